This is an optimization exercise on Yosys and OpenROAD, whose aim is a short achievable clock period and few clock cycles, not a production implementation.
Only simulation tests tie the RTL to the original design; equivalence was not proved.
Order is by start time. A run may have started before the one above it ended, and the first run may already hold edits.
Some runs may be left out. An edit can pass the tests and still lose a function that they never use.
Power and IR drop assume default switching activity.

[design/flow/design.v]
module fsm_b1 (
	input 	logic clk,
	input	logic rst,
	input 	logic req_1,
	output 	logic req_2,
	output 	logic ack_1,
	input  	logic ack_2,
	output 	logic req_int_a,
	output 	logic req_int_b,
	input  	logic ack_int_a,
	input  	logic ack_int_b,
	output  logic req_init,
	input   logic ack_init,
	output 	logic init_br,
	output	logic eoc,
	input   logic eol_a,
	input	logic eol_b
); 
	typedef enum {Wait, Req_Init, Init, Init_Br, Calc, Fill_First, Wait_Fill_First, Wait_Calc, Wait_Ack_Fill, Req_Fill, Wait_Ack, Stage_Two, End} fsm_t;
	fsm_t state, next_state;
	logic next_ack_1, stage_2, next_stage_2;
	always_ff @ ( posedge clk )
		begin
			if (rst == 1'b0)
				begin
					ack_1   <= 1'b0;
					stage_2 <= 1'b0;
					state   <= Wait;
				end
			else
				begin
					stage_2 <= next_stage_2;
					ack_1   <= next_ack_1;
					state   <= next_state;
				end
		end
	always_comb 
		begin
			init_br    	= 1'b0;
			req_int_a  	= 1'b0;
			req_int_b  	= 1'b0;
			req_2      	= 1'b0;		
			req_init   	= 1'b0;
			eoc 		= 1'b0;
			next_ack_1 	 = ack_1;
			next_stage_2 = stage_2;
			next_state 	 = state;
			case (state)
				Wait: begin
					next_ack_1 = 1'b0;
					next_stage_2    = 1'b0;
					if( req_1 == 1'b0 ) begin
							next_state = Req_Init;
					end
				end
				Req_Init : begin
					req_init   = 1'b1;
					next_ack_1 = 1'b1;
					next_state = Init;
				end
				Init :
					if ( ack_init == 1'b0 ) begin
						next_state = Init_Br;
					end
				Init_Br : begin
					init_br    = 1'b1;
					next_state = Calc;
				end
				Calc:
					if ( ack_int_a == 1'b0 && ack_int_b == 1'b0 ) begin
						next_state = Fill_First;
					end
				Fill_First : begin
					req_2 = 1'b1;
					next_state = Wait_Fill_First;
				end
				Wait_Fill_First : begin
					if ( ack_2 == 1'b0 ) begin
						next_state = Wait_Calc;
					end
				end
				Wait_Calc: begin
					req_int_a = 1'b1;
					req_int_b = 1'b1; 
					next_state = Wait_Ack_Fill;
				end
				Wait_Ack_Fill : begin
					if ( ack_int_a == 1'b0 && ack_int_b == 1'b0 )begin
							next_state = Req_Fill;
					end
				end
				Req_Fill: begin
					req_2 = 1'b1;
					next_state = Wait_Ack;
				end
				Wait_Ack: begin
					req_2 = 1'b0;
					if ( eoc == 1'b1 ) begin
						next_state = Wait;
					end
					else if ( ( stage_2 == 1'b1 && (eol_a == 1'b1 || eol_b == 1'b1 ) ) && ack_int_a == 1'b0 && ack_int_b == 1'b0 && ack_2 == 1'b0 )begin
						next_state = End;					
					end
					else if ( ( eol_a == 1'b1 && eol_b == 1'b1 ) && ack_int_a == 1'b0 && ack_int_b == 1'b0 && ack_2 == 1'b0 ) begin
						next_state = End;
					end
					else if ( ( eol_a == 1'b1 || eol_b == 1'b1 ) && ack_int_a == 1'b0 && ack_int_b == 1'b0 && ack_2 == 1'b0 ) begin
						next_state = Stage_Two;
					end
					else begin
						if ( ack_2 == 1'b0 ) begin
							next_state = Wait_Calc;
						end
					end
				end
				Stage_Two : begin
					next_stage_2 = 1'b1;
					next_state   = Req_Init;				
				end
				End : begin
					eoc = 1'b1;
					next_state = Wait;
				end
				default : begin
					req_init   	= 1'b0;
					next_ack_1 	= 1'b0;
					req_int_a  	= 1'b0;
					req_int_b  	= 1'b0;
					init_br    	= 1'b0;
					req_2      	= 1'b0;
					next_state 	= Wait;
				end
				endcase
		end
endmodule 
module initiator (
	input 	logic clk,
	input	logic rst,
	input 	logic req_init,
	output 	logic ack_init,
	input	logic eoc,
	input   logic [23:0] point_a,
    input   logic [23:0] point_b,
    input   logic [23:0] point_c,
    input   logic [23:0] point_out_a,
    input   logic [23:0] point_out_b,
    output  logic [23:0] point_max,
    output  logic [23:0] point_1,
    output  logic [23:0] point_2
); 
	typedef enum {Wait, Init_Max, Calc_Max, Req_Init_Br_Max, Wait_Eol, Init_Min, Calc_Min, Req_Init_Br_Min, End} fsm_t;
	fsm_t state, next_state;
    logic [23:0] a, b, c, next_point_max, next_point_1, next_point_2;
    logic [23:0] next_a, next_b, next_c;
    always_ff @ ( posedge clk )
		begin
			if ( rst == 1'b0 )
				begin
					a         <= 0;
					b	      <= 0;
					c	      <= 0;
					point_max <= 0;
					point_1   <= 0;
					point_2   <= 0;
					state     <= Wait;
				end
			else
				begin
                    a         <= next_a;
                    b         <= next_b;
                    c         <= next_c;
                    point_max <= next_point_max;
                    point_1   <= next_point_1;
                    point_2   <= next_point_2;
					state     <= next_state;
				end
		end
    always_comb begin
            ack_init       = 1'b0;
            next_a         = a;
            next_b         = b;
            next_c         = c;
            next_point_max = point_max;
            next_point_1   = point_1;
            next_point_2   = point_2;
            next_state     = state;
            case (state)
                Wait: begin
                    if ( req_init == 1'b1 ) begin
                            next_state = Init_Max; 
                    end
                end
                Init_Max : begin
                	ack_init = 1'b1;
                	next_state    = Calc_Max;
                end
                Calc_Max: begin
                		ack_init = 1'b1;
                		if ( point_a[15:8] == point_b[15:8] && point_a[15:8] < point_c[15:8] ) begin
                			    next_point_max = point_c;
                                next_point_1   = point_b;
                                next_point_2   = point_a;
                                next_a = point_c;
                                next_b = point_a;
                                next_c = point_c;
                				next_state = Req_Init_Br_Max;
                		end
                		else if ( point_c[15:8] == point_b[15:8] && point_c[15:8] < point_a[15:8] ) begin
                			    next_point_max = point_a;
                                next_point_1   = point_b;
                                next_point_2   = point_c;
                                next_a = point_a;
                                next_b = point_b;
                                next_c = point_c;
                				next_state = Req_Init_Br_Max;
                		end
                		else if ( point_a[15:8] == point_c[15:8] && point_a[15:8] < point_b[15:8] ) begin
                			    next_point_max = point_b;
                                next_point_1   = point_c;
                                next_point_2   = point_a;
                                next_a = point_b;
                                next_b = point_a;
                                next_c = point_c;
                				next_state = Req_Init_Br_Max;
                		end
                        else if ( point_a[15:8] <= point_b[15:8] && point_a[15:8] <= point_c[15:8] ) begin
                                next_point_max = point_a;
                                next_point_1   = point_b;
                                next_point_2   = point_c;
                                next_a = point_a;
                                next_b = point_b;
                                next_c = point_c;
                				next_state = Req_Init_Br_Max;
                            end
                        else if ( point_b[15:8] <= point_a[15:8] && point_b[15:8] <= point_c[15:8] ) begin
                                next_point_max = point_b;
                                next_point_1   = point_a;
                                next_point_2   = point_c;
                                next_a = point_b;
                                next_b = point_a;
                                next_c = point_c;
                				next_state = Req_Init_Br_Max;
                        end
                        else if ( point_c[15:8] <= point_a[15:8] && point_c[15:8] <= point_b[15:8] ) begin
                                next_point_max = point_c;
                                next_point_1   = point_a;
                                next_point_2   = point_b;
                                next_a = point_c;
                                next_b = point_a;
                                next_c = point_b;
                				next_state = Req_Init_Br_Max;
                        end
                        else
                            begin
                                next_state = End;
                            end
                end
                Req_Init_Br_Max: begin
                	ack_init    = 1'b1;
                	next_state  = Wait_Eol;
                end
                Wait_Eol: begin
                    if ( req_init == 1'b1 ) begin
                    	next_state = Init_Min;
                    end
                    else if ( eoc ) begin
                    	next_state = End;
                    end
                end
                Init_Min : begin
                    ack_init      = 1'b1;
                	next_state    = Calc_Min;
                end
                Calc_Min: begin
                	ack_init   = 1'b1;
                	next_state = Req_Init_Br_Min;
                	if ( point_out_b == b ) begin
                		next_point_max = c;
                		next_point_1   = b;
                		next_point_2   = point_out_a;
                	end
                	else if ( point_out_b == c ) begin
                		next_point_max = b;
                		next_point_1   = c;
                		next_point_2   = point_out_a;
                	end
                	else if ( point_out_a == b ) begin
                		next_point_max = c;
                		next_point_1   = b;
                		next_point_2   = point_out_b;
                	end
                	else if ( point_out_a == c ) begin
                		next_point_max = b;
                		next_point_1   = c;
                		next_point_2   = point_out_b;
                	end
                end
                Req_Init_Br_Min : begin
                	ack_init    = 1'b1;
                	next_state  = End;
                end
                End: begin
                	next_state     = Wait;
                end
            default : begin
            	ack_init   = 1'b0;
            	next_state      = Wait;
            end 
            endcase
        end
endmodule
module brensenham_line (
	input logic clk,  
	input logic rst,
	input  logic req,
	output logic ack,
	input  logic init,
	input  logic eoc,
	output logic eol,
	input  logic [23:0] point_a,   
	input  logic [23:0] point_b,   
	output logic [23:0] point_out  
);
	logic [7:0] dx, next_dx;
	logic [7:0] dy, next_dy;
	logic [7:0] dz, next_dz;
	logic [7:0] x1, next_x1;
	logic [7:0] y1, next_y1, i_y1;
	logic [7:0] z1, next_z1, i_z1;
	logic [7:0] y_old, next_y_old;
	logic [7:0] xs, next_xs;
	logic [7:0] ys, next_ys;
	logic [7:0] zs, next_zs;
	logic [23:0] p_o, next_p_o;
	logic [8:0] p1, next_p1, i_p1;
	logic [8:0] p2, next_p2, i_p2;
	typedef enum {Wait,Init,Axis,Calc_x,Calc_y,Calc_z, Wait_x,Wait_y,Wait_z, Inter_x, Inter_z, End} fsm_t;  
	fsm_t state,next_state;
  always_ff @( posedge clk ) begin 
	if( rst == 1'b0 ) begin
		state <= Wait;
		p1    <= 0;
		p2    <= 0;
		x1    <= 0;
		y1    <= 0;
		z1    <= 0;
		p_o   <= 0;
		y_old <= 0;
		dx <= next_dx;
	    dy <= next_dy;
		dz <= next_dz;
	end
	else begin
			p1 <= next_p1;
			p2 <= next_p2;
			x1 <= next_x1;
			y1 <= next_y1;
			z1 <= next_z1;
			xs <= next_xs;
			ys <= next_ys;
			zs <= next_zs;
			dx <= next_dx;
			dy <= next_dy;
			dz <= next_dz;
			p_o 	<= next_p_o;
			state   <= next_state;
			y_old   <= next_y_old;
	end
  end
  always_comb begin
		next_p1 = p1;
		next_p2 = p2;
		next_x1 = x1;
		next_y1 = y1;
		next_z1 = z1;
		next_dx = dx;
		next_dy = dy;
		next_dz = dz;
		next_xs = xs;
		next_ys = ys;
		next_zs = zs;
		next_y_old = y_old;
		next_p_o = p_o;
		next_state = state;
		i_y1 = y_old;
		ack = 1'b0;
		eol = 1'b0;
		point_out = p_o;
		i_p1=0;
		i_p2=0;
		i_z1=0;
	  case (state)
	  	Wait : begin
			next_p1 = 0;
			next_p2 = 0;
			next_x1 = 0;
			next_y1 = 0;
			next_z1 = 0;
			next_y_old = 0;
			  if( init == 1'b1 ) begin
				  next_state = Init;
			  end
		end 
		Init : begin
			ack  = 1'b1	;
			next_dx = (point_a[23:16]<point_b[23:16])? (point_b[23:16]-point_a[23:16])     : (point_a[23:16]-point_b[23:16]);
			next_dy = (point_a[15:8]<point_b[15:8])?   (point_b[15:8]-point_a[15:8])       : (point_a[15:8]-point_b[15:8]);
			next_dz = (point_a[7:0]<point_b[7:0])?     (point_b[7:0]-point_a[7:0])         : (point_a[7:0]-point_b[7:0]);
			next_xs = (point_a[23:16]<point_b[23:16])? 1 : -1;
			next_ys = (point_a[15:8] <point_b[15:8])?  1 : -1;
			next_zs = (point_a[7:0]  <point_b[7:0])?   1 : -1;
			next_x1 = point_a[23:16];
			next_y1 = point_a[15:8];
			next_z1 = point_a[7:0];
			next_y_old = point_a[15:8];
			next_state = Axis;
			end
		Axis : begin
			ack  = 1'b1;
			if( dx >= dy && dx >= dz) begin 
				next_p1 = 2*dy - dx;
				next_p2 = 2*dz - dx;
				next_state = Wait_x;
			end
			else if (dy >= dx && dy >=dz ) begin 
				next_p1 = 2*dx - dy;
				next_p2 = 2*dz - dy;
				next_state = Wait_y;
			end
			else begin
				next_p1 = 2*dy - dz;
				next_p2 = 2*dx - dz;
				next_state = Wait_z;
			end
		end 
		Calc_x : begin 
			ack = 1'b1;
			next_x1 = x1 + xs;
			if(p1[8] == 1'b0) begin
				next_y1 = y1 + ys;
				i_y1 = y1 + ys;
				i_p1 = - 2 * dx;
			end
			else begin
				i_p1 = 0;
				end
			if(p2[8] == 1'b0) begin
				next_z1 = z1 + zs;
				i_p2 = - 2 * dx;
			end
			else begin
				i_p2 = 0;
				end
			next_p1 = p1 + i_p1 + 2 * dy;
			next_p2 = p2 + i_p2 + 2 * dz;
			if (y_old == i_y1 &&  i_y1 != point_b[15:8] ) begin
				next_state = Calc_x;
				next_y_old = y_old;
			end
			else begin
				next_y_old = i_y1;
				next_state = Inter_x;
			end 
		end 
		Calc_y : begin
			ack = 1'b1;
			next_y1 = y1 + ys;
			if(p1[8] == 1'b0) begin
				next_x1 = x1 + xs;
				i_p1 = - 2 * dy;
			end
			else begin
				i_p1 = 0;
			end
			if(p2[8] == 1'b0) begin
				next_z1 = z1 + zs;
				i_p2 = - 2 * dy;
			end 
			else begin
				i_p2 = 0;
			end
			next_p1 = p1 + i_p1 + 2 * dx;
			next_p2 = p2 + i_p2 + 2 * dz;
			next_y_old = y_old + ys;
			next_state = Wait_y;
		end
		Calc_z : begin 
			ack = 1'b1;
			next_z1 = z1 + zs;
			i_z1 = z1 + zs;
			if(p1[8] == 1'b0) begin
				next_y1 = y1 + ys;
				i_y1 = y1 + ys;
				i_p1 = - 2 * dz;
			end 
			else begin
				i_p1 = 0;
			end 
			if(p2[8] == 1'b0) begin
				next_x1 = x1 + xs;
				i_p2 = - 2 * dz;
			end 
			else begin
				i_p2 = 0;
			end
			next_p1 = p1 + i_p1 + 2 * dy;
			next_p2 = p2 + i_p2 + 2 * dx;
			if (y_old == i_y1 && i_y1 != point_b[15:8] && i_z1 != point_b[7:0]) begin
				next_state = Calc_z;
				next_y_old = y_old;
			end
			else begin
				next_state = Inter_z;
			end 
		end
		Wait_x : begin
			next_p_o[23:16]  = x1;
			next_p_o[15:8]   = y1;
			next_p_o[7:0]    = z1;
			point_out[23:16] = x1;
			point_out[15:8]  = y1;
			point_out[7:0]   = z1;
			if( req ==1'b1 && x1 != point_b[23:16] ) begin
				next_state = Calc_x;
			end
			else if (  x1 == point_b[23:16] && y1 == point_b[15:8] && z1 == point_b[7:0]) begin
				next_state = End;
			end
			else if( init == 1'b1) begin
			next_state = Init;
			end
		end
		Wait_y : begin 
			next_p_o[23:16]  = x1;
			next_p_o[15:8]   = y1;
			next_p_o[7:0]    = z1;
			point_out[23:16] = x1;
			point_out[15:8]  = y1;
			point_out[7:0]   = z1;
			if( req ==1'b1 && y1 != point_b[15:8]  ) begin
				next_state = Calc_y;
			end
			else if ( x1 == point_b[23:16] && y1 == point_b[15:8] && z1 == point_b[7:0]) begin
				next_state = End;
			end
			else if( init == 1'b1) begin
			next_state = Init;
			end
		end
		Wait_z : begin 
			next_p_o[23:16]  = x1;
			next_p_o[15:8]   = y1;
			next_p_o[7:0]    = z1;
			point_out[23:16] = x1;
			point_out[15:8]  = y1;
			point_out[7:0]   = z1;
			if( req == 1'b1 && z1 != point_b[7:0]) begin
				next_state = Calc_z;
			end
			else if ( x1 == point_b[23:16] && y1 == point_b[15:8] && z1 == point_b[7:0]) begin
				next_state = End;
			end
			else if( init == 1'b1) begin
			next_state = Init;
			end
		end
		Inter_x : begin
			ack = 1'b1;
			if ( ( x1 != point_b[23:16] || z1 != point_b[7:0] ) && y1 == point_b[15:8] ) begin
				next_state = Calc_x;
			end
			else begin
				next_state = Wait_x;
			end			
		end
		Inter_z : begin
			ack = 1'b1;
			if ( ( x1 != point_b[23:16] || z1 != point_b[7:0] ) && y1 == point_b[15:8] ) begin
				next_state = Calc_z;
			end
			else begin
				next_state = Wait_z;
			end	
		end
		End : begin
		eol = 1'b1;
		if(init == 1'b1) begin
			next_state = Init;
			end 
		else if( eoc == 1'b1 ) begin
			next_state = Wait;
		end 
		end 
	  default : begin
	  		next_p1 = p1;
		next_p2 = p2;
		next_x1 = x1;
		next_y1 = y1;
		next_z1 = z1;
		next_dx = dx;
		next_dy = dy;
		next_dz = dz;
		next_xs = xs;
		next_ys = ys;
		next_zs = zs;
		next_p_o = p_o;
		next_state = state;
		ack = 1'b0;
		point_out = p_o;
	  end
	  endcase
	end
endmodule 
module b1( 
    input  logic clk,
    input  logic rst,
    input  logic req_1,
    output logic ack_1,
    output logic req_2,
    input  logic ack_2,
    input  logic [23:0] point_a,
    input  logic [23:0] point_b,
    input  logic [23:0] point_c,
    output logic [23:0] point_out_a,
    output logic [23:0] point_out_b
);
logic req_int_a, req_int_b, ack_int_a, ack_int_b;
logic req_init, eoc, eol_a, eol_b, ack_init, init_br;
logic [23:0] point_max, point_1, point_2;
fsm_b1 u_fsm_b1(
	.clk 		  ( clk ),
	.rst 		  ( rst ),
	.req_1 		  ( req_1 ),
	.req_2 		  ( req_2 ),
	.ack_1 		  ( ack_1 ),
	.ack_2 	      ( ack_2 ),
	.req_int_a    ( req_int_a ),
	.req_int_b    ( req_int_b ),
	.ack_int_a    ( ack_int_a ),
	.ack_int_b 	  ( ack_int_b ),
	.req_init     ( req_init ),
	.ack_init     ( ack_init ),
    .init_br      ( init_br ),
    .eoc          ( eoc ),
    .eol_a		  ( eol_a ),
    .eol_b        ( eol_b )
);
initiator u_initiator (
	.clk 		 ( clk ),
	.rst 		 ( rst ),
	.req_init    ( req_init ),
	.ack_init 	 ( ack_init ),
	.eoc         ( eoc ),
	.point_a 	 ( point_a ),
    .point_b 	 ( point_b ),
    .point_c     ( point_c ),
    .point_out_a ( point_out_a ),
    .point_out_b ( point_out_b ),
    .point_max   ( point_max ),
    .point_1     ( point_1 ),
    .point_2	 ( point_2 )
);
brensenham_line u_bresenham_line_a (
	.clk       ( clk ),  
	.rst       ( rst ),
	.req 	   ( req_int_a ),
	.ack 	   ( ack_int_a ),
	.init 	   ( init_br ),
	.eol       ( eol_a ),
	.eoc 	   ( eoc ),
	.point_a   ( point_max ),   
	.point_b   ( point_1 ),   
	.point_out ( point_out_a )  
);
brensenham_line u_bresenham_line_b (
	.clk       ( clk ),  
	.rst       ( rst ),
	.req 	   ( req_int_b ),
	.ack 	   ( ack_int_b ),
	.init 	   ( init_br ),
	.eol       ( eol_b   ),
	.eoc       ( eoc ),
	.point_a   ( point_max ),   
	.point_b   ( point_2 ),   
	.point_out ( point_out_b )  
);
endmodule 
module b2_with_z (
    input  logic clk, 
    input  logic rst,
    input  logic req_2,
    output logic ack_2, 
    input  logic [23:0] point_out_a,  
    input  logic [23:0] point_out_b, 
    input  logic [23:0] rgb,
    output logic [7:0]  rdata,
    output logic [7:0]  gdata,
    output logic [7:0]  bdata,
    output logic [15:0] waddr,
    output logic [15:0] raddr,
    output logic we,
    output logic [7:0] zdata_out,
    output logic wez,
    input  logic [7:0] zdata_in
); 
    typedef enum {Wait, Initiate_b,Axis_b, Calc_x_b,X_axis, Z_axis, Calc_z_b, Wait_x_b, Wait_z_b, Calc_Addr,Wait_Addr, Wait_To_Write, Write_RGB, End} fsm_t;
    fsm_t state, next_state;
    reg [15:0] next_waddr, next_raddr;
    reg [7:0]  next_rdata, next_gdata, next_bdata, next_zdata;
	logic [7:0] dx, next_dx;
	logic [7:0] dz, next_dz;
	logic [7:0] x1, next_x1;
	logic [7:0] z1, next_z1;
	logic [7:0] xs, next_xs;
	logic [7:0] zs, next_zs;
	logic [8:0] p2, next_p2, i_p2;
    logic axis, next_axis;
    always_ff @(posedge clk) begin
        if ( rst == 1'b0 ) begin
            state       <= Wait;
            waddr       <= 0;
            rdata       <= 0;
            gdata       <= 0;
            bdata       <= 0;
            dx          <= 0;
            dz          <= 0;
            x1          <= 0;
            z1          <= 0;
            xs          <= 0;
            zs          <= 0;
            p2          <= 0;
            axis        <= 0;
            zdata_out   <= 0;
            raddr		<= 0;
        end
        else begin
        	raddr       <= next_raddr;
            rdata       <= next_rdata;
            gdata       <= next_gdata;
            bdata       <= next_bdata;
            zdata_out   <= next_zdata;
            waddr       <= next_waddr;
            state       <= next_state;
            dx          <= next_dx;
            dz          <= next_dz;
            x1          <= next_x1;
            z1          <= next_z1;
            xs          <= next_xs;
            zs          <= next_zs;
            p2          <= next_p2;
            axis        <= next_axis;
        end
    end
    always_comb begin
    	next_state   = state;	
    	next_rdata   = rdata;
    	next_gdata   = gdata;
    	next_bdata   = bdata;
        next_zdata   = zdata_out ;
        next_dx      = dx;
        next_dz      = dz;
        next_x1      = x1;
        next_z1      = z1;
        next_xs      = xs;
        next_zs      = zs;
        next_p2      = p2;
        next_axis    = axis;
		ack_2        = 1'b0;
    	we 		     = 1'b0;
        wez 		 = 1'b0;
		i_p2 		 = 1'b0;
		next_waddr[15:8]   = point_out_b[15:8];
       	next_waddr[7:0]    = x1;
        next_raddr[15:8]   = point_out_b[15:8];
        next_raddr[7:0]    = x1;
        case (state)
            Wait:
                if ( req_2 == 1'b1 ) begin
                    next_state = Initiate_b;
                end
            Initiate_b: begin
                ack_2      = 1'b1; 
				next_state = Calc_Addr;
                next_dx = (point_out_a[23:16]<point_out_b[23:16])? (point_out_b[23:16]-point_out_a[23:16])     : (point_out_a[23:16]-point_out_b[23:16]);
                next_dz = (point_out_a[7:0]<point_out_b[7:0])?     (point_out_b[7:0]-point_out_a[7:0])         : (point_out_a[7:0]-point_out_b[7:0]);
                next_xs = (point_out_a[23:16]<point_out_b[23:16])? 1 : -1;
                next_zs = (point_out_a[7:0]  <point_out_b[7:0])?   1 : -1;
                next_x1 = point_out_a[23:16];
                next_z1 = point_out_a[7:0];
                next_state = Axis_b;
            end
            Axis_b : begin
                ack_2 = 1'b1;
                if( dx >= dz) begin 
				    next_p2    = 2*dz - dx;
				    next_state = X_axis;
			    end
                else begin
                    next_p2    = 2*dx - dz;
                    next_state = Z_axis;
                end
            end
            X_axis : begin
            	ack_2     = 1'b1;
            	next_axis  = 1'b1;
            	next_state = Calc_Addr;
            end 
            Z_axis : begin
            	ack_2     = 1'b1;
            	next_axis  = 1'b0;
            	next_state = Calc_Addr;
            end 
            Calc_x_b : begin
                ack_2     = 1'b1;
                next_axis = 1'b1; 
                next_x1   = x1 + xs;
			    if(p2[8] == 1'b0) begin
			    	next_z1 = z1 + zs;
			    	i_p2    = 2 * dx;
			    end
			    else begin
				    i_p2 = 0;
			    end
                next_p2    = p2 - i_p2 + 2 * dz;
                next_state = Calc_Addr;
            end
            Calc_z_b : begin
                ack_2     = 1'b1;
                next_axis = 1'b0;
                next_z1   = z1 + zs;
			    if(p2[8] == 1'b0) begin
				    next_x1 = x1 + xs;
				    i_p2    = 2 * dz;
			    end 
			    else begin
				    i_p2 = 0;
			    end
			    next_p2    = p2 - i_p2 + 2 * dx;
                next_state = Calc_Addr;
            end
            Calc_Addr: begin
                ack_2              = 1'b1;	
                next_zdata = z1;
                next_state         = Wait_Addr;
            end
            Wait_Addr : begin
            	ack_2              = 1'b1;
            	next_state = Wait_To_Write;
            end
            Wait_To_Write: begin
                ack_2      = 1'b1;
                next_rdata = ( rgb[23:16] < z1 ) ? 0 : rgb[23:16] - z1;
                next_gdata = ( rgb[15:8] < z1 ) ? 0 : rgb[15:8] - z1;
                next_bdata = ( rgb[7:0] < z1 ) ? 0 : rgb[7:0] - z1;
                if( zdata_in < z1 && zdata_in != 0 )begin
                    if(x1 == point_out_b[23:16] && z1 == point_out_b[7:0]) begin
                        next_state   = End;
                    end  
                    else if(axis == 1'b1) begin
                        next_state   = Calc_x_b;
                    end
                    else begin
                        next_state   = Calc_z_b;
                    end
                end
                else begin
                	next_state = Write_RGB;
                end
            end
            Write_RGB : begin
                ack_2        = 1'b1;
                we           = 1'b1;
                wez          = 1'b1;
                if(x1 == point_out_b[23:16] && z1 == point_out_b[7:0]) begin
                    next_state   = End;
                end  
                else if(axis == 1'b1) begin
                    next_state   = Calc_x_b;
                end
                else begin
                    next_state   = Calc_z_b;
                end
            end
            End: begin
               ack_2      = 1'b1;
               next_state = Wait; 
            end
            default: begin
            	we		   = 1'b0;
                ack_2      = 1'b0;
            	next_state = Wait;
            	end 
        endcase        
    end
endmodule 
module zbuf_raster (
    input  logic        clk,
    input  logic        rst,
    input  logic        req_1,
    output logic        ack_1,
    input  logic [23:0] point_a,
    input  logic [23:0] point_b,
    input  logic [23:0] point_c,
    input  logic [23:0] rgb,
    output logic        we,
    output logic [15:0] waddr,
    output logic [7:0]  rdata,
    output logic [7:0]  gdata,
    output logic [7:0]  bdata,
    output logic [7:0]  zdata_out,
    output logic [15:0] raddr,
    input  logic [7:0]  zdata_in
);
logic [23:0] point_out_a, point_out_b;
logic req_2, ack_2, wez;
b1 u_b1(
    .clk         ( clk ),
    .rst         ( rst ),
    .req_1       ( req_1 ),
    .ack_1       ( ack_1 ),
    .req_2       ( req_2 ),
    .ack_2       ( ack_2 ),
    .point_a     ( point_a ),
    .point_b     ( point_b ),
    .point_c     ( point_c ),
    .point_out_a ( point_out_a ),
    .point_out_b ( point_out_b )
);
b2_with_z u_b2_with_z (
    .clk         ( clk ),
    .rst         ( rst ),
    .req_2       ( req_2 ),
    .ack_2       ( ack_2 ),
    .point_out_a ( point_out_a ),
    .point_out_b ( point_out_b ),
    .rgb         ( rgb ),
    .rdata       ( rdata ),
    .gdata       ( gdata ),
    .bdata       ( bdata ),
    .waddr       ( waddr ),
    .zdata_in    ( zdata_in ),
    .zdata_out   ( zdata_out ),
    .wez         ( wez ),
    .raddr       ( raddr ),
    .we          ( we )
);
endmodule
[design/flow/config.mk]
export PLATFORM = sky130hd
export DESIGN_NAME = zbuf_raster
export DESIGN_NICKNAME = zbuf_raster
export VERILOG_FILES = /design/flow/design.v
export SDC_FILE = /design/flow/constraint.sdc
export NUM_CORES = 4
export LEC_CHECK = 0
export CAP_MARGIN = 20
export CORE_MARGIN = 2
export CORE_UTILIZATION = 40
export SLEW_MARGIN = 20
[design/flow/constraint.sdc]
create_clock -name core_clock -period 6.0 [get_ports {clk}]
set_input_delay 1.2000 -clock core_clock [delete_from_list [all_inputs] [get_ports {clk}]]
set_output_delay 1.2000 -clock core_clock [all_outputs]
set_load 0.01 [all_outputs]
[design/flow/run.sh]
#!/bin/bash
# synth_recipe.tcl (not shown) runs the flow's synth.tcl, then flattens the netlist and writes it again
# the make line also repeats each setting of config.mk as NAME=value (left out here)
make -C /OpenROAD-flow-scripts/flow DESIGN_CONFIG=/design/flow/config.mk WORK_HOME=/design/flow/orfs CLKGATE_MAP_FILE= SYNTH_SCRIPT=/design/flow/synth_recipe.tcl finish
==> flow_summary_export.csv, run 1 <==
group,metric,value,unit
final_layout,drive_gt1_share,6.27,%
die,die_area,133000,µm²
final_layout,fillers,12900,
final_layout,synthToLayoutAreaGrowth,12.3,%
timing,max_slew_margin,26.4,%
die,ioPinCount,173,
route,drt-met1-wl,87800,µm
global_routing,grt_overflow,0,
die,coreArea,129000,µm²
die,fp.dieW,365,µm
synthesis,syn_area,52200,µm²
job,maxCapViolations,0,
cts,h-tree-depth,3,
cts,clk_pin_slew,0.06,ns
power,p_per_area,610,nW/µm²
synthesis,yosysWarningCount,4,
route,via_per_inst,5.92,
critical_path,crit_required,6.52,ns
cts,cts_made_buffers,67,
critical_path,worstSetupPathType,"register to register",
cts,cts_resized,0,
final_layout,final_core_util,45.2,%
power,vdd_drop_max,0.659,mV
synthesis,ys_seq_elements,508,
critical_path,critical_path_arrival,6.01,ns
critical_path,critPathMaxStageDelay,0.62,ns
synthesis,synth_area_per_cell,8.18,µm²
synthesis,ys_seq_area_share,20.5,%
final_layout,fin_nets,7328,
worst_hold_path,min_path_cells,1,
cts,cts_hold_buf,0,
synthesis,synth_edf_count,54,
global_routing,grt_pass1_wl,302000,µm
placed_design,port_buffers,172,
timing,fmax,182,MHz
timing,report.final.slew_viol_count,0,
cts,postCtsSetupBuffers,0,
worst_hold_path,holdPathEnd,"u_b1.u_bresenham_line_a.state[28]",
die,die_h,365,µm
critical_path,crit_top_cell,"fa_1",
global_routing,grt_pass1_vias,47000,
route,drc,0,
cts,cts_tree,"done",
timing,period_needed,5.49,ns
timing,setup_violations,0,
global_routing,antenna_found_initial,5,
synthesis,yosysUniqueCellTypes,91,
critical_path,cp_max_fo,8,
critical_path,cp_slowest_cell,"edfxtp_1",
placed_design,place_congestion,1.02,
timing,hold_viol_final,0,
timing,rsz0062_at_grt,"no",
critical_path,cp-end-kind,"register",
global_routing,grt_max_degree,87,
die,initial_core_util,40.3,%
placed_design,place_hpwl,156000,µm
global_routing,track_usage,29.7,%
power,p_total,35.7,mW
die,rows,132,
critical_path,worstReg2RegStart,"u_b1.u_bresenham_line_a.dx[3]",
synthesis,post_synth_inst_count,6375,
worst_hold_path,min_path_type,"register to register",
timing,fin_setup_tns,0,ns
route,wl_met2,87800,µm
route,routed.top_layer,"met5",
power,p_leak,25.3,nW
final_layout,final_area,58600,µm²
route,num_vias,48800,
timing,worstMarginPinSlew,1.10,ns
synthesis,synthArstFlopShare,0,%
critical_path,path_cells,"fa_1 > fa_1 > inv_1 > fa_1 > inv_1 > fa_1 > ha_1 > xor2_1 > nor2_1 > fa_1 > ha_1 > a21oi_1 > xnor2_1 > o22ai_1 > nor3_1 > nor2_1 > nor3_1 > a21oi_1",
worst_hold_path,hp-start,"u_b1.u_bresenham_line_a.state[28]",
cts,cts.sinks,508,
route,drtIter0Drc,5032,
critical_path,regToRegSetupSlack,0.51,ns
critical_path,r2r_end,"u_b1.u_bresenham_line_a.p1[8]",
cts,clockBufferDepth,3,
route,wl_met3,15400,µm
synthesis,synth_flop_cell,"dfxtp_1",
route,antenna_violating_nets_post_route,0,
outcome,status,"finished clean",
cts,cts_root_buf,"clkbuf_16",
critical_path,critPathLaunchType,"register",
cts,clkLatencyLatePin,0.68,ns
timing,min_period_over_period,91.4,%
route,drt-pass1-iter-count,6,
critical_path,reg2reg_depth,18,
route,route.detailed.wl_per_inst,24.4,µm
timing,clock_skew,0.0366,ns
route,wl,201000,µm
placed_design,placed_area,56200,µm²
stage by stage:
step | worst slack, ns | hold slack (ns) | cells
after detailed placement | 0.528 | 0.444 | 8125
after global placement | 0.621 | 0.442 | 8124
after CTS | 0.511 | 0.462 | 8245
after floorplan | 1.05 | 0.430 | 6402
after global routing | 0.231 | 0.468 | 8246
final | 0.515 | 0.457 | 8248
worst max path at each step:
stage	endpoint	depth (start not counted)	startpoint	slack [ns]
6_report	u_b1.u_bresenham_line_a.p1[8]	18	u_b1.u_bresenham_line_a.dx[3]	0.51
2_1_floorplan	u_b1.u_bresenham_line_a.p1[8]	18	u_b1.u_bresenham_line_a.dx[2]	1.05
3_3_place_gp	u_b1.u_bresenham_line_a.p1[8]	18	u_b1.u_bresenham_line_a.dx[3]	0.62
3_5_place_dp	u_b1.u_bresenham_line_a.p1[8]	18	u_b1.u_bresenham_line_a.dx[3]	0.53
4_1_cts	u_b1.u_bresenham_line_a.p1[8]	18	u_b1.u_bresenham_line_a.dx[3]	0.51
5_1_grt	u_b1.u_bresenham_line_a.p1[8]	18	u_b1.u_bresenham_line_a.dx[3]	0.23
flip-flops by register name (all words and copies together) (netlist names), 24 cells and up:
name	cells
u_b1.u_bresenham_line_a.state	32
u_b1.u_bresenham_line_b.state	32
u_b1.u_fsm_b1.state	32
u_b1.u_bresenham_line_a.p_o	24
u_b1.u_bresenham_line_b.p_o	24
u_b1.u_initiator.b	24
u_b1.u_initiator.c	24
u_b1.u_initiator.point_1	24
u_b1.u_initiator.point_2	24
u_b1.u_initiator.point_max	24
metal layers:
layer / global-route usage (%) / up-vias
li1: - / 22800
met1: 40.2 / 23500
met2: 46.0 / 2080
met3: 4.86 / 434
met4: 13.5 / 2
met5: 0 / -
Yosys cell counts (all sizes together), types with 25 or more instances:
| cell type | instances | area, µm² |
|---|---|---|
| o31ai | 48 | 360 |
| a32o | 28 | 280 |
| a221o | 28 | 280 |
| nor2b | 111 | 694 |
| o21ai | 309 | 1550 |
| a311oi | 44 | 385 |
| o21a | 39 | 293 |
| edfxtp | 54 | 1620 |
| mux2i | 131 | 1330 |
| fa | 209 | 4180 |
| nand3 | 119 | 608 |
| a22oi | 98 | 736 |
| xnor2 | 312 | 2730 |
| a22o | 49 | 429 |
| o22ai | 73 | 457 |
| inv | 582 | 2180 |
| nor2 | 519 | 1950 |
| and2 | 95 | 594 |
| o2111ai | 25 | 219 |
| a221oi | 38 | 333 |
| a31oi | 68 | 425 |
| o21bai | 66 | 495 |
| a21boi | 42 | 315 |
| dfxtp | 454 | 9090 |
| nor3 | 71 | 360 |
| a211oi | 55 | 413 |
| ha | 559 | 6990 |
| a21o | 152 | 1140 |
| nand4 | 47 | 294 |
| o211ai | 102 | 766 |
| clkbuf | 299 | 1120 |
| nand2 | 416 | 1560 |
| nor4 | 64 | 407 |
| mux2 | 30 | 338 |
| a21oi | 401 | 2010 |
| buf | 82 | 500 |
| nand2b | 70 | 438 |
| o221a | 29 | 327 |
| xor2 | 210 | 1840 |
report_power, final:
group          total (mW)  internal [mW]  leakage [nW]  switching, mW
sequential           4.65           3.80          4.17          0.843
clock                4.39           2.58          1.16           1.81
combinational        26.7           11.6          20.0           15.1
total                35.7           18.0          25.3           17.7
kinds of logic after synthesis:
logic type | after synthesis | synth area share, %
and+or+nand+nor | 1611 | 14.7
DFF | 508 | 20.5
other | 1 | 0.00719
muxes | 161 | 3.19
AOI/OAI and AO/OA | 1837 | 24.0
buffers and inverters | 964 | 7.31
xor gates and xnor gates | 524 | 8.85
adders and majority gates | 769 | 21.5
critical path: cells and delay by family (launching register included):
kind	cells	cell delay (ns)
XOR/XNOR	2	0.44
buffers and inverters	2	0.15
adder cells (fa/ha/maj)	7	3.17
AO/OA/AOI/OAI	3	0.39
flip-flops	1	0.62
AND/OR/NAND/NOR	4	0.58
cell usage in the layout, fill, tap and decap left out, drive strengths merged, types with 119 or more instances in the layout:
cell           instances
ha                   559
a21o                 152
inv                  586
nand2                416
nor2                 519
fa                   209
buf                  191
xor2                 210
mux2i                131
o21ai                309
nand3                119
a21oi                401
xnor2                312
clkdlybuf4s50        171
dfxtp                454
final cells by class:
cell class	instances	area, µm²	share of cell area (%)
antenna	2	5.00	0.00854
multi-input combinational	4930	37900	64.7
clock buffer	88	1920	3.27
tap	1742	2180	3.72
inverter	583	2200	3.75
timing repair buffer	363	3270	5.58
sequential	508	10700	18.3
clock inverter	32	429	0.733
Testbench counts, summed over its fixed seeds: cycles 719,944.
==> run 2, diff against run 1 <==
==> design/flow/design.v (replaced) <==
module fsm_b1 (
    input  logic clk,
    input  logic rst,
    input  logic req_1,
    output logic busy_next,        
    input  logic emit_ok,
    output logic emit,
    output logic init_br,
    output logic go,
    output logic stage2,
    output logic load,             
    input  logic busy_a,
    input  logic busy_b,
    input  logic eol_a,
    input  logic eol_b
);
    typedef enum logic [2:0] {Wait, Setup, Init, Axis, First, Row, Min} fsm_t;
    fsm_t state, next_state;
    logic next_stage2;
    always_ff @(posedge clk) begin
        if (rst == 1'b0) begin
            state  <= Wait;
            stage2 <= 1'b0;
        end else begin
            state  <= next_state;
            stage2 <= next_stage2;
        end
    end
    always_comb begin
        next_state  = state;
        next_stage2 = stage2;
        emit    = 1'b0;
        init_br = 1'b0;
        go      = 1'b0;
        load    = 1'b0;
        case (state)
            Wait: begin
                next_stage2 = 1'b0;
                if (req_1 == 1'b0) next_state = Setup;
            end
            Setup: begin
                load = 1'b1;
                next_state = Init;
            end
            Init: begin
                init_br = 1'b1;
                next_state = Axis;
            end
            Axis: next_state = First;
            First:
                if (emit_ok) begin
                    emit = 1'b1;
                    go   = 1'b1;
                    next_state = Row;
                end
            Row:
                if (!busy_a && !busy_b && emit_ok) begin
                    emit = 1'b1;
                    if ((stage2 && (eol_a || eol_b)) || (eol_a && eol_b)) begin
                        next_state = Wait;
                    end else if (eol_a || eol_b) begin
                        next_stage2 = 1'b1;
                        next_state = Min;
                    end else begin
                        go = 1'b1;
                    end
                end
            Min: begin
                load = 1'b1;
                next_state = Init;
            end
            default: next_state = Wait;
        endcase
        busy_next = (next_state != Wait);
    end
endmodule
module initiator (
    input  logic        stage2,       
    input  logic [23:0] point_a,
    input  logic [23:0] point_b,
    input  logic [23:0] point_c,
    input  logic [23:0] point_out_a,
    input  logic [23:0] point_out_b,
    input  logic [23:0] b,            
    input  logic [23:0] c,
    input  logic [23:0] point_max,    
    input  logic [23:0] point_1,
    input  logic [23:0] point_2,
    output logic [23:0] next_point_max,
    output logic [23:0] next_point_1,
    output logic [23:0] next_point_2,
    output logic [23:0] next_b,
    output logic [23:0] next_c
);
    logic [7:0] ya, yb, yc;
    assign ya = point_a[15:8];
    assign yb = point_b[15:8];
    assign yc = point_c[15:8];
    always_comb begin
        next_point_max = point_max;
        next_point_1   = point_1;
        next_point_2   = point_2;
        next_b         = b;
        next_c         = c;
        if (!stage2) begin
            if (ya == yb && ya < yc) begin
                next_point_max = point_c; next_point_1 = point_b; next_point_2 = point_a;
                next_b = point_a; next_c = point_c;
            end else if (yc == yb && yc < ya) begin
                next_point_max = point_a; next_point_1 = point_b; next_point_2 = point_c;
                next_b = point_b; next_c = point_c;
            end else if (ya == yc && ya < yb) begin
                next_point_max = point_b; next_point_1 = point_c; next_point_2 = point_a;
                next_b = point_a; next_c = point_c;
            end else if (ya <= yb && ya <= yc) begin
                next_point_max = point_a; next_point_1 = point_b; next_point_2 = point_c;
                next_b = point_b; next_c = point_c;
            end else if (yb <= ya && yb <= yc) begin
                next_point_max = point_b; next_point_1 = point_a; next_point_2 = point_c;
                next_b = point_a; next_c = point_c;
            end else begin
                next_point_max = point_c; next_point_1 = point_a; next_point_2 = point_b;
                next_b = point_a; next_c = point_b;
            end
        end else begin
            if (point_out_b == b) begin
                next_point_max = c; next_point_1 = b; next_point_2 = point_out_a;
            end else if (point_out_b == c) begin
                next_point_max = b; next_point_1 = c; next_point_2 = point_out_a;
            end else if (point_out_a == b) begin
                next_point_max = c; next_point_1 = b; next_point_2 = point_out_b;
            end else if (point_out_a == c) begin
                next_point_max = b; next_point_1 = c; next_point_2 = point_out_b;
            end
        end
    end
endmodule
module brensenham_line (
    input  logic clk,
    input  logic rst,
    input  logic init,
    input  logic go,
    output logic busy,
    output logic at_b,
    input  logic [23:0] point_a,    
    input  logic [23:0] point_b,    
    output logic [23:0] point_out
);
    localparam logic [1:0] MX = 2'd0, MY = 2'd1, MZ = 2'd2;
    logic [7:0] x, y, z;
    logic [7:0] xb, yb, zb;
    logic [7:0] dx, dy, dz;
    logic       xs, ys, zs;           
    logic       setup;                
    logic [1:0] mode;
    logic [8:0] p1, p2;
    logic [8:0] ia1, ib1, ia2, ib2;       
    logic [7:0] xb_m, yb_m, zb_m;     
    logic [7:0] yo_m;                 
    logic       yo_ne_yb;             
    assign point_out = {x, y, z};
    assign at_b = (x == xb) && (y == yb) && (z == zb);
    function [7:0] stp;
        input [7:0] v;
        input       s;
        stp = s ? v + 8'd1 : v - 8'd1;
    endfunction
    logic [7:0] nx, ny, nz;
    logic [8:0] np1, np2;
    logic       cont;                 
    logic       guard;                
    always_comb begin
        nx = x; ny = y; nz = z;
        np1 = p1 + (p1[8] ? ib1 : ia1);
        np2 = p2 + (p2[8] ? ib2 : ia2);
        cont = 1'b0;
        guard = 1'b0;
        case (mode)
            MX: begin
                nx = stp(x, xs);
                if (!p1[8]) ny = stp(y, ys);
                if (!p2[8]) nz = stp(z, zs);
                guard = (x != xb);
                cont = (p1[8] && (y != yb))
                    || (((x != xb_m) || (p2[8] ? (z != zb) : (z != zb_m)))
                        && (p1[8] ? (y == yb) : (y == yb_m)));
            end
            MY: begin
                ny = stp(y, ys);
                if (!p1[8]) nx = stp(x, xs);
                if (!p2[8]) nz = stp(z, zs);
                guard = (y != yb);
                cont = 1'b0;
            end
            default: begin
                nz = stp(z, zs);
                if (!p1[8]) ny = stp(y, ys);
                if (!p2[8]) nx = stp(x, xs);
                guard = (z != zb);
                cont = ((p1[8] ? yo_ne_yb : ((y == yo_m) && (y != yb_m))) && (z != zb_m))
                    || (((p2[8] ? (x != xb) : (x != xb_m)) || (z != zb_m))
                        && (p1[8] ? (y == yb) : (y == yb_m)));
            end
        endcase
    end
    logic step;
    assign step = busy || (go && guard);
    always_ff @(posedge clk) begin
        if (rst == 1'b0) begin
            busy  <= 1'b0;
            setup <= 1'b0;
        end else begin
            setup <= init;
            if (init) begin
                busy <= 1'b0;
                x  <= point_a[23:16];
                y  <= point_a[15:8];
                z  <= point_a[7:0];
                xb <= point_b[23:16];
                yb <= point_b[15:8];
                zb <= point_b[7:0];
                xs <= point_a[23:16] < point_b[23:16];
                ys <= point_a[15:8]  < point_b[15:8];
                zs <= point_a[7:0]   < point_b[7:0];
                dx <= (point_a[23:16] < point_b[23:16]) ? point_b[23:16] - point_a[23:16] : point_a[23:16] - point_b[23:16];
                dy <= (point_a[15:8]  < point_b[15:8])  ? point_b[15:8]  - point_a[15:8]  : point_a[15:8]  - point_b[15:8];
                dz <= (point_a[7:0]   < point_b[7:0])   ? point_b[7:0]   - point_a[7:0]   : point_a[7:0]   - point_b[7:0];
            end else if (setup) begin
                xb_m     <= stp(xb, !xs);
                yb_m     <= stp(yb, !ys);
                zb_m     <= stp(zb, !zs);
                yo_m     <= stp(y, !ys);
                yo_ne_yb <= (y != yb);
                if (dx >= dy && dx >= dz) begin
                    mode <= MX;
                    p1 <= 9'(2*dy - dx);
                    p2 <= 9'(2*dz - dx);
                    ia1 <= 9'(2*dy - 2*dx);
                    ib1 <= 9'(2*dy);
                    ia2 <= 9'(2*dz - 2*dx);
                    ib2 <= 9'(2*dz);
                end else if (dy >= dx && dy >= dz) begin
                    mode <= MY;
                    p1 <= 9'(2*dx - dy);
                    p2 <= 9'(2*dz - dy);
                    ia1 <= 9'(2*dx - 2*dy);
                    ib1 <= 9'(2*dx);
                    ia2 <= 9'(2*dz - 2*dy);
                    ib2 <= 9'(2*dz);
                end else begin
                    mode <= MZ;
                    p1 <= 9'(2*dy - dz);
                    p2 <= 9'(2*dx - dz);
                    ia1 <= 9'(2*dy - 2*dz);
                    ib1 <= 9'(2*dy);
                    ia2 <= 9'(2*dx - 2*dz);
                    ib2 <= 9'(2*dx);
                end
            end else if (step) begin
                x  <= nx;
                y  <= ny;
                z  <= nz;
                p1 <= np1;
                p2 <= np2;
                busy <= cont;
            end
        end
    end
endmodule
module b1 (
    input  logic clk,
    input  logic rst,
    input  logic req_1,
    output logic busy_next,
    input  logic emit_ok,
    output logic emit,
    input  logic [23:0] point_a,
    input  logic [23:0] point_b,
    input  logic [23:0] point_c,
    output logic [23:0] point_out_a,
    output logic [23:0] point_out_b
);
    logic init_br, go, stage2, load;
    logic busy_a, busy_b, eol_a, eol_b;
    logic [23:0] point_max, point_1, point_2, reg_b, reg_c;
    logic [23:0] n_max, n_1, n_2, n_b, n_c;
    fsm_b1 u_fsm_b1 (
        .clk       ( clk ),
        .rst       ( rst ),
        .req_1     ( req_1 ),
        .busy_next ( busy_next ),
        .emit_ok   ( emit_ok ),
        .emit      ( emit ),
        .init_br   ( init_br ),
        .go        ( go ),
        .stage2    ( stage2 ),
        .load      ( load ),
        .busy_a    ( busy_a ),
        .busy_b    ( busy_b ),
        .eol_a     ( eol_a ),
        .eol_b     ( eol_b )
    );
    initiator u_initiator (
        .stage2         ( stage2 ),
        .point_a        ( point_a ),
        .point_b        ( point_b ),
        .point_c        ( point_c ),
        .point_out_a    ( point_out_a ),
        .point_out_b    ( point_out_b ),
        .b              ( reg_b ),
        .c              ( reg_c ),
        .point_max      ( point_max ),
        .point_1        ( point_1 ),
        .point_2        ( point_2 ),
        .next_point_max ( n_max ),
        .next_point_1   ( n_1 ),
        .next_point_2   ( n_2 ),
        .next_b         ( n_b ),
        .next_c         ( n_c )
    );
    always_ff @(posedge clk) begin
        if (load) begin
            point_max <= n_max;
            point_1   <= n_1;
            point_2   <= n_2;
            reg_b     <= n_b;
            reg_c     <= n_c;
        end
    end
    brensenham_line u_bresenham_line_a (
        .clk       ( clk ),
        .rst       ( rst ),
        .init      ( init_br ),
        .go        ( go ),
        .busy      ( busy_a ),
        .at_b      ( eol_a ),
        .point_a   ( point_max ),
        .point_b   ( point_1 ),
        .point_out ( point_out_a )
    );
    brensenham_line u_bresenham_line_b (
        .clk       ( clk ),
        .rst       ( rst ),
        .init      ( init_br ),
        .go        ( go ),
        .busy      ( busy_b ),
        .at_b      ( eol_b ),
        .point_a   ( point_max ),
        .point_b   ( point_2 ),
        .point_out ( point_out_b )
    );
endmodule
module b2_with_z #(
    parameter int K = 4
) (
    input  logic clk,
    input  logic rst,
    input  logic emit,          
    output logic emit_ok,       
    output logic pending,       
    input  logic [23:0] point_out_a,
    input  logic [23:0] point_out_b,
    input  logic [23:0] rgb,
    output logic [7:0]  rdata,
    output logic [7:0]  gdata,
    output logic [7:0]  bdata,
    output logic [15:0] waddr,
    output logic [15:0] raddr,
    output logic we,
    output logic [7:0] zdata_out,
    input  logic [7:0] zdata_in
);
    localparam int DEPTH = 8;
    localparam int W = 8*5 + 3 + 9*2 + 9*K + 9*K + 8*K + 8*K;
    logic       c_v;
    logic [7:0] c_xa, c_za, c_xb, c_zb, c_y, c_dx, c_dz;
    logic       c_xs, c_zs;    
    logic [7:0] i_xa, i_za, i_y, i_xb, i_zb;
    logic       i_xs, i_zs, i_axis;
    logic [8:0] i_p2, i_inca;
    logic [9*K-1:0] i_m;
    logic [9*K-1:0] i_n;
    logic [8*K-1:0] i_ze;
    logic [8*K-1:0] i_zz;
    logic [W-1:0] q_in;
    logic [W-1:0] q [DEPTH];
    logic [2:0] q_rd, q_wr;
    logic [3:0] q_cnt, q_cnt_next;
    logic [W-1:0] qh;
    logic       s_v;
    logic [7:0] s_x, s_z, s_y, s_xb, s_zb;
    logic       s_xs, s_zs, s_axis;
    logic [8:0] s_p2, s_inca;
    logic [9*K-1:0] s_m;
    logic [9*K-1:0] s_n;
    logic [8*K-1:0] s_ze;
    logic [8*K-1:0] s_zz;
    logic [7:0] h_xa, h_za, h_y, h_xb, h_zb;
    logic       h_xs, h_zs, h_axis;
    logic [8:0] h_p2, h_inca;
    logic [9*K-1:0] h_m;
    logic [9*K-1:0] h_n;
    logic [8*K-1:0] h_ze;
    logic [8*K-1:0] h_zz;
    logic        v1;
    logic [15:0] a1;
    logic [7:0]  z1;
    logic        we3;
    logic [15:0] a3;
    logic [7:0]  z3;
    logic s_last, pop, push;
    always_comb begin
        i_xa = c_xa; i_za = c_za; i_y = c_y; i_xb = c_xb; i_zb = c_zb;
        i_xs = c_xs; i_zs = c_zs;
        i_axis = (c_dx >= c_dz);
        if (i_axis) begin
            i_p2   = 9'(2*c_dz - c_dx);
            i_inca = 9'(2*c_dz - 2*c_dx);
            for (int j = 0; j < K; j++) begin
                i_m[9*(j) +: 9] = 9'((j+1)*2*c_dz);
                i_n[9*(j) +: 9] = 9'((j+1)*2*c_dz - 2*c_dx);
            end
        end else begin
            i_p2   = 9'(2*c_dx - c_dz);
            i_inca = 9'(2*c_dx - 2*c_dz);
            for (int j = 0; j < K; j++) begin
                i_m[9*(j) +: 9] = 9'((j+1)*2*c_dx);
                i_n[9*(j) +: 9] = 9'((j+1)*2*c_dx - 2*c_dz);
            end
        end
        for (int j = 0; j < K; j++) begin
            i_ze[8*(j) +: 8] = c_zs ? 8'(c_zb - j) : 8'(c_zb + j);
            i_zz[8*(j) +: 8] = c_zs ? 8'(0 - j)    : 8'(j);
        end
        q_in = '0;
        q_in[39:0] = {i_xa, i_za, i_y, i_xb, i_zb};
        q_in[42:40] = {i_xs, i_zs, i_axis};
        q_in[60:43] = {i_p2, i_inca};
        for (int j = 0; j < K; j++) begin
            q_in[61 + 9*j +: 9]         = i_m[9*(j) +: 9];
            q_in[61 + 9*K + 9*j +: 9]   = i_n[9*(j) +: 9];
            q_in[61 + 18*K + 8*j +: 8]  = i_ze[8*(j) +: 8];
            q_in[61 + 26*K + 8*j +: 8]  = i_zz[8*(j) +: 8];
        end
    end
    assign qh = q[q_rd];
    always_comb begin
        {h_xa, h_za, h_y, h_xb, h_zb} = qh[39:0];
        {h_xs, h_zs, h_axis} = qh[42:40];
        {h_p2, h_inca} = qh[60:43];
        for (int j = 0; j < K; j++) begin
            h_m[9*(j) +: 9]  = qh[61 + 9*j +: 9];
            h_n[9*(j) +: 9]  = qh[61 + 9*K + 9*j +: 9];
            h_ze[8*(j) +: 8] = qh[61 + 18*K + 8*j +: 8];
            h_zz[8*(j) +: 8] = qh[61 + 26*K + 8*j +: 8];
        end
    end
    logic [8:0] pj [K+1];
    logic [8:0] pn [K];
    logic [7:0] zj [K+1];
    logic       inc [K];      
    logic       endj [K];     
    logic [7:0] g_zmin;
    logic [7:0] nx_x, nx_z;
    logic [8:0] nx_p;
    always_comb begin
        pj[0] = s_p2;
        zj[0] = s_z;
        for (int j = 1; j <= K; j++) begin
            pj[j] = s_p2 + s_m[9*(j-1) +: 9];
            zj[j] = s_zs ? 8'(s_z + j) : 8'(s_z - j);
        end
        for (int j = 0; j < K; j++) begin
            pn[j] = s_p2 + s_n[9*(j) +: 9];
            endj[j] = (s_x == s_xb) && (s_z == s_ze[8*(j) +: 8]);
        end
        inc[0] = 1'b1;
        for (int j = 1; j < K; j++)
            inc[j] = inc[j-1] && !s_axis && pj[j-1][8] && !endj[j-1]
                     && (s_z != s_zz[8*(j) +: 8]) && (s_z != 8'd0);
        s_last = 1'b0;
        g_zmin = s_z;
        nx_x = s_x; nx_z = s_z; nx_p = s_p2;
        for (int j = 0; j < K; j++) begin
            if (inc[j] && (j == K-1 || !inc[j+1])) begin
                s_last = endj[j];
                g_zmin = s_zs ? s_z : zj[j];
                nx_z = zj[j+1];
                if (s_axis) begin
                    nx_x = s_xs ? s_x + 8'd1 : s_x - 8'd1;
                    nx_p = pj[j][8] ? pj[1] : pn[0];
                    nx_z = pj[j][8] ? s_z : zj[1];
                end else begin
                    nx_x = pj[j][8] ? s_x : (s_xs ? s_x + 8'd1 : s_x - 8'd1);
                    nx_p = pj[j][8] ? pj[j+1] : pn[j];
                end
            end
        end
    end
    assign push   = c_v;
    assign pop    = (q_cnt != 0) && (!s_v || s_last);
    assign emit_ok = ({1'b0, q_cnt} + c_v) <= DEPTH-1;
    logic [7:0] zd;
    logic       wr1;
    always_comb begin
        if (we && waddr == a1)      zd = zdata_out;
        else if (we3 && a3 == a1)   zd = z3;
        else                        zd = zdata_in;
        wr1 = v1 && ((zd == 8'd0) || !(zd < z1));
    end
    logic s_v_next;
    assign s_v_next = pop || (s_v && !s_last);
    assign q_cnt_next = q_cnt + (push ? 4'd1 : 4'd0) - (pop ? 4'd1 : 4'd0);
    assign pending = emit || c_v || (q_cnt_next != 0) || s_v_next || s_v || v1;
    always_ff @(posedge clk) begin
        if (rst == 1'b0) begin
            c_v   <= 1'b0;
            q_rd  <= 0;
            q_wr  <= 0;
            q_cnt <= 0;
            s_v   <= 1'b0;
            v1    <= 1'b0;
            we    <= 1'b0;
            we3   <= 1'b0;
        end else begin
            c_v  <= emit;
            c_xa <= point_out_a[23:16];
            c_za <= point_out_a[7:0];
            c_xb <= point_out_b[23:16];
            c_y  <= point_out_b[15:8];
            c_zb <= point_out_b[7:0];
            c_xs <= point_out_a[23:16] < point_out_b[23:16];
            c_zs <= point_out_a[7:0]   < point_out_b[7:0];
            c_dx <= (point_out_a[23:16] < point_out_b[23:16]) ? point_out_b[23:16] - point_out_a[23:16]
                                                              : point_out_a[23:16] - point_out_b[23:16];
            c_dz <= (point_out_a[7:0] < point_out_b[7:0]) ? point_out_b[7:0] - point_out_a[7:0]
                                                          : point_out_a[7:0] - point_out_b[7:0];
            if (push) begin
                q[q_wr] <= q_in;
                q_wr    <= q_wr + 1'b1;
            end
            if (pop) q_rd <= q_rd + 1'b1;
            q_cnt <= q_cnt_next;
            s_v <= s_v_next;
            if (pop) begin
                s_x <= h_xa; s_z <= h_za; s_y <= h_y; s_xb <= h_xb; s_zb <= h_zb;
                s_xs <= h_xs; s_zs <= h_zs; s_axis <= h_axis;
                s_p2 <= h_p2; s_inca <= h_inca;
                s_m <= h_m; s_n <= h_n; s_ze <= h_ze; s_zz <= h_zz;
            end else if (s_v) begin
                s_x  <= nx_x;
                s_z  <= nx_z;
                s_p2 <= nx_p;
            end
            v1 <= s_v;
            a1 <= {s_y, s_x};
            z1 <= g_zmin;
            we        <= wr1;
            waddr     <= a1;
            zdata_out <= z1;
            rdata     <= (rgb[23:16] < z1) ? 8'd0 : rgb[23:16] - z1;
            gdata     <= (rgb[15:8]  < z1) ? 8'd0 : rgb[15:8]  - z1;
            bdata     <= (rgb[7:0]   < z1) ? 8'd0 : rgb[7:0]   - z1;
            we3 <= we;
            a3  <= waddr;
            z3  <= zdata_out;
        end
    end
    assign raddr = {s_y, s_x};
endmodule
module zbuf_raster (
    input  logic        clk,
    input  logic        rst,
    input  logic        req_1,
    output logic        ack_1,
    input  logic [23:0] point_a,
    input  logic [23:0] point_b,
    input  logic [23:0] point_c,
    input  logic [23:0] rgb,
    output logic        we,
    output logic [15:0] waddr,
    output logic [7:0]  rdata,
    output logic [7:0]  gdata,
    output logic [7:0]  bdata,
    output logic [7:0]  zdata_out,
    output logic [15:0] raddr,
    input  logic [7:0]  zdata_in
);
logic [23:0] point_out_a, point_out_b;
logic emit, emit_ok, b1_busy, fill_pending;
b1 u_b1(
    .clk         ( clk ),
    .rst         ( rst ),
    .req_1       ( req_1 ),
    .busy_next   ( b1_busy ),
    .emit_ok     ( emit_ok ),
    .emit        ( emit ),
    .point_a     ( point_a ),
    .point_b     ( point_b ),
    .point_c     ( point_c ),
    .point_out_a ( point_out_a ),
    .point_out_b ( point_out_b )
);
b2_with_z u_b2_with_z (
    .clk         ( clk ),
    .rst         ( rst ),
    .emit        ( emit ),
    .emit_ok     ( emit_ok ),
    .pending     ( fill_pending ),
    .point_out_a ( point_out_a ),
    .point_out_b ( point_out_b ),
    .rgb         ( rgb ),
    .rdata       ( rdata ),
    .gdata       ( gdata ),
    .bdata       ( bdata ),
    .waddr       ( waddr ),
    .zdata_in    ( zdata_in ),
    .zdata_out   ( zdata_out ),
    .raddr       ( raddr ),
    .we          ( we )
);
always_ff @(posedge clk) begin
    if (rst == 1'b0) ack_1 <= 1'b0;
    else             ack_1 <= b1_busy | fill_pending;
end
endmodule
==> run 2 against run 1 <==
Net effect:
- clock power is 150% higher
- via count is 19% higher
- setup slack improved by 0.30 ns
- die area increased by 73%
- utilization is 0.094 points higher
- wire length rose by 28%
- final area grew 74%
- synthesized cell count rose by 9.4%
- sequential power rose to 3.3 times the previous value
- power rose by 10%
- sequential cell count up 1123
==> flow_summary_export.csv, run 2 <==
group,metric,value,unit
synthesis,yosysUniqueCellTypes,88,
global_routing,antenna_found_initial,3,
die,ioPinCount,173,
placed_design,placed_cells,9946,
placed_design,port_buffers,172,
synthesis,synth_top_area_share,53.2,%
critical_path,endpoint,"ack_1",
route,drt-pass1-iter-count,6,
synthesis,synth_edf_count,1605,
route,num_vias,58200,
critical_path,path_depth,20,
timing,report.final.slew_viol_count,0,
job,maxCapViolations,0,
die,coreArea,225000,µm²
final_layout,instances_no_fill,10300,
critical_path,cp_max_fo,12,
critical_path,cp-end-kind,"register",
power,vdd_drop_max,0.322,mV
cts,cts.sinks,1631,
final_layout,drive_gt1_share,11.8,%
outcome,status,"finished clean",
die,die_area,230000,µm²
final_layout,seqCellArea,48700,µm²
cts,clk_pin_slew,0.06,ns
die,fp.dieW,480,µm
final_layout,synthToLayoutAreaGrowth,12.6,%
critical_path,cp_slowest_cell,"ha_1",
synthesis,synth_common_cells,"edfxtp_1 (1,605), ha_1 (584), inv_1 (469)",
critical_path,critPathLaunchType,"register",
global_routing,grt_pass1_wl,382000,µm
synthesis,ys_seq_elements,1631,
cts,cts_resized,0,
final_layout,largest_register,"u_b2_with_z.q",
cts,cts_hold_buf,0,
cts,clkLatencyLatePin,0.84,ns
synthesis,synth_area_per_cell,13.0,µm²
placed_design,place_congestion,0.970,
worst_hold_path,min_path_type,"register to register",
synthesis,post_synth_inst_count,6976,
global_routing,grt_max_degree,135,
timing,worstMarginPinSlew,1.08,ns
synthesis,syn_area,90600,µm²
critical_path,worstReg2RegStart,"u_b2_with_z.s_zz[30]",
final_layout,fin_nets,7907,
critical_path,reg2reg_depth,20,
synthesis,yosysMostFrequentCell,"edfxtp_1",
final_layout,multi_input_area,39100,µm²
cts,cts_tree,"done",
synthesis,ys_seq_area_share,53.7,%
timing,max_slew_margin,27.3,%
global_routing,grt_pass1_vias,58500,
cts,cts_root_buf,"clkbuf_16",
critical_path,crit_start,"u_b2_with_z.s_zz[30]",
critical_path,cp_top_family,"compound AO/OA/AOI/OAI gates",
timing,period_needed,5.18,ns
critical_path,crit_required,6.72,ns
cts,cts_made_buffers,177,
cts,h-tree-depth,4,
final_layout,final_cell_mix,"edfxtp_1 (1,605), ha_1 (584), inv_1 (469)",
die,die_h,480,µm
final_layout,largest_reg_flops,896,
route,wl,257000,µm
critical_path,critPathMaxStageDelay,0.48,ns
route,drtIter0Drc,5604,
critical_path,path_buf_inv,5,
die,rows,174,
route,route.detailed.wl_per_inst,25.0,µm
power,p_per_area,387,nW/µm²
synthesis,synth_flop_cell,"edfxtp_1",
route,antenna_violating_nets_post_route,0,
final_layout,fillers,20100,
route,drc,0,
critical_path,r2r_end,"ack_1",
critical_path,worstSetupPathType,"register to register",
power,p_total,39.5,mW
synthesis,yosysWarningCount,11,
timing,hold_viol_final,0,
critical_path,path_cells,"buf_4 > inv_1 > ha_1 > and4_1 > nand3_1 > o31ai_1 > nor3_4 > a211oi_1 > o32a_1 > o21ai_4 > inv_2 > ha_1 > inv_1 > ha_1 > inv_1 > fa_1 > xnor2_1 > a2111oi_0 > nand4_1 > a21o_1",
synthesis,yosys-top-cells-area,"edfxtp_1 (53%), ha_1 (8.1%), mux4_2 (5.7%), xnor2_1 (4.0%), xor2_1 (2.5%)",
timing,fin_setup_tns,0,ns
critical_path,regToRegSetupSlack,0.82,ns
timing,fmax,193,MHz
final_layout,largestRegisters,"u_b2_with_z.q: 896 flops, u_b2_with_z.s_n: 30 flops, u_b2_with_z.s_ze: 30 flops",
cts,postCtsSetupBuffers,0,
synthesis,yosys.area.top_type,"edfxtp_1",
critical_path,critical_path_arrival,5.91,ns
placed_design,place_hpwl,181000,µm
final_layout,final_common_cell,"edfxtp_1",
synthesis,synthArstFlopShare,0,%
die,initial_core_util,40.3,%
global_routing,grt_overflow,0,
route,via_per_inst,5.67,
timing,min_period_over_period,86.4,%
cts,clockBufferDepth,3,
timing,setup_violations,0,
timing,clock_skew,0.0411,ns
timing,rsz0062_at_grt,"no",
power,p_leak,36.7,nW
global_routing,track_usage,22.0,%
-- run 2: cell types whose count changed in the layout (fill, tap and decap cells not counted), moves of 101 or more --
cell / change
edfxtp_1: +1551
dfxtp_1: -432
nor2_1: -288
mux4_2: +228
mux2_2: +152
o21ai_0: +146
fa_1: -127
clkbuf_16: +111
inv_1: -111
xnor2_1: +101
-- run 2: where the power goes --
| part | leakage (nW) | total (mW) | switching, mW | internal, mW |
|---|---|---|---|---|
| clock network | 2.80 | 10.9 | 4.72 | 6.19 |
| registers | 14.9 | 15.3 | 1.03 | 14.3 |
| logic | 19.0 | 13.2 | 7.72 | 5.53 |
-- run 2: worst min-delay path by stage --
stage                                 startpoint                  endpoint  slack (ns)  cells after the start
floorplan           u_b1.u_bresenham_line_b.y[7]        u_b2_with_z.c_y[7]        0.42                      0
global placement              u_b2_with_z.s_y[7]        u_b2_with_z.a1[15]        0.43                      0
CTS                           u_b2_with_z.s_y[1]         u_b2_with_z.a1[9]        0.45                      0
detailed placement            u_b2_with_z.s_y[1]         u_b2_with_z.a1[9]        0.44                      0
global route                   u_b2_with_z.z1[2]  u_b2_with_z.zdata_out[2]        0.47                      0
finish                        u_b2_with_z.s_y[1]         u_b2_with_z.a1[9]        0.45                      0
-- run 2: area by class of cell --
class | instances | share of cell area [%]
Inverter | 477 | 1.75
Tap cell | 2992 | 3.67
Clock inverter | 105 | 1.16
Sequential cell | 1631 | 47.7
Antenna cell | 2 | 0.00490
Multi-Input combinational cell | 4559 | 38.3
Clock buffer | 218 | 4.53
Timing Repair Buffer | 288 | 2.81
-- run 2: cell families after synthesis --
group                      share of synthesized area, %
DFF                                                53.7
AOI/OAI and AO/OA                                  11.4
adders and majority gates                          9.87
and+or+nand+nor                                    5.54
buffers and inverters                              3.36
muxes                                              9.61
xor gates and xnor gates                           6.53
-- run 2: stage by stage --
| stage | utilization (%) | setup slack, ns | cell area, µm² | hold WS [ns] |
|---|---|---|---|---|
| 2_1_floorplan | - | -0.798 | 90700 | 0.421 |
| 3_3_place_gp | 42.7 | 0.796 | 96200 | 0.435 |
| 3_5_place_dp | 42.7 | 0.880 | 96200 | 0.439 |
| 4_1_cts | 45.3 | 0.834 | 102000 | 0.455 |
| 5_1_grt | 45.3 | 0.424 | 102000 | 0.465 |
| 6_report | 45.3 | 0.817 | 102000 | 0.452 |
-- run 2: layer usage --
metal / vias up / share of wire, % / global-route usage, %
met5: - / 0 / 0
met4: 0 / 3.6 / 7.88
met3: 436 / 6.2 / 3.26
met2: 2106 / 46 / 35.6
met1: 29100 / 44 / 30.2
li1: 26500 / - / -
-- run 2: worst reg2reg max path: cells and delay by family (launching register included) --
family,cells,cell delay (ns)
fa+ha+maj,4,1.31
compound gates,6,1.69
simple gates,4,0.70
xor+xnor,1,0.15
flops,1,0.37
buf+inv,5,0.89
Testbench counts for the RTL of run 2, summed over its fixed seeds: cycles 118,787.
==> run 3, diff against run 2 <==
--- a/design/flow/design.v
+++ b/design/flow/design.v
@@ -372,151 +372,166 @@
 );
     localparam int DEPTH = 8;
-    localparam int W = 8*5 + 3 + 9*2 + 9*K + 9*K + 8*K + 8*K;
+    localparam int NM = 2*K;        
+    localparam int W = 52 + K + 18*NM + 16*K;
     logic       c_v;
     logic [7:0] c_xa, c_za, c_xb, c_zb, c_y, c_dx, c_dz;
     logic       c_xs, c_zs;    
-    logic [7:0] i_xa, i_za, i_y, i_xb, i_zb;
-    logic       i_xs, i_zs, i_axis;
-    logic [8:0] i_p2, i_inca;
-    logic [9*K-1:0] i_m;
-    logic [9*K-1:0] i_n;
-    logic [8*K-1:0] i_ze;
-    logic [8*K-1:0] i_zz;
-    logic [W-1:0] q_in;
+    logic       d_v;
+    logic [7:0] d_xa, d_za, d_xb, d_zb, d_y;
+    logic       d_xs, d_zs, d_axis;
+    logic [8:0] d_p0, d_inca, d_incb;
+    logic       e_v;
+    logic [7:0] e_xa, e_za, e_xb, e_zb, e_y;
+    logic       e_xs, e_zs, e_axis;
+    logic [8:0] e_p0, e_inca;
+    logic [9*NM-1:0] e_m;
+    logic [W-1:0] f_q;
+    logic       f_v;
     logic [W-1:0] q [DEPTH];
     logic [2:0] q_rd, q_wr;
-    logic [3:0] q_cnt, q_cnt_next;
+    logic [3:0] q_cnt;
+    logic [3:0] occ;              
     logic [W-1:0] qh;
     logic       s_v;
-    logic [7:0] s_x, s_z, s_y, s_xb, s_zb;
+    logic [7:0] s_x, s_z, s_y, s_xb;
     logic       s_xs, s_zs, s_axis;
-    logic [8:0] s_p2, s_inca;
-    logic [9*K-1:0] s_m;
-    logic [9*K-1:0] s_n;
-    logic [8*K-1:0] s_ze;
-    logic [8*K-1:0] s_zz;
-    logic [7:0] h_xa, h_za, h_y, h_xb, h_zb;
-    logic       h_xs, h_zs, h_axis;
-    logic [8:0] h_p2, h_inca;
-    logic [9*K-1:0] h_m;
-    logic [9*K-1:0] h_n;
-    logic [8*K-1:0] h_ze;
-    logic [8*K-1:0] h_zz;
+    logic [8:0] s_p;              
+    logic [K-1:0] s_s;            
+    logic [9*NM-1:0] s_m, s_mn;   
+    logic [8*K-1:0] s_ze, s_zz;
     logic        v1;
     logic [15:0] a1;
     logic [7:0]  z1;
+    logic        f2, f3;          
     logic        we3;
     logic [15:0] a3;
     logic [7:0]  z3;
-    logic s_last, pop, push;
-    always_comb begin
-        i_xa = c_xa; i_za = c_za; i_y = c_y; i_xb = c_xb; i_zb = c_zb;
-        i_xs = c_xs; i_zs = c_zs;
-        i_axis = (c_dx >= c_dz);
-        if (i_axis) begin
-            i_p2   = 9'(2*c_dz - c_dx);
-            i_inca = 9'(2*c_dz - 2*c_dx);
-            for (int j = 0; j < K; j++) begin
-                i_m[9*(j) +: 9] = 9'((j+1)*2*c_dz);
-                i_n[9*(j) +: 9] = 9'((j+1)*2*c_dz - 2*c_dx);
-            end
+    logic pop;
+    always_ff @(posedge clk) begin
+        if (rst == 1'b0) begin
+            c_v <= 1'b0; d_v <= 1'b0; e_v <= 1'b0; f_v <= 1'b0;
         end else begin
-            i_p2   = 9'(2*c_dx - c_dz);
-            i_inca = 9'(2*c_dx - 2*c_dz);
-            for (int j = 0; j < K; j++) begin
-                i_m[9*(j) +: 9] = 9'((j+1)*2*c_dx);
-                i_n[9*(j) +: 9] = 9'((j+1)*2*c_dx - 2*c_dz);
-            end
+            c_v <= emit; d_v <= c_v; e_v <= d_v; f_v <= e_v;
         end
-        for (int j = 0; j < K; j++) begin
-            i_ze[8*(j) +: 8] = c_zs ? 8'(c_zb - j) : 8'(c_zb + j);
-            i_zz[8*(j) +: 8] = c_zs ? 8'(0 - j)    : 8'(j);
+        c_xa <= point_out_a[23:16];
+        c_za <= point_out_a[7:0];
+        c_xb <= point_out_b[23:16];
+        c_y  <= point_out_b[15:8];
+        c_zb <= point_out_b[7:0];
+        c_xs <= point_out_a[23:16] < point_out_b[23:16];
+        c_zs <= point_out_a[7:0]   < point_out_b[7:0];
+        c_dx <= (point_out_a[23:16] < point_out_b[23:16]) ? point_out_b[23:16] - point_out_a[23:16]
+                                                          : point_out_a[23:16] - point_out_b[23:16];
+        c_dz <= (point_out_a[7:0] < point_out_b[7:0]) ? point_out_b[7:0] - point_out_a[7:0]
+                                                      : point_out_a[7:0] - point_out_b[7:0];
+        d_xa <= c_xa; d_za <= c_za; d_xb <= c_xb; d_zb <= c_zb; d_y <= c_y;
+        d_xs <= c_xs; d_zs <= c_zs;
+        d_axis <= (c_dx >= c_dz);
+        if (c_dx >= c_dz) begin
+            d_p0   <= 9'(2*c_dz - c_dx);
+            d_inca <= 9'(2*c_dz - 2*c_dx);
+            d_incb <= 9'(2*c_dz);
+        end else begin
+            d_p0   <= 9'(2*c_dx - c_dz);
+            d_inca <= 9'(2*c_dx - 2*c_dz);
+            d_incb <= 9'(2*c_dx);
         end
-        q_in = '0;
-        q_in[39:0] = {i_xa, i_za, i_y, i_xb, i_zb};
-        q_in[42:40] = {i_xs, i_zs, i_axis};
-        q_in[60:43] = {i_p2, i_inca};
+        e_xa <= d_xa; e_za <= d_za; e_xb <= d_xb; e_zb <= d_zb; e_y <= d_y;
+        e_xs <= d_xs; e_zs <= d_zs; e_axis <= d_axis;
+        e_p0 <= d_p0; e_inca <= d_inca;
+        for (int j = 0; j < NM; j++) e_m[9*j +: 9] <= 9'(j * d_incb);
+        f_q <= f_next;
+    end
+    logic [W-1:0] f_next;
+    always_comb begin
+        f_next = '0;
+        f_next[39:0]  = {e_xa, e_za, e_y, e_xb, e_zb};
+        f_next[42:40] = {e_xs, e_zs, e_axis};
+        f_next[51:43] = e_p0;
         for (int j = 0; j < K; j++) begin
-            q_in[61 + 9*j +: 9]         = i_m[9*(j) +: 9];
-            q_in[61 + 9*K + 9*j +: 9]   = i_n[9*(j) +: 9];
-            q_in[61 + 18*K + 8*j +: 8]  = i_ze[8*(j) +: 8];
-            q_in[61 + 26*K + 8*j +: 8]  = i_zz[8*(j) +: 8];
+            f_next[52 + j] = e_sp[j][8];
+            f_next[52 + K + 8*j +: 8]       = e_zs ? 8'(e_zb - j) : 8'(e_zb + j);
+            f_next[52 + K + 8*K + 8*j +: 8] = e_zs ? 8'(0 - j) : 8'(j);
+        end
+        for (int j = 0; j < NM; j++) begin
+            f_next[52 + 17*K + 9*j +: 9]      = e_m[9*j +: 9];
+            f_next[52 + 17*K + 9*NM + 9*j +: 9] = 9'(e_m[9*j +: 9] + e_inca);
         end
     end
+    logic [8:0] e_sp [K];
+    always_comb
+        for (int j = 0; j < K; j++) e_sp[j] = 9'(e_p0 + e_m[9*j +: 9]);
     assign qh = q[q_rd];
+    assign emit_ok = (occ <= DEPTH - 1);
+    logic [8*K-1:0] h_ze, h_zz;
+    logic [9*NM-1:0] h_m, h_mn;
     always_comb begin
-        {h_xa, h_za, h_y, h_xb, h_zb} = qh[39:0];
-        {h_xs, h_zs, h_axis} = qh[42:40];
-        {h_p2, h_inca} = qh[60:43];
-        for (int j = 0; j < K; j++) begin
-            h_m[9*(j) +: 9]  = qh[61 + 9*j +: 9];
-            h_n[9*(j) +: 9]  = qh[61 + 9*K + 9*j +: 9];
-            h_ze[8*(j) +: 8] = qh[61 + 18*K + 8*j +: 8];
-            h_zz[8*(j) +: 8] = qh[61 + 26*K + 8*j +: 8];
-        end
+        h_ze = qh[52 + K +: 8*K];
+        h_zz = qh[52 + 9*K +: 8*K];
+        h_m  = qh[52 + 17*K +: 9*NM];
+        h_mn = qh[52 + 17*K + 9*NM +: 9*NM];
     end
-    logic [8:0] pj [K+1];
-    logic [8:0] pn [K];
-    logic [7:0] zj [K+1];
-    logic       inc [K];      
+    logic [8:0] am [NM];      
+    logic [8:0] an [NM];      
+    logic [7:0] zj [K+1];     
     logic       endj [K];     
-    logic [7:0] g_zmin;
-    logic [7:0] nx_x, nx_z;
+    logic       inc [K+1];    
+    logic       sel [K];      
+    logic       s_last;
+    logic [7:0] g_zmin, nx_x, nx_z;
     logic [8:0] nx_p;
+    logic [K-1:0] nx_s;
     always_comb begin
-        pj[0] = s_p2;
-        zj[0] = s_z;
-        for (int j = 1; j <= K; j++) begin
-            pj[j] = s_p2 + s_m[9*(j-1) +: 9];
-            zj[j] = s_zs ? 8'(s_z + j) : 8'(s_z - j);
-        end
-        for (int j = 0; j < K; j++) begin
-            pn[j] = s_p2 + s_n[9*(j) +: 9];
-            endj[j] = (s_x == s_xb) && (s_z == s_ze[8*(j) +: 8]);
+        for (int j = 0; j < NM; j++) begin
+            am[j] = s_p + s_m[9*j +: 9];
+            an[j] = s_p + s_mn[9*j +: 9];
         end
+        zj[0] = s_z;
+        for (int j = 1; j <= K; j++) zj[j] = s_zs ? 8'(s_z + j) : 8'(s_z - j);
+        for (int j = 0; j < K; j++) endj[j] = (s_x == s_xb) && (s_z == s_ze[8*j +: 8]);
         inc[0] = 1'b1;
         for (int j = 1; j < K; j++)
-            inc[j] = inc[j-1] && !s_axis && pj[j-1][8] && !endj[j-1]
-                     && (s_z != s_zz[8*(j) +: 8]) && (s_z != 8'd0);
+            inc[j] = inc[j-1] && !s_axis && s_s[j-1] && !endj[j-1]
+                     && (s_z != s_zz[8*j +: 8]) && (s_z != 8'd0);
+        inc[K] = 1'b0;
+        for (int j = 0; j < K; j++) sel[j] = inc[j] && !inc[j+1];
         s_last = 1'b0;
         g_zmin = s_z;
-        nx_x = s_x; nx_z = s_z; nx_p = s_p2;
+        nx_x = s_x; nx_z = s_z; nx_p = s_p; nx_s = s_s;
         for (int j = 0; j < K; j++) begin
-            if (inc[j] && (j == K-1 || !inc[j+1])) begin
+            if (sel[j]) begin
                 s_last = endj[j];
                 g_zmin = s_zs ? s_z : zj[j];
-                nx_z = zj[j+1];
-                if (s_axis) begin
-                    nx_x = s_xs ? s_x + 8'd1 : s_x - 8'd1;
-                    nx_p = pj[j][8] ? pj[1] : pn[0];
-                    nx_z = pj[j][8] ? s_z : zj[1];
+                if (s_s[j]) begin
+                    nx_p = am[j+1];
+                    for (int i = 0; i < K; i++) nx_s[i] = am[j+1+i][8];
+                    nx_x = s_axis ? (s_xs ? s_x + 8'd1 : s_x - 8'd1) : s_x;
+                    nx_z = s_axis ? s_z : zj[j+1];
                 end else begin
-                    nx_x = pj[j][8] ? s_x : (s_xs ? s_x + 8'd1 : s_x - 8'd1);
-                    nx_p = pj[j][8] ? pj[j+1] : pn[j];
+                    nx_p = an[j];
+                    for (int i = 0; i < K; i++) nx_s[i] = an[j+i][8];
+                    nx_x = s_xs ? s_x + 8'd1 : s_x - 8'd1;
+                    nx_z = zj[j+1];
                 end
             end
         end
     end
-    assign push   = c_v;
-    assign pop    = (q_cnt != 0) && (!s_v || s_last);
-    assign emit_ok = ({1'b0, q_cnt} + c_v) <= DEPTH-1;
-    logic [7:0] zd;
-    logic       wr1;
+    assign pop = (q_cnt != 0) && (!s_v || s_last);
+    logic wr1, t_in, t2, t3;
     always_comb begin
-        if (we && waddr == a1)      zd = zdata_out;
-        else if (we3 && a3 == a1)   zd = z3;
-        else                        zd = zdata_in;
-        wr1 = v1 && ((zd == 8'd0) || !(zd < z1));
-    end
-    logic s_v_next;
-    assign s_v_next = pop || (s_v && !s_last);
-    assign q_cnt_next = q_cnt + (push ? 4'd1 : 4'd0) - (pop ? 4'd1 : 4'd0);
-    assign pending = emit || c_v || (q_cnt_next != 0) || s_v_next || s_v || v1;
+        t_in = (zdata_in == 8'd0) || !(zdata_in < z1);
+        t2   = (zdata_out == 8'd0) || !(zdata_out < z1);
+        t3   = (z3 == 8'd0) || !(z3 < z1);
+        if (f2 && we)        wr1 = v1 && t2;
+        else if (f3 && we3)  wr1 = v1 && t3;
+        else                 wr1 = v1 && t_in;
+    end
+    assign pending = emit || (occ != 0) || s_v || v1;
     always_ff @(posedge clk) begin
         if (rst == 1'b0) begin
-            c_v   <= 1'b0;
             q_rd  <= 0;
             q_wr  <= 0;
             q_cnt <= 0;
+            occ   <= 0;
             s_v   <= 1'b0;
             v1    <= 1'b0;
@@ -524,46 +539,42 @@
             we3   <= 1'b0;
         end else begin
-            c_v  <= emit;
-            c_xa <= point_out_a[23:16];
-            c_za <= point_out_a[7:0];
-            c_xb <= point_out_b[23:16];
-            c_y  <= point_out_b[15:8];
-            c_zb <= point_out_b[7:0];
-            c_xs <= point_out_a[23:16] < point_out_b[23:16];
-            c_zs <= point_out_a[7:0]   < point_out_b[7:0];
-            c_dx <= (point_out_a[23:16] < point_out_b[23:16]) ? point_out_b[23:16] - point_out_a[23:16]
-                                                              : point_out_a[23:16] - point_out_b[23:16];
-            c_dz <= (point_out_a[7:0] < point_out_b[7:0]) ? point_out_b[7:0] - point_out_a[7:0]
-                                                          : point_out_a[7:0] - point_out_b[7:0];
-            if (push) begin
-                q[q_wr] <= q_in;
+            if (f_v) begin
+                q[q_wr] <= f_q;
                 q_wr    <= q_wr + 1'b1;
             end
             if (pop) q_rd <= q_rd + 1'b1;
-            q_cnt <= q_cnt_next;
-            s_v <= s_v_next;
-            if (pop) begin
-                s_x <= h_xa; s_z <= h_za; s_y <= h_y; s_xb <= h_xb; s_zb <= h_zb;
-                s_xs <= h_xs; s_zs <= h_zs; s_axis <= h_axis;
-                s_p2 <= h_p2; s_inca <= h_inca;
-                s_m <= h_m; s_n <= h_n; s_ze <= h_ze; s_zz <= h_zz;
-            end else if (s_v) begin
-                s_x  <= nx_x;
-                s_z  <= nx_z;
-                s_p2 <= nx_p;
-            end
-            v1 <= s_v;
-            a1 <= {s_y, s_x};
-            z1 <= g_zmin;
-            we        <= wr1;
-            waddr     <= a1;
-            zdata_out <= z1;
-            rdata     <= (rgb[23:16] < z1) ? 8'd0 : rgb[23:16] - z1;
-            gdata     <= (rgb[15:8]  < z1) ? 8'd0 : rgb[15:8]  - z1;
-            bdata     <= (rgb[7:0]   < z1) ? 8'd0 : rgb[7:0]   - z1;
-            we3 <= we;
-            a3  <= waddr;
-            z3  <= zdata_out;
+            q_cnt <= q_cnt + (f_v ? 4'd1 : 4'd0) - (pop ? 4'd1 : 4'd0);
+            occ   <= occ + (emit ? 4'd1 : 4'd0) - (pop ? 4'd1 : 4'd0);
+            s_v   <= pop || (s_v && !s_last);
+            v1    <= s_v;
+            we    <= wr1;
+            we3   <= we;
+        end
+        if (pop) begin
+            {s_x, s_z, s_y, s_xb} <= qh[39:8];
+            {s_xs, s_zs, s_axis}  <= qh[42:40];
+            s_p  <= qh[51:43];
+            s_s  <= qh[52 +: K];
+            s_ze <= h_ze;
+            s_zz <= h_zz;
+            s_m  <= h_m;
+            s_mn <= h_mn;
+        end else begin
+            s_x <= nx_x;
+            s_z <= nx_z;
+            s_p <= nx_p;
+            s_s <= nx_s;
         end
+        a1 <= {s_y, s_x};
+        z1 <= g_zmin;
+        f2 <= (a1 == {s_y, s_x});
+        f3 <= (waddr == {s_y, s_x});
+        waddr     <= a1;
+        zdata_out <= z1;
+        rdata     <= (rgb[23:16] < z1) ? 8'd0 : rgb[23:16] - z1;
+        gdata     <= (rgb[15:8]  < z1) ? 8'd0 : rgb[15:8]  - z1;
+        bdata     <= (rgb[7:0]   < z1) ? 8'd0 : rgb[7:0]   - z1;
+        a3  <= waddr;
+        z3  <= zdata_out;
     end
     assign raddr = {s_y, s_x};
@@ -589,4 +600,11 @@
 logic [23:0] point_out_a, point_out_b;
 logic emit, emit_ok, b1_busy, fill_pending;
+logic [23:0] pa_r, pb_r, pc_r, rgb_r;
+always_ff @(posedge clk) begin
+    pa_r  <= point_a;
+    pb_r  <= point_b;
+    pc_r  <= point_c;
+    rgb_r <= rgb;
+end
 b1 u_b1(
     .clk         ( clk ),
@@ -596,7 +614,7 @@
     .emit_ok     ( emit_ok ),
     .emit        ( emit ),
-    .point_a     ( point_a ),
-    .point_b     ( point_b ),
-    .point_c     ( point_c ),
+    .point_a     ( pa_r ),
+    .point_b     ( pb_r ),
+    .point_c     ( pc_r ),
     .point_out_a ( point_out_a ),
     .point_out_b ( point_out_b )
@@ -610,5 +628,5 @@
     .point_out_a ( point_out_a ),
     .point_out_b ( point_out_b ),
-    .rgb         ( rgb ),
+    .rgb         ( rgb_r ),
     .rdata       ( rdata ),
     .gdata       ( gdata ),
--- a/design/flow/config.mk
+++ b/design/flow/config.mk
@@ -6,6 +6,9 @@
 export NUM_CORES = 4
 export LEC_CHECK = 0
+export ABC_CLOCK_PERIOD_IN_PS = 2500
 export CAP_MARGIN = 20
 export CORE_MARGIN = 2
 export CORE_UTILIZATION = 40
+export SETUP_SLACK_MARGIN = 3.0
 export SLEW_MARGIN = 20
+export TNS_END_PERCENT = 100
==> run 3 against run 2 <==
Net effect:
- global-route usage increased by 0.79 points
- synthesized cell count rose by 17%
- power rose by 57%
- clock skew up 0.050 ns
- clock-buffer cell count rose by 118
- clock power increased by 42%
- combinational power is 78% higher
- final area is 36% higher
- sequential cell count increased by 747
- sequential share of layout area fell by 0.36 points
- wire length increased by 32%
- first-iteration DRC count increased by 13%
- critical endpoint is now u_b2_with_z.occ[2]
==> flow_summary_export.csv, run 3 <==
group,metric,value,unit
synthesis,post_synth_inst_count,8179,
cts,h-tree-depth,4,
final_layout,drive_gt1_share,26.2,%
route,drtIter0Drc,6328,
synthesis,synth-simple-area-share,5.26,%
timing,max_slew_margin,41.0,%
route,num_vias,72400,
cts,cts_tree,"done",
job,maxCapViolations,0,
synthesis,ys_seq_area_share,58.3,%
die,coreArea,280000,µm²
timing,setup_slack,2.60,ns
timing,setup_violations,0,
die,die_h,534,µm
final_layout,synthToLayoutAreaGrowth,23.3,%
synthesis,yosysWarningCount,13,
timing,worstMarginPinSlew,0.883,ns
timing,min_period_over_period,56.7,%
global_routing,track_usage,22.8,%
timing,clock_skew,0.0907,ns
global_routing,antenna_found_initial,18,
timing,report.final.slew_viol_count,0,
die,fp.dieW,534,µm
cts,clk_pin_slew,0.07,ns
worst_hold_path,min_path_cells,0,
synthesis,ys_seq_elements,2378,
synthesis,synth_mux_area_share,9.73,%
die,rows,194,
placed_design,place_ws,1.28,ns
cts,clkLatencyLatePin,0.90,ns
route,wl,339000,µm
critical_path,cp-end-kind,"register",
placed_design,place_hpwl,219000,µm
synthesis,synthAdderAreaFrac,9.02,%
final_layout,largestRegisters,"u_b2_with_z.q: 1216 flops, u_b2_with_z.f_q: 152 flops, u_b2_with_z.s_mn: 48 flops",
route,drt-pass1-iter-count,6,
power,combPwrFrac,37.9,%
critical_path,cp_slowest_cell,"a311o_2",
synthesis,yosysUniqueCellTypes,102,
die,initial_core_util,40.3,%
synthesis,yosysMostFrequentCell,"edfxtp_1",
timing,period_needed,3.40,ns
power,seqPwrFrac,37.2,%
power,intPower,40.7,mW
timing,hold_viol_final,0,
global_routing,grt_max_degree,101,
critical_path,cp_max_fo,6,
critical_path,reg2reg_depth,17,
power,p_per_area,448,nW/µm²
critical_path,critPathMaxStageDelay,0.43,ns
final_layout,final_cell_mix,"edfxtp_1 (1,804), ha_1 (610), dfxtp_1 (541)",
cts,cts_hold_buf,0,
synthesis,yosys.area.top_type,"edfxtp_1",
die,die_area,286000,µm²
power,switchingPower,21.5,mW
power,vdd_drop_max,0.367,mV
timing,rsz0062_at_grt,"yes",
synthesis,synth-compound-area-share,9.24,%
cts,clockBufferDepth,4,
timing,fmax,294,MHz
timing,holdWs,0.263,ns
critical_path,worstSetupPathType,"register to register",
synthesis,synthArstFlopShare,0,%
critical_path,critical_path_arrival,4.20,ns
critical_path,path_depth,17,
synthesis,synthXorXnorAreaFrac,5.63,%
placed_design,port_buffers,172,
route,drc,0,
cts,cts_root_buf,"clkbuf_16",
power,p_leak,51.4,nW
synthesis,synth_top_family_by_area,"multiplexers",
synthesis,synth_common_cells,"edfxtp_1 (1,804), ha_1 (663), dfxtp_1 (574)",
critical_path,path_cells,"clkinvlp_4 > buf_8 > buf_6 > ha_4 > nand2_4 > nor3_4 > a311o_2 > a211oi_4 > a21oi_4 > buf_12 > nor2_8 > xor2_2 > ha_2 > inv_2 > fa_2 > xnor2_1 > and2_1",
synthesis,synth_edf_count,1804,
final_layout,final_common_cell,"edfxtp_1",
timing,fin_setup_tns,0,ns
power,p_clk_share,24.9,%
route,via_per_inst,5.55,
route,route.detailed.wl_per_inst,26.0,µm
global_routing,grt_pass1_vias,71900,
synthesis,yosys-top-cells-area,"edfxtp_1 (48%), dfxtp_1 (10%), ha_1 (7.4%), mux4_2 (6.1%), xnor2_1 (3.4%)",
synthesis,synth_area_per_cell,13.8,µm²
final_layout,fin_nets,9955,
critical_path,path_buf_inv,5,
synthesis,synth_top_area_share,48.1,%
worst_hold_path,min_path_type,"register to register",
final_layout,largest_register,"u_b2_with_z.q",
final_layout,largest_reg_flops,1216,
outcome,status,"finished clean",
synthesis,synth_flop_cell,"edfxtp_1",
power,p_sw_share,34.6,%
global_routing,grt_pass1_wl,484000,µm
die,ioPinCount,173,
placed_design,place_congestion,0.936,
critical_path,crit_required,6.80,ns
final_layout,fillers,23600,
cts,cts.sinks,2378,
critical_path,critPathLaunchType,"register",
synthesis,syn_area,113000,µm²
cts,cts_made_buffers,248,
global_routing,grt_overflow,0,
critical_path,cp_top_family,"compound AO/OA/AOI/OAI gates",
route,antenna_violating_nets_post_route,0,
run 3: area by class of cell:
| cell class | instances | area, µm² | share of cell area [%] |
|---|---|---|---|
| flip-flops and latches | 2378 | 65700 | 47.4 |
| inverters | 447 | 1760 | 1.27 |
| clock buffers | 336 | 7120 | 5.13 |
| clock inverters | 125 | 1160 | 0.834 |
| well taps | 3724 | 4660 | 3.36 |
| repair inverters | 10 | 80.1 | 0.0577 |
| diodes | 6 | 15.0 | 0.0108 |
| multi-input cells | 5041 | 48000 | 34.6 |
| repair buffers | 966 | 10200 | 7.35 |
run 3: path summary, 6_finish.rpt:
check,from,to,slack (ns)
setup / recovery,u_b2_with_z.s_zz[30],u_b2_with_z.occ[2],2.60
hold / removal,u_b2_with_z.d_xb[2],u_b2_with_z.e_xb[2],0.26
setup reg to reg,u_b2_with_z.s_zz[30],u_b2_with_z.occ[2],2.60
hold reg to reg,u_b2_with_z.d_xb[2],u_b2_with_z.e_xb[2],0.26
run 3: power by group through the flow:
stage	sequential [mW]	clock, mW	combinational [mW]
3_3_place_gp	23.8	0	18.0
4_1_cts	23.1	15.8	21.8
3_5_place_dp	23.9	0	18.2
2_1_floorplan	22.4	0	12.8
5_1_grt	23.3	16.4	25.2
6_report	23.1	15.5	23.5
run 3: stage by stage:
step                instance area [µm²]  std cells  power [mW]  util [%]
global route                     139000      13000        64.9      49.6
detailed placement               119000      11900        42.1      42.6
floorplan                        113000       8195        35.3         -
global placement                 119000      11900        41.8      42.6
finish                           139000      13000        62.2      49.6
CTS                              135000      12800        60.7      48.2
run 3: routing by layer:
| layer | vias to the layer above | GRT usage, % | part of all wire, % | routed length, µm |
|---|---|---|---|---|
| met5 | - | 0 | 0 | 0 |
| met4 | 0 | 10.5 | 5.5 | 18700 |
| met3 | 712 | 3.11 | 6.2 | 20900 |
| met2 | 2744 | 37.4 | 47 | 160000 |
| met1 | 36600 | 30.1 | 41 | 140000 |
| li1 | 32400 | - | - | - |
run 3: logic make-up after synthesis:
group | Yosys count
buf+inv | 784
mux | 688
fa+ha+maj | 756
flops | 2378
simple gates | 1231
xor+xnor | 721
compound gates | 1620
other cells | 1
run 3: worst register-to-register path, stage by stage, from the launching register on:
cell and delay, ns:
edfxtp_1 0.42, clkinvlp_4 0.13, buf_8 0.15, buf_6 0.12
ha_4 0.22, nand2_4 0.08, nor3_4 0.05, a311o_2 0.43
a211oi_4 0.29, a21oi_4 0.13, buf_12 0.16, nor2_8 0.11
xor2_2 0.15, ha_2 0.22, inv_2 0.05, fa_2 0.33
xnor2_1 0.13, and2_1 0.15
run 3: timing repair:
action,CTS,global route
cloned,47,22
resized for setup,754,514
endpoints found under the setup margin,844,558
pin swaps,189,217
buffers inserted,423,178
Testbench counts for the RTL of run 3, summed over its fixed seeds: cycles 119,747.
==> run 4, diff against run 3 <==
--- a/design/flow/design.v
+++ b/design/flow/design.v
@@ -212,57 +212,59 @@
         end else begin
             setup <= init;
-            if (init) begin
-                busy <= 1'b0;
-                x  <= point_a[23:16];
-                y  <= point_a[15:8];
-                z  <= point_a[7:0];
-                xb <= point_b[23:16];
-                yb <= point_b[15:8];
-                zb <= point_b[7:0];
-                xs <= point_a[23:16] < point_b[23:16];
-                ys <= point_a[15:8]  < point_b[15:8];
-                zs <= point_a[7:0]   < point_b[7:0];
-                dx <= (point_a[23:16] < point_b[23:16]) ? point_b[23:16] - point_a[23:16] : point_a[23:16] - point_b[23:16];
-                dy <= (point_a[15:8]  < point_b[15:8])  ? point_b[15:8]  - point_a[15:8]  : point_a[15:8]  - point_b[15:8];
-                dz <= (point_a[7:0]   < point_b[7:0])   ? point_b[7:0]   - point_a[7:0]   : point_a[7:0]   - point_b[7:0];
-            end else if (setup) begin
-                xb_m     <= stp(xb, !xs);
-                yb_m     <= stp(yb, !ys);
-                zb_m     <= stp(zb, !zs);
-                yo_m     <= stp(y, !ys);
-                yo_ne_yb <= (y != yb);
-                if (dx >= dy && dx >= dz) begin
-                    mode <= MX;
-                    p1 <= 9'(2*dy - dx);
-                    p2 <= 9'(2*dz - dx);
-                    ia1 <= 9'(2*dy - 2*dx);
-                    ib1 <= 9'(2*dy);
-                    ia2 <= 9'(2*dz - 2*dx);
-                    ib2 <= 9'(2*dz);
-                end else if (dy >= dx && dy >= dz) begin
-                    mode <= MY;
-                    p1 <= 9'(2*dx - dy);
-                    p2 <= 9'(2*dz - dy);
-                    ia1 <= 9'(2*dx - 2*dy);
-                    ib1 <= 9'(2*dx);
-                    ia2 <= 9'(2*dz - 2*dy);
-                    ib2 <= 9'(2*dz);
-                end else begin
-                    mode <= MZ;
-                    p1 <= 9'(2*dy - dz);
-                    p2 <= 9'(2*dx - dz);
-                    ia1 <= 9'(2*dy - 2*dz);
-                    ib1 <= 9'(2*dy);
-                    ia2 <= 9'(2*dx - 2*dz);
-                    ib2 <= 9'(2*dx);
-                end
-            end else if (step) begin
-                x  <= nx;
-                y  <= ny;
-                z  <= nz;
-                p1 <= np1;
-                p2 <= np2;
-                busy <= cont;
+            if (init)      busy <= 1'b0;
+            else if (step) busy <= cont;
+        end
+    end
+    always_ff @(posedge clk) begin
+        if (init) begin
+            x  <= point_a[23:16];
+            y  <= point_a[15:8];
+            z  <= point_a[7:0];
+            xb <= point_b[23:16];
+            yb <= point_b[15:8];
+            zb <= point_b[7:0];
+            xs <= point_a[23:16] < point_b[23:16];
+            ys <= point_a[15:8]  < point_b[15:8];
+            zs <= point_a[7:0]   < point_b[7:0];
+            dx <= (point_a[23:16] < point_b[23:16]) ? point_b[23:16] - point_a[23:16] : point_a[23:16] - point_b[23:16];
+            dy <= (point_a[15:8]  < point_b[15:8])  ? point_b[15:8]  - point_a[15:8]  : point_a[15:8]  - point_b[15:8];
+            dz <= (point_a[7:0]   < point_b[7:0])   ? point_b[7:0]   - point_a[7:0]   : point_a[7:0]   - point_b[7:0];
+        end else if (setup) begin
+            xb_m     <= stp(xb, !xs);
+            yb_m     <= stp(yb, !ys);
+            zb_m     <= stp(zb, !zs);
+            yo_m     <= stp(y, !ys);
+            yo_ne_yb <= (y != yb);
+            if (dx >= dy && dx >= dz) begin
+                mode <= MX;
+                p1  <= 9'(2*dy - dx);
+                p2  <= 9'(2*dz - dx);
+                ia1 <= 9'(2*dy - 2*dx);
+                ib1 <= 9'(2*dy);
+                ia2 <= 9'(2*dz - 2*dx);
+                ib2 <= 9'(2*dz);
+            end else if (dy >= dx && dy >= dz) begin
+                mode <= MY;
+                p1  <= 9'(2*dx - dy);
+                p2  <= 9'(2*dz - dy);
+                ia1 <= 9'(2*dx - 2*dy);
+                ib1 <= 9'(2*dx);
+                ia2 <= 9'(2*dz - 2*dy);
+                ib2 <= 9'(2*dz);
+            end else begin
+                mode <= MZ;
+                p1  <= 9'(2*dy - dz);
+                p2  <= 9'(2*dx - dz);
+                ia1 <= 9'(2*dy - 2*dz);
+                ib1 <= 9'(2*dy);
+                ia2 <= 9'(2*dx - 2*dz);
+                ib2 <= 9'(2*dx);
             end
+        end else if (step) begin
+            x  <= nx;
+            y  <= ny;
+            z  <= nz;
+            p1 <= np1;
+            p2 <= np2;
         end
     end
@@ -373,5 +375,15 @@
     localparam int DEPTH = 8;
     localparam int NM = 2*K;        
-    localparam int W = 52 + K + 18*NM + 16*K;
+    localparam int LK = (K >= 8) ? 3 : (K >= 4) ? 2 : 1;    
+    localparam int O_PT  = 0;                  
+    localparam int O_FL  = 32;                 
+    localparam int O_XBM = 36;                 
+    localparam int O_P0  = 44;                 
+    localparam int O_S0  = 53;                 
+    localparam int O_ZQ  = O_S0 + K;           
+    localparam int O_ZE  = O_ZQ + K;           
+    localparam int O_M   = O_ZE + 8*NM;        
+    localparam int O_MN  = O_M + 9*NM;         
+    localparam int W     = O_MN + 9*NM;
     logic       c_v;
     logic [7:0] c_xa, c_za, c_xb, c_zb, c_y, c_dx, c_dz;
@@ -382,22 +394,25 @@
     logic [8:0] d_p0, d_inca, d_incb;
     logic       e_v;
-    logic [7:0] e_xa, e_za, e_xb, e_zb, e_y;
+    logic [7:0] e_xa, e_za, e_xb, e_y, e_xbm;
     logic       e_xs, e_zs, e_axis;
     logic [8:0] e_p0, e_inca;
     logic [9*NM-1:0] e_m;
+    logic [8*NM-1:0] e_ze;
     logic [W-1:0] f_q;
     logic       f_v;
     logic [W-1:0] q [DEPTH];
     logic [2:0] q_rd, q_wr;
-    logic [3:0] q_cnt;
-    logic [3:0] occ;              
+    logic [DEPTH-1:0] q_cnt;      
+    logic [DEPTH-1:0] occ;        
     logic [W-1:0] qh;
     logic       s_v;
-    logic [7:0] s_x, s_z, s_y, s_xb;
+    logic [7:0] s_x, s_z, s_y, s_xbm;
     logic       s_xs, s_zs, s_axis;
+    logic       s_xeq;            
+    logic [K-1:0] s_zq;           
     logic [8:0] s_p;              
     logic [K-1:0] s_s;            
     logic [9*NM-1:0] s_m, s_mn;   
-    logic [8*K-1:0] s_ze, s_zz;
+    logic [8*NM-1:0] s_ze;
     logic        v1;
     logic [15:0] a1;
@@ -437,85 +452,102 @@
             d_incb <= 9'(2*c_dx);
         end
-        e_xa <= d_xa; e_za <= d_za; e_xb <= d_xb; e_zb <= d_zb; e_y <= d_y;
+        e_xa <= d_xa; e_za <= d_za; e_xb <= d_xb; e_y <= d_y;
+        e_xbm <= d_xs ? d_xb - 8'd1 : d_xb + 8'd1;
         e_xs <= d_xs; e_zs <= d_zs; e_axis <= d_axis;
         e_p0 <= d_p0; e_inca <= d_inca;
-        for (int j = 0; j < NM; j++) e_m[9*j +: 9] <= 9'(j * d_incb);
+        for (int j = 0; j < NM; j++) begin
+            e_m[9*j +: 9]  <= 9'(j * d_incb);
+            e_ze[8*j +: 8] <= d_zs ? 8'(d_zb - j) : 8'(d_zb + j);
+        end
         f_q <= f_next;
     end
     logic [W-1:0] f_next;
+    logic [8:0] e_sp [K];
     always_comb begin
+        for (int j = 0; j < K; j++) e_sp[j] = 9'(e_p0 + e_m[9*j +: 9]);
         f_next = '0;
-        f_next[39:0]  = {e_xa, e_za, e_y, e_xb, e_zb};
-        f_next[42:40] = {e_xs, e_zs, e_axis};
-        f_next[51:43] = e_p0;
+        f_next[O_PT +: 32] = {e_xa, e_za, e_y, e_xb};
+        f_next[O_FL +: 4]  = {e_xs, e_zs, e_axis, e_xa == e_xb};
+        f_next[O_XBM +: 8] = e_xbm;
+        f_next[O_P0 +: 9]  = e_p0;
         for (int j = 0; j < K; j++) begin
-            f_next[52 + j] = e_sp[j][8];
-            f_next[52 + K + 8*j +: 8]       = e_zs ? 8'(e_zb - j) : 8'(e_zb + j);
-            f_next[52 + K + 8*K + 8*j +: 8] = e_zs ? 8'(0 - j) : 8'(j);
+            f_next[O_S0 + j] = e_sp[j][8];
+            f_next[O_ZQ + j] = (e_za == e_ze[8*j +: 8]);
         end
+        f_next[O_ZE +: 8*NM] = e_ze;
         for (int j = 0; j < NM; j++) begin
-            f_next[52 + 17*K + 9*j +: 9]      = e_m[9*j +: 9];
-            f_next[52 + 17*K + 9*NM + 9*j +: 9] = 9'(e_m[9*j +: 9] + e_inca);
+            f_next[O_M + 9*j +: 9]  = e_m[9*j +: 9];
+            f_next[O_MN + 9*j +: 9] = 9'(e_m[9*j +: 9] + e_inca);
         end
     end
-    logic [8:0] e_sp [K];
-    always_comb
-        for (int j = 0; j < K; j++) e_sp[j] = 9'(e_p0 + e_m[9*j +: 9]);
     assign qh = q[q_rd];
-    assign emit_ok = (occ <= DEPTH - 1);
-    logic [8*K-1:0] h_ze, h_zz;
-    logic [9*NM-1:0] h_m, h_mn;
-    always_comb begin
-        h_ze = qh[52 + K +: 8*K];
-        h_zz = qh[52 + 9*K +: 8*K];
-        h_m  = qh[52 + 17*K +: 9*NM];
-        h_mn = qh[52 + 17*K + 9*NM +: 9*NM];
-    end
+    assign emit_ok = !occ[DEPTH-1];
     logic [8:0] am [NM];      
     logic [8:0] an [NM];      
     logic [7:0] zj [K+1];     
-    logic       endj [K];     
+    logic       zc [NM];      
+    logic       safe;         
     logic       inc [K+1];    
     logic       sel [K];      
     logic       s_last;
+    logic       eq_stay, eq_move;
     logic [7:0] g_zmin, nx_x, nx_z;
     logic [8:0] nx_p;
-    logic [K-1:0] nx_s;
+    logic [K-1:0] nx_s, nx_zq;
+    logic       nx_xeq;
     always_comb begin
         for (int j = 0; j < NM; j++) begin
             am[j] = s_p + s_m[9*j +: 9];
             an[j] = s_p + s_mn[9*j +: 9];
+            zc[j] = (s_z == s_ze[8*j +: 8]);
         end
         zj[0] = s_z;
         for (int j = 1; j <= K; j++) zj[j] = s_zs ? 8'(s_z + j) : 8'(s_z - j);
-        for (int j = 0; j < K; j++) endj[j] = (s_x == s_xb) && (s_z == s_ze[8*j +: 8]);
+        safe = s_zs ? ((s_z != 8'd0) && (s_z[7:LK] != '1)) : (s_z[7:LK] != '0);
+        eq_stay = s_xeq;
+        eq_move = (s_x == s_xbm);
         inc[0] = 1'b1;
         for (int j = 1; j < K; j++)
-            inc[j] = inc[j-1] && !s_axis && s_s[j-1] && !endj[j-1]
-                     && (s_z != s_zz[8*j +: 8]) && (s_z != 8'd0);
+            inc[j] = inc[j-1] && !s_axis && safe && s_s[j-1] && !(s_xeq && s_zq[j-1]);
         inc[K] = 1'b0;
         for (int j = 0; j < K; j++) sel[j] = inc[j] && !inc[j+1];
         s_last = 1'b0;
+        for (int j = 0; j < K; j++) s_last = s_last || (inc[j] && s_xeq && s_zq[j]);
         g_zmin = s_z;
-        nx_x = s_x; nx_z = s_z; nx_p = s_p; nx_s = s_s;
+        nx_x = s_x; nx_z = s_z; nx_p = s_p; nx_s = s_s; nx_zq = s_zq; nx_xeq = s_xeq;
         for (int j = 0; j < K; j++) begin
             if (sel[j]) begin
-                s_last = endj[j];
                 g_zmin = s_zs ? s_z : zj[j];
                 if (s_s[j]) begin
                     nx_p = am[j+1];
                     for (int i = 0; i < K; i++) nx_s[i] = am[j+1+i][8];
-                    nx_x = s_axis ? (s_xs ? s_x + 8'd1 : s_x - 8'd1) : s_x;
-                    nx_z = s_axis ? s_z : zj[j+1];
+                    if (s_axis) begin
+                        nx_x = s_xs ? s_x + 8'd1 : s_x - 8'd1;
+                        nx_xeq = eq_move;
+                        nx_z = s_z;
+                        for (int i = 0; i < K; i++) nx_zq[i] = zc[i];
+                    end else begin
+                        nx_x = s_x;
+                        nx_xeq = s_xeq;
+                        nx_z = zj[j+1];
+                        for (int i = 0; i < K; i++) nx_zq[i] = zc[j+1+i];
+                    end
                 end else begin
                     nx_p = an[j];
                     for (int i = 0; i < K; i++) nx_s[i] = an[j+i][8];
                     nx_x = s_xs ? s_x + 8'd1 : s_x - 8'd1;
+                    nx_xeq = eq_move;
                     nx_z = zj[j+1];
+                    for (int i = 0; i < K; i++) nx_zq[i] = zc[j+1+i];
                 end
             end
         end
     end
-    assign pop = (q_cnt != 0) && (!s_v || s_last);
+    assign pop = q_cnt[0] && (!s_v || s_last);
+    logic [DEPTH-1:0] q_cnt_up, q_cnt_dn, occ_up, occ_dn;
+    assign q_cnt_up = f_v  ? {q_cnt[DEPTH-2:0], 1'b1} : q_cnt;
+    assign q_cnt_dn = f_v  ? q_cnt : {1'b0, q_cnt[DEPTH-1:1]};
+    assign occ_up   = emit ? {occ[DEPTH-2:0], 1'b1} : occ;
+    assign occ_dn   = emit ? occ : {1'b0, occ[DEPTH-1:1]};
     logic wr1, t_in, t2, t3;
     always_comb begin
@@ -527,5 +559,5 @@
         else                 wr1 = v1 && t_in;
     end
-    assign pending = emit || (occ != 0) || s_v || v1;
+    assign pending = emit || occ[0] || s_v || v1;
     always_ff @(posedge clk) begin
         if (rst == 1'b0) begin
@@ -539,11 +571,8 @@
             we3   <= 1'b0;
         end else begin
-            if (f_v) begin
-                q[q_wr] <= f_q;
-                q_wr    <= q_wr + 1'b1;
-            end
+            if (f_v) q_wr <= q_wr + 1'b1;
             if (pop) q_rd <= q_rd + 1'b1;
-            q_cnt <= q_cnt + (f_v ? 4'd1 : 4'd0) - (pop ? 4'd1 : 4'd0);
-            occ   <= occ + (emit ? 4'd1 : 4'd0) - (pop ? 4'd1 : 4'd0);
+            q_cnt <= pop ? q_cnt_dn : q_cnt_up;
+            occ   <= pop ? occ_dn : occ_up;
             s_v   <= pop || (s_v && !s_last);
             v1    <= s_v;
@@ -551,18 +580,22 @@
             we3   <= we;
         end
+        if (f_v) q[q_wr] <= f_q;
         if (pop) begin
-            {s_x, s_z, s_y, s_xb} <= qh[39:8];
-            {s_xs, s_zs, s_axis}  <= qh[42:40];
-            s_p  <= qh[51:43];
-            s_s  <= qh[52 +: K];
-            s_ze <= h_ze;
-            s_zz <= h_zz;
-            s_m  <= h_m;
-            s_mn <= h_mn;
+            {s_x, s_z, s_y}  <= qh[O_PT + 8 +: 24];
+            {s_xs, s_zs, s_axis, s_xeq} <= qh[O_FL +: 4];
+            s_xbm <= qh[O_XBM +: 8];
+            s_p   <= qh[O_P0 +: 9];
+            s_s   <= qh[O_S0 +: K];
+            s_zq  <= qh[O_ZQ +: K];
+            s_ze  <= qh[O_ZE +: 8*NM];
+            s_m   <= qh[O_M +: 9*NM];
+            s_mn  <= qh[O_MN +: 9*NM];
         end else begin
-            s_x <= nx_x;
-            s_z <= nx_z;
-            s_p <= nx_p;
-            s_s <= nx_s;
+            s_x   <= nx_x;
+            s_z   <= nx_z;
+            s_p   <= nx_p;
+            s_s   <= nx_s;
+            s_zq  <= nx_zq;
+            s_xeq <= nx_xeq;
         end
         a1 <= {s_y, s_x};
--- a/design/flow/config.mk
+++ b/design/flow/config.mk
@@ -6,9 +6,9 @@
 export NUM_CORES = 4
 export LEC_CHECK = 0
-export ABC_CLOCK_PERIOD_IN_PS = 2500
+export ABC_CLOCK_PERIOD_IN_PS = 2000
 export CAP_MARGIN = 20
 export CORE_MARGIN = 2
 export CORE_UTILIZATION = 40
-export SETUP_SLACK_MARGIN = 3.0
+export SETUP_SLACK_MARGIN = 4.0
 export SLEW_MARGIN = 20
 export TNS_END_PERCENT = 100
==> run 4 against run 3 <==
Net effect:
- critical path type unchanged
- highest routed layer unchanged
- via count grew 18%
- setup slack gained 0.19 ns
- power grew 11%
- fmax grew 5.8%
- sequential share of layout area shrank 2.6 points
- critical path depth shrank 4
- clock power grew 18%
- synthesized cell count grew 8.0%
- clock-buffer cell count grew 62
- sequential power grew 14%
==> flow_summary_export.csv, run 4 <==
group,metric,value,unit
critical_path,endpoint,"u_b1.u_bresenham_line_b.dy[5]",
route,drt-pass1-iter-count,9,
synthesis,yosys-top-cells-area,"edfxtp_1 (49%), dfxtp_1 (11%), ha_1 (6.6%), mux4_2 (6.5%), xnor2_1 (3.2%)",
synthesis,synthArstFlopShare,0,%
critical_path,critPathLaunchType,"register",
power,p_leak,62.1,nW
global_routing,track_usage,25.1,%
power,combPwrFrac,35.5,%
cts,clockBufferDepth,4,
timing,fin_setup_tns,0,ns
power,p_sw_share,33.8,%
die,coreArea,311000,µm²
power,intPower,45.8,mW
timing,fmax,311,MHz
die,rows,205,
power,p_clk_share,26.5,%
synthesis,syn_area,125000,µm²
critical_path,r2r_end,"u_b1.u_bresenham_line_b.dy[5]",
final_layout,drive_gt1_share,38.0,%
route,wl,419000,µm
placed_design,place_hpwl,227000,µm
cts,cts_tree,"done",
die,die_h,563,µm
placed_design,place_congestion,0.970,
final_layout,largestRegisters,"u_b2_with_z.q: 1440 flops, u_b2_with_z.f_q: 180 flops",
power,seqPwrFrac,38.0,%
die,initial_core_util,40.1,%
synthesis,synth_top_area_share,49.4,%
critical_path,worstSetupPathType,"register to register",
synthesis,synth_flop_cell,"edfxtp_1",
final_layout,synthToLayoutAreaGrowth,34.4,%
route,antenna_violating_nets_post_route,0,
cts,clkLatencyLatePin,0.88,ns
critical_path,crit_required,6.60,ns
timing,rsz0062_at_grt,"yes",
cts,h-tree-depth,5,
synthesis,post_synth_inst_count,8836,
power,switchingPower,23.3,mW
power,vdd_drop_max,0.371,mV
final_layout,largest_reg_flops,1440,
timing,min_period_over_period,53.5,%
critical_path,worstReg2RegStart,"u_b1.point_max[8]",
cts,cts_hold_buf,0,
synthesis,yosys.area.top_type,"edfxtp_1",
route,drtIter0Drc,9313,
final_layout,fillers,24400,
global_routing,grt_overflow,0,
final_layout,final_area,168000,µm²
final_layout,fin_nets,11300,
timing,setup_violations,0,
critical_path,cp_max_fo,6,
route,num_vias,85100,
job,maxCapViolations,0,
cts,clk_pin_slew,0.07,ns
synthesis,ys_seq_area_share,60.1,%
timing,max_slew_margin,28.5,%
timing,period_needed,3.21,ns
final_layout,final_cell_mix,"edfxtp_1 (2,056), buf_4 (774), dfxtp_1 (565)",
die,die_area,317000,µm²
final_layout,final_common_cell,"edfxtp_1",
critical_path,regToRegSetupSlack,2.79,ns
global_routing,grt_pass1_wl,585000,µm
cts,cts_made_buffers,292,
cts,cts_root_buf,"clkbuf_16",
synthesis,synth_edf_count,2056,
worst_hold_path,min_path_type,"register to register",
die,ioPinCount,173,
outcome,status,"finished clean",
critical_path,cp-end-kind,"register",
critical_path,critical_path_arrival,3.81,ns
critical_path,crit_start,"u_b1.point_max[8]",
final_layout,largest_register,"u_b2_with_z.q",
route,drc,0,
synthesis,yosysUniqueCellTypes,96,
global_routing,grt_max_degree,68,
power,p_per_area,412,nW/µm²
global_routing,grt_pass1_vias,84800,
route,route.detailed.wl_per_inst,28.2,µm
timing,worstMarginPinSlew,1.07,ns
timing,clock_skew,0.0618,ns
cts,cts.sinks,2720,
power,p_total,69.1,mW
critical_path,reg2reg_depth,13,
synthesis,synth_common_cells,"edfxtp_1 (2,056), dfxtp_1 (664), ha_1 (660)",
die,fp.dieW,563,µm
global_routing,antenna_found_initial,16,
synthesis,yosysMostFrequentCell,"edfxtp_1",
placed_design,port_buffers,172,
timing,hold_viol_final,0,
synthesis,yosysWarningCount,13,
timing,report.final.slew_viol_count,0,
route,via_per_inst,5.74,
placed_design,placed_area,132000,µm²
synthesis,synth_area_per_cell,14.1,µm²
synthesis,ys_seq_elements,2720,
run 4: cell count changes after synthesis, moves of 54 or more:
cell	change
dfxtp_1	+90
mux4_2	+56
edfxtp_1	+252
o21ai_0	+79
xor2_1	+54
nand2_1	+105
nor2_1	-118
run 4: layout make-up:
| type | count | area, µm² | share of cell area [%] |
|---|---|---|---|
| diodes | 13 | 32.5 | 0.0194 |
| inverters | 492 | 2090 | 1.24 |
| multi-input cells | 5280 | 55800 | 33.2 |
| repair buffers | 1640 | 19500 | 11.6 |
| clock inverters | 135 | 1410 | 0.838 |
| flip-flops and latches | 2720 | 75300 | 44.8 |
| well taps | 4140 | 5180 | 3.08 |
| repair inverters | 24 | 369 | 0.220 |
| clock buffers | 398 | 8250 | 4.91 |
run 4: worst max-delay path, cell delays in order (launching register included):
cell and delay, ns:
edfxtp_1 0.57, inv_2 0.12, buf_6 0.14, ha_4 0.16
fa_2 0.34, nand2b_4 0.16, a21oi_4 0.19, o22ai_4 0.09
buf_6 0.14, mux2i_1 0.13, a221o_1 0.39, a31oi_4 0.26
nand2_1 0.12, xor2_1 0.16
run 4: worst min path at each step:
stage / startpoint / to / slack [ns] / depth (start not counted)
2_1_floorplan: u_b2_with_z.c_xa[0] / u_b2_with_z.d_xa[0] / 0.31 / 0
3_3_place_gp: u_b2_with_z.d_xa[4] / u_b2_with_z.e_xa[4] / 0.31 / 0
3_5_place_dp: u_b2_with_z.d_p0[2] / u_b2_with_z.e_p0[2] / 0.31 / 0
4_1_cts: u_b2_with_z.c_xa[4] / u_b2_with_z.d_xa[4] / 0.29 / 0
5_1_grt: u_b2_with_z.c_xa[4] / u_b2_with_z.d_xa[4] / 0.29 / 0
6_report: u_b2_with_z.c_xa[4] / u_b2_with_z.d_xa[4] / 0.29 / 0
run 4: logic make-up after synthesis:
kind of cell,after synthesis,synth area share [%]
other cells,1,0.00300
mux,745,9.80
buf+inv,861,2.74
simple gates,1314,5.08
xor+xnor,797,5.59
flops,2720,60.1
fa+ha+maj,754,8.11
compound gates,1644,8.61
run 4: per-stage QoR:
step / hold WS, ns / setup WS, ns / cells / utilization [%]
floorplan: 0.310 / 0.663 / 8857 / -
global placement: 0.311 / 1.50 / 12900 / 42.2
detailed placement: 0.312 / 1.44 / 12900 / 42.2
CTS: 0.288 / 2.96 / 14500 / 51.6
global route: 0.293 / 2.73 / 14800 / 53.9
finish: 0.287 / 2.79 / 14800 / 53.9
run 4: power by group through the flow:
| stage | logic (mW) | registers, mW | clock network [mW] |
|---|---|---|---|
| 3_3_place_gp | 14.7 | 26.9 | 0 |
| 4_1_cts | 21.3 | 26.1 | 18.5 |
| 5_1_grt | 26.0 | 26.5 | 19.2 |
| 3_5_place_dp | 14.9 | 27.1 | 0 |
| 6_report | 24.5 | 26.3 | 18.3 |
| 2_1_floorplan | 10.7 | 25.4 | 0 |
run 4: layer usage:
metal	vias to the layer above	track usage, %	wire [µm]
met1	43200	31.9	162000
met4	0	12.3	25400
met2	4127	42.0	200000
met3	1170	3.84	31000
li1	36600	-	-
met5	-	0	0
run 4: repair_timing:
| item | 4_1_cts | 5_1_grt |
|---|---|---|
| gates resized for setup | 2392 | 1006 |
| pin swaps | 548 | 445 |
| setup buffers | 911 | 315 |
| cloned | 151 | 19 |
| setup endpoints to repair | 2454 | 1476 |
Testbench counts for the RTL of run 4, summed over its fixed seeds: cycles 119,779.
==> run 5, diff against run 4 <==
--- a/design/flow/design.v
+++ b/design/flow/design.v
@@ -15,5 +15,5 @@
     input  logic eol_b
 );
-    typedef enum logic [2:0] {Wait, Setup, Init, Axis, First, Row, Min} fsm_t;
+    typedef enum logic [2:0] {Wait, Setup, Init, Axis, Axis2, First, Row, Min} fsm_t;
     fsm_t state, next_state;
     logic next_stage2;
@@ -47,5 +47,6 @@
                 next_state = Axis;
             end
-            Axis: next_state = First;
+            Axis:  next_state = Axis2;
+            Axis2: next_state = First;
             First:
                 if (emit_ok) begin
@@ -80,4 +81,5 @@
     input  logic [23:0] point_b,
     input  logic [23:0] point_c,
+    input  logic [7:0]  ycmp,         
     input  logic [23:0] point_out_a,
     input  logic [23:0] point_out_b,
@@ -93,8 +95,6 @@
     output logic [23:0] next_c
 );
-    logic [7:0] ya, yb, yc;
-    assign ya = point_a[15:8];
-    assign yb = point_b[15:8];
-    assign yc = point_c[15:8];
+    logic eq_ab, eq_bc, eq_ac, lt_ac, lt_ca, lt_ab, lt_ba, lt_cb;
+    assign {eq_ab, eq_bc, eq_ac, lt_ac, lt_ca, lt_ab, lt_ba, lt_cb} = ycmp;
     always_comb begin
         next_point_max = point_max;
@@ -104,17 +104,17 @@
         next_c         = c;
         if (!stage2) begin
-            if (ya == yb && ya < yc) begin
+            if (eq_ab && lt_ac) begin
                 next_point_max = point_c; next_point_1 = point_b; next_point_2 = point_a;
                 next_b = point_a; next_c = point_c;
-            end else if (yc == yb && yc < ya) begin
+            end else if (eq_bc && lt_ca) begin
                 next_point_max = point_a; next_point_1 = point_b; next_point_2 = point_c;
                 next_b = point_b; next_c = point_c;
-            end else if (ya == yc && ya < yb) begin
+            end else if (eq_ac && lt_ab) begin
                 next_point_max = point_b; next_point_1 = point_c; next_point_2 = point_a;
                 next_b = point_a; next_c = point_c;
-            end else if (ya <= yb && ya <= yc) begin
+            end else if (!lt_ba && !lt_ca) begin
                 next_point_max = point_a; next_point_1 = point_b; next_point_2 = point_c;
                 next_b = point_b; next_c = point_c;
-            end else if (yb <= ya && yb <= yc) begin
+            end else if (!lt_ab && !lt_cb) begin
                 next_point_max = point_b; next_point_1 = point_a; next_point_2 = point_c;
                 next_b = point_a; next_c = point_c;
@@ -152,5 +152,6 @@
     logic [7:0] dx, dy, dz;
     logic       xs, ys, zs;           
-    logic       setup;                
+    logic       setup, setup2;        
+    logic       cxy, cxz, cyz;        
     logic [1:0] mode;
     logic [8:0] p1, p2;
@@ -160,5 +161,6 @@
     logic       yo_ne_yb;             
     assign point_out = {x, y, z};
-    assign at_b = (x == xb) && (y == yb) && (z == zb);
+    logic eqx, eqy, eqz;
+    assign at_b = eqx && eqy && eqz;
     function [7:0] stp;
         input [7:0] v;
@@ -167,4 +169,5 @@
     endfunction
     logic [7:0] nx, ny, nz;
+    logic       mvx, mvy, mvz;        
     logic [8:0] np1, np2;
     logic       cont;                 
@@ -176,4 +179,5 @@
         cont = 1'b0;
         guard = 1'b0;
+        mvx = 1'b0; mvy = 1'b0; mvz = 1'b0;
         case (mode)
             MX: begin
@@ -181,5 +185,6 @@
                 if (!p1[8]) ny = stp(y, ys);
                 if (!p2[8]) nz = stp(z, zs);
-                guard = (x != xb);
+                mvx = 1'b1; mvy = !p1[8]; mvz = !p2[8];
+                guard = !eqx;
                 cont = (p1[8] && (y != yb))
                     || (((x != xb_m) || (p2[8] ? (z != zb) : (z != zb_m)))
@@ -190,5 +195,6 @@
                 if (!p1[8]) nx = stp(x, xs);
                 if (!p2[8]) nz = stp(z, zs);
-                guard = (y != yb);
+                mvy = 1'b1; mvx = !p1[8]; mvz = !p2[8];
+                guard = !eqy;
                 cont = 1'b0;
             end
@@ -197,5 +203,6 @@
                 if (!p1[8]) ny = stp(y, ys);
                 if (!p2[8]) nx = stp(x, xs);
-                guard = (z != zb);
+                mvz = 1'b1; mvy = !p1[8]; mvx = !p2[8];
+                guard = !eqz;
                 cont = ((p1[8] ? yo_ne_yb : ((y == yo_m) && (y != yb_m))) && (z != zb_m))
                     || (((p2[8] ? (x != xb) : (x != xb_m)) || (z != zb_m))
@@ -209,7 +216,9 @@
         if (rst == 1'b0) begin
             busy  <= 1'b0;
-            setup <= 1'b0;
+            setup  <= 1'b0;
+            setup2 <= 1'b0;
         end else begin
-            setup <= init;
+            setup  <= init;
+            setup2 <= setup;
             if (init)      busy <= 1'b0;
             else if (step) busy <= cont;
@@ -230,4 +239,7 @@
             dy <= (point_a[15:8]  < point_b[15:8])  ? point_b[15:8]  - point_a[15:8]  : point_a[15:8]  - point_b[15:8];
             dz <= (point_a[7:0]   < point_b[7:0])   ? point_b[7:0]   - point_a[7:0]   : point_a[7:0]   - point_b[7:0];
+            eqx <= (point_a[23:16] == point_b[23:16]);
+            eqy <= (point_a[15:8]  == point_b[15:8]);
+            eqz <= (point_a[7:0]   == point_b[7:0]);
         end else if (setup) begin
             xb_m     <= stp(xb, !xs);
@@ -235,6 +247,10 @@
             zb_m     <= stp(zb, !zs);
             yo_m     <= stp(y, !ys);
-            yo_ne_yb <= (y != yb);
-            if (dx >= dy && dx >= dz) begin
+            yo_ne_yb <= !eqy;
+            cxy <= (dx >= dy);
+            cxz <= (dx >= dz);
+            cyz <= (dy >= dz);
+        end else if (setup2) begin
+            if (cxy && cxz) begin
                 mode <= MX;
                 p1  <= 9'(2*dy - dx);
@@ -244,5 +260,5 @@
                 ia2 <= 9'(2*dz - 2*dx);
                 ib2 <= 9'(2*dz);
-            end else if (dy >= dx && dy >= dz) begin
+            end else if (!cxy && cyz) begin
                 mode <= MY;
                 p1  <= 9'(2*dx - dy);
@@ -267,4 +283,7 @@
             p1 <= np1;
             p2 <= np2;
+            if (mvx) eqx <= (x == xb_m);
+            if (mvy) eqy <= (y == yb_m);
+            if (mvz) eqz <= (z == zb_m);
         end
     end
@@ -280,4 +299,5 @@
     input  logic [23:0] point_b,
     input  logic [23:0] point_c,
+    input  logic [7:0]  ycmp,
     output logic [23:0] point_out_a,
     output logic [23:0] point_out_b
@@ -308,4 +328,5 @@
         .point_b        ( point_b ),
         .point_c        ( point_c ),
+        .ycmp           ( ycmp ),
         .point_out_a    ( point_out_a ),
         .point_out_b    ( point_out_b ),
@@ -378,7 +399,7 @@
     localparam int O_PT  = 0;                  
     localparam int O_FL  = 32;                 
-    localparam int O_XBM = 36;                 
-    localparam int O_P0  = 44;                 
-    localparam int O_S0  = 53;                 
+    localparam int O_XBM = 37;                 
+    localparam int O_P0  = 45;                 
+    localparam int O_S0  = 54;                 
     localparam int O_ZQ  = O_S0 + K;           
     localparam int O_ZE  = O_ZQ + K;           
@@ -410,4 +431,5 @@
     logic       s_xs, s_zs, s_axis;
     logic       s_xeq;            
+    logic       s_safe;           
     logic [K-1:0] s_zq;           
     logic [8:0] s_p;              
@@ -468,5 +490,6 @@
         f_next = '0;
         f_next[O_PT +: 32] = {e_xa, e_za, e_y, e_xb};
-        f_next[O_FL +: 4]  = {e_xs, e_zs, e_axis, e_xa == e_xb};
+        f_next[O_FL +: 5]  = {e_xs, e_zs, e_axis, e_xa == e_xb,
+                              e_zs ? ((e_za != 8'd0) && (e_za <= 8'(256 - K))) : (e_za >= 8'(K))};
         f_next[O_XBM +: 8] = e_xbm;
         f_next[O_P0 +: 9]  = e_p0;
@@ -495,5 +518,6 @@
     logic [8:0] nx_p;
     logic [K-1:0] nx_s, nx_zq;
-    logic       nx_xeq;
+    logic       nx_xeq, nx_safe;
+    logic       zsafe [K+1];    
     always_comb begin
         for (int j = 0; j < NM; j++) begin
@@ -504,5 +528,7 @@
         zj[0] = s_z;
         for (int j = 1; j <= K; j++) zj[j] = s_zs ? 8'(s_z + j) : 8'(s_z - j);
-        safe = s_zs ? ((s_z != 8'd0) && (s_z[7:LK] != '1)) : (s_z[7:LK] != '0);
+        safe = s_safe;
+        for (int d = 0; d <= K; d++)
+            zsafe[d] = s_zs ? ((zj[d] != 8'd0) && (zj[d] <= 8'(256 - K))) : (zj[d] >= 8'(K));
         eq_stay = s_xeq;
         eq_move = (s_x == s_xbm);
@@ -515,5 +541,5 @@
         for (int j = 0; j < K; j++) s_last = s_last || (inc[j] && s_xeq && s_zq[j]);
         g_zmin = s_z;
-        nx_x = s_x; nx_z = s_z; nx_p = s_p; nx_s = s_s; nx_zq = s_zq; nx_xeq = s_xeq;
+        nx_x = s_x; nx_z = s_z; nx_p = s_p; nx_s = s_s; nx_zq = s_zq; nx_xeq = s_xeq; nx_safe = s_safe;
         for (int j = 0; j < K; j++) begin
             if (sel[j]) begin
@@ -526,4 +552,5 @@
                         nx_xeq = eq_move;
                         nx_z = s_z;
+                        nx_safe = zsafe[0];
                         for (int i = 0; i < K; i++) nx_zq[i] = zc[i];
                     end else begin
@@ -531,4 +558,5 @@
                         nx_xeq = s_xeq;
                         nx_z = zj[j+1];
+                        nx_safe = zsafe[j+1];
                         for (int i = 0; i < K; i++) nx_zq[i] = zc[j+1+i];
                     end
@@ -539,4 +567,5 @@
                     nx_xeq = eq_move;
                     nx_z = zj[j+1];
+                    nx_safe = zsafe[j+1];
                     for (int i = 0; i < K; i++) nx_zq[i] = zc[j+1+i];
                 end
@@ -583,5 +612,5 @@
         if (pop) begin
             {s_x, s_z, s_y}  <= qh[O_PT + 8 +: 24];
-            {s_xs, s_zs, s_axis, s_xeq} <= qh[O_FL +: 4];
+            {s_xs, s_zs, s_axis, s_xeq, s_safe} <= qh[O_FL +: 5];
             s_xbm <= qh[O_XBM +: 8];
             s_p   <= qh[O_P0 +: 9];
@@ -598,4 +627,5 @@
             s_zq  <= nx_zq;
             s_xeq <= nx_xeq;
+            s_safe <= nx_safe;
         end
         a1 <= {s_y, s_x};
@@ -634,5 +664,10 @@
 logic emit, emit_ok, b1_busy, fill_pending;
 logic [23:0] pa_r, pb_r, pc_r, rgb_r;
+logic [7:0]  ycmp;
 always_ff @(posedge clk) begin
+    ycmp  <= {point_a[15:8] == point_b[15:8], point_b[15:8] == point_c[15:8],
+              point_a[15:8] == point_c[15:8], point_a[15:8] <  point_c[15:8],
+              point_c[15:8] <  point_a[15:8], point_a[15:8] <  point_b[15:8],
+              point_b[15:8] <  point_a[15:8], point_c[15:8] <  point_b[15:8]};
     pa_r  <= point_a;
     pb_r  <= point_b;
@@ -650,4 +685,5 @@
     .point_b     ( pb_r ),
     .point_c     ( pc_r ),
+    .ycmp        ( ycmp ),
     .point_out_a ( point_out_a ),
     .point_out_b ( point_out_b )
==> run 5 against run 4 <==
Net effect:
- register-to-register slack improved by 0.09 ns
- combinational power shrank 3%
- utilization fell by 0.46 points
- die area is 1.2% higher
- power barely moved
- via count fell by 0.77%
- setup slack gained 0.093 ns
- largest cell class unchanged
- critical endpoint is now u_b2_with_z.s_safe
- clock-buffer cell count is 5 lower
- critical path depth decreased by 2
- synthesized area is 1.2% higher
- sequential share of layout area increased by 0.38 points
==> flow_summary_export.csv, run 5 <==
group,metric,value,unit
critical_path,worstSetupPathType,"register to register",
synthesis,synth-compound-area-share,8.55,%
die,rows,206,
route,wl_met2,194000,µm
final_layout,multi_input_area,56500,µm²
die,die_area,320000,µm²
synthesis,synth_top_family_by_area,"multiplexers",
final_layout,instances_no_fill,14900,
critical_path,critical_path_arrival,3.74,ns
timing,setup_violations,0,
placed_design,place_ws,2.16,ns
final_layout,final_cell_mix,"edfxtp_1 (2,077), buf_4 (736), dfxtp_1 (584)",
route,via_per_inst,5.66,
final_layout,seqCellArea,76100,µm²
route,wl,405000,µm
cts,cts_made_buffers,299,
synthesis,synth_mux_area_share,10.1,%
final_layout,largest_register,"u_b2_with_z.q",
route,route.detailed.wl_per_inst,27.2,µm
synthesis,syn_area,126000,µm²
cts,cts_tree,"done",
synthesis,yosys-top-cells-area,"edfxtp_1 (49%), dfxtp_1 (11%), ha_1 (6.6%), mux4_2 (6.5%), xnor2_1 (3.3%)",
route,num_vias,84500,
placed_design,place_hpwl,226000,µm
power,p_leak,61.9,nW
synthesis,synth_edf_count,2077,
global_routing,grt_pass1_vias,84700,
cts,cts.sinks,2751,
cts,cts_root_buf,"clkbuf_16",
critical_path,cp-end-kind,"register",
placed_design,place_congestion,0.919,
die,die_h,566,µm
synthesis,synth_top_area_share,49.4,%
timing,period_needed,3.12,ns
global_routing,antenna_found_initial,9,
cts,clockBufferDepth,4,
synthesis,yosysWarningCount,14,
final_layout,synthToLayoutAreaGrowth,33.1,%
synthesis,yosysUniqueCellTypes,99,
synthesis,synth-simple-area-share,5.20,%
worst_hold_path,min_path_type,"register to register",
critical_path,critPathLaunchType,"register",
power,p_per_area,411,nW/µm²
synthesis,synthArstFlopShare,0,%
timing,worstMarginPinSlew,1.18,ns
synthesis,yosysMostFrequentCell,"edfxtp_1",
timing,clock_skew,0.0732,ns
timing,rsz0062_at_grt,"yes",
die,ioPinCount,173,
synthesis,synthXorXnorAreaFrac,5.43,%
final_layout,final_area,168000,µm²
cts,cts_hold_buf,0,
critical_path,crit_required,6.62,ns
outcome,status,"finished clean",
route,wl_met3,26200,µm
timing,fmax,321,MHz
die,coreArea,315000,µm²
synthesis,synth_area_per_cell,14.0,µm²
global_routing,track_usage,23.9,%
final_layout,final_common_cell,"edfxtp_1",
synthesis,synth_flop_cell,"edfxtp_1",
final_layout,fillers,24700,
placed_design,port_buffers,172,
global_routing,grt_max_degree,99,
synthesis,synthAdderAreaFrac,8.07,%
timing,hold_viol_final,0,
synthesis,ys_seq_area_share,60.0,%
final_layout,largestRegisters,"u_b2_with_z.q: 1448 flops, u_b2_with_z.f_q: 181 flops",
timing,report.final.slew_viol_count,0,
die,initial_core_util,40.2,%
route,drc,0,
route,routed.top_layer,"met4",
job,maxCapViolations,0,
global_routing,grt_pass1_wl,572000,µm
global_routing,grt_overflow,0,
route,drt-met1-wl,162000,µm
cts,clk_pin_slew,0.06,ns
timing,max_slew_margin,21.5,%
placed_design,placed_area,133000,µm²
final_layout,final_core_util,53.5,%
final_layout,fin_nets,11400,
cts,h-tree-depth,5,
route,drtIter0Drc,8233,
power,p_total,69.1,mW
synthesis,yosys.area.top_type,"edfxtp_1",
timing,fin_setup_tns,0,ns
cts,clkLatencyLatePin,0.94,ns
timing,min_period_over_period,52.0,%
final_layout,drive_gt1_share,37.1,%
placed_design,placed_cells,13100,
power,vdd_drop_max,0.324,mV
die,fp.dieW,566,µm
critical_path,cp_max_fo,5,
route,antenna_violating_nets_post_route,0,
synthesis,post_synth_inst_count,9004,
route,drt-pass1-iter-count,8,
timing,holdWs,0.297,ns
synthesis,synth_common_cells,"edfxtp_1 (2,077), dfxtp_1 (674), ha_1 (667)",
final_layout,largest_reg_flops,1448,
timing,setup_slack,2.88,ns
synthesis,ys_seq_elements,2751,
run 5: cell types whose count changed in the layout (fill, tap and decap cells not counted), moves of 30 or more:
cell,before,now
nand2_1,316,242
nand4_1,69,99
nor2_1,189,326
nand2_2,76,42
nor2b_4,6,36
buf_4,774,736
o22ai_1,30,113
a21oi_1,210,272
a211oi_1,19,55
buf_16,139,107
a21oi_2,119,173
xor2_1,319,289
nand2_4,65,21
a221oi_2,47,14
run 5: area by class of cell:
class,instances,share of cell area [%]
Sequential cell,2751,45.2
Timing Repair Buffer,1545,10.7
Tap cell,4160,3.09
Antenna cell,4,0.00595
Clock inverter,159,1.07
Inverter,465,1.15
Multi-Input combinational cell,5438,33.6
Timing Repair inverter,17,0.219
Clock buffer,393,5.00
run 5: final timing paths:
path / depth (start not counted) / from / slack [ns] / end
max: 11 / u_b2_with_z.s_zs / 2.88 / u_b2_with_z.s_safe
min: 0 / u_b2_with_z.d_za[0] / 0.30 / u_b2_with_z.e_za[0]
max reg2reg: 11 / u_b2_with_z.s_zs / 2.88 / u_b2_with_z.s_safe
min reg2reg: 0 / u_b2_with_z.d_za[0] / 0.30 / u_b2_with_z.e_za[0]
run 5: critical path: stages (launching register included):
cell	delay, ns
edfxtp_1	0.41
buf_12	0.12
clkinvlp_4	0.19
fa_2	0.43
inv_2	0.07
a21o_1	0.13
a21oi_2	0.06
xnor2_2	0.14
or4_1	0.52
or4_4	0.49
a21oi_2	0.15
o22ai_1	0.08
run 5: kinds of logic (layout without fill, tap and decap cells):
| family | count (synthesis) | in the layout |
|---|---|---|
| buffers and inverters | 845 | 2579 |
| xor gates and xnor gates | 783 | 783 |
| other | 1 | 27 |
| muxes | 789 | 789 |
| adders and majority gates | 760 | 760 |
| and+or+nand+nor | 1342 | 1347 |
| AOI/OAI and AO/OA | 1733 | 1736 |
| DFF | 2751 | 2751 |
run 5: routing by layer:
layer / vias up / track usage, %
li1: 37000 / -
met1: 43000 / 31.0
met2: 3558 / 39.9
met3: 951 / 2.92
met4: 0 / 11.3
met5: - / 0
run 5: report_power, final:
| part | leakage (nW) | total [mW] | internal (mW) | switching [mW] |
|---|---|---|---|---|
| clock | 4.99 | 19.0 | 11.1 | 7.93 |
| combinational | 32.4 | 23.7 | 11.1 | 12.6 |
| sequential | 24.5 | 26.3 | 23.8 | 2.50 |
| total | 61.9 | 69.1 | 46.0 | 23.1 |
run 5: what timing repair did:
action,4_1_cts,5_1_grt
buffers inserted,841,306
endpoints found under the setup margin,2315,1407
gates cloned,115,19
gates resized for setup,2271,930
pin swaps,634,625
Testbench counts for the RTL of run 5, summed over its fixed seeds: cycles 120,163.
==> run 6, diff against run 5 <==
--- a/design/flow/design.v
+++ b/design/flow/design.v
@@ -84,4 +84,5 @@
     input  logic [23:0] point_out_a,
     input  logic [23:0] point_out_b,
+    input  logic [3:0]  ecmp,         
     input  logic [23:0] b,            
     input  logic [23:0] c,
@@ -124,11 +125,11 @@
             end
         end else begin
-            if (point_out_b == b) begin
+            if (ecmp[3]) begin
                 next_point_max = c; next_point_1 = b; next_point_2 = point_out_a;
-            end else if (point_out_b == c) begin
+            end else if (ecmp[2]) begin
                 next_point_max = b; next_point_1 = c; next_point_2 = point_out_a;
-            end else if (point_out_a == b) begin
+            end else if (ecmp[1]) begin
                 next_point_max = c; next_point_1 = b; next_point_2 = point_out_b;
-            end else if (point_out_a == c) begin
+            end else if (ecmp[0]) begin
                 next_point_max = b; next_point_1 = c; next_point_2 = point_out_b;
             end
@@ -151,4 +152,9 @@
     logic [7:0] xb, yb, zb;
     logic [7:0] dx, dy, dz;
+    logic [7:0] fx, fy, fz, rx, ry, rz;    
+    logic [7:0] adx, ady, adz;
+    assign adx = xs ? rx : fx;
+    assign ady = ys ? ry : fy;
+    assign adz = zs ? rz : fz;
     logic       xs, ys, zs;           
     logic       setup, setup2;        
@@ -236,7 +242,10 @@
             ys <= point_a[15:8]  < point_b[15:8];
             zs <= point_a[7:0]   < point_b[7:0];
-            dx <= (point_a[23:16] < point_b[23:16]) ? point_b[23:16] - point_a[23:16] : point_a[23:16] - point_b[23:16];
-            dy <= (point_a[15:8]  < point_b[15:8])  ? point_b[15:8]  - point_a[15:8]  : point_a[15:8]  - point_b[15:8];
-            dz <= (point_a[7:0]   < point_b[7:0])   ? point_b[7:0]   - point_a[7:0]   : point_a[7:0]   - point_b[7:0];
+            fx <= point_a[23:16] - point_b[23:16];
+            fy <= point_a[15:8]  - point_b[15:8];
+            fz <= point_a[7:0]   - point_b[7:0];
+            rx <= point_b[23:16] - point_a[23:16];
+            ry <= point_b[15:8]  - point_a[15:8];
+            rz <= point_b[7:0]   - point_a[7:0];
             eqx <= (point_a[23:16] == point_b[23:16]);
             eqy <= (point_a[15:8]  == point_b[15:8]);
@@ -248,7 +257,10 @@
             yo_m     <= stp(y, !ys);
             yo_ne_yb <= !eqy;
-            cxy <= (dx >= dy);
-            cxz <= (dx >= dz);
-            cyz <= (dy >= dz);
+            dx  <= adx;
+            dy  <= ady;
+            dz  <= adz;
+            cxy <= (adx >= ady);
+            cxz <= (adx >= adz);
+            cyz <= (ady >= adz);
         end else if (setup2) begin
             if (cxy && cxz) begin
@@ -331,4 +343,5 @@
         .point_out_a    ( point_out_a ),
         .point_out_b    ( point_out_b ),
+        .ecmp           ( ecmp ),
         .b              ( reg_b ),
         .c              ( reg_c ),
@@ -342,4 +355,8 @@
         .next_c         ( n_c )
     );
+    logic [3:0] ecmp;
+    always_ff @(posedge clk)
+        ecmp <= {point_out_b == reg_b, point_out_b == reg_c,
+                 point_out_a == reg_b, point_out_a == reg_c};
     always_ff @(posedge clk) begin
         if (load) begin
@@ -504,5 +521,5 @@
         end
     end
-    assign qh = q[q_rd];
+    assign qh = q_cnt[0] ? q[q_rd] : f_q;
     assign emit_ok = !occ[DEPTH-1];
     logic [8:0] am [NM];      
@@ -529,6 +546,8 @@
         for (int j = 1; j <= K; j++) zj[j] = s_zs ? 8'(s_z + j) : 8'(s_z - j);
         safe = s_safe;
-        for (int d = 0; d <= K; d++)
-            zsafe[d] = s_zs ? ((zj[d] != 8'd0) && (zj[d] <= 8'(256 - K))) : (zj[d] >= 8'(K));
+        zsafe[0] = s_zs ? ((s_z != 8'd0) && (s_z <= 8'(256 - K))) : (s_z >= 8'(K));
+        for (int d = 1; d <= K; d++)
+            zsafe[d] = s_zs ? ((s_z <= 8'(256 - K - d)) || ({1'b0, s_z} >= 9'(257 - d)))
+                            : ((s_z >= 8'(K + d)) || (s_z < 8'(d)));
         eq_stay = s_xeq;
         eq_move = (s_x == s_xbm);
@@ -573,8 +592,12 @@
         end
     end
-    assign pop = q_cnt[0] && (!s_v || s_last);
+    logic take, push_q, pop_q;
+    assign take   = (q_cnt[0] || f_v) && (!s_v || s_last);
+    assign pop_q  = take && q_cnt[0];
+    assign push_q = f_v && !(take && !q_cnt[0]);
+    assign pop    = take;
     logic [DEPTH-1:0] q_cnt_up, q_cnt_dn, occ_up, occ_dn;
     assign q_cnt_up = f_v  ? {q_cnt[DEPTH-2:0], 1'b1} : q_cnt;
-    assign q_cnt_dn = f_v  ? q_cnt : {1'b0, q_cnt[DEPTH-1:1]};
+    assign q_cnt_dn = f_v  ? q_cnt : {1'b0, q_cnt[DEPTH-1:1]};    
     assign occ_up   = emit ? {occ[DEPTH-2:0], 1'b1} : occ;
     assign occ_dn   = emit ? occ : {1'b0, occ[DEPTH-1:1]};
@@ -600,7 +623,7 @@
             we3   <= 1'b0;
         end else begin
-            if (f_v) q_wr <= q_wr + 1'b1;
-            if (pop) q_rd <= q_rd + 1'b1;
-            q_cnt <= pop ? q_cnt_dn : q_cnt_up;
+            if (push_q) q_wr <= q_wr + 1'b1;
+            if (pop_q)  q_rd <= q_rd + 1'b1;
+            q_cnt <= take ? q_cnt_dn : q_cnt_up;
             occ   <= pop ? occ_dn : occ_up;
             s_v   <= pop || (s_v && !s_last);
@@ -609,5 +632,5 @@
             we3   <= we;
         end
-        if (f_v) q[q_wr] <= f_q;
+        if (f_v) q[q_wr] <= f_q;       
         if (pop) begin
             {s_x, s_z, s_y}  <= qh[O_PT + 8 +: 24];
==> run 6 against run 5 <==
Net effect:
- still clean
- hold slack improved by 0.0025 ns
- critical path depth up 1
- setup slack improved by 0.27 ns
- sequential cell count is 94 higher
- sequential power grew 5%
- synthesized cell count increased by 6.5%
- final area is 3.0% higher
- utilization shrank 0.48 points
- clock power increased by 3%
- clock-buffer cell count rose by 18
- final cell count is 5.2% higher
==> flow_summary_export.csv, run 6 <==
group,metric,value,unit
power,p_clk_share,28.3,%
final_layout,final_core_util,53.0,%
power,combPwrFrac,31.8,%
die,rows,210,
cts,cts_tree,"done",
global_routing,grt_max_degree,104,
timing,period_needed,2.85,ns
cts,cts_hold_buf,0,
cts,clockBufferDepth,4,
critical_path,cp-end-kind,"register",
timing,hold_viol_final,0,
cts,cts_made_buffers,305,
critical_path,path_buf_inv,3,
synthesis,syn_area,131000,µm²
die,fp.dieW,577,µm
timing,clock_skew,0.0634,ns
power,vdd_drop_max,0.307,mV
route,route.detailed.wl_per_inst,26.8,µm
critical_path,cp_max_fo,4,
critical_path,reg2reg_depth,12,
critical_path,critPathLaunchType,"register",
synthesis,ys_seq_elements,2845,
die,die_h,577,µm
job,maxCapViolations,0,
timing,min_period_over_period,47.5,%
synthesis,yosys.area.top_type,"edfxtp_1",
critical_path,path_depth,12,
final_layout,drive_gt1_share,34.7,%
critical_path,critPathMaxStageDelay,0.41,ns
route,wl,422000,µm
synthesis,yosys-top-cells-area,"edfxtp_1 (49%), dfxtp_1 (10%), ha_1 (6.7%), mux4_2 (6.2%), xnor2_1 (3.5%)",
synthesis,ys_seq_area_share,59.8,%
global_routing,track_usage,24.0,%
placed_design,place_congestion,0.925,
synthesis,synth_common_cells,"edfxtp_1 (2,167), ha_1 (708), dfxtp_1 (678)",
global_routing,grt_pass1_vias,88400,
synthesis,synthArstFlopShare,0,%
synthesis,yosysMostFrequentCell,"edfxtp_1",
placed_design,place_hpwl,236000,µm
worst_hold_path,min_path_type,"register to register",
final_layout,instances_no_fill,15700,
global_routing,grt_pass1_wl,595000,µm
die,ioPinCount,173,
route,drt-pass1-iter-count,9,
power,switchingPower,22.6,mW
final_layout,final_cell_mix,"edfxtp_1 (2,167), buf_4 (772), dfxtp_1 (582)",
final_layout,largest_reg_flops,1448,
timing,fmax,351,MHz
final_layout,final_common_cell,"edfxtp_1",
timing,setup_violations,0,
synthesis,post_synth_inst_count,9591,
cts,h-tree-depth,5,
timing,max_slew_margin,21.5,%
final_layout,largest_register,"u_b2_with_z.q",
critical_path,worstSetupPathType,"register to register",
critical_path,cp_top_family,"compound AO/OA/AOI/OAI gates",
final_layout,synthToLayoutAreaGrowth,31.8,%
route,num_vias,88900,
critical_path,critical_path_arrival,3.47,ns
synthesis,yosysUniqueCellTypes,89,
route,via_per_inst,5.66,
timing,worstMarginPinSlew,1.18,ns
final_layout,fin_nets,12000,
outcome,status,"finished clean",
power,intPower,46.5,mW
power,p_per_area,399,nW/µm²
timing,rsz0062_at_grt,"yes",
synthesis,synth_area_per_cell,13.7,µm²
cts,cts.sinks,2845,
route,drc,0,
power,p_leak,63.6,nW
placed_design,port_buffers,172,
route,drtIter0Drc,9074,
cts,clk_pin_slew,0.06,ns
global_routing,grt_overflow,0,
power,seqPwrFrac,39.9,%
power,p_sw_share,32.8,%
critical_path,crit_required,6.62,ns
synthesis,yosysWarningCount,14,
synthesis,synth_top_area_share,49.5,%
die,coreArea,327000,µm²
die,initial_core_util,40.2,%
critical_path,crit_top_cell,"buf_4",
timing,report.final.slew_viol_count,0,
critical_path,cp_slowest_cell,"edfxtp_1",
die,die_area,333000,µm²
synthesis,synth_edf_count,2167,
cts,cts_root_buf,"clkbuf_16",
synthesis,synth_flop_cell,"edfxtp_1",
final_layout,largestRegisters,"u_b2_with_z.q: 1448 flops, u_b2_with_z.f_q: 181 flops",
cts,clkLatencyLatePin,0.93,ns
timing,fin_setup_tns,0,ns
critical_path,path_cells,"buf_4 > buf_2 > buf_4 > fa_2 > a21o_1 > a21oi_2 > o21bai_1 > a21oi_1 > xor2_1 > o21ai_2 > a222oi_1 > o21ai_1",
route,antenna_violating_nets_post_route,0,
worst_hold_path,min_path_cells,0,
placed_design,placed_cells,13800,
global_routing,antenna_found_initial,20,
==> run 6: cell count changes after synthesis, moves of 109 or more <==
cell / previous run / this run
a21oi_1: 479 / 605
mux2_2: 220 / 108
mux2i_1: 158 / 313
nor2_1: 374 / 538
o21ai_0: 320 / 438
o21ai_1: 120 / 11
==> run 6: stage by stage <==
| step | instance area (µm²) | power, mW | setup slack, ns | hold WS, ns |
|---|---|---|---|---|
| 2_1_floorplan | 132000 | 36.7 | 0.599 | 0.310 |
| 3_3_place_gp | 138000 | 42.2 | 2.18 | 0.310 |
| 3_5_place_dp | 138000 | 42.6 | 2.18 | 0.312 |
| 4_1_cts | 167000 | 66.7 | 3.12 | 0.303 |
| 5_1_grt | 173000 | 71.7 | 3.09 | 0.314 |
| 6_report | 173000 | 69.1 | 3.15 | 0.300 |
==> run 6: per-layer routing <==
| layer | GRT usage [%] | wire length (µm) | share of wire (%) | vias up |
|---|---|---|---|---|
| met5 | 0 | 30 | 0.0071 | - |
| met2 | 39.9 | 199000 | 47 | 4086 |
| met3 | 3.28 | 31100 | 7.4 | 1012 |
| met4 | 10.5 | 22800 | 5.4 | 6 |
| li1 | - | - | - | 38900 |
| met1 | 31.6 | 168000 | 40 | 44900 |
==> run 6: area by class of cell <==
| class | instances | area (µm²) |
|---|---|---|
| diodes | 8 | 20.0 |
| clock buffers | 411 | 8630 |
| clock inverters | 153 | 1800 |
| fillers | 26000 | 154000 |
| inverters | 476 | 1960 |
| multi-input cells | 5863 | 57800 |
| flip-flops and latches | 2845 | 78800 |
| well taps | 4346 | 5440 |
| repair buffers | 1605 | 18800 |
| repair inverters | 3 | 23.8 |
==> run 6: power groups by stage <==
stage | Clock [mW] | Sequential (mW) | Combinational [mW]
2_1_floorplan | 0 | 26.6 | 10.1
3_3_place_gp | 0 | 28.1 | 14.1
3_5_place_dp | 0 | 28.3 | 14.3
4_1_cts | 19.7 | 27.5 | 19.5
5_1_grt | 20.5 | 27.8 | 23.4
6_report | 19.5 | 27.6 | 22.0
==> run 6: logic make-up (layout without fill, tap and decap cells) <==
| family | count (synthesis) | in the layout | synth area share, % |
|---|---|---|---|
| other cells | 1 | 31 | 0.00285 |
| flops | 2845 | 2845 | 59.8 |
| fa+ha+maj | 798 | 798 | 8.10 |
| buf+inv | 913 | 2648 | 2.67 |
| mux | 784 | 784 | 9.52 |
| xor+xnor | 831 | 831 | 5.54 |
| simple gates | 1559 | 1563 | 5.65 |
| compound gates | 1860 | 1864 | 8.71 |
==> run 6: worst paths after layout <==
kind | startpoint | end | slack, ns
min | u_b2_with_z.e_y[4] | u_b2_with_z.f_q[12] | 0.30
max | u_b2_with_z.s_p[2] | u_b2_with_z.s_p[7] | 3.15
min reg2reg | u_b2_with_z.e_y[4] | u_b2_with_z.f_q[12] | 0.30
max reg2reg | u_b2_with_z.s_p[2] | u_b2_with_z.s_p[7] | 3.15
==> run 6: repair_timing <==
item	CTS	global route
endpoints found under the setup margin	2433	1495
gates cloned	116	19
pin swaps	760	666
resized for setup	2319	886
buffers inserted	933	250
Testbench counts for the RTL of run 6, summed over its fixed seeds: cycles 119,843.
==> run 7, diff against run 6 <==
--- a/design/flow/design.v
+++ b/design/flow/design.v
@@ -423,5 +423,6 @@
     localparam int O_M   = O_ZE + 8*NM;        
     localparam int O_MN  = O_M + 9*NM;         
-    localparam int W     = O_MN + 9*NM;
+    localparam int O_P1  = O_MN + 9*NM;        
+    localparam int W     = O_P1 + 9;
     logic       c_v;
     logic [7:0] c_xa, c_za, c_xb, c_zb, c_y, c_dx, c_dz;
@@ -431,10 +432,4 @@
     logic       d_xs, d_zs, d_axis;
     logic [8:0] d_p0, d_inca, d_incb;
-    logic       e_v;
-    logic [7:0] e_xa, e_za, e_xb, e_y, e_xbm;
-    logic       e_xs, e_zs, e_axis;
-    logic [8:0] e_p0, e_inca;
-    logic [9*NM-1:0] e_m;
-    logic [8*NM-1:0] e_ze;
     logic [W-1:0] f_q;
     logic       f_v;
@@ -451,4 +446,5 @@
     logic [K-1:0] s_zq;           
     logic [8:0] s_p;              
+    logic [8:0] s_p1;             
     logic [K-1:0] s_s;            
     logic [9*NM-1:0] s_m, s_mn;   
@@ -464,7 +460,7 @@
     always_ff @(posedge clk) begin
         if (rst == 1'b0) begin
-            c_v <= 1'b0; d_v <= 1'b0; e_v <= 1'b0; f_v <= 1'b0;
+            c_v <= 1'b0; d_v <= 1'b0; f_v <= 1'b0;
         end else begin
-            c_v <= emit; d_v <= c_v; e_v <= d_v; f_v <= e_v;
+            c_v <= emit; d_v <= c_v; f_v <= d_v;
         end
         c_xa <= point_out_a[23:16];
@@ -491,32 +487,31 @@
             d_incb <= 9'(2*c_dx);
         end
-        e_xa <= d_xa; e_za <= d_za; e_xb <= d_xb; e_y <= d_y;
-        e_xbm <= d_xs ? d_xb - 8'd1 : d_xb + 8'd1;
-        e_xs <= d_xs; e_zs <= d_zs; e_axis <= d_axis;
-        e_p0 <= d_p0; e_inca <= d_inca;
-        for (int j = 0; j < NM; j++) begin
-            e_m[9*j +: 9]  <= 9'(j * d_incb);
-            e_ze[8*j +: 8] <= d_zs ? 8'(d_zb - j) : 8'(d_zb + j);
-        end
         f_q <= f_next;
     end
     logic [W-1:0] f_next;
-    logic [8:0] e_sp [K];
+    logic [9*NM-1:0] e_m;
+    logic [8*NM-1:0] e_ze;
+    logic [7:0] e_xbm;
     always_comb begin
-        for (int j = 0; j < K; j++) e_sp[j] = 9'(e_p0 + e_m[9*j +: 9]);
+        e_xbm = d_xs ? d_xb - 8'd1 : d_xb + 8'd1;
+        for (int j = 0; j < NM; j++) begin
+            e_m[9*j +: 9]  = 9'(j * d_incb);
+            e_ze[8*j +: 8] = d_zs ? 8'(d_zb - j) : 8'(d_zb + j);
+        end
         f_next = '0;
-        f_next[O_PT +: 32] = {e_xa, e_za, e_y, e_xb};
-        f_next[O_FL +: 5]  = {e_xs, e_zs, e_axis, e_xa == e_xb,
-                              e_zs ? ((e_za != 8'd0) && (e_za <= 8'(256 - K))) : (e_za >= 8'(K))};
+        f_next[O_PT +: 32] = {d_xa, d_za, d_y, d_xb};
+        f_next[O_FL +: 5]  = {d_xs, d_zs, d_axis, d_xa == d_xb,
+                              d_zs ? ((d_za != 8'd0) && (d_za <= 8'(256 - K))) : (d_za >= 8'(K))};
         f_next[O_XBM +: 8] = e_xbm;
-        f_next[O_P0 +: 9]  = e_p0;
+        f_next[O_P0 +: 9]  = d_p0;
+        f_next[O_P1 +: 9]  = 9'(d_p0 + d_incb);
         for (int j = 0; j < K; j++) begin
-            f_next[O_S0 + j] = e_sp[j][8];
-            f_next[O_ZQ + j] = (e_za == e_ze[8*j +: 8]);
+            f_next[O_S0 + j] = 9'(d_p0 + j * d_incb) >> 8;
+            f_next[O_ZQ + j] = (d_za == e_ze[8*j +: 8]);
         end
         f_next[O_ZE +: 8*NM] = e_ze;
         for (int j = 0; j < NM; j++) begin
             f_next[O_M + 9*j +: 9]  = e_m[9*j +: 9];
-            f_next[O_MN + 9*j +: 9] = 9'(e_m[9*j +: 9] + e_inca);
+            f_next[O_MN + 9*j +: 9] = 9'(j * d_incb + d_inca);
         end
     end
@@ -533,5 +528,5 @@
     logic       eq_stay, eq_move;
     logic [7:0] g_zmin, nx_x, nx_z;
-    logic [8:0] nx_p;
+    logic [8:0] nx_p, nx_p1;
     logic [K-1:0] nx_s, nx_zq;
     logic       nx_xeq, nx_safe;
@@ -539,6 +534,11 @@
     always_comb begin
         for (int j = 0; j < NM; j++) begin
-            am[j] = s_p + s_m[9*j +: 9];
-            an[j] = s_p + s_mn[9*j +: 9];
+            if (j % 2 == 0) begin
+                am[j] = s_p + s_m[9*j +: 9];
+                an[j] = s_p + s_mn[9*j +: 9];
+            end else begin
+                am[j] = s_p1 + s_m[9*(j-1) +: 9];
+                an[j] = s_p1 + s_mn[9*(j-1) +: 9];
+            end
             zc[j] = (s_z == s_ze[8*j +: 8]);
         end
@@ -560,5 +560,5 @@
         for (int j = 0; j < K; j++) s_last = s_last || (inc[j] && s_xeq && s_zq[j]);
         g_zmin = s_z;
-        nx_x = s_x; nx_z = s_z; nx_p = s_p; nx_s = s_s; nx_zq = s_zq; nx_xeq = s_xeq; nx_safe = s_safe;
+        nx_x = s_x; nx_z = s_z; nx_p = s_p; nx_p1 = s_p1; nx_s = s_s; nx_zq = s_zq; nx_xeq = s_xeq; nx_safe = s_safe;
         for (int j = 0; j < K; j++) begin
             if (sel[j]) begin
@@ -566,4 +566,5 @@
                 if (s_s[j]) begin
                     nx_p = am[j+1];
+                    nx_p1 = am[j+2];
                     for (int i = 0; i < K; i++) nx_s[i] = am[j+1+i][8];
                     if (s_axis) begin
@@ -582,4 +583,5 @@
                 end else begin
                     nx_p = an[j];
+                    nx_p1 = an[j+1];
                     for (int i = 0; i < K; i++) nx_s[i] = an[j+i][8];
                     nx_x = s_xs ? s_x + 8'd1 : s_x - 8'd1;
@@ -638,4 +640,5 @@
             s_xbm <= qh[O_XBM +: 8];
             s_p   <= qh[O_P0 +: 9];
+            s_p1  <= qh[O_P1 +: 9];
             s_s   <= qh[O_S0 +: K];
             s_zq  <= qh[O_ZQ +: K];
@@ -647,4 +650,5 @@
             s_z   <= nx_z;
             s_p   <= nx_p;
+            s_p1  <= nx_p1;
             s_s   <= nx_s;
             s_zq  <= nx_zq;
@@ -664,5 +668,9 @@
         z3  <= zdata_out;
     end
-    assign raddr = {s_y, s_x};
+    always_ff @(posedge clk) begin
+        if (rst == 1'b0) raddr <= 16'd0;
+        else if (pop)    raddr <= {qh[O_PT + 8 +: 8], qh[O_PT + 24 +: 8]};
+        else             raddr <= {s_y, nx_x};
+    end
 endmodule
 module zbuf_raster (
==> run 7 against run 6 <==
Net effect:
- still clean
- sequential cell count fell by 405
- synthesized area fell by 10%
- sequential share of layout area fell by 2.6 points
- non-clock buffer count rose by 21
- largest cell class unchanged
==> flow_summary_export.csv, run 7 <==
group,metric,value,unit
outcome,status,"finished clean",
timing,max_slew_margin,23.7,%
final_layout,largest_register,"u_b2_with_z.q",
route,via_per_inst,5.72,
global_routing,track_usage,25.0,%
timing,period_needed,2.98,ns
synthesis,ys_seq_area_share,57.5,%
synthesis,synthArstFlopShare,0,%
cts,cts_made_buffers,270,
global_routing,grt_overflow,0,
synthesis,synth_flop_cell,"edfxtp_1",
route,wl,399000,µm
synthesis,synth_edf_count,1907,
final_layout,final_cell_mix,"edfxtp_1 (1,907), buf_4 (788), ha_1 (502)",
critical_path,crit_start,"u_b2_with_z.s_p[2]",
cts,clkLatencyLatePin,0.93,ns
global_routing,grt_pass1_vias,83400,
synthesis,synth_area_per_cell,13.2,µm²
synthesis,synthXorXnorAreaFrac,5.90,%
synthesis,yosys-top-cells-area,"edfxtp_1 (48%), dfxtp_1 (9.0%), ha_1 (7.1%), mux4_2 (5.8%), xnor2_1 (3.4%)",
die,coreArea,294000,µm²
critical_path,cp_max_fo,4,
timing,setup_violations,0,
synthesis,post_synth_inst_count,8975,
timing,hold_viol_final,0,
synthesis,synthAdderAreaFrac,8.51,%
worst_hold_path,hp-start,"u_b2_with_z.c_xa[5]",
synthesis,synth-compound-area-share,9.67,%
final_layout,largestRegisters,"u_b2_with_z.q: 1224 flops, u_b2_with_z.f_q: 153 flops, u_b2_with_z.s_ze: 54 flops",
cts,clockBufferDepth,4,
synthesis,yosys.area.top_type,"edfxtp_1",
final_layout,fin_nets,11400,
placed_design,place_congestion,0.930,
synthesis,yosysWarningCount,13,
cts,cts.sinks,2440,
placed_design,placed_cells,12800,
route,antenna_violating_nets_post_route,0,
global_routing,grt_pass1_wl,558000,µm
synthesis,synth_top_area_share,48.4,%
die,initial_core_util,40.2,%
synthesis,synth_top_family_by_area,"compound AO/OA/AOI/OAI gates",
timing,holdWs,0.323,ns
route,drt-pass1-iter-count,8,
global_routing,grt_max_degree,100,
timing,rsz0062_at_grt,"yes",
critical_path,critPathLaunchType,"register",
synthesis,synth_common_cells,"edfxtp_1 (1,907), ha_1 (674), a21oi_1 (586)",
synthesis,synth_mux_area_share,9.39,%
timing,fmax,335,MHz
critical_path,regToRegSetupSlack,3.02,ns
cts,cts_root_buf,"clkbuf_16",
cts,h-tree-depth,5,
final_layout,largest_reg_flops,1224,
final_layout,synthToLayoutAreaGrowth,34.5,%
timing,min_period_over_period,49.7,%
route,route.detailed.wl_per_inst,27.3,µm
synthesis,ys_seq_elements,2440,
worst_hold_path,min_path_type,"register to register",
synthesis,yosysUniqueCellTypes,90,
die,die_area,300000,µm²
die,fp.dieW,548,µm
placed_design,place_hpwl,225000,µm
critical_path,reg2reg_depth,10,
route,drc,0,
critical_path,worstReg2RegStart,"u_b2_with_z.s_p[2]",
die,die_h,548,µm
cts,clk_pin_slew,0.07,ns
global_routing,antenna_found_initial,13,
placed_design,port_buffers,172,
power,p_leak,58.9,nW
critical_path,critical_path_arrival,3.63,ns
route,drtIter0Drc,8124,
synthesis,syn_area,118000,µm²
critical_path,endpoint,"u_b2_with_z.s_s[0]",
job,maxCapViolations,0,
synthesis,synth-simple-area-share,6.21,%
critical_path,cp-end-kind,"register",
route,num_vias,83800,
critical_path,crit_required,6.65,ns
power,p_per_area,394,nW/µm²
synthesis,yosysMostFrequentCell,"edfxtp_1",
power,vdd_drop_max,0.269,mV
die,rows,199,
critical_path,r2r_end,"u_b2_with_z.s_s[0]",
timing,fin_setup_tns,0,ns
timing,worstMarginPinSlew,1.14,ns
timing,report.final.slew_viol_count,0,
cts,cts_tree,"done",
timing,clock_skew,0.0781,ns
final_layout,drive_gt1_share,37.3,%
critical_path,worstSetupPathType,"register to register",
die,ioPinCount,173,
final_layout,instances_no_fill,14600,
final_layout,final_common_cell,"edfxtp_1",
==> run 7: metrics by stage <==
step / power (mW) / util (%) / area, µm² / setup slack [ns]
6_report: 62.6 / 54.0 / 159000 / 3.02
5_1_grt: 64.9 / 54.0 / 159000 / 2.91
4_1_cts: 59.2 / 51.3 / 151000 / 3.14
3_5_place_dp: 37.9 / 42.4 / 125000 / 2.00
3_3_place_gp: 37.6 / 42.4 / 125000 / 2.01
2_1_floorplan: 32.3 / - / 118000 / 1.25
==> run 7: cell type report <==
| class | count | area, µm² |
|---|---|---|
| inverters | 473 | 2030 |
| multi-input cells | 5681 | 56500 |
| well taps | 3919 | 4900 |
| clock inverters | 122 | 1330 |
| flip-flops and latches | 2440 | 68200 |
| clock buffers | 371 | 7440 |
| repair inverters | 9 | 155 |
| fillers | 23000 | 135000 |
| repair buffers | 1626 | 18400 |
| diodes | 5 | 12.5 |
==> run 7: repair_timing <==
action	in CTS	in global routing
gates resized for setup	2396	1126
gates cloned	95	21
hold buffers	0	0
setup endpoints to repair	2135	1444
pin swaps	765	798
endpoints found under the hold margin	0	0
setup buffers	888	353
==> run 7: worst min-delay path by stage <==
stage,end,slack (ns),cells past startpoint
2_1_floorplan,u_b2_with_z.d_xa[0],0.31,0
3_3_place_gp,u_b2_with_z.d_xb[4],0.31,0
3_5_place_dp,u_b2_with_z.d_xa[6],0.31,0
4_1_cts,u_b2_with_z.d_xa[6],0.33,0
5_1_grt,u_b2_with_z.d_xa[5],0.33,0
6_report,u_b2_with_z.d_xa[5],0.32,0
==> run 7: worst max-delay path: stages, from the launching register on <==
cell and delay (ns):
edfxtp_1 0.52, buf_4 0.21, ha_1 0.28, a21o_1 0.21
nand4_1 0.15, nand3_1 0.11, o211ai_1 0.26, xnor2_2 0.34
nor3_1 0.13, a2111oi_4 0.33, o221ai_1 0.18
==> run 7: cells by family after synthesis <==
family | count (synthesis)
flops | 2440
mux | 709
fa+ha+maj | 755
other cells | 1
buf+inv | 880
xor+xnor | 794
simple gates | 1547
compound gates | 1849
==> run 7: power by group <==
part | internal (mW) | switching [mW]
clock network | 9.45 | 7.08
logic | 10.6 | 11.6
registers | 21.1 | 2.61
==> run 7: layer usage <==
layer	global-route usage, %	routed length (µm)	vias to the layer above
li1	-	-	36600
met1	31.7	153000	42100
met2	41.5	189000	4028
met3	4.02	31500	1108
met4	13.0	25700	8
met5	0	38	-
Testbench counts for the RTL of run 7, summed over its fixed seeds: cycles 119,523.
==> run 8, diff against run 7 <==
--- a/design/flow/config.mk
+++ b/design/flow/config.mk
@@ -9,5 +9,5 @@
 export CAP_MARGIN = 20
 export CORE_MARGIN = 2
-export CORE_UTILIZATION = 40
+export CORE_UTILIZATION = 30
 export SETUP_SLACK_MARGIN = 4.0
 export SLEW_MARGIN = 20
==> run 8 against run 7 <==
Net effect:
- still clean
- fmax shrank 0.54%
- via count shrank 0.47%
- clock skew is essentially flat
- die area grew 33%
- global-route usage shrank 6.7 points
- combinational power is essentially flat
- utilization shrank 13 points
- hold slack lost 0.032 ns
- final cell count grew 8.7%
- critical path type unchanged
==> flow_summary_export.csv, run 8 <==
group,metric,value,unit
outcome,status,"finished clean",
timing,period_needed,3.00,ns
route,drtIter0Drc,9295,
global_routing,met1_usage,24.8,%
final_layout,fin_nets,11300,
synthesis,synth_common_cells,"edfxtp_1 (1,907), ha_1 (674), a21oi_1 (586)",
cts,cts_tree,"done",
timing,fmax,334,MHz
die,ioPinCount,173,
global_routing,gr-max-usage-layer,"met2",
critical_path,critPathLaunchType,"register",
synthesis,yosysMostFrequentCell,"edfxtp_1",
timing,clock_skew,0.0783,ns
synthesis,synth_flop_cell,"edfxtp_1",
final_layout,final_common_cell,"edfxtp_1",
synthesis,synth_top_family_by_area,"compound AO/OA/AOI/OAI gates",
synthesis,synthAdderAreaFrac,8.51,%
placed_design,placed_area,126000,µm²
critical_path,cp_top_family,"compound AO/OA/AOI/OAI gates",
synthesis,synth_top_area_share,48.4,%
placed_design,place_hpwl,218000,µm
power,p_per_area,391,nW/µm²
cts,cts.sinks,2440,
die,coreArea,392000,µm²
power,p_leak,58.8,nW
critical_path,cp-end-kind,"register",
worst_hold_path,min_path_type,"register to register",
global_routing,grt_pass1_vias,81000,
synthesis,syn_area,118000,µm²
synthesis,synth_mux_area_share,9.39,%
route,wl,393000,µm
synthesis,yosys-top-cells-area,"edfxtp_1 (48%), dfxtp_1 (9.0%), ha_1 (7.1%), mux4_2 (5.8%), xnor2_1 (3.4%)",
die,fp.dieW,632,µm
critical_path,crit_required,6.63,ns
final_layout,final_area,161000,µm²
critical_path,crit_start,"u_b2_with_z.s_mn[55]",
global_routing,grt_pass1_wl,549000,µm
critical_path,reg2reg_depth,10,
synthesis,yosysWarningCount,13,
cts,clkLatencyLatePin,0.94,ns
critical_path,path_cells,"ha_4 > fa_2 > a21o_1 > a21o_1 > a21o_1 > a21oi_2 > xor2_1 > o21ai_2 > a222oi_1 > o211ai_1",
synthesis,synthXorXnorAreaFrac,5.90,%
critical_path,regToRegSetupSlack,3.00,ns
critical_path,path_depth,10,
timing,setup_violations,0,
cts,cts_made_buffers,271,
synthesis,yosys.area.top_type,"edfxtp_1",
timing,report.final.slew_viol_count,0,
timing,worstMarginPinSlew,1.14,ns
die,rows,230,
die,initial_core_util,30.1,%
global_routing,grt.met3_usage,3.49,%
die,die_h,632,µm
timing,rsz0062_at_grt,"yes",
timing,fin_setup_tns,0,ns
critical_path,r2r_end,"u_b2_with_z.s_p1[7]",
route,via_per_inst,5.24,
synthesis,yosysUniqueCellTypes,90,
synthesis,synth-simple-area-share,6.21,%
cts,h-tree-depth,5,
timing,max_slew_margin,24.2,%
cts,clockBufferDepth,4,
critical_path,worstReg2RegStart,"u_b2_with_z.s_mn[55]",
synthesis,synthArstFlopShare,0,%
synthesis,synth_area_per_cell,13.2,µm²
final_layout,synthToLayoutAreaGrowth,35.9,%
critical_path,worstSetupPathType,"register to register",
route,route.detailed.wl_per_inst,24.7,µm
power,vdd_drop_max,0.409,mV
die,die_area,399000,µm²
worst_hold_path,hp-start,"u_b2_with_z.c_xa[7]",
worst_hold_path,min_path_cells,0,
final_layout,fillers,34900,
critical_path,crit_top_cell,"a21o_1",
global_routing,grtUsageMet2,28.7,%
critical_path,critPathMaxStageDelay,0.51,ns
critical_path,path_buf_inv,0,
final_layout,drive_gt1_share,37.0,%
cts,clk_pin_slew,0.06,ns
global_routing,antenna_found_initial,9,
cts,cts_root_buf,"clkbuf_16",
synthesis,synth_edf_count,1907,
route,num_vias,83400,
route,drt-pass1-iter-count,10,
worst_hold_path,holdPathEnd,"u_b2_with_z.d_xa[7]",
synthesis,ys_seq_elements,2440,
global_routing,grt_max_degree,81,
final_layout,largest_reg_flops,1224,
synthesis,post_synth_inst_count,8975,
job,maxCapViolations,0,
final_layout,final_cell_mix,"edfxtp_1 (1,907), buf_4 (762), ha_1 (496)",
critical_path,critical_path_arrival,3.62,ns
critical_path,cp_max_fo,3,
timing,hold_viol_final,0,
timing,min_period_over_period,50.0,%
critical_path,cp_slowest_cell,"edfxtp_1",
global_routing,track_usage,18.4,%
synthesis,synth-compound-area-share,9.67,%
final_layout,largest_register,"u_b2_with_z.q",
final_layout,largestRegisters,"u_b2_with_z.q: 1224 flops, u_b2_with_z.f_q: 153 flops, u_b2_with_z.s_ze: 54 flops",
placed_design,place_congestion,0.889,
global_routing,grt_overflow,0,
route,antenna_violating_nets_post_route,0,
route,drc,0,
synthesis,ys_seq_area_share,57.5,%
placed_design,port_buffers,172,
==> run 8: final cells by class <==
class,instances,area (µm²),share of cell area [%]
Inverter,473,2020,1.26
Timing Repair Buffer,1595,18400,11.5
Tap cell,5220,6530,4.06
Clock buffer,385,7620,4.74
Timing Repair inverter,10,184,0.114
Clock inverter,108,1160,0.723
Multi-Input combinational cell,5678,56500,35.2
Antenna cell,4,10.0,0.00623
Sequential cell,2440,68200,42.4
==> run 8: worst max-delay path by stage <==
stage / endpoint / slack, ns
2_1_floorplan: u_b2_with_z.q[0][100] / 1.25
3_3_place_gp: u_b2_with_z.raddr[11] / 2.11
3_5_place_dp: u_b2_with_z.s_z[7] / 2.03
4_1_cts: u_b2_with_z.s_p1[7] / 3.13
5_1_grt: u_b2_with_z.d_inca[6] / 2.97
6_report: u_b2_with_z.s_p1[7] / 3.00
==> run 8: metal layers <==
metal	vias up	part of all wire, %
li1	36500	-
met1	41600	41
met2	4121	45
met3	1132	8.9
met4	6	5.5
met5	-	0.010
==> run 8: power by group <==
| part | switching (mW) | leakage [nW] | internal, mW | total (mW) |
|---|---|---|---|---|
| logic | 11.7 | 32.7 | 10.8 | 22.5 |
| clock network | 7.04 | 4.31 | 9.57 | 16.6 |
| registers | 2.51 | 21.8 | 21.1 | 23.7 |
==> run 8: cells by family after synthesis <==
family                   after synthesis
AND/OR/NAND/NOR                     1547
other                                  1
flip-flops                          2440
adder cells (fa/ha/maj)              755
AO/OA/AOI/OAI                       1849
XOR/XNOR                             794
multiplexers                         709
buffers and inverters                880
==> run 8: stage by stage <==
| stage | util [%] | total power [mW] | worst slack [ns] | hold slack [ns] | std cells |
|---|---|---|---|---|---|
| floorplan | - | 32.3 | 1.25 | 0.310 | 8994 |
| global placement | 32.2 | 37.6 | 2.11 | 0.312 | 14100 |
| detailed placement | 32.2 | 37.7 | 2.03 | 0.312 | 14100 |
| CTS | 39.1 | 59.8 | 3.13 | 0.301 | 15600 |
| global route | 41.0 | 65.3 | 2.97 | 0.284 | 15900 |
| finish | 41.0 | 62.8 | 3.00 | 0.291 | 15900 |
==> run 8: what timing repair did <==
item                                    in CTS  in global routing
cloned                                      93                 32
buffers inserted                           920                280
hold buffers                                 0                  0
pin swaps                                  820                677
gates resized for setup                   2535               1035
endpoints found under the hold margin        0                  0
endpoints found under the setup margin    2307               1525
==> run 9, diff against run 8 <==
==> design/flow/design.v: back to that of run 6 <==
==> run 9 against run 8 <==
Net effect:
- still clean on timing, DRC and antenna
- sequential share of layout area grew 2.8 points
- final cell count is 7.2% higher
- utilization fell by 1.2 points
- clock power increased by 11%
- clock-buffer cell count rose by 24
- global-route usage down 0.94 points
- largest cell class unchanged
==> flow_summary_export.csv, run 9 <==
group,metric,value,unit
die,die_h,666,µm
final_layout,largest_reg_flops,1448,
final_layout,fin_nets,12000,
route,route.detailed.wl_per_inst,24.2,µm
synthesis,post_synth_inst_count,9591,
route,via_per_inst,5.14,
critical_path,crit_required,6.67,ns
timing,clock_skew,0.0613,ns
timing,hold_viol_final,0,
critical_path,cp-end-kind,"register",
timing,max_slew_margin,28.3,%
cts,h-tree-depth,5,
cts,clk_pin_slew,0.07,ns
route,num_vias,87700,
timing,rsz0062_at_grt,"yes",
timing,report.final.slew_viol_count,0,
outcome,status,"finished clean",
placed_design,place_congestion,0.891,
critical_path,critPathLaunchType,"register",
critical_path,cp_slowest_cell,"or4_1",
final_layout,largestRegisters,"u_b2_with_z.q: 1448 flops, u_b2_with_z.f_q: 181 flops",
placed_design,port_buffers,172,
critical_path,path_buf_inv,1,
cts,cts_root_buf,"clkbuf_16",
timing,setup_violations,0,
global_routing,grt_pass1_wl,581000,µm
synthesis,yosysUniqueCellTypes,89,
cts,cts_made_buffers,295,
timing,period_needed,2.95,ns
worst_hold_path,min_path_type,"register to register",
cts,clockBufferDepth,4,
synthesis,synth_edf_count,2167,
final_layout,largest_register,"u_b2_with_z.q",
critical_path,critical_path_arrival,3.62,ns
final_layout,final_common_cell,"edfxtp_1",
route,antenna_violating_nets_post_route,0,
route,drtIter0Drc,9460,
critical_path,cp_max_fo,5,
synthesis,synth_top_area_share,49.5,%
final_layout,drive_gt1_share,34.2,%
power,p_total,68.3,mW
die,rows,243,
route,wl,413000,µm
final_layout,final_cell_mix,"edfxtp_1 (2,167), buf_4 (756), dfxtp_1 (584)",
cts,clkLatencyLatePin,0.93,ns
global_routing,track_usage,17.4,%
job,maxCapViolations,0,
critical_path,regToRegSetupSlack,3.05,ns
synthesis,synthArstFlopShare,0,%
power,p_leak,63.2,nW
die,ioPinCount,173,
timing,worstMarginPinSlew,1.08,ns
synthesis,synth_area_per_cell,13.7,µm²
synthesis,yosysWarningCount,14,
final_layout,synthToLayoutAreaGrowth,32.4,%
timing,fmax,339,MHz
timing,min_period_over_period,49.1,%
critical_path,cp_top_family,"compound AO/OA/AOI/OAI gates",
cts,cts_tree,"done",
synthesis,yosys.area.top_type,"edfxtp_1",
synthesis,syn_area,131000,µm²
route,drc,0,
synthesis,ys_seq_area_share,59.8,%
die,initial_core_util,30.1,%
synthesis,ys_seq_elements,2845,
critical_path,critPathMaxStageDelay,0.54,ns
cts,cts_hold_buf,0,
die,die_area,444000,µm²
global_routing,grt_pass1_vias,85200,
timing,fin_setup_tns,0,ns
die,fp.dieW,666,µm
cts,cts.sinks,2845,
synthesis,synth_common_cells,"edfxtp_1 (2,167), ha_1 (708), dfxtp_1 (678)",
global_routing,grt_overflow,0,
critical_path,path_cells,"buf_6 > ha_1 > a21oi_2 > o211ai_1 > o41ai_2 > xnor2_1 > o21ai_0 > o21ai_1 > a21oi_1 > or4_1",
synthesis,synth_flop_cell,"edfxtp_1",
die,coreArea,437000,µm²
synthesis,yosysMostFrequentCell,"edfxtp_1",
critical_path,worstSetupPathType,"register to register",
route,drt-pass1-iter-count,7,
global_routing,antenna_found_initial,16,
synthesis,yosys-top-cells-area,"edfxtp_1 (49%), dfxtp_1 (10%), ha_1 (6.7%), mux4_2 (6.2%), xnor2_1 (3.5%)",
final_layout,fillers,39500,
power,vdd_drop_max,0.337,mV
placed_design,place_hpwl,231000,µm
power,p_per_area,392,nW/µm²
global_routing,grt_max_degree,115,
## run 9: metrics by stage
stage               hold WS, ns  instance area (µm²)  cells  utilization [%]  worst slack, ns
floorplan                 0.310               132000   9613                -            0.599
global placement          0.310               140000  15200             32.1             2.34
detailed placement        0.312               140000  15200             32.1             2.27
CTS                       0.271               167000  16700             38.2             3.09
global route              0.293               174000  17100             39.8             3.08
finish                    0.276               174000  17100             39.8             3.05
## run 9: path summary, 6_finish.rpt
kind | cells past startpoint | from | to
worst min register to register | 0 | u_b2_with_z.d_p0[1] | u_b2_with_z.e_p0[1]
worst max-delay path | 10 | u_b2_with_z.s_p[2] | u_b2_with_z.s_s[2]
worst min-delay path | 0 | u_b2_with_z.d_p0[1] | u_b2_with_z.e_p0[1]
worst max register to register | 10 | u_b2_with_z.s_p[2] | u_b2_with_z.s_s[2]
## run 9: repair_timing
action	4_1_cts	5_1_grt
endpoints found under the hold margin	0	0
buffers inserted	869	284
gates cloned	105	25
pin swaps	689	709
resized for setup	2259	972
setup endpoints to repair	2599	1291
## run 9: cells by family (layout without fill, tap and decap cells)
family / after synthesis / count (layout) / synth area share [%]
compound gates: 1860 / 1864 / 8.71
flops: 2845 / 2845 / 59.8
xor+xnor: 831 / 831 / 5.54
fa+ha+maj: 798 / 798 / 8.10
buf+inv: 913 / 2583 / 2.67
simple gates: 1559 / 1568 / 5.65
other cells: 1 / 29 / 0.00285
mux: 784 / 784 / 9.52
## run 9: where the power goes
part / internal (mW) / switching [mW]
combinational: 10.4 / 11.8
sequential: 24.8 / 2.77
clock: 10.5 / 7.95
## run 9: final cells by class
| class | count | area [µm²] | area share [%] |
|---|---|---|---|
| Clock buffer | 409 | 8290 | 4.76 |
| Sequential cell | 2845 | 78800 | 45.3 |
| Antenna cell | 6 | 15.0 | 0.00863 |
| Clock inverter | 130 | 1460 | 0.837 |
| Inverter | 476 | 1990 | 1.14 |
| Tap cell | 5757 | 7200 | 4.14 |
| Timing Repair Buffer | 1567 | 18200 | 10.5 |
| Multi-Input combinational cell | 5868 | 58100 | 33.4 |
| Timing Repair inverter | 1 | 11.3 | 0.00647 |
## run 9: worst reg2reg max path: stages, from the launching register on
cell and delay (ns):
edfxtp_1 0.46, buf_6 0.18, ha_1 0.30, a21oi_2 0.16, o211ai_1 0.15, o41ai_2 0.33, xnor2_1 0.23, o21ai_0 0.14
o21ai_1 0.11, a21oi_1 0.10, or4_1 0.54
## run 9: per-layer routing
metal | routed length, µm | global-route usage [%] | part of all wire, %
met3 | 31800 | 2.42 | 7.7
met4 | 21700 | 7.49 | 5.3
met5 | 25 | 0 | 0.0061
met1 | 170000 | 23.5 | 41
met2 | 190000 | 28.0 | 46
Testbench counts for the RTL of run 9, summed over its fixed seeds: cycles 119,843.

## separate check: timing with driven ports
How much do the figures lean on ideal ports? The routed layouts below were timed once more, with nothing changed but the port constraints. Step 1: set_driving_cell puts a clkbuf_16 on clk and a buf_2 on each other input, an assumption about the parent block. Step 2 times the ports against the registers' clock, not the clock port: input delays grow and output delays shrink by t, the midpoint of the rising clock arrivals with the driver on. Three values: no drivers, after step 1, after step 2; two values: the first two.
| run | t (ns) | slack for setup (ns) | latest minus earliest clock arrival (ns) | pins driven straight from the clock port |
|---|---|---|---|---|
| run 1 | 0.740 | 0.515 / 0.515 / 0.515 | 0.044 / 0.043 | 1 |
| run 2 | 0.918 | 0.817 / 0.817 / 0.817 | 0.042 / 0.042 | 1 |
| run 3 | 0.984 | 2.600 / 2.600 / 2.163 | 0.143 / 0.144 | 1 |
| run 4 | 0.945 | 2.787 / 2.787 / 2.787 | 0.079 / 0.079 | 1 |
| run 5 | 1.008 | 2.880 / 2.880 / 2.880 | 0.073 / 0.073 | 1 |
| run 6 | 1.000 | 3.148 / 3.075 / 2.989 | 0.066 / 0.066 | 1 |
| run 7 | 0.991 | 3.019 / 3.019 / 2.967 | 0.091 / 0.091 | 1 |
| run 8 | 1.011 | 3.003 / 3.003 / 2.741 | 0.083 / 0.083 | 1 |
| run 9 | 1.022 | 3.052 / 3.016 / 3.052 | 0.073 / 0.074 | 1 |
After both steps every run listed still meets setup and hold. The setup slack of run 3, which loses most, moves by 0.000 ns with the drivers and by -0.437 ns with both steps.
